Source: an optimization exercise on an open RTL-to-GDS flow (aim: small area and a short achievable clock period). Production flows keep margins and buffers that such runs may drop. Where RTL was checked, it was by simulation tests only, not by an equivalence proof against the original. Order is by start time. A run may have started before the one above it ended, and the first run may already hold edits. Not every run is shown, and edits may drop behaviour that the tests do not exercise. Function not checked in runs 2 to 8 and 12: the RTL went through the layout flow alone.

[run.sh]
#!/bin/bash
# synth_recipe.tcl (not shown) runs the flow's synth.tcl, then flattens the netlist and writes it again
# the make line also repeats each setting of config.mk as NAME=value (left out here)
make -C /OpenROAD-flow-scripts/flow DESIGN_CONFIG=/design/flow/config.mk WORK_HOME=/design/flow/orfs CLKGATE_MAP_FILE= SYNTH_SCRIPT=/design/flow/synth_recipe.tcl finish
[constraint.sdc]
create_clock -name core_clock -period 8.5 [get_ports {clk}]
set_input_delay 1.7000 -clock core_clock [delete_from_list [all_inputs] [get_ports {clk}]]
set_output_delay 1.7000 -clock core_clock [all_outputs]
set_load 0.01 [all_outputs]
[design.v]
module nco_sin_rom (
    input      [9:0]  addr,
    output reg [15:0] data
);
    always @(*) begin
        case (addr)
        10'd0: data = 16'h0000;
        10'd1: data = 16'h00c9;
        10'd2: data = 16'h0192;
        10'd3: data = 16'h025b;
        10'd4: data = 16'h0324;
        10'd5: data = 16'h03ed;
        10'd6: data = 16'h04b6;
        10'd7: data = 16'h057f;
        10'd8: data = 16'h0648;
        10'd9: data = 16'h0711;
        10'd10: data = 16'h07d9;
        10'd11: data = 16'h08a2;
        10'd12: data = 16'h096a;
        10'd13: data = 16'h0a33;
        10'd14: data = 16'h0afb;
        10'd15: data = 16'h0bc4;
        10'd16: data = 16'h0c8c;
        10'd17: data = 16'h0d54;
        10'd18: data = 16'h0e1c;
        10'd19: data = 16'h0ee3;
        10'd20: data = 16'h0fab;
        10'd21: data = 16'h1072;
        10'd22: data = 16'h113a;
        10'd23: data = 16'h1201;
        10'd24: data = 16'h12c8;
        10'd25: data = 16'h138f;
        10'd26: data = 16'h1455;
        10'd27: data = 16'h151c;
        10'd28: data = 16'h15e2;
        10'd29: data = 16'h16a8;
        10'd30: data = 16'h176e;
        10'd31: data = 16'h1833;
        10'd32: data = 16'h18f9;
        10'd33: data = 16'h19be;
        10'd34: data = 16'h1a82;
        10'd35: data = 16'h1b47;
        10'd36: data = 16'h1c0b;
        10'd37: data = 16'h1ccf;
        10'd38: data = 16'h1d93;
        10'd39: data = 16'h1e57;
        10'd40: data = 16'h1f1a;
        10'd41: data = 16'h1fdd;
        10'd42: data = 16'h209f;
        10'd43: data = 16'h2161;
        10'd44: data = 16'h2223;
        10'd45: data = 16'h22e5;
        10'd46: data = 16'h23a6;
        10'd47: data = 16'h2467;
        10'd48: data = 16'h2528;
        10'd49: data = 16'h25e8;
        10'd50: data = 16'h26a8;
        10'd51: data = 16'h2767;
        10'd52: data = 16'h2826;
        10'd53: data = 16'h28e5;
        10'd54: data = 16'h29a3;
        10'd55: data = 16'h2a61;
        10'd56: data = 16'h2b1f;
        10'd57: data = 16'h2bdc;
        10'd58: data = 16'h2c99;
        10'd59: data = 16'h2d55;
        10'd60: data = 16'h2e11;
        10'd61: data = 16'h2ecc;
        10'd62: data = 16'h2f87;
        10'd63: data = 16'h3041;
        10'd64: data = 16'h30fb;
        10'd65: data = 16'h31b5;
        10'd66: data = 16'h326e;
        10'd67: data = 16'h3326;
        10'd68: data = 16'h33df;
        10'd69: data = 16'h3496;
        10'd70: data = 16'h354d;
        10'd71: data = 16'h3604;
        10'd72: data = 16'h36ba;
        10'd73: data = 16'h376f;
        10'd74: data = 16'h3824;
        10'd75: data = 16'h38d9;
        10'd76: data = 16'h398c;
        10'd77: data = 16'h3a40;
        10'd78: data = 16'h3af2;
        10'd79: data = 16'h3ba5;
        10'd80: data = 16'h3c56;
        10'd81: data = 16'h3d07;
        10'd82: data = 16'h3db8;
        10'd83: data = 16'h3e68;
        10'd84: data = 16'h3f17;
        10'd85: data = 16'h3fc5;
        10'd86: data = 16'h4073;
        10'd87: data = 16'h4121;
        10'd88: data = 16'h41ce;
        10'd89: data = 16'h427a;
        10'd90: data = 16'h4325;
        10'd91: data = 16'h43d0;
        10'd92: data = 16'h447a;
        10'd93: data = 16'h4524;
        10'd94: data = 16'h45cd;
        10'd95: data = 16'h4675;
        10'd96: data = 16'h471c;
        10'd97: data = 16'h47c3;
        10'd98: data = 16'h4869;
        10'd99: data = 16'h490f;
        10'd100: data = 16'h49b4;
        10'd101: data = 16'h4a58;
        10'd102: data = 16'h4afb;
        10'd103: data = 16'h4b9d;
        10'd104: data = 16'h4c3f;
        10'd105: data = 16'h4ce0;
        10'd106: data = 16'h4d81;
        10'd107: data = 16'h4e20;
        10'd108: data = 16'h4ebf;
        10'd109: data = 16'h4f5d;
        10'd110: data = 16'h4ffb;
        10'd111: data = 16'h5097;
        10'd112: data = 16'h5133;
        10'd113: data = 16'h51ce;
        10'd114: data = 16'h5268;
        10'd115: data = 16'h5302;
        10'd116: data = 16'h539b;
        10'd117: data = 16'h5432;
        10'd118: data = 16'h54c9;
        10'd119: data = 16'h5560;
        10'd120: data = 16'h55f5;
        10'd121: data = 16'h568a;
        10'd122: data = 16'h571d;
        10'd123: data = 16'h57b0;
        10'd124: data = 16'h5842;
        10'd125: data = 16'h58d3;
        10'd126: data = 16'h5964;
        10'd127: data = 16'h59f3;
        10'd128: data = 16'h5a82;
        10'd129: data = 16'h5b0f;
        10'd130: data = 16'h5b9c;
        10'd131: data = 16'h5c28;
        10'd132: data = 16'h5cb3;
        10'd133: data = 16'h5d3e;
        10'd134: data = 16'h5dc7;
        10'd135: data = 16'h5e4f;
        10'd136: data = 16'h5ed7;
        10'd137: data = 16'h5f5d;
        10'd138: data = 16'h5fe3;
        10'd139: data = 16'h6068;
        10'd140: data = 16'h60eb;
        10'd141: data = 16'h616e;
        10'd142: data = 16'h61f0;
        10'd143: data = 16'h6271;
        10'd144: data = 16'h62f1;
        10'd145: data = 16'h6370;
        10'd146: data = 16'h63ee;
        10'd147: data = 16'h646c;
        10'd148: data = 16'h64e8;
        10'd149: data = 16'h6563;
        10'd150: data = 16'h65dd;
        10'd151: data = 16'h6656;
        10'd152: data = 16'h66cf;
        10'd153: data = 16'h6746;
        10'd154: data = 16'h67bc;
        10'd155: data = 16'h6832;
        10'd156: data = 16'h68a6;
        10'd157: data = 16'h6919;
        10'd158: data = 16'h698b;
        10'd159: data = 16'h69fd;
        10'd160: data = 16'h6a6d;
        10'd161: data = 16'h6adc;
        10'd162: data = 16'h6b4a;
        10'd163: data = 16'h6bb7;
        10'd164: data = 16'h6c23;
        10'd165: data = 16'h6c8e;
        10'd166: data = 16'h6cf8;
        10'd167: data = 16'h6d61;
        10'd168: data = 16'h6dc9;
        10'd169: data = 16'h6e30;
        10'd170: data = 16'h6e96;
        10'd171: data = 16'h6efb;
        10'd172: data = 16'h6f5e;
        10'd173: data = 16'h6fc1;
        10'd174: data = 16'h7022;
        10'd175: data = 16'h7083;
        10'd176: data = 16'h70e2;
        10'd177: data = 16'h7140;
        10'd178: data = 16'h719d;
        10'd179: data = 16'h71f9;
        10'd180: data = 16'h7254;
        10'd181: data = 16'h72ae;
        10'd182: data = 16'h7307;
        10'd183: data = 16'h735e;
        10'd184: data = 16'h73b5;
        10'd185: data = 16'h740a;
        10'd186: data = 16'h745f;
        10'd187: data = 16'h74b2;
        10'd188: data = 16'h7504;
        10'd189: data = 16'h7555;
        10'd190: data = 16'h75a5;
        10'd191: data = 16'h75f3;
        10'd192: data = 16'h7641;
        10'd193: data = 16'h768d;
        10'd194: data = 16'h76d8;
        10'd195: data = 16'h7722;
        10'd196: data = 16'h776b;
        10'd197: data = 16'h77b3;
        10'd198: data = 16'h77fa;
        10'd199: data = 16'h783f;
        10'd200: data = 16'h7884;
        10'd201: data = 16'h78c7;
        10'd202: data = 16'h7909;
        10'd203: data = 16'h794a;
        10'd204: data = 16'h7989;
        10'd205: data = 16'h79c8;
        10'd206: data = 16'h7a05;
        10'd207: data = 16'h7a41;
        10'd208: data = 16'h7a7c;
        10'd209: data = 16'h7ab6;
        10'd210: data = 16'h7aee;
        10'd211: data = 16'h7b26;
        10'd212: data = 16'h7b5c;
        10'd213: data = 16'h7b91;
        10'd214: data = 16'h7bc5;
        10'd215: data = 16'h7bf8;
        10'd216: data = 16'h7c29;
        10'd217: data = 16'h7c59;
        10'd218: data = 16'h7c88;
        10'd219: data = 16'h7cb6;
        10'd220: data = 16'h7ce3;
        10'd221: data = 16'h7d0e;
        10'd222: data = 16'h7d39;
        10'd223: data = 16'h7d62;
        10'd224: data = 16'h7d89;
        10'd225: data = 16'h7db0;
        10'd226: data = 16'h7dd5;
        10'd227: data = 16'h7dfa;
        10'd228: data = 16'h7e1d;
        10'd229: data = 16'h7e3e;
        10'd230: data = 16'h7e5f;
        10'd231: data = 16'h7e7e;
        10'd232: data = 16'h7e9c;
        10'd233: data = 16'h7eb9;
        10'd234: data = 16'h7ed5;
        10'd235: data = 16'h7eef;
        10'd236: data = 16'h7f09;
        10'd237: data = 16'h7f21;
        10'd238: data = 16'h7f37;
        10'd239: data = 16'h7f4d;
        10'd240: data = 16'h7f61;
        10'd241: data = 16'h7f74;
        10'd242: data = 16'h7f86;
        10'd243: data = 16'h7f97;
        10'd244: data = 16'h7fa6;
        10'd245: data = 16'h7fb4;
        10'd246: data = 16'h7fc1;
        10'd247: data = 16'h7fcd;
        10'd248: data = 16'h7fd8;
        10'd249: data = 16'h7fe1;
        10'd250: data = 16'h7fe9;
        10'd251: data = 16'h7ff0;
        10'd252: data = 16'h7ff5;
        10'd253: data = 16'h7ff9;
        10'd254: data = 16'h7ffd;
        10'd255: data = 16'h7ffe;
        10'd256: data = 16'h7fff;
        10'd257: data = 16'h7ffe;
        10'd258: data = 16'h7ffd;
        10'd259: data = 16'h7ff9;
        10'd260: data = 16'h7ff5;
        10'd261: data = 16'h7ff0;
        10'd262: data = 16'h7fe9;
        10'd263: data = 16'h7fe1;
        10'd264: data = 16'h7fd8;
        10'd265: data = 16'h7fcd;
        10'd266: data = 16'h7fc1;
        10'd267: data = 16'h7fb4;
        10'd268: data = 16'h7fa6;
        10'd269: data = 16'h7f97;
        10'd270: data = 16'h7f86;
        10'd271: data = 16'h7f74;
        10'd272: data = 16'h7f61;
        10'd273: data = 16'h7f4d;
        10'd274: data = 16'h7f37;
        10'd275: data = 16'h7f21;
        10'd276: data = 16'h7f09;
        10'd277: data = 16'h7eef;
        10'd278: data = 16'h7ed5;
        10'd279: data = 16'h7eb9;
        10'd280: data = 16'h7e9c;
        10'd281: data = 16'h7e7e;
        10'd282: data = 16'h7e5f;
        10'd283: data = 16'h7e3e;
        10'd284: data = 16'h7e1d;
        10'd285: data = 16'h7dfa;
        10'd286: data = 16'h7dd5;
        10'd287: data = 16'h7db0;
        10'd288: data = 16'h7d89;
        10'd289: data = 16'h7d62;
        10'd290: data = 16'h7d39;
        10'd291: data = 16'h7d0e;
        10'd292: data = 16'h7ce3;
        10'd293: data = 16'h7cb6;
        10'd294: data = 16'h7c88;
        10'd295: data = 16'h7c59;
        10'd296: data = 16'h7c29;
        10'd297: data = 16'h7bf8;
        10'd298: data = 16'h7bc5;
        10'd299: data = 16'h7b91;
        10'd300: data = 16'h7b5c;
        10'd301: data = 16'h7b26;
        10'd302: data = 16'h7aee;
        10'd303: data = 16'h7ab6;
        10'd304: data = 16'h7a7c;
        10'd305: data = 16'h7a41;
        10'd306: data = 16'h7a05;
        10'd307: data = 16'h79c8;
        10'd308: data = 16'h7989;
        10'd309: data = 16'h794a;
        10'd310: data = 16'h7909;
        10'd311: data = 16'h78c7;
        10'd312: data = 16'h7884;
        10'd313: data = 16'h783f;
        10'd314: data = 16'h77fa;
        10'd315: data = 16'h77b3;
        10'd316: data = 16'h776b;
        10'd317: data = 16'h7722;
        10'd318: data = 16'h76d8;
        10'd319: data = 16'h768d;
        10'd320: data = 16'h7641;
        10'd321: data = 16'h75f3;
        10'd322: data = 16'h75a5;
        10'd323: data = 16'h7555;
        10'd324: data = 16'h7504;
        10'd325: data = 16'h74b2;
        10'd326: data = 16'h745f;
        10'd327: data = 16'h740a;
        10'd328: data = 16'h73b5;
        10'd329: data = 16'h735e;
        10'd330: data = 16'h7307;
        10'd331: data = 16'h72ae;
        10'd332: data = 16'h7254;
        10'd333: data = 16'h71f9;
        10'd334: data = 16'h719d;
        10'd335: data = 16'h7140;
        10'd336: data = 16'h70e2;
        10'd337: data = 16'h7083;
        10'd338: data = 16'h7022;
        10'd339: data = 16'h6fc1;
        10'd340: data = 16'h6f5e;
        10'd341: data = 16'h6efb;
        10'd342: data = 16'h6e96;
        10'd343: data = 16'h6e30;
        10'd344: data = 16'h6dc9;
        10'd345: data = 16'h6d61;
        10'd346: data = 16'h6cf8;
        10'd347: data = 16'h6c8e;
        10'd348: data = 16'h6c23;
        10'd349: data = 16'h6bb7;
        10'd350: data = 16'h6b4a;
        10'd351: data = 16'h6adc;
        10'd352: data = 16'h6a6d;
        10'd353: data = 16'h69fd;
        10'd354: data = 16'h698b;
        10'd355: data = 16'h6919;
        10'd356: data = 16'h68a6;
        10'd357: data = 16'h6832;
        10'd358: data = 16'h67bc;
        10'd359: data = 16'h6746;
        10'd360: data = 16'h66cf;
        10'd361: data = 16'h6656;
        10'd362: data = 16'h65dd;
        10'd363: data = 16'h6563;
        10'd364: data = 16'h64e8;
        10'd365: data = 16'h646c;
        10'd366: data = 16'h63ee;
        10'd367: data = 16'h6370;
        10'd368: data = 16'h62f1;
        10'd369: data = 16'h6271;
        10'd370: data = 16'h61f0;
        10'd371: data = 16'h616e;
        10'd372: data = 16'h60eb;
        10'd373: data = 16'h6068;
        10'd374: data = 16'h5fe3;
        10'd375: data = 16'h5f5d;
        10'd376: data = 16'h5ed7;
        10'd377: data = 16'h5e4f;
        10'd378: data = 16'h5dc7;
        10'd379: data = 16'h5d3e;
        10'd380: data = 16'h5cb3;
        10'd381: data = 16'h5c28;
        10'd382: data = 16'h5b9c;
        10'd383: data = 16'h5b0f;
        10'd384: data = 16'h5a82;
        10'd385: data = 16'h59f3;
        10'd386: data = 16'h5964;
        10'd387: data = 16'h58d3;
        10'd388: data = 16'h5842;
        10'd389: data = 16'h57b0;
        10'd390: data = 16'h571d;
        10'd391: data = 16'h568a;
        10'd392: data = 16'h55f5;
        10'd393: data = 16'h5560;
        10'd394: data = 16'h54c9;
        10'd395: data = 16'h5432;
        10'd396: data = 16'h539b;
        10'd397: data = 16'h5302;
        10'd398: data = 16'h5268;
        10'd399: data = 16'h51ce;
        10'd400: data = 16'h5133;
        10'd401: data = 16'h5097;
        10'd402: data = 16'h4ffb;
        10'd403: data = 16'h4f5d;
        10'd404: data = 16'h4ebf;
        10'd405: data = 16'h4e20;
        10'd406: data = 16'h4d81;
        10'd407: data = 16'h4ce0;
        10'd408: data = 16'h4c3f;
        10'd409: data = 16'h4b9d;
        10'd410: data = 16'h4afb;
        10'd411: data = 16'h4a58;
        10'd412: data = 16'h49b4;
        10'd413: data = 16'h490f;
        10'd414: data = 16'h4869;
        10'd415: data = 16'h47c3;
        10'd416: data = 16'h471c;
        10'd417: data = 16'h4675;
        10'd418: data = 16'h45cd;
        10'd419: data = 16'h4524;
        10'd420: data = 16'h447a;
        10'd421: data = 16'h43d0;
        10'd422: data = 16'h4325;
        10'd423: data = 16'h427a;
        10'd424: data = 16'h41ce;
        10'd425: data = 16'h4121;
        10'd426: data = 16'h4073;
        10'd427: data = 16'h3fc5;
        10'd428: data = 16'h3f17;
        10'd429: data = 16'h3e68;
        10'd430: data = 16'h3db8;
        10'd431: data = 16'h3d07;
        10'd432: data = 16'h3c56;
        10'd433: data = 16'h3ba5;
        10'd434: data = 16'h3af2;
        10'd435: data = 16'h3a40;
        10'd436: data = 16'h398c;
        10'd437: data = 16'h38d9;
        10'd438: data = 16'h3824;
        10'd439: data = 16'h376f;
        10'd440: data = 16'h36ba;
        10'd441: data = 16'h3604;
        10'd442: data = 16'h354d;
        10'd443: data = 16'h3496;
        10'd444: data = 16'h33df;
        10'd445: data = 16'h3326;
        10'd446: data = 16'h326e;
        10'd447: data = 16'h31b5;
        10'd448: data = 16'h30fb;
        10'd449: data = 16'h3041;
        10'd450: data = 16'h2f87;
        10'd451: data = 16'h2ecc;
        10'd452: data = 16'h2e11;
        10'd453: data = 16'h2d55;
        10'd454: data = 16'h2c99;
        10'd455: data = 16'h2bdc;
        10'd456: data = 16'h2b1f;
        10'd457: data = 16'h2a61;
        10'd458: data = 16'h29a3;
        10'd459: data = 16'h28e5;
        10'd460: data = 16'h2826;
        10'd461: data = 16'h2767;
        10'd462: data = 16'h26a8;
        10'd463: data = 16'h25e8;
        10'd464: data = 16'h2528;
        10'd465: data = 16'h2467;
        10'd466: data = 16'h23a6;
        10'd467: data = 16'h22e5;
        10'd468: data = 16'h2223;
        10'd469: data = 16'h2161;
        10'd470: data = 16'h209f;
        10'd471: data = 16'h1fdd;
        10'd472: data = 16'h1f1a;
        10'd473: data = 16'h1e57;
        10'd474: data = 16'h1d93;
        10'd475: data = 16'h1ccf;
        10'd476: data = 16'h1c0b;
        10'd477: data = 16'h1b47;
        10'd478: data = 16'h1a82;
        10'd479: data = 16'h19be;
        10'd480: data = 16'h18f9;
        10'd481: data = 16'h1833;
        10'd482: data = 16'h176e;
        10'd483: data = 16'h16a8;
        10'd484: data = 16'h15e2;
        10'd485: data = 16'h151c;
        10'd486: data = 16'h1455;
        10'd487: data = 16'h138f;
        10'd488: data = 16'h12c8;
        10'd489: data = 16'h1201;
        10'd490: data = 16'h113a;
        10'd491: data = 16'h1072;
        10'd492: data = 16'h0fab;
        10'd493: data = 16'h0ee3;
        10'd494: data = 16'h0e1c;
        10'd495: data = 16'h0d54;
        10'd496: data = 16'h0c8c;
        10'd497: data = 16'h0bc4;
        10'd498: data = 16'h0afb;
        10'd499: data = 16'h0a33;
        10'd500: data = 16'h096a;
        10'd501: data = 16'h08a2;
        10'd502: data = 16'h07d9;
        10'd503: data = 16'h0711;
        10'd504: data = 16'h0648;
        10'd505: data = 16'h057f;
        10'd506: data = 16'h04b6;
        10'd507: data = 16'h03ed;
        10'd508: data = 16'h0324;
        10'd509: data = 16'h025b;
        10'd510: data = 16'h0192;
        10'd511: data = 16'h00c9;
        10'd512: data = 16'h0000;
        10'd513: data = 16'hff37;
        10'd514: data = 16'hfe6e;
        10'd515: data = 16'hfda5;
        10'd516: data = 16'hfcdc;
        10'd517: data = 16'hfc13;
        10'd518: data = 16'hfb4a;
        10'd519: data = 16'hfa81;
        10'd520: data = 16'hf9b8;
        10'd521: data = 16'hf8ef;
        10'd522: data = 16'hf827;
        10'd523: data = 16'hf75e;
        10'd524: data = 16'hf696;
        10'd525: data = 16'hf5cd;
        10'd526: data = 16'hf505;
        10'd527: data = 16'hf43c;
        10'd528: data = 16'hf374;
        10'd529: data = 16'hf2ac;
        10'd530: data = 16'hf1e4;
        10'd531: data = 16'hf11d;
        10'd532: data = 16'hf055;
        10'd533: data = 16'hef8e;
        10'd534: data = 16'heec6;
        10'd535: data = 16'hedff;
        10'd536: data = 16'hed38;
        10'd537: data = 16'hec71;
        10'd538: data = 16'hebab;
        10'd539: data = 16'heae4;
        10'd540: data = 16'hea1e;
        10'd541: data = 16'he958;
        10'd542: data = 16'he892;
        10'd543: data = 16'he7cd;
        10'd544: data = 16'he707;
        10'd545: data = 16'he642;
        10'd546: data = 16'he57e;
        10'd547: data = 16'he4b9;
        10'd548: data = 16'he3f5;
        10'd549: data = 16'he331;
        10'd550: data = 16'he26d;
        10'd551: data = 16'he1a9;
        10'd552: data = 16'he0e6;
        10'd553: data = 16'he023;
        10'd554: data = 16'hdf61;
        10'd555: data = 16'hde9f;
        10'd556: data = 16'hdddd;
        10'd557: data = 16'hdd1b;
        10'd558: data = 16'hdc5a;
        10'd559: data = 16'hdb99;
        10'd560: data = 16'hdad8;
        10'd561: data = 16'hda18;
        10'd562: data = 16'hd958;
        10'd563: data = 16'hd899;
        10'd564: data = 16'hd7da;
        10'd565: data = 16'hd71b;
        10'd566: data = 16'hd65d;
        10'd567: data = 16'hd59f;
        10'd568: data = 16'hd4e1;
        10'd569: data = 16'hd424;
        10'd570: data = 16'hd367;
        10'd571: data = 16'hd2ab;
        10'd572: data = 16'hd1ef;
        10'd573: data = 16'hd134;
        10'd574: data = 16'hd079;
        10'd575: data = 16'hcfbf;
        10'd576: data = 16'hcf05;
        10'd577: data = 16'hce4b;
        10'd578: data = 16'hcd92;
        10'd579: data = 16'hccda;
        10'd580: data = 16'hcc21;
        10'd581: data = 16'hcb6a;
        10'd582: data = 16'hcab3;
        10'd583: data = 16'hc9fc;
        10'd584: data = 16'hc946;
        10'd585: data = 16'hc891;
        10'd586: data = 16'hc7dc;
        10'd587: data = 16'hc727;
        10'd588: data = 16'hc674;
        10'd589: data = 16'hc5c0;
        10'd590: data = 16'hc50e;
        10'd591: data = 16'hc45b;
        10'd592: data = 16'hc3aa;
        10'd593: data = 16'hc2f9;
        10'd594: data = 16'hc248;
        10'd595: data = 16'hc198;
        10'd596: data = 16'hc0e9;
        10'd597: data = 16'hc03b;
        10'd598: data = 16'hbf8d;
        10'd599: data = 16'hbedf;
        10'd600: data = 16'hbe32;
        10'd601: data = 16'hbd86;
        10'd602: data = 16'hbcdb;
        10'd603: data = 16'hbc30;
        10'd604: data = 16'hbb86;
        10'd605: data = 16'hbadc;
        10'd606: data = 16'hba33;
        10'd607: data = 16'hb98b;
        10'd608: data = 16'hb8e4;
        10'd609: data = 16'hb83d;
        10'd610: data = 16'hb797;
        10'd611: data = 16'hb6f1;
        10'd612: data = 16'hb64c;
        10'd613: data = 16'hb5a8;
        10'd614: data = 16'hb505;
        10'd615: data = 16'hb463;
        10'd616: data = 16'hb3c1;
        10'd617: data = 16'hb320;
        10'd618: data = 16'hb27f;
        10'd619: data = 16'hb1e0;
        10'd620: data = 16'hb141;
        10'd621: data = 16'hb0a3;
        10'd622: data = 16'hb005;
        10'd623: data = 16'haf69;
        10'd624: data = 16'haecd;
        10'd625: data = 16'hae32;
        10'd626: data = 16'had98;
        10'd627: data = 16'hacfe;
        10'd628: data = 16'hac65;
        10'd629: data = 16'habce;
        10'd630: data = 16'hab37;
        10'd631: data = 16'haaa0;
        10'd632: data = 16'haa0b;
        10'd633: data = 16'ha976;
        10'd634: data = 16'ha8e3;
        10'd635: data = 16'ha850;
        10'd636: data = 16'ha7be;
        10'd637: data = 16'ha72d;
        10'd638: data = 16'ha69c;
        10'd639: data = 16'ha60d;
        10'd640: data = 16'ha57e;
        10'd641: data = 16'ha4f1;
        10'd642: data = 16'ha464;
        10'd643: data = 16'ha3d8;
        10'd644: data = 16'ha34d;
        10'd645: data = 16'ha2c2;
        10'd646: data = 16'ha239;
        10'd647: data = 16'ha1b1;
        10'd648: data = 16'ha129;
        10'd649: data = 16'ha0a3;
        10'd650: data = 16'ha01d;
        10'd651: data = 16'h9f98;
        10'd652: data = 16'h9f15;
        10'd653: data = 16'h9e92;
        10'd654: data = 16'h9e10;
        10'd655: data = 16'h9d8f;
        10'd656: data = 16'h9d0f;
        10'd657: data = 16'h9c90;
        10'd658: data = 16'h9c12;
        10'd659: data = 16'h9b94;
        10'd660: data = 16'h9b18;
        10'd661: data = 16'h9a9d;
        10'd662: data = 16'h9a23;
        10'd663: data = 16'h99aa;
        10'd664: data = 16'h9931;
        10'd665: data = 16'h98ba;
        10'd666: data = 16'h9844;
        10'd667: data = 16'h97ce;
        10'd668: data = 16'h975a;
        10'd669: data = 16'h96e7;
        10'd670: data = 16'h9675;
        10'd671: data = 16'h9603;
        10'd672: data = 16'h9593;
        10'd673: data = 16'h9524;
        10'd674: data = 16'h94b6;
        10'd675: data = 16'h9449;
        10'd676: data = 16'h93dd;
        10'd677: data = 16'h9372;
        10'd678: data = 16'h9308;
        10'd679: data = 16'h929f;
        10'd680: data = 16'h9237;
        10'd681: data = 16'h91d0;
        10'd682: data = 16'h916a;
        10'd683: data = 16'h9105;
        10'd684: data = 16'h90a2;
        10'd685: data = 16'h903f;
        10'd686: data = 16'h8fde;
        10'd687: data = 16'h8f7d;
        10'd688: data = 16'h8f1e;
        10'd689: data = 16'h8ec0;
        10'd690: data = 16'h8e63;
        10'd691: data = 16'h8e07;
        10'd692: data = 16'h8dac;
        10'd693: data = 16'h8d52;
        10'd694: data = 16'h8cf9;
        10'd695: data = 16'h8ca2;
        10'd696: data = 16'h8c4b;
        10'd697: data = 16'h8bf6;
        10'd698: data = 16'h8ba1;
        10'd699: data = 16'h8b4e;
        10'd700: data = 16'h8afc;
        10'd701: data = 16'h8aab;
        10'd702: data = 16'h8a5b;
        10'd703: data = 16'h8a0d;
        10'd704: data = 16'h89bf;
        10'd705: data = 16'h8973;
        10'd706: data = 16'h8928;
        10'd707: data = 16'h88de;
        10'd708: data = 16'h8895;
        10'd709: data = 16'h884d;
        10'd710: data = 16'h8806;
        10'd711: data = 16'h87c1;
        10'd712: data = 16'h877c;
        10'd713: data = 16'h8739;
        10'd714: data = 16'h86f7;
        10'd715: data = 16'h86b6;
        10'd716: data = 16'h8677;
        10'd717: data = 16'h8638;
        10'd718: data = 16'h85fb;
        10'd719: data = 16'h85bf;
        10'd720: data = 16'h8584;
        10'd721: data = 16'h854a;
        10'd722: data = 16'h8512;
        10'd723: data = 16'h84da;
        10'd724: data = 16'h84a4;
        10'd725: data = 16'h846f;
        10'd726: data = 16'h843b;
        10'd727: data = 16'h8408;
        10'd728: data = 16'h83d7;
        10'd729: data = 16'h83a7;
        10'd730: data = 16'h8378;
        10'd731: data = 16'h834a;
        10'd732: data = 16'h831d;
        10'd733: data = 16'h82f2;
        10'd734: data = 16'h82c7;
        10'd735: data = 16'h829e;
        10'd736: data = 16'h8277;
        10'd737: data = 16'h8250;
        10'd738: data = 16'h822b;
        10'd739: data = 16'h8206;
        10'd740: data = 16'h81e3;
        10'd741: data = 16'h81c2;
        10'd742: data = 16'h81a1;
        10'd743: data = 16'h8182;
        10'd744: data = 16'h8164;
        10'd745: data = 16'h8147;
        10'd746: data = 16'h812b;
        10'd747: data = 16'h8111;
        10'd748: data = 16'h80f7;
        10'd749: data = 16'h80df;
        10'd750: data = 16'h80c9;
        10'd751: data = 16'h80b3;
        10'd752: data = 16'h809f;
        10'd753: data = 16'h808c;
        10'd754: data = 16'h807a;
        10'd755: data = 16'h8069;
        10'd756: data = 16'h805a;
        10'd757: data = 16'h804c;
        10'd758: data = 16'h803f;
        10'd759: data = 16'h8033;
        10'd760: data = 16'h8028;
        10'd761: data = 16'h801f;
        10'd762: data = 16'h8017;
        10'd763: data = 16'h8010;
        10'd764: data = 16'h800b;
        10'd765: data = 16'h8007;
        10'd766: data = 16'h8003;
        10'd767: data = 16'h8002;
        10'd768: data = 16'h8001;
        10'd769: data = 16'h8002;
        10'd770: data = 16'h8003;
        10'd771: data = 16'h8007;
        10'd772: data = 16'h800b;
        10'd773: data = 16'h8010;
        10'd774: data = 16'h8017;
        10'd775: data = 16'h801f;
        10'd776: data = 16'h8028;
        10'd777: data = 16'h8033;
        10'd778: data = 16'h803f;
        10'd779: data = 16'h804c;
        10'd780: data = 16'h805a;
        10'd781: data = 16'h8069;
        10'd782: data = 16'h807a;
        10'd783: data = 16'h808c;
        10'd784: data = 16'h809f;
        10'd785: data = 16'h80b3;
        10'd786: data = 16'h80c9;
        10'd787: data = 16'h80df;
        10'd788: data = 16'h80f7;
        10'd789: data = 16'h8111;
        10'd790: data = 16'h812b;
        10'd791: data = 16'h8147;
        10'd792: data = 16'h8164;
        10'd793: data = 16'h8182;
        10'd794: data = 16'h81a1;
        10'd795: data = 16'h81c2;
        10'd796: data = 16'h81e3;
        10'd797: data = 16'h8206;
        10'd798: data = 16'h822b;
        10'd799: data = 16'h8250;
        10'd800: data = 16'h8277;
        10'd801: data = 16'h829e;
        10'd802: data = 16'h82c7;
        10'd803: data = 16'h82f2;
        10'd804: data = 16'h831d;
        10'd805: data = 16'h834a;
        10'd806: data = 16'h8378;
        10'd807: data = 16'h83a7;
        10'd808: data = 16'h83d7;
        10'd809: data = 16'h8408;
        10'd810: data = 16'h843b;
        10'd811: data = 16'h846f;
        10'd812: data = 16'h84a4;
        10'd813: data = 16'h84da;
        10'd814: data = 16'h8512;
        10'd815: data = 16'h854a;
        10'd816: data = 16'h8584;
        10'd817: data = 16'h85bf;
        10'd818: data = 16'h85fb;
        10'd819: data = 16'h8638;
        10'd820: data = 16'h8677;
        10'd821: data = 16'h86b6;
        10'd822: data = 16'h86f7;
        10'd823: data = 16'h8739;
        10'd824: data = 16'h877c;
        10'd825: data = 16'h87c1;
        10'd826: data = 16'h8806;
        10'd827: data = 16'h884d;
        10'd828: data = 16'h8895;
        10'd829: data = 16'h88de;
        10'd830: data = 16'h8928;
        10'd831: data = 16'h8973;
        10'd832: data = 16'h89bf;
        10'd833: data = 16'h8a0d;
        10'd834: data = 16'h8a5b;
        10'd835: data = 16'h8aab;
        10'd836: data = 16'h8afc;
        10'd837: data = 16'h8b4e;
        10'd838: data = 16'h8ba1;
        10'd839: data = 16'h8bf6;
        10'd840: data = 16'h8c4b;
        10'd841: data = 16'h8ca2;
        10'd842: data = 16'h8cf9;
        10'd843: data = 16'h8d52;
        10'd844: data = 16'h8dac;
        10'd845: data = 16'h8e07;
        10'd846: data = 16'h8e63;
        10'd847: data = 16'h8ec0;
        10'd848: data = 16'h8f1e;
        10'd849: data = 16'h8f7d;
        10'd850: data = 16'h8fde;
        10'd851: data = 16'h903f;
        10'd852: data = 16'h90a2;
        10'd853: data = 16'h9105;
        10'd854: data = 16'h916a;
        10'd855: data = 16'h91d0;
        10'd856: data = 16'h9237;
        10'd857: data = 16'h929f;
        10'd858: data = 16'h9308;
        10'd859: data = 16'h9372;
        10'd860: data = 16'h93dd;
        10'd861: data = 16'h9449;
        10'd862: data = 16'h94b6;
        10'd863: data = 16'h9524;
        10'd864: data = 16'h9593;
        10'd865: data = 16'h9603;
        10'd866: data = 16'h9675;
        10'd867: data = 16'h96e7;
        10'd868: data = 16'h975a;
        10'd869: data = 16'h97ce;
        10'd870: data = 16'h9844;
        10'd871: data = 16'h98ba;
        10'd872: data = 16'h9931;
        10'd873: data = 16'h99aa;
        10'd874: data = 16'h9a23;
        10'd875: data = 16'h9a9d;
        10'd876: data = 16'h9b18;
        10'd877: data = 16'h9b94;
        10'd878: data = 16'h9c12;
        10'd879: data = 16'h9c90;
        10'd880: data = 16'h9d0f;
        10'd881: data = 16'h9d8f;
        10'd882: data = 16'h9e10;
        10'd883: data = 16'h9e92;
        10'd884: data = 16'h9f15;
        10'd885: data = 16'h9f98;
        10'd886: data = 16'ha01d;
        10'd887: data = 16'ha0a3;
        10'd888: data = 16'ha129;
        10'd889: data = 16'ha1b1;
        10'd890: data = 16'ha239;
        10'd891: data = 16'ha2c2;
        10'd892: data = 16'ha34d;
        10'd893: data = 16'ha3d8;
        10'd894: data = 16'ha464;
        10'd895: data = 16'ha4f1;
        10'd896: data = 16'ha57e;
        10'd897: data = 16'ha60d;
        10'd898: data = 16'ha69c;
        10'd899: data = 16'ha72d;
        10'd900: data = 16'ha7be;
        10'd901: data = 16'ha850;
        10'd902: data = 16'ha8e3;
        10'd903: data = 16'ha976;
        10'd904: data = 16'haa0b;
        10'd905: data = 16'haaa0;
        10'd906: data = 16'hab37;
        10'd907: data = 16'habce;
        10'd908: data = 16'hac65;
        10'd909: data = 16'hacfe;
        10'd910: data = 16'had98;
        10'd911: data = 16'hae32;
        10'd912: data = 16'haecd;
        10'd913: data = 16'haf69;
        10'd914: data = 16'hb005;
        10'd915: data = 16'hb0a3;
        10'd916: data = 16'hb141;
        10'd917: data = 16'hb1e0;
        10'd918: data = 16'hb27f;
        10'd919: data = 16'hb320;
        10'd920: data = 16'hb3c1;
        10'd921: data = 16'hb463;
        10'd922: data = 16'hb505;
        10'd923: data = 16'hb5a8;
        10'd924: data = 16'hb64c;
        10'd925: data = 16'hb6f1;
        10'd926: data = 16'hb797;
        10'd927: data = 16'hb83d;
        10'd928: data = 16'hb8e4;
        10'd929: data = 16'hb98b;
        10'd930: data = 16'hba33;
        10'd931: data = 16'hbadc;
        10'd932: data = 16'hbb86;
        10'd933: data = 16'hbc30;
        10'd934: data = 16'hbcdb;
        10'd935: data = 16'hbd86;
        10'd936: data = 16'hbe32;
        10'd937: data = 16'hbedf;
        10'd938: data = 16'hbf8d;
        10'd939: data = 16'hc03b;
        10'd940: data = 16'hc0e9;
        10'd941: data = 16'hc198;
        10'd942: data = 16'hc248;
        10'd943: data = 16'hc2f9;
        10'd944: data = 16'hc3aa;
        10'd945: data = 16'hc45b;
        10'd946: data = 16'hc50e;
        10'd947: data = 16'hc5c0;
        10'd948: data = 16'hc674;
        10'd949: data = 16'hc727;
        10'd950: data = 16'hc7dc;
        10'd951: data = 16'hc891;
        10'd952: data = 16'hc946;
        10'd953: data = 16'hc9fc;
        10'd954: data = 16'hcab3;
        10'd955: data = 16'hcb6a;
        10'd956: data = 16'hcc21;
        10'd957: data = 16'hccda;
        10'd958: data = 16'hcd92;
        10'd959: data = 16'hce4b;
        10'd960: data = 16'hcf05;
        10'd961: data = 16'hcfbf;
        10'd962: data = 16'hd079;
        10'd963: data = 16'hd134;
        10'd964: data = 16'hd1ef;
        10'd965: data = 16'hd2ab;
        10'd966: data = 16'hd367;
        10'd967: data = 16'hd424;
        10'd968: data = 16'hd4e1;
        10'd969: data = 16'hd59f;
        10'd970: data = 16'hd65d;
        10'd971: data = 16'hd71b;
        10'd972: data = 16'hd7da;
        10'd973: data = 16'hd899;
        10'd974: data = 16'hd958;
        10'd975: data = 16'hda18;
        10'd976: data = 16'hdad8;
        10'd977: data = 16'hdb99;
        10'd978: data = 16'hdc5a;
        10'd979: data = 16'hdd1b;
        10'd980: data = 16'hdddd;
        10'd981: data = 16'hde9f;
        10'd982: data = 16'hdf61;
        10'd983: data = 16'he023;
        10'd984: data = 16'he0e6;
        10'd985: data = 16'he1a9;
        10'd986: data = 16'he26d;
        10'd987: data = 16'he331;
        10'd988: data = 16'he3f5;
        10'd989: data = 16'he4b9;
        10'd990: data = 16'he57e;
        10'd991: data = 16'he642;
        10'd992: data = 16'he707;
        10'd993: data = 16'he7cd;
        10'd994: data = 16'he892;
        10'd995: data = 16'he958;
        10'd996: data = 16'hea1e;
        10'd997: data = 16'heae4;
        10'd998: data = 16'hebab;
        10'd999: data = 16'hec71;
        10'd1000: data = 16'hed38;
        10'd1001: data = 16'hedff;
        10'd1002: data = 16'heec6;
        10'd1003: data = 16'hef8e;
        10'd1004: data = 16'hf055;
        10'd1005: data = 16'hf11d;
        10'd1006: data = 16'hf1e4;
        10'd1007: data = 16'hf2ac;
        10'd1008: data = 16'hf374;
        10'd1009: data = 16'hf43c;
        10'd1010: data = 16'hf505;
        10'd1011: data = 16'hf5cd;
        10'd1012: data = 16'hf696;
        10'd1013: data = 16'hf75e;
        10'd1014: data = 16'hf827;
        10'd1015: data = 16'hf8ef;
        10'd1016: data = 16'hf9b8;
        10'd1017: data = 16'hfa81;
        10'd1018: data = 16'hfb4a;
        10'd1019: data = 16'hfc13;
        10'd1020: data = 16'hfcdc;
        10'd1021: data = 16'hfda5;
        10'd1022: data = 16'hfe6e;
        10'd1023: data = 16'hff37;
        default: data = 16'h0000;
        endcase
    end
endmodule
module nco (
    input         aclk,
    input         aresetn,
    input         s_axis_phase_tvalid,
    input  [31:0] s_axis_phase_tdata,
    output        m_axis_data_tvalid,
    output [31:0] m_axis_data_tdata
);
    reg [25:0] inc_r;
    reg [25:0] acc;
    reg [9:0]  addr_r;
    reg [15:0] sin_r [0:3];
    reg [15:0] cos_r [0:3];
    reg [6:0]  vld;
    wire [15:0] sin_w, cos_w;
    nco_sin_rom sin_rom (.addr(addr_r),           .data(sin_w));
    nco_sin_rom cos_rom (.addr(addr_r + 10'd256), .data(cos_w));
    integer k;
    always @(posedge aclk or negedge aresetn) begin
        if (!aresetn) begin
            inc_r  <= 26'd0;
            acc    <= 26'd0;
            addr_r <= 10'd0;
            for (k = 0; k < 4; k = k + 1) begin
                sin_r[k] <= 16'd0;
                cos_r[k] <= 16'd0;
            end
            vld    <= 7'd0;
        end else begin
            inc_r  <= s_axis_phase_tdata[25:0];
            acc    <= acc + inc_r;
            addr_r <= acc[25:16];
            sin_r[0] <= sin_w;
            cos_r[0] <= cos_w;
            for (k = 1; k < 4; k = k + 1) begin
                sin_r[k] <= sin_r[k-1];
                cos_r[k] <= cos_r[k-1];
            end
            vld    <= {vld[5:0], s_axis_phase_tvalid};
        end
    end
    assign m_axis_data_tdata  = {sin_r[3], cos_r[3]};
    assign m_axis_data_tvalid = vld[6];
endmodule
module cmpy_0 (
    input         aclk,
    input         aresetn,
    input         s_axis_a_tvalid,
    input  [31:0] s_axis_a_tdata,
    input         s_axis_b_tvalid,
    input  [31:0] s_axis_b_tdata,
    output [79:0] m_axis_dout_tdata
);
    reg signed [15:0] ar, ai, br, bi;
    reg signed [31:0] p_rr, p_ii, p_ri, p_ir;
    reg signed [32:0] re_s, im_s;
    reg signed [32:0] re_o, im_o;
    always @(posedge aclk or negedge aresetn) begin
        if (!aresetn) begin
            ar <= 16'd0; ai <= 16'd0; br <= 16'd0; bi <= 16'd0;
            p_rr <= 32'd0; p_ii <= 32'd0; p_ri <= 32'd0; p_ir <= 32'd0;
            re_s <= 33'd0; im_s <= 33'd0;
            re_o <= 33'd0; im_o <= 33'd0;
        end else begin
            ar <= s_axis_a_tdata[15:0];
            ai <= s_axis_a_tdata[31:16];
            br <= s_axis_b_tdata[15:0];
            bi <= s_axis_b_tdata[31:16];
            p_rr <= ar * br;
            p_ii <= ai * bi;
            p_ri <= ar * bi;
            p_ir <= ai * br;
            re_s <= {p_rr[31], p_rr} - {p_ii[31], p_ii};
            im_s <= {p_ri[31], p_ri} + {p_ir[31], p_ir};
            re_o <= re_s;
            im_o <= im_s;
        end
    end
    assign m_axis_dout_tdata = {7'd0, im_o, 7'd0, re_o};
endmodule
module c_addsub_0 (
    input  [15:0] A,
    input  [15:0] B,
    input         CLK,
    input         ARESETN,
    output [16:0] S
);
    reg signed [16:0] s_r;
    always @(posedge CLK or negedge ARESETN) begin
        if (!ARESETN)
            s_r <= 17'd0;
        else
            s_r <= $signed({A[15], A}) - $signed({B[15], B});
    end
    assign S = s_r;
endmodule
module add_pre_phase (
    input  [26:0] A,
    output [27:0] S
);
    assign S = {1'b0, A + 27'h4000000};
endmodule
module loop_filter
#(
	parameter AVE_DATA_NUM = 64,
	parameter AVE_DATA_BIT = 6
)
(
   input rst_n,
   input clk,
   input signed [16:0] pd,                 
   output signed [22:0] dout   
);
reg [16:0] data_reg [AVE_DATA_NUM-1:0];
reg [7:0]temp_i;
always @ (posedge clk or negedge rst_n)
if(!rst_n)
	for (temp_i=0; temp_i<AVE_DATA_NUM; temp_i=temp_i+1)
		data_reg[temp_i] <= 'd0;
else
begin
	data_reg[0] <= pd;
	for (temp_i=0; temp_i<AVE_DATA_NUM-1; temp_i=temp_i+1)
		data_reg[temp_i+1] <= data_reg[temp_i];
end
reg signed [22:0] sum;
always @ (posedge clk or negedge rst_n)
if (!rst_n)
	sum <= 'd0;
else
	sum <= sum + {{6{pd[16]}}, pd} - {{6{data_reg[AVE_DATA_NUM-1][16]}}, data_reg[AVE_DATA_NUM-1]};  
assign dout = sum;  
endmodule
module polar_costas(
    input ce_clk,
    input ce_rst,
    input signed [15:0] i, q,
    output signed [15:0] i_sync, q_sync
);
    wire nco_tvalid;
    wire [31:0] nco_complex_cos_sin;
    wire [31: 0] loopfilter_out;
    nco nco (
        .aclk(ce_clk),                         
        .aresetn(ce_rst),                      
        .s_axis_phase_tvalid(1'b1),            
        .s_axis_phase_tdata(loopfilter_out),   
        .m_axis_data_tvalid(nco_tvalid),
        .m_axis_data_tdata(nco_complex_cos_sin)         
    );
    wire [79:0] cmult_m_axis_dout_tdata;
    wire signed [15:0] i_after_nco_s;
    wire signed [15:0] q_after_nco_s;
    assign q_after_nco_s = cmult_m_axis_dout_tdata[72:57];
    assign i_after_nco_s = cmult_m_axis_dout_tdata[32:17];
    reg signed [15:0] before_LF_plus;
    reg signed [15:0] before_LF_minus;
    wire signed [16:0] pd;
    cmpy_0 cmult_nco (
        .aclk(ce_clk),                               
        .aresetn(ce_rst),                         
        .s_axis_a_tvalid(nco_tvalid),         
        .s_axis_a_tdata({q,i}),           
        .s_axis_b_tvalid(nco_tvalid),         
        .s_axis_b_tdata(nco_complex_cos_sin),           
        .m_axis_dout_tdata(cmult_m_axis_dout_tdata)     
    );
    always @ (posedge ce_clk or negedge ce_rst) begin
        if(!ce_rst) begin
            before_LF_plus <= 0;
            before_LF_minus <= 0;
        end
        else begin
            if (i_after_nco_s[15])   
                before_LF_plus <= -q_after_nco_s;
            else
                before_LF_plus <= q_after_nco_s;
            if (q_after_nco_s[15])
                before_LF_minus <= -i_after_nco_s;
            else
                before_LF_minus <= i_after_nco_s;
        end
    end
    c_addsub_0 pd_sub (
        .A(before_LF_plus),       
        .B(before_LF_minus),       
        .CLK(ce_clk),   
        .ARESETN(ce_rst),
        .S(pd)       
    );
    assign i_sync = i_after_nco_s;
    assign q_sync = q_after_nco_s;
    wire [22:0] loop_filter;
    wire [27:0] loop_pre_phase;
    assign loopfilter_out = {{6'b0}, loop_pre_phase[25:0]};
    loop_filter lp
    (
       .rst_n(ce_rst),
       .clk(ce_clk),
       .pd(pd),                 
       .dout(loop_filter)  
    );
    add_pre_phase add_pre_phase (
      .A(-{{5{loop_filter[22]}},loop_filter}),   
      .S(loop_pre_phase)   
    );
endmodule
module clktrans (
	rst,clk32,       
	clk_d1,clk_d2);
	input		rst;    
	input		clk32;  
	output clk_d1;   
    output clk_d2;	  
	 reg [1:0] c;
	 reg clkd1,clkd2;
	 always @(posedge clk32 or posedge rst)
	    if (rst)
		    begin
			    c = 0;
				 clkd1 <= 0;
				 clkd2 <= 0;
			end
		else
		   begin
			   c = c+1'b1;
				if (c==0)
				   begin 
					   clkd1 <= 1'b1;
						clkd2 <= 1'b0;
					end
				else if (c==2)
				   begin
					   clkd1 <= 1'b0;
						clkd2 <= 1'b1;
					end
				else 
				   begin
					   clkd1 <= 1'b0;
						clkd2 <= 1'b0;
					end
			end
   assign clk_d1 = clkd1;
   assign clk_d2 = clkd2;
endmodule
module differpd (
	rst,clk32,datain,clk_i,clk_q,
	pd_bef,pd_aft);
	input		rst;     
	input		clk32;   
	input[5:0] datain;  
	input    clk_i;   
	input    clk_q;   
	output pd_bef;    
   output pd_aft;	   
	 wire din;
	 assign din = datain[5];
	 reg din_d,din_edge;
	 reg pdbef,pdaft;
	 always @(posedge clk32 or posedge rst)
	    if (rst)
		    begin
			    din_d <= 0;
				 din_edge <= 0;
				 pdbef <= 0;
				 pdaft <= 0;
			 end
	    else 
		    begin
			    din_d <= din;
				 din_edge <= (din ^ din_d); 
				 pdbef <= (din_edge & clk_i);  
				 pdaft <= (din_edge & clk_q);  
			 end
	 assign pd_bef = pdbef;
	 assign pd_aft = pdaft;
endmodule
module monostable(
	rst,clk32,din,
	dout);
	input		rst;     
	input		clk32;   
	input    din;    
   output   dout;	   
	reg [1:0] c;
	reg start,dtem;
	always @(posedge clk32 or posedge rst)
	   if (rst)
		   begin
			   c = 0;
				start = 0;
				dtem <= 0;
			end 
		else
		   begin
			   if (din)
				   begin
					   start = 1'b1;
						dtem <= 1'b1;
					end
				if (start)
				   begin
					   dtem <= 1'b1;
						if (c<1) 
						   c = c+2'b01;
						else
						   start = 1'b0;
				   end
				else
				   begin
					   c = 0;
						dtem <= 1'b0;
					end
			end
	assign dout = dtem;
endmodule
module controldivfreq(
	rst,clk32,clk_d1,clk_d2,pd_before,pd_after,
	clk_i,clk_q);
	input		rst;     
	input		clk32;   
	input    clk_d1;  
	input    clk_d2;   
	input    pd_before;   
	input    pd_after;   
   output   clk_i;	  
   output   clk_q;
   wire gate_open,gate_close,clk_in;
	assign gate_open  = (~ pd_before) & clk_d1;
	assign gate_close = pd_after & clk_d2;
	assign clk_in = gate_open | gate_close;
	reg clki,clkq;
	reg [1:0] c;
	always @(posedge clk32 or posedge rst)
	   if (rst)
		   begin
			   c = 0;
				clki <= 0;
				clkq <= 0;
			end
		else 
		   begin
			   if (clk_in)
				   c = c + 2'b01;
			   clki <= ~c[1];
				clkq <= c[1];
			end
   assign clk_i = clki;
	assign clk_q = clkq;
endmodule
module syncout(
	rst,clk32,clk_i,clk_d2,datain,
	Bit_Sync,dataout);
	input		rst;     
	input		clk32;   
	input    clk_d2;   
	input    clk_i;  
	input   [5:0] datain;   
   output   Bit_Sync;	  
   output  [5:0] dataout;
	 reg clki,sync;
	 always @(posedge clk32 or posedge rst)
	    if (rst)
		    begin
			    sync <= 0;
				 clki <= 0;
			 end
		 else
		    begin
			    clki <= clk_i;
				 if ((clki==1'b0) & (clk_i==1'b1))
				    sync <= 1'b1;
				 else
				    sync <= 1'b0;
			end	 
	assign Bit_Sync = sync;	
	reg clk_d2_d;
	reg [5:0] dtem;
	always @(posedge clk32 or posedge rst)
	   if (rst)
		   begin
			   clk_d2_d <= 0;
				dtem <= 0;
			end
		else
		   begin
			   clk_d2_d <= clk_d2;
				if ((clk_d2==1'b0) & (clk_d2_d==1'b1))
				   dtem <= datain;
			end
	assign dataout = dtem;
endmodule
module BitSync (
    rst,clk,datain,
    dataout,Bit_Sync);
    input  rst;                    
    input  clk;                    
    input  signed [5:0] datain;    
    output signed [5:0] dataout;   
    output Bit_Sync;               
    wire clk_d1,clk_d2;
    clktrans u2(
        .rst   (rst),
        .clk32 (clk),
        .clk_d1(clk_d1),
        .clk_d2(clk_d2));
    wire clk_i,clk_q,pd_bef,pd_aft;
    differpd u3(
        .rst    (rst),
        .clk32  (clk),
        .datain (datain),
        .clk_i  (clk_i),
        .clk_q  (clk_q),
        .pd_bef (pd_bef),
        .pd_aft (pd_aft));
    wire pd_before,pd_after;
    monostable u4 (
        .rst   (rst),
        .clk32 (clk),
        .din   (pd_bef),
        .dout  (pd_before));
    monostable u5 (
        .rst   (rst),
        .clk32 (clk),
        .din   (pd_aft),
        .dout  (pd_after));
    controldivfreq u6 (
        .rst       (rst),
        .clk32     (clk),
        .clk_d1    (clk_d1),
        .clk_d2    (clk_d2),
        .pd_before (pd_before),
        .pd_after  (pd_after),
        .clk_i     (clk_i),
        .clk_q     (clk_q));
    syncout u7 (
        .rst      (rst),
        .clk32    (clk),
        .clk_i    (clk_i),
        .clk_d2   (clk_d2),
        .datain   (datain),
        .Bit_Sync (Bit_Sync),
        .dataout  (dataout));
endmodule
module qpsk_demod (
    input         clk,
    input         rst,
    input  [15:0] in_i,
    input  [15:0] in_q,
    output [15:0] i_sync,
    output [15:0] q_sync,
    output        bit_sync,
    output [31:0] sym_iq
);
  wire ce_clk = clk;
  wire ce_rst = rst;
  wire [15:0] i = in_i;
  wire [15:0] q = in_q;
  wire [15:0] i_out;
  wire [15:0] q_out;
  polar_costas polar_costas(
    .ce_clk(ce_clk),
    .ce_rst(~ce_rst),
    .i(i),
    .q(q),
    .i_sync(i_out),
    .q_sync(q_out)
  );
  wire [31:0] iq_out = {i_out, q_out};
  reg [15:0] i_out_div2;
  reg div_flag;
  always @(posedge ce_clk or posedge ce_rst) begin
      if (ce_rst) begin
          div_flag <= 0;
          i_out_div2 <= 16'b0;
      end
      else begin
          div_flag <= div_flag + 1'b1;
          if (div_flag == 1'b1) begin
              i_out_div2 <= i_out;
          end
          else begin
              i_out_div2 <= i_out_div2;
          end
      end
  end
  wire Bit_Sync;
  wire signed [5:0] datain;    
  assign datain = {6{i_out_div2[15]}};
  BitSync tb_bs(
    .rst(ce_rst),
    .clk(ce_clk),
    .datain(datain),
    .dataout(),
    .Bit_Sync(Bit_Sync)
  );
  reg [31:0] iq_out_bitsync;
  always @(posedge ce_clk or posedge ce_rst) begin
      if (ce_rst) begin
          iq_out_bitsync <= 32'b0;
      end
      else begin
          if (Bit_Sync) begin
              iq_out_bitsync <= iq_out;
          end
          else begin
              iq_out_bitsync <= iq_out_bitsync;
          end
      end
  end
  assign i_sync   = i_out;
  assign q_sync   = q_out;
  assign bit_sync = Bit_Sync;
  assign sym_iq   = iq_out_bitsync;
endmodule
[config.mk]
export PLATFORM = sky130hd
export DESIGN_NAME = qpsk_demod
export DESIGN_NICKNAME = qpsk_demod
export VERILOG_FILES = /design/flow/design.v
export SDC_FILE = /design/flow/constraint.sdc
export NUM_CORES = 4
export LEC_CHECK = 0
export CAP_MARGIN = 20
export CORE_MARGIN = 2
export CORE_UTILIZATION = 40
export SLEW_MARGIN = 20
export SYNTH_MEMORY_MAX_BITS = 65536
==> implementation parameters, run 1 <==
Parameter                              Value

STA
  Unrepaired setup endpoints after global routing ... false
  Setup-failing EPs final ... 0
  Actual slew at the worst max-slew pin ... 1.26 ns
  Slew Viols, Final ... 0
  Setup TNS Final ... 0 ns
  Minimum clock period ... 7.62 ns
  Period Utilization, post-route ... 0.896
  Hold Violations, Final ... 0
  Rel. slew slack ... 0.156
  Worst Skew ... 0.109 ns
  Highest Clock Rate ... around 130 MHz

Layout
  Final Non-Filler Cells ... 12,700
  Post-Layout Inst Area ... 112,000 µm²
  Largest register FFs ... 1,088
  Total number of nets in the final design ... 10,800
  Layout cell share with drive strength beyond 1 ... 0.0784
  Synthesis-to-layout area growth ... 11.5%
  Share of the core filled with cells ... 0.447

Synthesis
  Library cells used by synthesis ... 92
  Fraction of registers with async set or reset after synthesis ... 1.00
  Primary flip-flop cell chosen by synthesis mapping ... dfrtp_1
  Number of synthesized register bits ... 1,661
  Number of instances in the synthesized netlist ... 9,199
  Seq/Total Area, Yosys ... 0.413
  Number of warnings issued by yosys ... 16
  Fraction of post-synthesis cell area in the top cell type by area ... 0.413
  Post-synthesis instance area ... 101,000 µm²
  Top post-synthesis cells by count ... dfrtp_1 (1,661), inv_1 (1,337), fa_1 (1,072)
  Cell taking the most area after synthesis ... dfrtp_1
  Average instance area after synthesis ... 11.0 µm²
  Cells taking the most area after synthesis ... dfrtp_1 (41%), fa_1 (21%), ha_1 (6.1%)
  Post-synth EDFFs ... 0
  Most common cell in the synthesized netlist ... dfrtp_1

Setup path
  Startpoint types ... flip-flop
  Crit path arrival time ... about 8.3 ns
  Launching element of the worst setup path ... polar_costas.cmult_nco.bi[1]
  Worst flop-to-flop path startpoint ... polar_costas.cmult_nco.bi[1]
  Worst endpoint required time ... between 9 and 10 ns
  Biggest fanout along the worst timing path ... 18
  Start-to-end type of the worst setup path ... reg -> reg
  Kind of end point of the critical path ... flip-flop

Placed design
  HPWL after detailed placement ... approximately 250,000 µm
  Cell total after placement ... 12,400
  Number of input and output port buffers inserted ... 98
  RD Place Congestion ... between 1 and 1.5
  Placed cell areas ... 106,000 µm²

Clock network
  Clock transition at the register clock pins on the worst setup and hold paths after CTS ... around 0.070 ns
  TritonCTS buffer count ... 170
  Clock insertion delay at the later pin of the skew report ... 0.84 ns
  TritonCTS clock tree ... yes
  Hold-fix buffers at CTS ... 0
  Number of levels in the clock H-tree ... 4
  Number of cells upsized or downsized after cts ... 0
  TritonCTS sink count ... between 1,500 and 2,000
  Number of buffers on the longest clock path ... 3
  Master cell of the clock root buffer ... clkbuf_16
  Post-CTS setup buffer count ... 0

Drt
  Antenna viol nets, final ... 0
  Violation count after the first detailed-route iteration ... 6,912
  Wirelength per Cell ... 27.0 µm
  Iteration count of the initial detailed-routing pass ... 6
  Wirelength, routed ... between 300,000 and 400,000 µm
  Vias/cell ... approximately 5.5
  Number of design rule violations left after detail routing ... 0
  DR vias ... 70,000

Min path
  Min-Delay Startpoint ... polar_costas.nco.cos_r[1][15]
  Class of the worst hold path ... reg -> reg

Global route
  GRT Resource Usage Total ... 0.272
  Antenna violations before repair ... 30
  Global-route congestion overflow total ... 0
  Via count of the first global-routing pass ... 73,900
  First-pass GRT wire length ... 510,000 µm
  Maximum number of pins on one net before global-route repair ... 192

Floorplanning
  Cell Rows ... around 180
  Height of the die ... 506 µm
  Die area ... 256,000 µm²
  Initial core utilization ... 0.401
  Core box area ... 251,000 µm²
  # IOs ... 99
  Floorplan die width ... 506 µm

Run
  Max capacitance violation total ... 0

Status
  Run status ... timing/DRC/antenna clean
[metrics by stage]
stage	hold WS [ns]	setup WS, ns
6_report	0.281	0.884
5_1_grt	0.290	0.505
4_1_cts	0.284	0.915
3_5_place_dp	0.335	1.01
3_3_place_gp	0.331	1.15
2_1_floorplan	0.331	-16.22
[routing by layer]
layer,global-route usage,vias to the layer above,part of all wire,routed length [µm]
met3,0.0515,912,0.072,24600
li1,-,29700,-,-
met2,0.414,2932,0.45,153000
met1,0.362,36500,0.41,140000
met4,0.165,14,0.075,25700
met5,0,-,0.00026,88
[layout make-up]
cell class                      count  area, µm²
Sequential cell                  1661      41600
Tap cell                         3348       4190
Timing Repair Buffer              357       3150
Fill cell                       23300     139000
Inverter                         1340       5040
Clock buffer                      237       4880
Antenna cell                       18       45.0
Multi-Input combinational cell   5700      52300
Clock inverter                     77       1100
[critical path, cell delays in order (launching register included)]
cell	delay [ns]
dfrtp_1	1.01
nand2_1	0.23
inv_1	0.19
fa_1	0.55
fa_1	0.93
fa_1	0.54
fa_1	0.50
fa_1	0.50
inv_1	0.05
fa_1	0.48
inv_1	0.04
ha_1	0.35
a21o_1	0.22
nand3_1	0.09
o211ai_1	0.11
a2111oi_0	0.45
nor2_1	0.18
and4_1	0.26
a2111oi_2	0.45
a21oi_1	0.14
xnor2_1	0.15
[placed cells by master (no fill, tap or decap), drive strengths merged, types with 128 or more instances in the layout]
cell / count
nand2: 823
xnor2: 217
dfrtp: 1661
a21oi: 420
clkbuf: 237
buf: 259
inv: 1348
nor2: 346
o21ai: 372
and2: 522
fa: 1072
ha: 490
nor3: 128
[final timing paths]
path                                                    to  depth (start not counted)  slack [ns]
hold / removal               polar_costas.nco.cos_r[2][15]                          0        0.28
max in group asynchronous  polar_costas.lp.data_reg[30][9]                          4        5.17
setup reg to reg           polar_costas.cmult_nco.p_ri[31]                         20        0.88
min in group asynchronous                   tb_bs.u4.start                          2        1.34
hold reg to reg              polar_costas.nco.cos_r[2][15]                          0        0.28
setup / recovery           polar_costas.cmult_nco.p_ri[31]                         20        0.88
[kinds of logic after synthesis]
kind of cell | count (synthesis) | share of synthesized area
flops | 1661 | 0.413
xor+xnor | 273 | 0.0237
simple gates | 2170 | 0.103
compound gates | 1597 | 0.103
mux | 98 | 0.0136
buf+inv | 1838 | 0.0699
fa+ha+maj | 1562 | 0.274
Power of run 1 is left out: the tool's default activity adds up to more than one toggle a clock period on the data nets, which glitch-free logic cannot reach.
## Run 2: large edit since run 1, in outline
design.v: 1549 -> 3953 lines; modules unchanged: 6
  qpsk_demod: edited, 71 -> 3716 lines, shown in part
  removed: nco_sin_rom, nco, cmpy_0, c_addsub_0, add_pre_phase, loop_filter, polar_costas
==> module qpsk_demod, changes in run 2, first 61 of 3760 lines <==
@@ -9,62 +9,3707 @@
     output [31:0] sym_iq
 );
-  wire ce_clk = clk;
-  wire ce_rst = rst;
-  wire [15:0] i = in_i;
-  wire [15:0] q = in_q;
-  wire [15:0] i_out;
-  wire [15:0] q_out;
-  polar_costas polar_costas(
-    .ce_clk(ce_clk),
-    .ce_rst(~ce_rst),
-    .i(i),
-    .q(q),
-    .i_sync(i_out),
-    .q_sync(q_out)
-  );
-  wire [31:0] iq_out = {i_out, q_out};
-  reg [15:0] i_out_div2;
-  reg div_flag;
-  always @(posedge ce_clk or posedge ce_rst) begin
-      if (ce_rst) begin
-          div_flag <= 0;
-          i_out_div2 <= 16'b0;
-      end
-      else begin
-          div_flag <= div_flag + 1'b1;
-          if (div_flag == 1'b1) begin
-              i_out_div2 <= i_out;
-          end
-          else begin
-              i_out_div2 <= i_out_div2;
-          end
-      end
+  reg [6:0] cnt;
+  always @(posedge clk or posedge rst)
+    if (rst) cnt <= 7'd0;
+    else if (!cnt[6]) cnt <= cnt + 7'd1;
+  wire run7  = cnt[6] | (|cnt[5:3]) | (&cnt[2:0]);
+  wire run64 = cnt[6];
+  reg  [15:0] re_o, im_o;             
+  reg  [15:0] plus, minus;
+  reg  [16:0] pdr;
+  always @(posedge clk) begin
+    plus  <= re_o[15] ? (16'd0 - im_o) : im_o;
+    minus <= im_o[15] ? (16'd0 - re_o) : re_o;
+  end
+  always @(posedge clk or posedge rst)
+    if (rst) pdr <= 17'd0;
+    else     pdr <= {plus[15], plus} - {minus[15], minus};
+  reg  [17*64-1:0] dl;                
+  always @(posedge clk) dl <= {dl[17*63-1:0], pdr};
+  wire [16:0] old = run64 ? dl[17*64-1:17*63] : 17'd0;
+  reg  [22:0] sum;
+  always @(posedge clk or posedge rst)
+    if (rst) sum <= 23'd0;
+    else     sum <= sum + {{6{pdr[16]}}, pdr} - {{6{old[16]}}, old};
+  reg  [22:0] sum_d;
+  always @(posedge clk) sum_d <= sum;
+  reg  [25:0] acc;
+  always @(posedge clk or posedge rst)
==> run 2 against run 1 <==
Clock skew shrank 0.033 ns; global-route usage shrank 3.0 points; hold slack gained 0.024 ns; flip-flop and latch count grew 107; count of clock-buffer cells in the layout grew 2; critical endpoint is now re_r790_q.
==> implementation parameters, run 2 <==
Parameter                              Value

Setup path
  Biggest fanout along the worst timing path ... 23
  Kind of end point of the critical path ... flip-flop
  CP cell instances ... buf_4, clkinv_1, xnor2_1, inv_1, fa_1, inv_1, fa_1, fa_1, inv_1, fa_1
  Delay of the slowest critical-path stage ... around 0.7 ns
  Start-to-end type of the worst setup path ... reg -> reg
  Startpoint types ... flip-flop
  Worst endpoint required time ... 9.15 ns
  Most used cell, CP ... fa_1
  Number of buffers and inverters on the critical path ... 5
  Family with the most delay on the worst path ... adder cells
  Worst-path cell with the longest stage delay ... clkinv_1
  Crit path arrival time ... a little under 5 ns

Layout
  Largest register FFs ... 1,088
  Layout cell share with drive strength beyond 1 ... 0.0890
  Synthesis-to-layout area growth ... 13.1%
  Total number of nets in the final design ... 7,244
  Commonest cells after routing, fill and taps aside ... dfxtp_1 (1,565), inv_1 (637), a22oi_1 (491)
  FILL cells ... 16,600
  Most common library cell in the layout ignoring fill and taps ... dfxtp_1

Global route
  Via count of the first global-routing pass ... 50,500
  First-pass GRT wire length ... between 300,000 and 400,000 µm
  Antenna violations before repair ... 17
  Global-route congestion overflow total ... 0
  Maximum number of pins on one net before global-route repair ... 154
  GRT Resource Usage Total ... 0.242

Synthesis
  Number of warnings issued by yosys ... 254
  Post-synthesis instance area ... 73,300 µm²
  Average instance area after synthesis ... 11.2 µm²
  Fraction of post-synthesis cell area in the top cell type by area ... 0.439
  Post-synth EDFFs ... 0
  Cells taking the most area after synthesis ... dfxtp_1 (44%), fa_1 (13%), xnor2_1 (5.6%)
  Number of synthesized register bits ... 1,768
  Cell taking the most area after synthesis ... dfxtp_1
  Fraction of registers with async set or reset after synthesis ... 0.0905
  Primary flip-flop cell chosen by synthesis mapping ... dfxtp_1
  Most common cell in the synthesized netlist ... dfxtp_1
  Seq/Total Area, Yosys ... 0.494
  Top post-synthesis cells by count ... dfxtp_1 (1,608), inv_1 (639), a22oi_1 (491)
  Number of instances in the synthesized netlist ... 6,529
  Library cells used by synthesis ... slightly above 90

Status
  Run status ... timing/DRC/antenna clean

Clock network
  Hold-fix buffers at CTS ... 0
  Clock insertion delay at the later pin of the skew report ... 0.84 ns
  Clock transition at the register clock pins on the worst setup and hold paths after CTS ... 0.06 ns
  TritonCTS clock tree ... yes
  Post-CTS setup buffer count ... 0
  Number of levels in the clock H-tree ... 4
  Master cell of the clock root buffer ... clkbuf_16
  TritonCTS buffer count ... approximately 180
  Number of buffers on the longest clock path ... 3
  Number of cells upsized or downsized after cts ... 0
  TritonCTS sink count ... 1,768

Floorplanning
  Height of the die ... 432 µm
  Die area ... between 150,000 and 200,000 µm²
  Core box area ... 182,000 µm²
  # IOs ... approximately 100
  Cell Rows ... 157
  Initial core utilization ... 0.402
  Floorplan die width ... 432 µm

STA
  Rel. slew slack ... 0.155
  Highest Clock Rate ... about 240 MHz
  Worst Skew ... 0.0759 ns
  Period Utilization, post-route ... 0.501
  Setup-failing EPs final ... 0
  Hold Violations, Final ... 0
  Unrepaired setup endpoints after global routing ... false
  Slew Viols, Final ... 0
  Setup TNS Final ... 0 ns
  Actual slew at the worst max-slew pin ... roughly 1.2 ns
  Minimum clock period ... 4.26 ns
  Final worst slack ... between 4 and 5 ns

Drt
  Iteration count of the initial detailed-routing pass ... 6
  Wirelength per Cell ... 25.1 µm
  Number of design rule violations left after detail routing ... 0
  Wirelength, routed ... roughly 230,000 µm
  DR vias ... 49,100
  Violation count after the first detailed-route iteration ... 4,762
  Antenna viol nets, final ... 0
  Vias/cell ... 5.43

Placed design
  RD Place Congestion ... 0.965
  Number of input and output port buffers inserted ... around 100
  HPWL after detailed placement ... 149,000 µm
  Placement-stage worst setup slack ... 4.33 ns

Run
  Max capacitance violation total ... 0

Min path
  Class of the worst hold path ... reg -> reg
## run 2: cell count changes in the layout (fill, tap and decap cells not counted), moves of 129 or more
cell	previous run	this run
dfxtp_1	0	1565
dfrtp_1	1650	159
inv_1	1332	637
nand2_1	821	227
fa_1	1072	482
and2_1	521	34
a22oi_1	9	491
ha_1	486	225
xnor2_1	217	471
a21oi_1	418	253
xor2_1	56	217
o21ai_0	364	221
nor2_1	331	202
## run 2: worst paths after layout
check | startpoint | end | slack [ns] | cells after the start
min in group asynchronous | rst | iq_out_bitsync[9] | 1.28 | 2
hold / removal | dl[1036] | dl[1053] | 0.31 | 0
max in group asynchronous | rst | sum[21] | 5.93 | 3
setup reg to reg | sb_neg[0] | re_r790_q | 4.24 | 10
setup / recovery | sb_neg[0] | re_r790_q | 4.24 | 10
hold reg to reg | dl[1036] | dl[1053] | 0.31 | 0
## run 2: cell families (layout without fill, tap and decap cells)
| group | count (synthesis) | in the layout | share of synthesized area |
|---|---|---|---|
| and+or+nand+nor | 800 | 800 | 0.0524 |
| AOI/OAI and AO/OA | 1375 | 1375 | 0.128 |
| buffers and inverters | 1091 | 1214 | 0.0572 |
| muxes | 96 | 96 | 0.0163 |
| DFF | 1768 | 1768 | 0.494 |
| xor gates and xnor gates | 688 | 688 | 0.0822 |
| other | 0 | 10 | 0 |
| adders and majority gates | 711 | 711 | 0.171 |
## run 2: stage by stage
stage	area (µm²)	instances	utilization	hold WS (ns)
2_1_floorplan	73300	6529	-	0.310
3_3_place_gp	76700	8711	0.420	0.310
3_5_place_dp	76700	8711	0.420	0.312
4_1_cts	82900	9037	0.454	0.305
5_1_grt	82900	9043	0.454	0.311
6_report	82900	9047	0.454	0.305
## run 2: routing by layer
| metal | track usage | part of all wire | up-vias |
|---|---|---|---|
| li1 | - | - | 21700 |
| met1 | 0.324 | 0.42 | 24500 |
| met2 | 0.371 | 0.44 | 2354 |
| met3 | 0.0554 | 0.085 | 578 |
| met4 | 0.111 | 0.048 | 2 |
| met5 | 0 | 0.000057 | - |
## run 2: cell type report
type / count / area [µm²] / area share
Clock inverter: 87 / 1160 / 0.0141
Clock buffer: 239 / 5000 / 0.0604
Tap cell: 2385 / 2980 / 0.0360
Sequential cell: 1768 / 36300 / 0.437
Inverter: 646 / 2430 / 0.0293
Antenna cell: 10 / 25.0 / 0.000302
Timing Repair Buffer: 242 / 2090 / 0.0252
Multi-Input combinational cell: 3670 / 32900 / 0.397
Power of run 2 is left out for the same reason.
==> run 3, diff against run 2 <==
--- a/config.mk
+++ b/config.mk
@@ -9,4 +9,5 @@
 export CORE_MARGIN = 2
 export CORE_UTILIZATION = 40
+export SETUP_SLACK_MARGIN = 5
 export SLEW_MARGIN = 20
 export SYNTH_MEMORY_MAX_BITS = 65536
==> run 3 against run 2 <==
Still clean; register-to-register slack improved by 0.62 ns; die area is the same; flip-flop and latch count unchanged; maximum frequency grew 17%; wire length is 0.42% higher; highest routed layer unchanged; synthesized cell count did not move; hold slack worse by 0.038 ns; critical endpoint is now v[2]; cell area is 0.77% higher; core utilization is 0.35 points higher.
==> implementation parameters, run 3 <==
Parameter                              Value

Status
  Run status ... timing/DRC/antenna clean

Clock network
  Number of buffers on the longest clock path ... 3
  Master cell of the clock root buffer ... clkbuf_16
  Number of levels in the clock H-tree ... 4
  Hold-fix buffers at CTS ... 0
  Clock transition at the register clock pins on the worst setup and hold paths after CTS ... approximately 0.070 ns
  TritonCTS sink count ... roughly 1,800
  TritonCTS buffer count ... 174
  TritonCTS clock tree ... yes
  Clock insertion delay at the later pin of the skew report ... roughly 0.85 ns

STA
  Slew Viols, Final ... 0
  Rel. slew slack ... 0.197
  Highest Clock Rate ... 275 MHz
  Hold Violations, Final ... 0
  Final worst slack ... 4.86 ns
  Actual slew at the worst max-slew pin ... 1.20 ns
  Worst Skew ... 0.0872 ns
  Unrepaired setup endpoints after global routing ... false
  Setup TNS Final ... 0 ns
  Setup-failing EPs final ... 0
  Minimum clock period ... 3.64 ns
  Period Utilization, post-route ... 0.428

Synthesis
  Fraction of registers with async set or reset after synthesis ... 0.0905
  Number of warnings issued by yosys ... between 200 and 300
  Seq/Total Area, Yosys ... 0.494
  Library cells used by synthesis ... 92
  Post-synth EDFFs ... 0
  Fraction of post-synthesis cell area in the top cell type by area ... 0.439
  Number of synthesized register bits ... 1,768
  Number of instances in the synthesized netlist ... between 6,000 and 7,000
  Cell taking the most area after synthesis ... dfxtp_1
  Cells taking the most area after synthesis ... dfxtp_1 (44%), fa_1 (13%), xnor2_1 (5.6%)
  Most common cell in the synthesized netlist ... dfxtp_1
  Top post-synthesis cells by count ... dfxtp_1 (1,608), inv_1 (639), a22oi_1 (491)
  Average instance area after synthesis ... 11.2 µm²
  Post-synthesis instance area ... ~73,000 µm²
  Primary flip-flop cell chosen by synthesis mapping ... dfxtp_1

Floorplanning
  Die area ... 187,000 µm²
  Floorplan die width ... 432 µm
  Cell Rows ... approximately 160
  Initial core utilization ... 0.402
  Height of the die ... 432 µm
  # IOs ... 99
  Core box area ... 182,000 µm²

Min path
  Class of the worst hold path ... reg -> reg

Drt
  Wirelength per Cell ... between 20 and 30 µm
  Number of design rule violations left after detail routing ... 0
  Vias/cell ... 5.46
  DR vias ... 49,500
  Antenna viol nets, final ... 0
  Iteration count of the initial detailed-routing pass ... 7
  Wirelength, routed ... 228,000 µm
  Violation count after the first detailed-route iteration ... ~4,700

Global route
  GRT Resource Usage Total ... 0.240
  Antenna violations before repair ... 19
  Global-route congestion overflow total ... 0
  Global Route met3 Usage ... 0.0634
  Maximum number of pins on one net before global-route repair ... 153
  Via count of the first global-routing pass ... a little over 50,000
  Met1 Use GR ... 0.318
  Met2 usage in global routing ... 0.361
  First-pass GRT wire length ... around 330,000 µm
  GR peak layer ... met2

Setup path
  Crit path arrival time ... 4.32 ns
  CP cell instances ... inv_1, ha_1, buf_4, nor2b_1, buf_4, nor3_1, o21ai_0, o211ai_1, o22ai_1, a21oi_1
  Worst-path cell with the longest stage delay ... nor3_1
  Most used cell, CP ... buf_4
  Worst endpoint required time ... 9.18 ns
  Family with the most delay on the worst path ... compound AO/OA/AOI/OAI gates
  Kind of end point of the critical path ... flip-flop
  Number of buffers and inverters on the critical path ... 3
  Startpoint types ... flip-flop
  Biggest fanout along the worst timing path ... 14
  Delay of the slowest critical-path stage ... 0.77 ns
  Start-to-end type of the worst setup path ... reg -> reg

Layout
  Most common library cell in the layout ignoring fill and taps ... dfxtp_1
  Total number of nets in the final design ... 7,263
  Synthesis-to-layout area growth ... 13.9%
  Layout cell share with drive strength beyond 1 ... 0.0972
  Commonest cells after routing, fill and taps aside ... dfxtp_1 (1,556), inv_1 (636), a22oi_1 (491)
  Largest register FFs ... 1,088
  Final Non-Filler Cells ... 9,065

Placed design
  Placement-stage worst setup slack ... 4.38 ns
  Cell total after placement ... 8,700
  HPWL after detailed placement ... 147,000 µm
  RD Place Congestion ... 1.01
  Number of input and output port buffers inserted ... just under 100

Run
  Max capacitance violation total ... 0
## run 3: cell counts after synthesis
Identical to the previous run, type by type.
## run 3: path summary, 6_finish.rpt
check                         from                  to  slack, ns  depth (start not counted)
min in group asynchronous      rst  iq_out_bitsync[16]       1.28                          2
hold reg to reg            dl[532]             dl[549]       0.27                          0
setup / recovery             a4[1]                v[2]       4.86                         10
setup reg to reg             a4[1]                v[2]       4.86                         10
max in group asynchronous      rst             im_o[0]       5.76                          3
hold / removal             dl[532]             dl[549]       0.27                          0
## run 3: cell type report
class	count	area (µm²)
Antenna cell	12	30.0
Clock buffer	236	4900
Clock inverter	86	1230
Fill cell	16700	99000
Inverter	646	2450
Multi-Input combinational cell	3670	33000
Sequential cell	1768	36300
Tap cell	2385	2980
Timing Repair Buffer	262	2540
## run 3: cell families (layout without fill, tap and decap cells)
family | count (synthesis) | after routing | share of synthesized area
adders and majority gates | 711 | 711 | 0.171
and+or+nand+nor | 800 | 800 | 0.0524
muxes | 96 | 96 | 0.0163
other | 0 | 12 | 0
xor gates and xnor gates | 688 | 688 | 0.0822
AOI/OAI and AO/OA | 1375 | 1375 | 0.128
buffers and inverters | 1091 | 1230 | 0.0572
DFF | 1768 | 1768 | 0.494
## run 3: timing repair
action / 4_1_cts / 5_1_grt
pin swaps: 1 / 2
setup endpoints to repair: 133 / 48
gates cloned: 2 / 0
buffers inserted: 17 / 11
gates resized for setup: 105 / 52
## run 3: per-stage QoR
stage,util,hold slack [ns],area (µm²)
floorplan,-,0.310,73300
global placement,0.420,0.310,76600
detailed placement,0.420,0.312,76600
CTS,0.456,0.260,83100
global route,0.458,0.263,83500
finish,0.458,0.267,83500
## run 3: per-layer routing
metal / up-vias / share of wire
li1: 21700 / -
met1: 24700 / 0.42
met2: 2458 / 0.44
met3: 649 / 0.094
met4: 8 / 0.054
met5: - / 0.00033
Power of run 3 is left out for the same reason.
==> run 4: too many edits to list; what changed since run 3 <==
design.v: 3953 -> 3433 lines; modules unchanged: 6
  qpsk_demod: edited, 3716 -> 3188 lines, shown in part
  fa1: new, 4 lines
  ha1: new, 4 lines
==> module qpsk_demod, changes in run 4, first 49 of 2908 lines <==
@@ -38,11 +38,11 @@
     if (rst) acc <= 26'd0;
     else     acc <= acc - {{3{sum_d[22]}}, sum_d};
-  reg  [9:0] a1, a2, a3, a4, a5;
+  reg  [9:0] a1, a2, a3, a4;
   always @(posedge clk) begin
-    a1 <= acc[25:16]; a2 <= a1; a3 <= a2; a4 <= a3; a5 <= a4;
+    a1 <= acc[25:16]; a2 <= a1; a3 <= a2; a4 <= a3;
   end
   reg [14:0] u, v;
   always @(*) begin
-    case (a5[7:0])
+    case (a4[7:0])
       8'd0: begin u = 15'd0; v = 15'd32767; end
       8'd1: begin u = 15'd201; v = 15'd32766; end
@@ -304,20 +304,34 @@
     endcase
   end
-  wire [14:0] smag = a5[8] ? v : u;
-  wire [14:0] cmag = a5[8] ? u : v;
-  wire        ssgn = a5[9];
-  wire        csgn = a5[9] ^ a5[8];
+  reg [14:0] u_r, v_r;
+  reg [1:0]  qd;
+  always @(posedge clk) begin
+    u_r <= u;
+    v_r <= v;
+    qd  <= a4[9:8];
+  end
+  wire [14:0] smag = qd[0] ? v_r : u_r;
+  wire [14:0] cmag = qd[0] ? u_r : v_r;
+  wire        ssgn = qd[1];
+  wire        csgn = qd[1] ^ qd[0];
   wire [16:0] sx = {2'b00, smag, 1'b0};
   wire [16:0] cx = {2'b00, cmag, 1'b0};
-  reg  [7:0] cb_one, cb_two, cb_neg, sb_one, sb_two, sb_neg;
+  reg  [7:0] rc_one, rc_two, rc_neg, rs_one, rs_two, rs_neg;
+  reg  [7:0] is_one, is_two, is_neg, ic_one, ic_two, ic_neg;
   integer j;
   always @(posedge clk)
     for (j = 0; j < 8; j = j + 1) begin
-      cb_one[j] <= cx[2*j+1] ^ cx[2*j];
-      cb_two[j] <= (cx[2*j+2] & ~cx[2*j+1] & ~cx[2*j]) | (~cx[2*j+2] & cx[2*j+1] & cx[2*j]);
-      cb_neg[j] <= cx[2*j+2] ^ csgn;
-      sb_one[j] <= sx[2*j+1] ^ sx[2*j];
-      sb_two[j] <= (sx[2*j+2] & ~sx[2*j+1] & ~sx[2*j]) | (~sx[2*j+2] & sx[2*j+1] & sx[2*j]);
-      sb_neg[j] <= sx[2*j+2] ^ ssgn;
+      rc_one[j] <= cx[2*j+1] ^ cx[2*j];
+      rc_two[j] <= (cx[2*j+2] & ~cx[2*j+1] & ~cx[2*j]) | (~cx[2*j+2] & cx[2*j+1] & cx[2*j]);
==> module fa1 as of run 4 <==
module fa1 (input a, input b, input c, output s, output co);
  assign s  = a ^ b ^ c;
  assign co = (a & b) | (a & c) | (b & c);
endmodule
==> module ha1 as of run 4 <==
module ha1 (input a, input b, output s, output co);
  assign s  = a ^ b;
  assign co = a & b;
endmodule
--- a/config.mk
+++ b/config.mk
@@ -11,3 +11,4 @@
 export SETUP_SLACK_MARGIN = 5
 export SLEW_MARGIN = 20
+export SYNTH_HIERARCHICAL = 1
 export SYNTH_MEMORY_MAX_BITS = 65536
==> run 4 against run 3 <==
Non-clock buffer count decreased by 19; largest cell class unchanged; cell area decreased by 1.7%; setup slack gained 0.033 ns; still clean on timing, DRC and antenna; final cell count down 4.9%; first-iteration DRC count decreased by 3.1%; wire length shrank 3.6%; highest routed layer unchanged; count of clock-buffer cells in the layout rose by 22; core utilization decreased by 0.19 points.
==> implementation parameters, run 4 <==
Parameter                              Value

Layout
  FILL cells ... 16,400
  Commonest cells after routing, fill and taps aside ... dfxtp_1 (1,555), xnor2_1 (639), fa_1 (520)
  Most common library cell in the layout ignoring fill and taps ... dfxtp_1
  Storage element area ... 36,500 µm²
  Multi-input gate area ... 33,400 µm²
  Post-Layout Inst Area ... 82,100 µm²
  Layout cell share with drive strength beyond 1 ... 0.102
  Total number of nets in the final design ... 6,869
  Synthesis-to-layout area growth ... 13.5%
  Largest register FFs ... 1,088

Placed design
  RD Place Congestion ... between 1 and 1.5
  Placement-stage worst setup slack ... 4.52 ns
  HPWL after detailed placement ... 144,000 µm
  Number of input and output port buffers inserted ... roughly 100
  Placed cell areas ... between 70,000 and 80,000 µm²

STA
  Rel. slew slack ... 0.203
  Slew Viols, Final ... 0
  Unrepaired setup endpoints after global routing ... false
  Worst Skew ... 0.0961 ns
  Final worst slack ... 4.89 ns
  Highest Clock Rate ... between 200 and 300 MHz
  Hold Violations, Final ... 0
  Setup TNS Final ... 0 ns
  Minimum clock period ... 3.61 ns
  Period Utilization, post-route ... 0.424
  Actual slew at the worst max-slew pin ... 1.19 ns
  Setup-failing EPs final ... 0
  Final hold slack ... 0.298 ns

Drt
  Wirelength, routed ... 220,000 µm
  Vias/cell ... 5.53
  Wirelength per Cell ... 25.5 µm
  Number of design rule violations left after detail routing ... 0
  Iteration count of the initial detailed-routing pass ... 7
  Violation count after the first detailed-route iteration ... 4,565
  DR vias ... 47,700
  Antenna viol nets, final ... 0

Clock network
  TritonCTS buffer count ... 173
  Clock insertion delay at the later pin of the skew report ... 0.86 ns
  Master cell of the clock root buffer ... clkbuf_16
  Number of levels in the clock H-tree ... 4
  Clock transition at the register clock pins on the worst setup and hold paths after CTS ... approximately 0.06 ns
  TritonCTS sink count ... 1,776
  Hold-fix buffers at CTS ... 0
  Number of buffers on the longest clock path ... 3
  TritonCTS clock tree ... yes

Synthesis
  Number of instances in the synthesized netlist ... roughly 6,100
  Post-synthesis instance area ... 72,300 µm²
  Average instance area after synthesis ... 11.8 µm²
  Number of warnings issued by yosys ... between 200 and 300

Status
  Run status ... timing/DRC/antenna clean

Setup path
  Worst endpoint required time ... 9.30 ns
  CP cell instances ... buf_12, nand2_1, a21oi_1, o21ai_0, o21ai_0, mux4_2
  Start-to-end type of the worst setup path ... reg -> reg
  Crit path arrival time ... 4.40 ns
  Delay of the slowest critical-path stage ... 0.70 ns
  Most used cell, CP ... o21ai_0
  Startpoint types ... flip-flop
  Worst-path cell with the longest stage delay ... nand2_1
  Biggest fanout along the worst timing path ... between 100 and 150
  Kind of end point of the critical path ... flip-flop

Floorplanning
  Core box area ... approximately 180,000 µm²
  # IOs ... 99
  Cell Rows ... 156
  Height of the die ... roughly 430 µm
  Initial core utilization ... 0.401
  Die area ... 184,000 µm²
  Floorplan die width ... approximately 430 µm

Global route
  Maximum number of pins on one net before global-route repair ... roughly 150
  GRT Resource Usage Total ... 0.237
  Global-route congestion overflow total ... 0
  Antenna violations before repair ... 9
  First-pass GRT wire length ... 327,000 µm
  Via count of the first global-routing pass ... 50,200

Run
  Max capacitance violation total ... 0

Min path
  Class of the worst hold path ... reg -> reg
run 4: routing by layer:
layer | part of all wire | track usage | vias up
met2 | 0.46 | 0.376 | 2325
met3 | 0.083 | 0.0539 | 806
li1 | - | - | 20800
met4 | 0.069 | 0.151 | 4
met5 | 0.00012 | 0 | -
met1 | 0.39 | 0.291 | 23700
run 4: worst max-delay path: cells and delay by family, from the launching register on:
family | cells | cell delay, ns
buffers and inverters | 1 | 0.52
AND/OR/NAND/NOR | 1 | 0.70
multiplexers | 1 | 0.36
flip-flops | 1 | 0.58
AO/OA/AOI/OAI | 3 | 1.20
run 4: what timing repair did:
item                                    4_1_cts  5_1_grt
endpoints found under the setup margin      131       85
pin swaps                                     0        4
buffers inserted                             22        7
resized for setup                           117       49
run 4: cell type report:
class,instances,area share
Timing Repair Buffer,243,0.0271
Clock inverter,64,0.0123
Tap cell,2370,0.0361
Clock buffer,258,0.0618
Antenna cell,1,0.0000305
Multi-Input combinational cell,3680,0.407
Sequential cell,1776,0.445
Inverter,230,0.0107
run 4: worst paths after layout:
path,start,to,slack (ns),cells past startpoint
worst max register to register,a4[2],u_r[4],4.89,6
max in group asynchronous,rst,acc[4],5.72,4
min in group asynchronous,rst,tb_bs.u7.clki,1.31,2
worst min register to register,dl[391],dl[408],0.30,0
worst max-delay path,a4[2],u_r[4],4.89,6
worst min-delay path,dl[391],dl[408],0.30,0
run 4: through the flow:
stage | util | instances
2_1_floorplan | - | 6141
3_3_place_gp | 0.419 | 8269
3_5_place_dp | 0.419 | 8269
4_1_cts | 0.454 | 8613
5_1_grt | 0.456 | 8621
6_report | 0.456 | 8622
Power of run 4 is left out for the same reason.
==> run 5: too many edits to list; what changed since run 4 <==
design.v: 3433 -> 3629 lines; modules unchanged: 8
  qpsk_demod: edited, 3188 -> 3384 lines, shown in part
==> module qpsk_demod as of run 5, first 53 of 3384 lines <==
module qpsk_demod (
    input         clk,
    input         rst,
    input  [15:0] in_i,
    input  [15:0] in_q,
    output [15:0] i_sync,
    output [15:0] q_sync,
    output        bit_sync,
    output [31:0] sym_iq
);
  reg [6:0] cnt;
  always @(posedge clk or posedge rst)
    if (rst) cnt <= 7'd0;
    else if (!cnt[6]) cnt <= cnt + 7'd1;
  wire run7  = cnt[6] | (|cnt[5:3]) | (&cnt[2:0]);
  wire run64 = cnt[6];
  reg  [15:0] re_o, im_o;             
  reg  [15:0] plus, minus;
  reg  [16:0] pdr;
  always @(posedge clk) begin
    plus  <= re_o[15] ? (16'd0 - im_o) : im_o;
    minus <= im_o[15] ? (16'd0 - re_o) : re_o;
  end
  always @(posedge clk or posedge rst)
    if (rst) pdr <= 17'd0;
    else     pdr <= {plus[15], plus} - {minus[15], minus};
  reg  [17*64-1:0] dl;                
  always @(posedge clk) dl <= {dl[17*63-1:0], pdr};
  wire [16:0] old = run64 ? dl[17*64-1:17*63] : 17'd0;
  reg  [22:0] sum;
  always @(posedge clk or posedge rst)
    if (rst) sum <= 23'd0;
    else     sum <= sum + {{6{pdr[16]}}, pdr} - {{6{old[16]}}, old};
  reg  [22:0] sum_d;
  always @(posedge clk) sum_d <= sum;
  reg  [25:0] acc;
  always @(posedge clk or posedge rst)
    if (rst) acc <= 26'd0;
    else     acc <= acc - {{3{sum_d[22]}}, sum_d};
  reg  [9:0] a1, a2, a3, a4;
  always @(posedge clk) begin
    a1 <= acc[25:16]; a2 <= a1; a3 <= a2; a4 <= a3;
  end
  reg [14:0] u, v;
  always @(*) begin
    case (a4[7:0])
      8'd0: begin u = 15'd0; v = 15'd32767; end
      8'd1: begin u = 15'd201; v = 15'd32766; end
      8'd2: begin u = 15'd402; v = 15'd32765; end
      8'd3: begin u = 15'd603; v = 15'd32761; end
      8'd4: begin u = 15'd804; v = 15'd32757; end
      8'd5: begin u = 15'd1005; v = 15'd32752; end
      8'd6: begin u = 15'd1206; v = 15'd32745; end
==> run 5 against run 4 <==
Still clean; count of clock-buffer cells in the layout is 3 lower; synthesized area is 2.4% higher; critical path depth is 3 higher; core utilization is 0.35 points higher; die area is 2.4% higher.
==> implementation parameters, run 5 <==
Parameter                              Value

Setup path
  Start-to-end type of the worst setup path ... reg -> reg
  Delay of the slowest critical-path stage ... 0.78 ns
  Worst endpoint required time ... 9.17 ns
  Startpoint types ... flip-flop
  Family with the most delay on the worst path ... simple AND/OR/NAND/NOR gates
  Number of buffers and inverters on the critical path ... 2
  Worst-path cell with the longest stage delay ... nand2_1
  Kind of end point of the critical path ... flip-flop
  Biggest fanout along the worst timing path ... 26
  CP cell instances ... buf_4, clkinvlp_4, ha_4, nand2_1, nand2_1, a221oi_1, o221ai_1, nand2_1, o21ai_0
  Most used cell, CP ... nand2_1
  Crit path arrival time ... 4.22 ns

Global route
  Maximum number of pins on one net before global-route repair ... 73
  Global-route congestion overflow total ... 0
  Antenna violations before repair ... 5
  GRT Resource Usage Total ... 0.234
  First-pass GRT wire length ... 328,000 µm
  Via count of the first global-routing pass ... 49,600

Drt
  Antenna viol nets, final ... 0
  Wirelength per Cell ... between 20 and 30 µm
  Number of design rule violations left after detail routing ... 0
  DR vias ... between 40,000 and 50,000
  Iteration count of the initial detailed-routing pass ... 8
  Vias/cell ... between 5 and 6
  Violation count after the first detailed-route iteration ... roughly 4,800
  Wirelength, routed ... 222,000 µm

STA
  Worst Skew ... 0.0879 ns
  Slew Viols, Final ... 0
  Setup-failing EPs final ... 0
  Hold Violations, Final ... 0
  Minimum clock period ... about 3.6 ns
  Highest Clock Rate ... 281 MHz
  Unrepaired setup endpoints after global routing ... true
  Setup TNS Final ... 0 ns
  Period Utilization, post-route ... 0.418
  Rel. slew slack ... 0.234
  Actual slew at the worst max-slew pin ... 1.15 ns

Floorplanning
  Core box area ... between 150,000 and 200,000 µm²
  Initial core utilization ... 0.404
  Cell Rows ... between 150 and 200
  Height of the die ... 434 µm
  Die area ... 189,000 µm²
  # IOs ... 99
  Floorplan die width ... 434 µm

Clock network
  Number of buffers on the longest clock path ... 3
  Master cell of the clock root buffer ... clkbuf_16
  TritonCTS buffer count ... about 180
  Number of levels in the clock H-tree ... 4
  Clock insertion delay at the later pin of the skew report ... 0.85 ns
  TritonCTS sink count ... approximately 1,900
  TritonCTS clock tree ... yes
  Hold-fix buffers at CTS ... 0
  Clock transition at the register clock pins on the worst setup and hold paths after CTS ... approximately 0.070 ns

Synthesis
  Post-synthesis instance area ... approximately 74,000 µm²
  Number of instances in the synthesized netlist ... 6,227
  Average instance area after synthesis ... roughly 12 µm²
  Number of warnings issued by yosys ... 358

Layout
  FILL cells ... 16,700
  Most common library cell in the layout ignoring fill and taps ... dfxtp_1
  Largest register FFs ... 1,088
  Total number of nets in the final design ... 6,997
  Commonest cells after routing, fill and taps aside ... dfxtp_1 (1,651), xnor2_1 (648), fa_1 (520)
  Layout cell share with drive strength beyond 1 ... 0.103
  Synthesis-to-layout area growth ... 13.8%

Min path
  Class of the worst hold path ... reg -> reg

Placed design
  HPWL after detailed placement ... 145,000 µm
  RD Place Congestion ... 0.991
  Number of input and output port buffers inserted ... 98

Run
  Max capacitance violation total ... 0

Status
  Run status ... timing/DRC/antenna clean
## run 5: final cells by class
| type | instances | area [µm²] | area share |
|---|---|---|---|
| diodes | 4 | 10.0 | 0.000119 |
| clock buffers | 255 | 5350 | 0.0635 |
| clock inverters | 83 | 1030 | 0.0122 |
| inverters | 226 | 856 | 0.0102 |
| multi-input cells | 3693 | 33400 | 0.396 |
| flip-flops and latches | 1872 | 38400 | 0.456 |
| well taps | 2464 | 3080 | 0.0366 |
| repair buffers | 255 | 2160 | 0.0256 |
## run 5: path summary, 6_finish.rpt
check	start	end	slack, ns	cells past startpoint
setup / recovery	a4[1]	u_r[0]	4.94	9
hold / removal	dl[448]	dl[465]	0.30	0
setup reg to reg	a4[1]	u_r[0]	4.94	9
hold reg to reg	dl[448]	dl[465]	0.30	0
max in group asynchronous	rst	re_o[1]	5.94	3
min in group asynchronous	rst	tb_bs.u7.sync	1.27	2
## run 5: timing repair
action                                  CTS  global route
endpoints found under the setup margin   73            29
resized for setup                        93            24
pin swaps                                 0             1
hold endpoints to repair                  0             0
setup buffers                            25             1
## run 5: through the flow
stage	area [µm²]	worst slack [ns]	instances	hold WS [ns]	utilization
after floorplan	74100	5.06	6242	0.310	-
after global placement	77500	4.42	8482	0.310	0.422
after detailed placement	77500	4.41	8482	0.312	0.422
after CTS	84100	4.91	8845	0.311	0.458
after global routing	84200	4.85	8849	0.309	0.459
final	84300	4.94	8852	0.296	0.459
## run 5: layer usage
| layer | global-route usage | vias to the layer above | wire [µm] |
|---|---|---|---|
| li1 | - | 21200 | - |
| met5 | 0.00102 | - | 13 |
| met4 | 0.131 | 2 | 14100 |
| met1 | 0.296 | 24300 | 89400 |
| met3 | 0.0537 | 664 | 17600 |
| met2 | 0.370 | 2276 | 101000 |
Power of run 5 is left out for the same reason.
==> run 6: too many edits to list; what changed since run 5 <==
design.v: 3629 -> 3313 lines; modules unchanged: 8
  qpsk_demod: edited, 3384 -> 3068 lines, shown in part
==> module qpsk_demod, changes in run 6, first 50 of 3772 lines <==
@@ -16,13 +16,12 @@
   wire run64 = cnt[6];
   reg  [15:0] re_o, im_o;             
-  reg  [15:0] plus, minus;
+  wire [15:0] plus  = re_o[15] ? (16'd0 - im_o) : im_o;
+  wire [15:0] minus = im_o[15] ? (16'd0 - re_o) : re_o;
+  reg  [16:0] pdg;
+  always @(posedge clk) pdg <= {plus[15], plus} - {minus[15], minus};
   reg  [16:0] pdr;
-  always @(posedge clk) begin
-    plus  <= re_o[15] ? (16'd0 - im_o) : im_o;
-    minus <= im_o[15] ? (16'd0 - re_o) : re_o;
-  end
   always @(posedge clk or posedge rst)
     if (rst) pdr <= 17'd0;
-    else     pdr <= {plus[15], plus} - {minus[15], minus};
+    else     pdr <= pdg;
   reg  [17*64-1:0] dl;                
   always @(posedge clk) dl <= {dl[17*63-1:0], pdr};
@@ -38,279 +37,163 @@
     if (rst) acc <= 26'd0;
     else     acc <= acc - {{3{sum_d[22]}}, sum_d};
-  reg  [9:0] a1, a2, a3, a4;
+  reg  [9:0] a1, a2, a3;
+  always @(posedge clk) begin
+    a1 <= acc[25:16]; a2 <= a1; a3 <= a2;
+  end
+  wire       big = a3[7] & (|a3[6:0]);
+  reg  [7:0] mf;
+  reg  [1:0] qd4;
+  reg        sw4;
   always @(posedge clk) begin
-    a1 <= acc[25:16]; a2 <= a1; a3 <= a2; a4 <= a3;
+    mf  <= big ? (8'd0 - a3[7:0]) : a3[7:0];
+    qd4 <= a3[9:8];
+    sw4 <= big ^ a3[8];
   end
-  reg [14:0] u, v;
+  reg [14:0] ts, tc;
   always @(*) begin
-    case (a4[7:0])
-      8'd0: begin u = 15'd0; v = 15'd32767; end
-      8'd1: begin u = 15'd201; v = 15'd32766; end
-      8'd2: begin u = 15'd402; v = 15'd32765; end
-      8'd3: begin u = 15'd603; v = 15'd32761; end
-      8'd4: begin u = 15'd804; v = 15'd32757; end
-      8'd5: begin u = 15'd1005; v = 15'd32752; end
-      8'd6: begin u = 15'd1206; v = 15'd32745; end
-      8'd7: begin u = 15'd1407; v = 15'd32737; end
-      8'd8: begin u = 15'd1608; v = 15'd32728; end
==> run 6 against run 5 <==
Non-clock buffer count shrank 16; final cell count shrank 9.9%; critical path type unchanged; still clean on timing, DRC and antenna; die area shrank 7.6%; sequential share of layout area shrank 0.22 points.
==> implementation parameters, run 6 <==
Parameter                              Value

Clock network
  TritonCTS buffer count ... 166
  Number of levels in the clock H-tree ... 4
  TritonCTS clock tree ... yes
  Clock transition at the register clock pins on the worst setup and hold paths after CTS ... 0.06 ns
  Master cell of the clock root buffer ... clkbuf_16
  Number of buffers on the longest clock path ... 3
  TritonCTS sink count ... 1,729
  Clock insertion delay at the later pin of the skew report ... 0.81 ns

Setup path
  Biggest fanout along the worst timing path ... 6
  Most used cell, CP ... a21o_1
  Delay of the slowest critical-path stage ... 0.54 ns
  Startpoint types ... flip-flop
  Kind of end point of the critical path ... flip-flop
  Worst-path cell with the longest stage delay ... fa_1
  Crit path arrival time ... 4.29 ns
  CP cell instances ... fa_1, fa_1, ha_2, a21o_1, a21o_1, a21oi_1, o21ai_0, o21bai_4, buf_12, a311o_1, a21o_1, a21o_1, xnor2_1
  Worst endpoint required time ... 9.16 ns
  Start-to-end type of the worst setup path ... reg -> reg

Drt
  Antenna viol nets, final ... 0
  Vias/cell ... 5.32
  Iteration count of the initial detailed-routing pass ... 6
  Violation count after the first detailed-route iteration ... 3,601
  Wirelength, routed ... 177,000 µm
  Number of design rule violations left after detail routing ... 0
  Wirelength per Cell ... between 20 and 25 µm
  DR vias ... 42,400

Placed design
  HPWL after detailed placement ... 112,000 µm
  Placed cell areas ... 71,500 µm²
  Placement-stage worst setup slack ... 4.29 ns
  Number of input and output port buffers inserted ... between 90 and 100
  RD Place Congestion ... 0.914

STA
  Actual slew at the worst max-slew pin ... 1.17 ns
  Minimum clock period ... 3.63 ns
  Highest Clock Rate ... 275 MHz
  Worst Skew ... 0.0604 ns
  Slew Viols, Final ... 0
  Unrepaired setup endpoints after global routing ... true
  Final worst slack ... about 4.9 ns
  Rel. slew slack ... 0.222
  Period Utilization, post-route ... 0.427
  Hold Violations, Final ... 0
  Setup TNS Final ... 0 ns
  Setup-failing EPs final ... 0

Global route
  First-pass GRT wire length ... 271,000 µm
  Met1 Use GR ... 0.256
  Global-route congestion overflow total ... 0
  Maximum number of pins on one net before global-route repair ... 74
  Antenna violations before repair ... 4
  GR peak layer ... met2
  GRT Resource Usage Total ... 0.201
  Met2 usage in global routing ... 0.328
  Via count of the first global-routing pass ... 44,600
  Global Route met3 Usage ... 0.0395

Layout
  Share of the core filled with cells ... 0.462
  FILL cells ... 15,200
  Total number of nets in the final design ... 6,377
  Commonest cells after routing, fill and taps aside ... dfxtp_1 (1,518), xnor2_1 (642), fa_1 (515)
  Synthesis-to-layout area growth ... 14.6%
  Layout cell share with drive strength beyond 1 ... 0.112
  Most common library cell in the layout ignoring fill and taps ... dfxtp_1
  Largest register FFs ... ~1,100
  Post-Layout Inst Area ... 78,400 µm²

Synthesis
  Number of instances in the synthesized netlist ... 5,580
  Post-synthesis instance area ... 68,400 µm²
  Number of warnings issued by yosys ... 260
  Average instance area after synthesis ... 12.3 µm²

Floorplanning
  Die area ... 174,000 µm²
  Floorplan die width ... 418 µm
  Core box area ... 170,000 µm²
  # IOs ... 99
  Cell Rows ... 151
  Height of the die ... approximately 420 µm
  Initial core utilization ... 0.403

Status
  Run status ... timing/DRC/antenna clean

Min path
  Class of the worst hold path ... reg -> reg

Run
  Max capacitance violation total ... 0
run 6: final cells by class:
class,instances,area (µm²),area share
well taps,2218,2780,0.0354
multi-input cells,3285,31400,0.400
inverters,198,754,0.00962
repair inverters,1,5.00,0.0000638
clock buffers,221,4660,0.0595
diodes,1,2.50,0.0000319
clock inverters,80,1010,0.0129
repair buffers,239,2280,0.0291
flip-flops and latches,1729,35600,0.454
run 6: through the flow:
step	hold slack [ns]	cells
CTS	0.258	7952
floorplan	0.310	5595
global placement	0.310	7619
global route	0.265	7971
detailed placement	0.312	7619
finish	0.269	7972
run 6: final timing paths:
check,from,endpoint,slack [ns],cells past startpoint
hold / removal,dl[202],dl[219],0.27,0
setup / recovery,im_r1773_q,im_h[15],4.87,13
setup reg to reg,im_r1773_q,im_h[15],4.87,13
max in group asynchronous,rst,re_o[15],6.00,3
hold reg to reg,dl[202],dl[219],0.27,0
min in group asynchronous,rst,tb_bs.u7.sync,1.33,2
run 6: what timing repair did:
item                                    CTS  global route
resized for setup                       137            80
endpoints found under the setup margin  152            72
pin swaps                                21            31
hold buffers                              0             0
setup buffers                            30            16
gates cloned                              2             2
run 6: critical path, delay by kind of cell (launching register included):
family                   cells  cell delay (ns)
buffers and inverters        1             0.14
XOR/XNOR                     1             0.11
adder cells (fa/ha/maj)      3             1.36
flip-flops                   1             0.31
AO/OA/AOI/OAI                8             1.57
run 6: per-layer routing:
layer  part of all wire  wire length, µm
met1               0.42            73600
met2               0.47            83100
met3              0.068            12000
met4              0.048             8470
met5           0.000085               15
Power of run 6 is left out for the same reason.
==> run 7, diff against run 6 <==
==> flow/run.sh (new file) <==
#!/bin/bash
set -euo pipefail
bash standard.sh SETUP_SLACK_MARGIN=6 finish > flow_standard.log 2>&1
==> standard.sh (new file) <==
#!/bin/bash
# synth_recipe.tcl (not shown) runs the flow's synth.tcl, then flattens the netlist and writes it again
# the make line also repeats each setting of config.mk as NAME=value (left out here)
make -C /OpenROAD-flow-scripts/flow DESIGN_CONFIG=/design/flow/config.mk WORK_HOME=/design/flow/orfs CLKGATE_MAP_FILE= SYNTH_SCRIPT=/design/flow/synth_recipe.tcl "${@:-finish}"
removed: run.sh
==> run 7 against run 6 <==
Still clean; flip-flop and latch count unchanged; die area unchanged; maximum frequency shrank 0.26%; register-to-register slack is essentially flat; largest cell class unchanged.
==> implementation parameters, run 7 <==
Parameter                              Value

Floorplanning
  Height of the die ... 418 µm
  Core box area ... 170,000 µm²
  Initial core utilization ... 0.403
  Die area ... 174,000 µm²
  Cell Rows ... between 150 and 200
  Floorplan die width ... 418 µm
  # IOs ... 99

STA
  Minimum clock period ... 3.64 ns
  Period Utilization, post-route ... 0.428
  Slew Viols, Final ... 0
  Rel. slew slack ... 0.341
  Hold Violations, Final ... 0
  Final hold slack ... 0.298 ns
  Highest Clock Rate ... approximately 270 MHz
  Unrepaired setup endpoints after global routing ... true
  Setup-failing EPs final ... 0
  Setup TNS Final ... 0 ns
  Worst Skew ... around 0.046 ns
  Actual slew at the worst max-slew pin ... 0.978 ns

Clock network
  Number of buffers on the longest clock path ... 3
  Clock transition at the register clock pins on the worst setup and hold paths after CTS ... 0.06 ns
  Master cell of the clock root buffer ... clkbuf_16
  TritonCTS sink count ... ~1,700
  Hold-fix buffers at CTS ... 0
  TritonCTS buffer count ... around 170
  TritonCTS clock tree ... yes
  Number of levels in the clock H-tree ... 4
  Clock insertion delay at the later pin of the skew report ... 0.80 ns

Global route
  Global-route congestion overflow total ... 0
  Maximum number of pins on one net before global-route repair ... 74
  Global Route met3 Usage ... 0.0696
  First-pass GRT wire length ... slightly above 300,000 µm
  Met1 Use GR ... 0.280
  Antenna violations before repair ... 9
  Met2 usage in global routing ... 0.371
  GRT Resource Usage Total ... 0.236
  Via count of the first global-routing pass ... 47,700
  GR peak layer ... met2

Placed design
  HPWL after detailed placement ... 112,000 µm
  Number of input and output port buffers inserted ... 98
  RD Place Congestion ... just over 0.9
  Placed cell areas ... ~73,000 µm²

Min path
  Hold Crit Depth ... 0
  Class of the worst hold path ... reg -> reg
  Min-Delay Startpoint ... dl[24]

Setup path
  Worst flop-to-flop path startpoint ... im_r1733_q
  Start-to-end type of the worst setup path ... reg -> reg
  Startpoint types ... flip-flop
  Biggest fanout along the worst timing path ... 4
  Worst endpoint required time ... 9.17 ns
  Launching element of the worst setup path ... im_r1733_q
  Length in cells of the worst reg-to-reg path ... 12
  Crit path arrival time ... 4.31 ns
  Kind of end point of the critical path ... flip-flop

Layout
  Synthesis-to-layout area growth ... 29.6%
  Share of the core filled with cells ... 0.523
  Largest register FFs ... around 1,100
  Post-Layout Inst Area ... 88,700 µm²
  Layout cell share with drive strength beyond 1 ... 0.306
  Commonest cells after routing, fill and taps aside ... dfxtp_1 (1,479), xnor2_1 (563), a22oi_1 (324)
  FILL cells ... 14,000
  Most common library cell in the layout ignoring fill and taps ... dfxtp_1
  Total number of nets in the final design ... 6,808

Drt
  Violation count after the first detailed-route iteration ... ~4,000
  Antenna viol nets, final ... 0
  Number of design rule violations left after detail routing ... 0
  Wirelength, routed ... 210,000 µm
  Iteration count of the initial detailed-routing pass ... 5
  DR vias ... 45,600
  Wirelength per Cell ... 24.9 µm
  Vias/cell ... about 5.4

Synthesis
  Number of instances in the synthesized netlist ... 5,580
  Number of warnings issued by yosys ... 260
  Post-synthesis instance area ... about 68,000 µm²
  Average instance area after synthesis ... approximately 12 µm²

Run
  Max capacitance violation total ... 0

Status
  Run status ... timing/DRC/antenna clean
==> run 7: layout make-up <==
cell class | count | area [µm²] | area share
Sequential cell | 1729 | 35700 | 0.403
Inverter | 198 | 773 | 0.00872
Multi-Input combinational cell | 3285 | 35000 | 0.394
Timing Repair inverter | 2 | 12.5 | 0.000141
Clock inverter | 72 | 1080 | 0.0121
Tap cell | 2218 | 2780 | 0.0313
Timing Repair Buffer | 670 | 8490 | 0.0957
Antenna cell | 5 | 12.5 | 0.000141
Clock buffer | 229 | 4860 | 0.0548
==> run 7: final timing paths <==
kind	slack [ns]	end
worst max-delay path	4.86	im_h[15]
max in group asynchronous	6.24	pdr[10]
worst min register to register	0.30	dl[41]
worst max register to register	4.86	im_h[15]
min in group asynchronous	1.39	asynchronous set/reset pin
worst min-delay path	0.30	dl[41]
==> run 7: stage by stage <==
stage | instances | setup slack (ns)
after floorplan | 5595 | 5.06
after global placement | 7607 | 4.09
after detailed placement | 7607 | 4.05
after CTS | 8317 | 4.88
after global routing | 8404 | 4.78
final | 8408 | 4.86
==> run 7: critical path, stage by stage, from the launching register on <==
cell	delay, ns
dfxtp_2	0.32
fa_1	0.55
fa_1	0.45
ha_4	0.25
a211o_1	0.27
a211oi_2	0.20
o211ai_1	0.18
a21boi_2	0.31
o21bai_4	0.18
a311o_1	0.34
a21o_1	0.19
a21o_1	0.17
xnor2_1	0.11
==> run 7: timing repair <==
item	CTS	global route
setup buffers	363	80
gates cloned	46	6
setup endpoints to repair	416	409
gates resized for setup	1098	276
pin swaps	394	242
==> run 7: per-layer routing <==
layer  wire [µm]  part of all wire  vias to the layer above
met3       20000             0.095                      866
met2       95100              0.45                     2455
li1            -                 -                    19800
met1       78500              0.37                    22500
met4       16100             0.077                        4
met5          24           0.00011                        -
Power of run 7 is left out for the same reason.
==> run 8, diff against run 7 <==
==> run.sh (new file) <==
#!/bin/bash
# synth_recipe.tcl (not shown) runs the flow's synth.tcl, then flattens the netlist and writes it again
# the make line also repeats each setting of config.mk as NAME=value (left out here)
make -C /OpenROAD-flow-scripts/flow DESIGN_CONFIG=/design/flow/config.mk WORK_HOME=/design/flow/orfs CLKGATE_MAP_FILE= SYNTH_SCRIPT=/design/flow/synth_recipe.tcl finish
--- a/config.mk
+++ b/config.mk
@@ -6,4 +6,5 @@
 export NUM_CORES = 4
 export LEC_CHECK = 0
+export ABC_CLOCK_PERIOD_IN_PS = 3000
 export CAP_MARGIN = 20
 export CORE_MARGIN = 2
removed: flow/run.sh
removed: standard.sh
==> run 8 against run 7 <==
Non-clock buffer count fell by 431; wire length shrank 16%; cell area down 12%; die area unchanged; sequential share of layout area rose by 5.1 points; global-route usage is 3.5 points lower; largest cell class unchanged.
==> implementation parameters, run 8 <==
Parameter                              Value

Synthesis
  Average instance area after synthesis ... 12.3 µm²
  Post-synthesis instance area ... 68,400 µm²
  Number of warnings issued by yosys ... 260
  Number of instances in the synthesized netlist ... 5,580

Clock network
  TritonCTS buffer count ... about 170
  TritonCTS clock tree ... yes
  Number of levels in the clock H-tree ... 4
  Number of buffers on the longest clock path ... 3
  Clock transition at the register clock pins on the worst setup and hold paths after CTS ... 0.06 ns
  TritonCTS sink count ... ~1,700
  Master cell of the clock root buffer ... clkbuf_16
  Hold-fix buffers at CTS ... 0
  Clock insertion delay at the later pin of the skew report ... 0.81 ns

Setup path
  Worst-path cell with the longest stage delay ... fa_1
  Crit path arrival time ... 4.29 ns
  Worst endpoint required time ... 9.16 ns
  Kind of end point of the critical path ... flip-flop
  Number of buffers and inverters on the critical path ... 1
  CP cell instances ... fa_1, fa_1, ha_2, a21o_1, a21o_1, a21oi_1, o21ai_0, o21bai_4, buf_12, a311o_1, a21o_1, a21o_1, xnor2_1
  Delay of the slowest critical-path stage ... 0.54 ns
  Biggest fanout along the worst timing path ... 6
  Start-to-end type of the worst setup path ... reg -> reg
  Family with the most delay on the worst path ... compound AO/OA/AOI/OAI gates
  Most used cell, CP ... a21o_1
  Startpoint types ... flip-flop

Global route
  First-pass GRT wire length ... 271,000 µm
  Via count of the first global-routing pass ... 44,600
  GRT Resource Usage Total ... 0.201
  Antenna violations before repair ... 4
  Global-route congestion overflow total ... 0
  Maximum number of pins on one net before global-route repair ... 74

STA
  Worst Skew ... 0.0604 ns
  Highest Clock Rate ... 275 MHz
  Hold Violations, Final ... 0
  Minimum clock period ... 3.63 ns
  Slew Viols, Final ... 0
  Setup-failing EPs final ... 0
  Period Utilization, post-route ... 0.427
  Setup TNS Final ... 0 ns
  Actual slew at the worst max-slew pin ... about 1.2 ns
  Unrepaired setup endpoints after global routing ... true
  Rel. slew slack ... 0.222

Drt
  Wirelength per Cell ... 22.2 µm
  Antenna viol nets, final ... 0
  Iteration count of the initial detailed-routing pass ... 6
  Vias/cell ... 5.32
  Wirelength, routed ... 177,000 µm
  Violation count after the first detailed-route iteration ... 3,601
  Number of design rule violations left after detail routing ... 0
  DR vias ... 42,400

Layout
  Synthesis-to-layout area growth ... 14.6%
  Total number of nets in the final design ... 6,377
  Most common library cell in the layout ignoring fill and taps ... dfxtp_1
  FILL cells ... 15,200
  Layout cell share with drive strength beyond 1 ... 0.112
  Largest register FFs ... between 1,000 and 1,500
  Commonest cells after routing, fill and taps aside ... dfxtp_1 (1,518), xnor2_1 (642), fa_1 (515)
  Final Non-Filler Cells ... 7,972

Floorplanning
  Initial core utilization ... 0.403
  Die area ... 174,000 µm²
  Height of the die ... 418 µm
  Core box area ... approximately 170,000 µm²
  Floorplan die width ... 418 µm
  Cell Rows ... 151
  # IOs ... 99

Placed design
  Number of input and output port buffers inserted ... 98
  HPWL after detailed placement ... 112,000 µm
  Cell total after placement ... 7,619
  RD Place Congestion ... 0.914

Status
  Run status ... timing/DRC/antenna clean

Run
  Max capacitance violation total ... 0

Min path
  Class of the worst hold path ... reg -> reg
-- run 8: changes by cell type in the layout (fill, tap and decap cells not counted), moves of 88 or more --
cell | before | now
a22oi_1 | 324 | 484
a22oi_2 | 160 | 0
buf_4 | 294 | 104
buf_6 | 138 | 21
buf_12 | 94 | 6
fa_2 | 237 | 1
fa_1 | 279 | 515
-- run 8: final timing paths --
| kind | start | to | slack, ns | depth (start not counted) |
|---|---|---|---|---|
| setup / recovery | im_r1773_q | im_h[15] | 4.87 | 13 |
| hold / removal | dl[202] | dl[219] | 0.27 | 0 |
| setup reg to reg | im_r1773_q | im_h[15] | 4.87 | 13 |
| hold reg to reg | dl[202] | dl[219] | 0.27 | 0 |
| max in group asynchronous | rst | re_o[15] | 6.00 | 3 |
| min in group asynchronous | rst | tb_bs.u7.sync | 1.33 | 2 |
-- run 8: repair_timing --
action                                  4_1_cts  5_1_grt
cloned                                        2        2
endpoints found under the setup margin      152       72
gates resized for setup                     137       80
pin swaps                                    21       31
endpoints found under the hold margin         0        0
buffers inserted                             30       16
-- run 8: metal layers --
metal,wire [µm],part of all wire,GRT usage
met1,73600,0.42,0.256
met2,83100,0.47,0.328
met5,15,0.000085,0
met3,12000,0.068,0.0395
met4,8470,0.048,0.0974
-- run 8: through the flow --
stage	util	setup slack, ns	cell area (µm²)	hold WS (ns)
finish	0.462	4.87	78400	0.269
global route	0.462	4.76	78400	0.265
CTS	0.459	4.90	77900	0.258
detailed placement	0.422	4.29	71500	0.312
global placement	0.422	4.26	71500	0.310
floorplan	-	5.05	68500	0.310
-- run 8: layout make-up --
type	instances	area (µm²)	share of cell area
inverter	198	754	0.00962
antenna	1	2.50	0.0000319
timing repair inverter	1	5.00	0.0000638
tap	2218	2780	0.0354
clock buffer	221	4660	0.0595
sequential	1729	35600	0.454
clock inverter	80	1010	0.0129
timing repair buffer	239	2280	0.0291
multi-input combinational	3285	31400	0.400
-- run 8: worst register-to-register path, cell delays in order, from the launching register on --
cell and delay, ns:
dfxtp_1 0.31, fa_1 0.51, fa_1 0.54, ha_2 0.31, a21o_1 0.17, a21o_1 0.18, a21oi_1 0.19, o21ai_0 0.13
o21bai_4 0.20, buf_12 0.14, a311o_1 0.33, a21o_1 0.21, a21o_1 0.17, xnor2_1 0.12
Power of run 8 is left out for the same reason.
==> run 9, diff against run 8 <==
--- a/design.v
+++ b/design.v
@@ -253,19 +253,23 @@
   wire run64 = cnt[6];
   reg  [15:0] re_o, im_o;             
-  wire [15:0] plus  = re_o[15] ? (16'd0 - im_o) : im_o;
-  wire [15:0] minus = im_o[15] ? (16'd0 - re_o) : re_o;
+  wire        si = re_o[15], sq = im_o[15];
+  wire [15:0] pa = im_o ^ {16{si}};
+  wire [15:0] pb = ~(re_o ^ {16{sq}});
+  wire [16:0] pds = {pa[15], pa} + {pb[15], pb} + {15'd0, si} + {15'd0, ~sq};
+  wire        ovp = si & (im_o == 16'h8000);
+  wire        ovm = sq & (re_o == 16'h8000);
   reg  [16:0] pdg;
-  always @(posedge clk) pdg <= {plus[15], plus} - {minus[15], minus};
-  reg  [16:0] pdr;
-  always @(posedge clk or posedge rst)
-    if (rst) pdr <= 17'd0;
-    else     pdr <= pdg;
-  reg  [17*64-1:0] dl;                
-  always @(posedge clk) dl <= {dl[17*63-1:0], pdr};
+  always @(posedge clk) pdg <= {pds[16] ^ ovp ^ ovm, pds[15:0]};
+  reg  [17*64-1:0] dl;
+  always @(posedge clk) dl <= {dl[17*63-1:0], pdg};
   wire [16:0] old = run64 ? dl[17*64-1:17*63] : 17'd0;
+  reg  [17:0] x;
+  always @(posedge clk or posedge rst)
+    if (rst) x <= 18'd0;
+    else     x <= {pdg[16], pdg} - {old[16], old};
   reg  [22:0] sum;
   always @(posedge clk or posedge rst)
     if (rst) sum <= 23'd0;
-    else     sum <= sum + {{6{pdr[16]}}, pdr} - {{6{old[16]}}, old};
+    else     sum <= sum + {{5{x[17]}}, x};
   reg  [22:0] sum_d;
   always @(posedge clk) sum_d <= sum;
@@ -3260,13 +3264,16 @@
   wire [32:0] re_a = {re5_c970, re5_c968, re5_c966, re5_c964, re5_c962, re5_c960, re5_c958, re5_c956, re5_c954, re5_c952, re5_c950, re5_c948, re5_c946, re5_c944, re5_c942, re5_c940, re5_c938, re5_c936, re5_c934, re5_c932, re5_c930, re5_c928, re5_c926, re5_c924, re5_c922, re5_c920, re5_c918, re5_c916, re5_c914, re5_c912, re5_c910, re5_c908, re5_s907};
   wire [32:0] re_b = {re4_c906, re5_s969, re5_s967, re5_s965, re5_s963, re5_s961, re5_s959, re5_s957, re5_s955, re5_s953, re5_s951, re5_s949, re5_s947, re5_s945, re5_s943, re5_s941, re5_s939, re5_s937, re5_s935, re5_s933, re5_s931, re5_s929, re5_s927, re5_s925, re5_s923, re5_s921, re5_s919, re5_s917, re5_s915, re5_s913, re5_s911, re5_s909, re_r724};
-  wire [32:0] re_s = re_a + re_b;
+  wire [17:0] re_lo = {1'b0, re_a[16:0]} + {1'b0, re_b[16:0]};
   wire [32:0] im_a = {im5_c1940, im5_c1938, im5_c1936, im5_c1934, im5_c1932, im5_c1930, im5_c1928, im5_c1926, im5_c1924, im5_c1922, im5_c1920, im5_c1918, im5_c1916, im5_c1914, im5_c1912, im5_c1910, im5_c1908, im5_c1906, im5_c1904, im5_c1902, im5_c1900, im5_c1898, im5_c1896, im5_c1894, im5_c1892, im5_c1890, im5_c1888, im5_c1886, im5_c1884, im5_c1882, im5_c1880, im5_c1878, im5_s1877};
   wire [32:0] im_b = {im4_c1876, im5_s1939, im5_s1937, im5_s1935, im5_s1933, im5_s1931, im5_s1929, im5_s1927, im5_s1925, im5_s1923, im5_s1921, im5_s1919, im5_s1917, im5_s1915, im5_s1913, im5_s1911, im5_s1909, im5_s1907, im5_s1905, im5_s1903, im5_s1901, im5_s1899, im5_s1897, im5_s1895, im5_s1893, im5_s1891, im5_s1889, im5_s1887, im5_s1885, im5_s1883, im5_s1881, im5_s1879, im_r1694};
-  wire [32:0] im_s = im_a + im_b;
-  reg [15:0] re_h, im_h;
+  wire [17:0] im_lo = {1'b0, im_a[16:0]} + {1'b0, im_b[16:0]};
+  reg [15:0] re_ha, re_hb, im_ha, im_hb;
+  reg        re_c, im_c;
   always @(posedge clk) begin
-    re_h <= re_s[32:17];
-    im_h <= im_s[32:17];
+    re_ha <= re_a[32:17]; re_hb <= re_b[32:17]; re_c <= re_lo[17];
+    im_ha <= im_a[32:17]; im_hb <= im_b[32:17]; im_c <= im_lo[17];
   end
+  wire [15:0] re_h = re_ha + re_hb + {15'd0, re_c};
+  wire [15:0] im_h = im_ha + im_hb + {15'd0, im_c};
   always @(posedge clk or posedge rst)
     if (rst) begin
--- a/config.mk
+++ b/config.mk
@@ -6,8 +6,9 @@
 export NUM_CORES = 4
 export LEC_CHECK = 0
-export ABC_CLOCK_PERIOD_IN_PS = 3000
 export CAP_MARGIN = 20
 export CORE_MARGIN = 2
-export CORE_UTILIZATION = 40
+export CORE_UTILIZATION = 50
+export CTS_CLUSTER_DIAMETER = 100
+export CTS_CLUSTER_SIZE = 25
 export SETUP_SLACK_MARGIN = 5
 export SLEW_MARGIN = 20
==> run 9 against run 8 <==
Synthesized area increased by 1.1%; die area shrank 19%; cell area fell by 4.9%; flip-flop and latch count up 35; first-iteration DRC count is 0.72% higher; setup slack improved by 0.13 ns; global-route usage grew 3.6 points; hold slack better by 0.031 ns; critical path type unchanged; sequential share of layout area up 3.3 points; clock skew hardly changed; critical endpoint is now tc_r[7]; maximum frequency rose by 3.6%; via count decreased by 2.2%.
==> implementation parameters, run 9 <==
Parameter                              Value

Floorplanning
  Height of the die ... 376 µm
  Initial core utilization ... 0.504
  Core box area ... 137,000 µm²
  Die area ... between 100,000 and 150,000 µm²
  # IOs ... 99
  Floorplan die width ... between 300 and 400 µm
  Cell Rows ... approximately 140

Drt
  Number of design rule violations left after detail routing ... 0
  Antenna viol nets, final ... 0
  Vias/cell ... ~5.6
  Wirelength per Cell ... 22.8 µm
  Iteration count of the initial detailed-routing pass ... 6
  Violation count after the first detailed-route iteration ... 3,627
  Wirelength, routed ... 168,000 µm
  DR vias ... slightly above 40,000

Placed design
  HPWL after detailed placement ... 106,000 µm
  Number of input and output port buffers inserted ... 98
  RD Place Congestion ... 0.914

Clock network
  TritonCTS clock tree ... yes
  Clock insertion delay at the later pin of the skew report ... approximately 0.76 ns
  Clock transition at the register clock pins on the worst setup and hold paths after CTS ... 0.10 ns
  Number of levels in the clock H-tree ... 3
  Master cell of the clock root buffer ... clkbuf_16
  Number of buffers on the longest clock path ... 3
  TritonCTS sink count ... 1,764
  TritonCTS buffer count ... 84

STA
  Rel. slew slack ... 0.176
  Slew Viols, Final ... 0
  Unrepaired setup endpoints after global routing ... true
  Hold Violations, Final ... 0
  Minimum clock period ... 3.51 ns
  Setup-failing EPs final ... 0
  Setup TNS Final ... 0 ns
  Final hold slack ... approximately 0.30 ns
  Period Utilization, post-route ... 0.412
  Actual slew at the worst max-slew pin ... 1.24 ns
  Worst Skew ... 0.0606 ns
  Highest Clock Rate ... 285 MHz

Layout
  FILL cells ... about 12,000
  Layout cell share with drive strength beyond 1 ... 0.0683
  Storage element area ... 36,300 µm²
  Multi-input gate area ... just over 30,000 µm²
  Synthesis-to-layout area growth ... 7.91%
  Largest register FFs ... 1,088
  Total number of nets in the final design ... 6,281
  Most common library cell in the layout ignoring fill and taps ... dfxtp_1
  Share of the core filled with cells ... 0.543
  Commonest cells after routing, fill and taps aside ... dfxtp_1 (1,554), xnor2_1 (646), fa_1 (501)

Global route
  Global-route congestion overflow total ... 0
  Antenna violations before repair ... 6
  Met1 Use GR ... 0.331
  Global Route met3 Usage ... 0.0407
  Via count of the first global-routing pass ... 41,900
  GRT Resource Usage Total ... 0.238
  First-pass GRT wire length ... between 200,000 and 300,000 µm
  GR peak layer ... met2
  Met2 usage in global routing ... 0.368
  Maximum number of pins on one net before global-route repair ... 78

Synthesis
  Number of warnings issued by yosys ... 260
  Post-synthesis instance area ... 69,200 µm²
  Number of instances in the synthesized netlist ... about 5,600
  Average instance area after synthesis ... approximately 12 µm²

Setup path
  Kind of end point of the critical path ... flip-flop
  Worst endpoint required time ... 9.07 ns
  Start-to-end type of the worst setup path ... reg -> reg
  Biggest fanout along the worst timing path ... 32
  Startpoint types ... flip-flop
  Crit path arrival time ... 4.08 ns

Min path
  Class of the worst hold path ... reg -> reg

Status
  Run status ... timing/DRC/antenna clean

Run
  Max capacitance violation total ... 0
[run 9: critical path: stages, from the launching register on]
cell      delay [ns]
dfxtp_1         0.33
buf_4           0.36
inv_1           0.14
buf_4           0.23
ha_1            0.29
buf_4           0.37
or2_1           0.39
nand3_1         0.16
o21ai_0         0.21
nand2_1         0.06
o21ai_0         0.13
a31oi_1         0.13
a221oi_1        0.49
[run 9: routing by layer]
| layer | up-vias | wire length (µm) |
|---|---|---|
| li1 | 18700 | - |
| met1 | 20700 | 73500 |
| met2 | 1715 | 74900 |
| met3 | 378 | 12200 |
| met4 | 2 | 7200 |
| met5 | - | 13 |
[run 9: worst paths after layout]
check / from / endpoint / slack, ns / cells past startpoint
min in group asynchronous: rst / tb_bs.u7.clki / 1.33 / 2
max reg2reg: mf[1] / tc_r[7] / 4.99 / 12
max: mf[1] / tc_r[7] / 4.99 / 12
min reg2reg: dl[765] / dl[782] / 0.30 / 0
min: dl[765] / dl[782] / 0.30 / 0
max in group asynchronous: rst / im_o[1] / 5.36 / 4
[run 9: cell type report]
cell class                      count  area share
Clock buffer                      104      0.0295
Antenna cell                        5    0.000168
Clock inverter                     17     0.00401
Inverter                          127     0.00644
Multi-Input combinational cell   3321       0.417
Sequential cell                  1764       0.486
Tap cell                         1794      0.0301
Timing Repair Buffer              216      0.0270
[run 9: stage by stage]
step | instance area, µm² | cells | setup slack (ns)
after floorplan | 69200 | 5607 | 5.05
after global placement | 71600 | 7191 | 4.35
after detailed placement | 71600 | 7191 | 4.34
after CTS | 74500 | 7336 | 4.89
after global routing | 74600 | 7344 | 4.86
final | 74600 | 7348 | 4.99
[run 9: repair_timing]
action / 4_1_cts / 5_1_grt
setup endpoints to repair: 117 / 45
hold buffers: 0 / 0
buffers inserted: 23 / 7
pin swaps: 2 / 3
cloned: 1 / 0
resized for setup: 77 / 17
Power of run 9 is left out for the same reason.
==> run 10, diff against run 9 <==
==> flow/run.sh (new file) <==
#!/bin/bash
set -euo pipefail
bash standard.sh SETUP_SLACK_MARGIN=5.5 finish > flow_standard.log 2>&1
==> standard.sh (new file) <==
#!/bin/bash
# synth_recipe.tcl (not shown) runs the flow's synth.tcl, then flattens the netlist and writes it again
# the make line also repeats each setting of config.mk as NAME=value (left out here)
make -C /OpenROAD-flow-scripts/flow DESIGN_CONFIG=/design/flow/config.mk WORK_HOME=/design/flow/orfs CLKGATE_MAP_FILE= SYNTH_SCRIPT=/design/flow/synth_recipe.tcl "${@:-finish}"
removed: run.sh
==> run 10 against run 9 <==
Still clean on timing, DRC and antenna; clock skew is 0.021 ns lower; wire length is 16% higher; flip-flop and latch count stayed put; largest cell class unchanged; highest routed layer unchanged.
==> implementation parameters, run 10 <==
Parameter                              Value

Global route
  Maximum number of pins on one net before global-route repair ... 75
  Global-route congestion overflow total ... 0
  Antenna violations before repair ... 11
  First-pass GRT wire length ... around 290,000 µm
  GRT Resource Usage Total ... 0.271
  Via count of the first global-routing pass ... 44,000

Placed design
  Placed cell areas ... roughly 70,000 µm²
  RD Place Congestion ... slightly above 0.9
  HPWL after detailed placement ... 106,000 µm
  Number of input and output port buffers inserted ... roughly 100

Layout
  Commonest cells after routing, fill and taps aside ... dfxtp_1 (1,530), xnor2_1 (616), fa_1 (420)
  Layout cell share with drive strength beyond 1 ... 0.167
  Total number of nets in the final design ... 6,552
  Post-Layout Inst Area ... 79,800 µm²
  Largest register FFs ... between 1,000 and 1,500
  Synthesis-to-layout area growth ... 15.4%
  Most common library cell in the layout ignoring fill and taps ... dfxtp_1

STA
  Hold Violations, Final ... 0
  Setup TNS Final ... 0 ns
  Rel. slew slack ... 0.246
  Period Utilization, post-route ... 0.378
  Worst Skew ... 0.0396 ns
  Actual slew at the worst max-slew pin ... 1.12 ns
  Minimum clock period ... 3.22 ns
  Highest Clock Rate ... 311 MHz
  Unrepaired setup endpoints after global routing ... true
  Setup-failing EPs final ... 0
  Slew Viols, Final ... 0

Setup path
  Crit path arrival time ... 3.83 ns
  Launching element of the worst setup path ... rc_one[1]
  Worst endpoint required time ... 9.11 ns
  Start-to-end type of the worst setup path ... reg -> reg
  Startpoint types ... flip-flop
  Worst flop-to-flop path startpoint ... rc_one[1]
  Biggest fanout along the worst timing path ... 7
  Length in cells of the worst reg-to-reg path ... 8
  Kind of end point of the critical path ... flip-flop

Floorplanning
  # IOs ... 99
  Initial core utilization ... 0.504
  Floorplan die width ... 376 µm
  Die area ... 141,000 µm²
  Height of the die ... 376 µm
  Core box area ... ~140,000 µm²
  Cell Rows ... ~140

Drt
  Antenna viol nets, final ... 0
  DR vias ... 44,100
  Wirelength, routed ... 194,000 µm
  Iteration count of the initial detailed-routing pass ... 6
  Violation count after the first detailed-route iteration ... approximately 4,500
  Wirelength per Cell ... 25.5 µm
  Vias/cell ... ~5.8
  Number of design rule violations left after detail routing ... 0

Min path
  Min-Delay Startpoint ... dl[842]
  Class of the worst hold path ... reg -> reg
  Hold Crit Depth ... 0

Clock network
  TritonCTS sink count ... approximately 1,800
  Number of buffers on the longest clock path ... 3
  Master cell of the clock root buffer ... clkbuf_16
  TritonCTS clock tree ... yes
  Clock transition at the register clock pins on the worst setup and hold paths after CTS ... approximately 0.1 ns
  Hold-fix buffers at CTS ... 0
  Number of levels in the clock H-tree ... 3
  Clock insertion delay at the later pin of the skew report ... ~0.75 ns
  TritonCTS buffer count ... 83

Synthesis
  Number of warnings issued by yosys ... 260
  Average instance area after synthesis ... 12.4 µm²
  Post-synthesis instance area ... 69,200 µm²
  Number of instances in the synthesized netlist ... 5,592

Status
  Run status ... timing/DRC/antenna clean

Run
  Max capacitance violation total ... 0
run 10: layout make-up:
cell class / count / area [µm²]
diodes: 2 / 5.00
clock buffers: 104 / 2170
clock inverters: 16 / 300
fillers: 11100 / 57500
inverters: 127 / 488
multi-input cells: 3321 / 32100
flip-flops and latches: 1764 / 36400
well taps: 1794 / 2240
repair buffers: 488 / 6060
run 10: final timing paths:
| check | end | slack (ns) |
|---|---|---|
| setup / recovery | re_r782_q | 5.28 |
| hold / removal | dl[859] | 0.32 |
| setup reg to reg | re_r782_q | 5.28 |
| hold reg to reg | dl[859] | 0.32 |
| max in group asynchronous | acc[23] | 5.77 |
| min in group asynchronous | tb_bs.u7.sync | 1.32 |
run 10: critical path: stages (launching register included):
cell and delay [ns]:
dfxtp_4 0.50, buf_6 0.23, buf_4 0.14, a22oi_2 0.06, xnor2_2 0.21, fa_2 0.49
fa_1 0.49, fa_2 0.56, fa_1 0.41
run 10: through the flow:
stage               utilization  hold WS, ns  std cells  setup slack [ns]
floorplan                     -        0.310       5607              5.05
global placement          0.522        0.310       7194              4.62
detailed placement        0.522        0.312       7194              4.57
CTS                       0.572        0.308       7559              5.33
global route              0.581        0.319       7614              5.28
finish                    0.581        0.317       7616              5.28
run 10: layer usage:
layer	routed length, µm	GRT usage	vias up	share of wire
met5	42	0.00206	-	0.00022
met4	12900	0.155	6	0.066
met3	19700	0.0737	716	0.10
met2	81400	0.396	2316	0.42
met1	80300	0.363	21800	0.41
li1	-	-	19300	-
run 10: what timing repair did:
action,in CTS,in global routing
resized for setup,709,149
pin swaps,182,121
gates cloned,38,7
setup buffers,207,48
setup endpoints to repair,305,207
Power of run 10 is left out for the same reason.
==> run 11, diff against run 10 <==
==> flow/run.sh (replaced) <==
#!/bin/bash
set -euo pipefail
bash standard.sh SETUP_SLACK_MARGIN=5.3 finish > flow_standard.log 2>&1
==> run 11 against run 10 <==
Still clean on timing, DRC and antenna; maximum frequency grew 1.2%; synthesized cell count unchanged; cell area down 4.2%; sequential share of layout area increased by 1.9 points; largest cell class unchanged; highest routed layer unchanged.
==> implementation parameters, run 11 <==
Parameter                              Value

Drt
  Number of design rule violations left after detail routing ... 0
  Vias/cell ... between 5 and 6
  Violation count after the first detailed-route iteration ... 4,311
  Wirelength per Cell ... 23.6 µm
  Antenna viol nets, final ... 0
  DR vias ... 41,900
  Iteration count of the initial detailed-routing pass ... 6
  Wirelength, routed ... approximately 180,000 µm

Layout
  Layout cell share with drive strength beyond 1 ... 0.0888
  Synthesis-to-layout area growth ... 10.5%
  Total number of nets in the final design ... 6,361
  Largest register FFs ... 1,088
  Commonest cells after routing, fill and taps aside ... dfxtp_1 (1,542), xnor2_1 (644), fa_1 (500)
  Most common library cell in the layout ignoring fill and taps ... dfxtp_1
  FILL cells ... approximately 11,000

Clock network
  Clock insertion delay at the later pin of the skew report ... 0.74 ns
  Clock transition at the register clock pins on the worst setup and hold paths after CTS ... approximately 0.10 ns
  Hold-fix buffers at CTS ... 0
  Number of buffers on the longest clock path ... 3
  TritonCTS sink count ... 1,764
  Master cell of the clock root buffer ... clkbuf_16
  Number of levels in the clock H-tree ... 3
  TritonCTS buffer count ... 83
  TritonCTS clock tree ... yes

STA
  Minimum clock period ... between 3 and 4 ns
  Unrepaired setup endpoints after global routing ... true
  Setup-failing EPs final ... 0
  Period Utilization, post-route ... 0.374
  Actual slew at the worst max-slew pin ... 1.03 ns
  Hold Violations, Final ... 0
  Slew Viols, Final ... 0
  Rel. slew slack ... 0.310
  Worst Skew ... 0.0593 ns
  Highest Clock Rate ... around 310 MHz
  Setup TNS Final ... 0 ns

Setup path
  Biggest fanout along the worst timing path ... 16
  Crit path arrival time ... ~3.8 ns
  Worst endpoint required time ... 9.12 ns
  Worst-path cell with the longest stage delay ... fa_1
  Family with the most delay on the worst path ... adder cells
  Most used cell, CP ... fa_1
  Kind of end point of the critical path ... flip-flop
  Delay of the slowest critical-path stage ... about 0.59 ns
  Number of buffers and inverters on the critical path ... 2
  Start-to-end type of the worst setup path ... reg -> reg
  Startpoint types ... flip-flop
  CP cell instances ... buf_12, o21ai_1, xnor2_2, inv_1, fa_1, fa_1, fa_1, fa_1

Global route
  Via count of the first global-routing pass ... 42,000
  Global-route congestion overflow total ... 0
  GRT Resource Usage Total ... 0.244
  Maximum number of pins on one net before global-route repair ... between 80 and 90
  Antenna violations before repair ... 4
  First-pass GRT wire length ... 263,000 µm

Floorplanning
  Height of the die ... 376 µm
  Floorplan die width ... 376 µm
  Cell Rows ... 136
  Die area ... 141,000 µm²
  # IOs ... 99
  Initial core utilization ... 0.504
  Core box area ... approximately 140,000 µm²

Run
  Max capacitance violation total ... 0

Synthesis
  Number of instances in the synthesized netlist ... 5,592
  Number of warnings issued by yosys ... 260
  Average instance area after synthesis ... 12.4 µm²
  Post-synthesis instance area ... between 60,000 and 70,000 µm²

Placed design
  Number of input and output port buffers inserted ... 98
  RD Place Congestion ... 0.884
  HPWL after detailed placement ... 106,000 µm

Status
  Run status ... timing/DRC/antenna clean

Min path
  Class of the worst hold path ... reg -> reg
==> run 11: layout make-up <==
class,instances,area (µm²),share of cell area
Antenna cell,3,7.51,0.0000982
Clock buffer,106,2180,0.0286
Inverter,127,482,0.00630
Tap cell,1794,2240,0.0294
Clock inverter,18,308,0.00403
Multi-Input combinational cell,3321,31200,0.408
Sequential cell,1764,36300,0.475
Timing Repair Buffer,297,3700,0.0484
==> run 11: worst register-to-register path: stages, from the launching register on <==
cell	delay, ns
dfxtp_4	0.40
buf_12	0.16
o21ai_1	0.12
xnor2_2	0.27
inv_1	0.11
fa_1	0.51
fa_1	0.59
fa_1	0.45
fa_1	0.47
==> run 11: through the flow <==
step	area [µm²]	util	hold slack, ns	setup WS, ns	instances
2_1_floorplan	69200	-	0.310	5.05	5607
3_3_place_gp	71600	0.521	0.310	4.68	7193
4_1_cts	75400	0.549	0.317	5.26	7379
5_1_grt	76400	0.557	0.325	5.22	7429
3_5_place_dp	71600	0.521	0.312	4.62	7193
6_report	76400	0.557	0.306	5.32	7430
==> run 11: layer usage <==
layer  GRT usage  wire [µm]
met5           0         19
met4       0.106       8630
met3      0.0492      14500
met2       0.365      75900
met1       0.343      76300
==> run 11: final timing paths <==
check / cells after the start / start / slack (ns) / end
max: 8 / ar[15] / 5.32 / im_r1768_q
min: 0 / dl[294] / 0.31 / dl[311]
max reg2reg: 8 / ar[15] / 5.32 / im_r1768_q
min reg2reg: 0 / dl[294] / 0.31 / dl[311]
max in group asynchronous: 3 / rst / 5.80 / im_o[8]
min in group asynchronous: 2 / rst / 1.35 / tb_bs.u7.clki
==> run 11: timing repair <==
item                                    in CTS  in global routing
endpoints found under the setup margin     203                157
gates cloned                                 5                 13
gates resized for setup                    257                128
pin swaps                                    5                 16
setup buffers                               57                 35
Power of run 11 is left out for the same reason.
## Run 12: large edit since run 11, in outline
design.v: 3320 -> 2804 lines; modules unchanged: 8
  qpsk_demod: edited, 3075 -> 2559 lines, shown in part
==> module qpsk_demod, changes in run 12, first 44 of 4616 lines <==
@@ -16,19 +16,17 @@
   wire run64 = cnt[6];
   reg  [15:0] re_o, im_o;             
-  wire        si = re_o[15], sq = im_o[15];
-  wire [15:0] pa = im_o ^ {16{si}};
-  wire [15:0] pb = ~(re_o ^ {16{sq}});
-  wire [16:0] pds = {pa[15], pa} + {pb[15], pb} + {15'd0, si} + {15'd0, ~sq};
-  wire        ovp = si & (im_o == 16'h8000);
-  wire        ovm = sq & (re_o == 16'h8000);
-  reg  [16:0] pdg;
-  always @(posedge clk) pdg <= {pds[16] ^ ovp ^ ovm, pds[15:0]};
+  reg  [15:0] plus, minus;
+  always @(posedge clk) begin
+    plus  <= re_o[15] ? (16'd0 - im_o) : im_o;
+    minus <= im_o[15] ? (16'd0 - re_o) : re_o;
+  end
+  wire [16:0] pd = {plus[15], plus} - {minus[15], minus};
   reg  [17*64-1:0] dl;
-  always @(posedge clk) dl <= {dl[17*63-1:0], pdg};
+  always @(posedge clk) dl <= {dl[17*63-1:0], pd};
   wire [16:0] old = run64 ? dl[17*64-1:17*63] : 17'd0;
   reg  [17:0] x;
   always @(posedge clk or posedge rst)
     if (rst) x <= 18'd0;
-    else     x <= {pdg[16], pdg} - {old[16], old};
+    else     x <= {plus[15], plus[15], plus} - {minus[15], minus[15], minus} - {old[16], old};
   reg  [22:0] sum;
   always @(posedge clk or posedge rst)
@@ -202,28 +200,50 @@
   wire        ssgn = qd[1];
   wire        csgn = qd[1] ^ qd[0];
-  wire [16:0] sx = {2'b00, smag, 1'b0};
-  wire [16:0] cx = {2'b00, cmag, 1'b0};
-  reg  [7:0] rc_one, rc_two, rc_neg, rs_one, rs_two, rs_neg;
-  reg  [7:0] is_one, is_two, is_neg, ic_one, ic_two, ic_neg;
+  wire [18:0] sx = {3'b000, smag, 1'b0};
+  wire [18:0] cx = {3'b000, cmag, 1'b0};
+  function [4:0] r8enc(input [3:0] w);   
+    case (w)
+      4'b0000: r8enc = 5'b00000;
+      4'b0001: r8enc = 5'b00010;
+      4'b0010: r8enc = 5'b00010;
+      4'b0011: r8enc = 5'b00100;
+      4'b0100: r8enc = 5'b00100;
==> run 12 against run 11 <==
Synthesized cell count rose by 5.6%; synthesized area grew 2.5%; first-iteration DRC count increased by 17%; final cell count rose by 4.3%; flip-flop and latch count rose by 52; maximum frequency is 1.9% lower; setup slack got worse by 0.063 ns; core utilization down 1.2 points; critical endpoint is now re_r584_q.
==> implementation parameters, run 12 <==
Parameter                              Value

Status
  Run status ... timing/DRC/antenna clean

Min path
  Min-Delay Startpoint ... dl[918]
  Class of the worst hold path ... reg -> reg
  Hold Crit Depth ... 0

Drt
  Iteration count of the initial detailed-routing pass ... 10
  Antenna viol nets, final ... 0
  Detailed route wirelength on metal3 ... about 17,000 µm
  Detailed-routing wirelength on met1 ... 81,800 µm
  Top sig layer ... met5
  DR vias ... 46,000
  Violation count after the first detailed-route iteration ... about 5,000
  Vias/cell ... around 5.9
  Number of design rule violations left after detail routing ... 0
  Wirelength, routed ... 196,000 µm
  Wirelength per Cell ... 25.2 µm
  Sum of met2 wire segment lengths after detailed routing ... 83,000 µm

Setup path
  Launching element of the worst setup path ... ai3[13]
  Worst flop-to-flop path startpoint ... ai3[13]
  CP Capture Point ... re_r584_q
  Register-to-Register Setup Slack ... around 5.3 ns
  Length in cells of the worst reg-to-reg path ... 5
  Reg2Reg Capture Point ... re_r584_q
  Startpoint types ... flip-flop
  Biggest fanout along the worst timing path ... 10
  Crit path arrival time ... 3.82 ns
  Worst endpoint required time ... 9.08 ns
  Start-to-end type of the worst setup path ... reg -> reg
  Kind of end point of the critical path ... flip-flop

STA
  Setup TNS Final ... 0 ns
  Rel. slew slack ... 0.250
  Slew Viols, Final ... 0
  Worst Skew ... 0.0545 ns
  Unrepaired setup endpoints after global routing ... true
  Setup-failing EPs final ... 0
  Final hold slack ... 0.312 ns
  Actual slew at the worst max-slew pin ... 1.12 ns
  Hold Violations, Final ... 0
  Highest Clock Rate ... between 300 and 400 MHz
  Period Utilization, post-route ... 0.381
  Minimum clock period ... 3.24 ns

Run
  Max capacitance violation total ... 0

Global route
  Antenna violations before repair ... 5
  First-pass GRT wire length ... 292,000 µm
  Via count of the first global-routing pass ... 45,100
  Global-route congestion overflow total ... 0
  GRT Resource Usage Total ... 0.265
  Maximum number of pins on one net before global-route repair ... 141

Clock network
  Clock transition at the register clock pins on the worst setup and hold paths after CTS ... 0.10 ns
  Number of levels in the clock H-tree ... 3
  Clock insertion delay at the later pin of the skew report ... 0.74 ns
  Number of buffers on the longest clock path ... 3
  Master cell of the clock root buffer ... clkbuf_16
  TritonCTS clock tree ... yes
  TritonCTS sink count ... around 1,800
  TritonCTS buffer count ... 86

Placed design
  Placed cell areas ... 73,500 µm²
  RD Place Congestion ... between 0.9 and 1
  Number of input and output port buffers inserted ... 98
  HPWL after detailed placement ... 124,000 µm

Layout
  Storage element area ... 37,400 µm²
  Total number of nets in the final design ... roughly 6,500
  Synthesis-to-layout area growth ... 8.43%
  Largest register FFs ... 1,088
  Most common library cell in the layout ignoring fill and taps ... dfxtp_1
  Layout cell share with drive strength beyond 1 ... 0.0906
  Total inserted antenna cells ... 0
  Commonest cells after routing, fill and taps aside ... dfxtp_1 (1,587), xnor2_1 (550), fa_1 (383)
  Post-Layout Inst Area ... 76,800 µm²
  Multi-input gate area ... 31,600 µm²
  FILL cells ... between 10,000 and 15,000
  Share of the core filled with cells ... 0.545

Synthesis
  Post-synthesis instance area ... 70,900 µm²
  Average instance area after synthesis ... 12.0 µm²
  Number of instances in the synthesized netlist ... 5,903
  Number of warnings issued by yosys ... roughly 260

Floorplanning
  Floorplan die width ... 380 µm
  Height of the die ... about 380 µm
  Initial core utilization ... 0.502
  Cell Rows ... 138
  Core box area ... roughly 140,000 µm²
  Die area ... 145,000 µm²
  # IOs ... 99
-- run 12: changes by cell type in the layout (fill, tap and decap cells not counted), sizes merged, moves of 38 or more --
cell,previous run,this run
fa,501,386
nand2,174,271
inv,129,183
a22o,1,283
a222oi,0,40
dfxtp,1603,1655
a221oi,15,292
o21ai,152,190
xnor2,647,553
ha,232,275
a22oi,487,5
-- run 12: timing repair --
item | CTS | global route
endpoints found under the hold margin | 0 | 0
endpoints found under the setup margin | 134 | 80
hold buffers | 0 | 0
cloned | 1 | 0
setup buffers | 31 | 25
pin swaps | 4 | 12
gates resized for setup | 247 | 61
-- run 12: how the worst min path moves through the flow --
stage                    to  slack [ns]
floorplan             a2[0]        0.31
global placement    dl[754]        0.31
detailed placement  dl[278]        0.31
CTS                 dl[533]        0.32
global route        dl[935]        0.32
finish              dl[935]        0.31
-- run 12: layout make-up --
| type | count | share of cell area |
|---|---|---|
| Inverter | 177 | 0.00876 |
| Sequential cell | 1816 | 0.486 |
| Clock inverter | 17 | 0.00406 |
| Timing Repair Buffer | 251 | 0.0288 |
| Tap cell | 1890 | 0.0308 |
| Clock buffer | 108 | 0.0295 |
| Multi-Input combinational cell | 3493 | 0.412 |
-- run 12: worst max-delay path, cell delays in order (launching register included) --
cell,delay (ns)
dfxtp_1,1.06
a221oi_1,0.24
xnor2_1,0.28
fa_1,0.47
fa_2,0.61
fa_1,0.44
-- run 12: per-layer routing --
metal  up-vias  GRT usage
met5         -          0
met4         2      0.157
met2      2429      0.395
met1     22500      0.357
li1      20400          -
met3       635     0.0538
-- run 12: per-stage QoR --
step	setup WS [ns]	instances
2_1_floorplan	5.05	5922
3_3_place_gp	4.34	7570
3_5_place_dp	4.36	7570
4_1_cts	5.08	7727
5_1_grt	5.24	7752
6_report	5.26	7752
Power of run 12 is left out for the same reason.
--- run 13: outline of the changes from run 12 ---
design.v: 2804 -> 3181 lines; modules unchanged: 8
  qpsk_demod: edited, 2559 -> 2936 lines, shown in part
==> module qpsk_demod, changes in run 13, first 47 of 4386 lines <==
@@ -16,30 +16,33 @@
   wire run64 = cnt[6];
   reg  [15:0] re_o, im_o;             
-  reg  [15:0] plus, minus;
-  always @(posedge clk) begin
-    plus  <= re_o[15] ? (16'd0 - im_o) : im_o;
-    minus <= im_o[15] ? (16'd0 - re_o) : re_o;
-  end
-  wire [16:0] pd = {plus[15], plus} - {minus[15], minus};
+  wire        si = re_o[15], sq = im_o[15];
+  wire [15:0] pa = im_o ^ {16{si}};
+  wire [15:0] pb = ~(re_o ^ {16{sq}});
+  wire [16:0] pds = {pa[15], pa} + {pb[15], pb} + {15'd0, si} + {15'd0, ~sq};
+  wire        ovp = si & (im_o == 16'h8000);
+  wire        ovm = sq & (re_o == 16'h8000);
+  reg  [16:0] pdg;
+  always @(posedge clk) pdg <= {pds[16] ^ ovp ^ ovm, pds[15:0]};
   reg  [17*64-1:0] dl;
-  always @(posedge clk) dl <= {dl[17*63-1:0], pd};
+  always @(posedge clk) dl <= {dl[17*63-1:0], pdg};
   wire [16:0] old = run64 ? dl[17*64-1:17*63] : 17'd0;
   reg  [17:0] x;
   always @(posedge clk or posedge rst)
     if (rst) x <= 18'd0;
-    else     x <= {plus[15], plus[15], plus} - {minus[15], minus[15], minus} - {old[16], old};
+    else     x <= {pdg[16], pdg} - {old[16], old};
   reg  [22:0] sum;
   always @(posedge clk or posedge rst)
     if (rst) sum <= 23'd0;
     else     sum <= sum + {{5{x[17]}}, x};
-  reg  [22:0] sum_d;
-  always @(posedge clk) sum_d <= sum;
   reg  [25:0] acc;
   always @(posedge clk or posedge rst)
     if (rst) acc <= 26'd0;
-    else     acc <= acc - {{3{sum_d[22]}}, sum_d};
-  reg  [9:0] a1, a2, a3;
+    else     acc <= acc - {{3{sum[22]}}, sum};
+  reg  [9:0] a0, a1, a2, a3;
+  always @(posedge clk or posedge rst)
+    if (rst) a0 <= 10'd0;
+    else     a0 <= acc[25:16];
   always @(posedge clk) begin
-    a1 <= acc[25:16]; a2 <= a1; a3 <= a2;
+    a1 <= a0; a2 <= a1; a3 <= a2;
   end
   wire       big = a3[7] & (|a3[6:0]);
==> flow/run.sh (replaced) <==
#!/bin/bash
set -euo pipefail
bash standard.sh SETUP_SLACK_MARGIN=5.1 finish > flow_standard.log 2>&1
==> run 13 against run 12 <==
Maximum frequency is 4.3% lower; highest routed layer unchanged; critical endpoint is now im_r1664_q; final cell count is 6.3% lower; still clean on timing, DRC and antenna; non-clock buffer count is 24 lower; flip-flop and latch count is 77 lower; cell area is 4.2% lower; clock skew is 0.025 ns lower.
==> implementation parameters, run 13 <==
Parameter                              Value

Global route
  Antenna violations before repair ... 7
  Maximum number of pins on one net before global-route repair ... 140
  GRT Resource Usage Total ... 0.254
  Met2 usage in global routing ... 0.386
  Met1 Use GR ... 0.349
  GR peak layer ... met2
  First-pass GRT wire length ... between 200,000 and 300,000 µm
  Global-route congestion overflow total ... 0
  Via count of the first global-routing pass ... 42,000
  Global Route met3 Usage ... 0.0449

Setup path
  Worst-path cell with the longest stage delay ... fa_1
  Crit path arrival time ... 4.00 ns
  Number of buffers and inverters on the critical path ... 1
  Startpoint types ... flip-flop
  Biggest fanout along the worst timing path ... 35
  Delay of the slowest critical-path stage ... 0.57 ns
  Kind of end point of the critical path ... flip-flop
  Worst endpoint required time ... 9.11 ns
  CP cell instances ... buf_4, xor2_1, fa_1, fa_1, fa_1, fa_1
  Most used cell, CP ... fa_1
  Family with the most delay on the worst path ... adder cells
  Start-to-end type of the worst setup path ... reg -> reg

Clock network
  TritonCTS sink count ... 1,739
  Clock insertion delay at the later pin of the skew report ... between 0.7 and 0.8 ns
  Master cell of the clock root buffer ... clkbuf_16
  Number of levels in the clock H-tree ... 3
  TritonCTS buffer count ... 84
  Clock transition at the register clock pins on the worst setup and hold paths after CTS ... approximately 0.10 ns
  TritonCTS clock tree ... yes
  Number of buffers on the longest clock path ... 3

Synthesis
  Number of warnings issued by yosys ... 252
  Average instance area after synthesis ... 12.4 µm²
  Post-synthesis instance area ... 67,900 µm²
  Number of instances in the synthesized netlist ... 5,498

Floorplanning
  Initial core utilization ... 0.503
  Core box area ... 135,000 µm²
  Die area ... 139,000 µm²
  Height of the die ... 373 µm
  Cell Rows ... around 140
  # IOs ... 99
  Floorplan die width ... 373 µm

Drt
  Vias/cell ... 5.71
  Antenna viol nets, final ... 0
  Wirelength, routed ... 177,000 µm
  Number of design rule violations left after detail routing ... 0
  Iteration count of the initial detailed-routing pass ... 6
  DR vias ... between 40,000 and 50,000
  Violation count after the first detailed-route iteration ... 4,101
  Wirelength per Cell ... between 20 and 25 µm

Layout
  Storage element area ... about 36,000 µm²
  Largest register FFs ... 1,088
  Most common library cell in the layout ignoring fill and taps ... dfxtp_1
  Multi-input gate area ... 30,400 µm²
  Layout cell share with drive strength beyond 1 ... 0.0716
  FILL cells ... roughly 11,000
  Total number of nets in the final design ... a little over 6,000
  Synthesis-to-layout area growth ... 8.41%
  Commonest cells after routing, fill and taps aside ... dfxtp_1 (1,516), xnor2_1 (616), a22oi_1 (484)

STA
  Highest Clock Rate ... 295 MHz
  Worst Skew ... 0.0291 ns
  Actual slew at the worst max-slew pin ... 1.23 ns
  Unrepaired setup endpoints after global routing ... false
  Setup TNS Final ... 0 ns
  Period Utilization, post-route ... 0.398
  Rel. slew slack ... 0.182
  Minimum clock period ... 3.39 ns
  Setup-failing EPs final ... 0
  Hold Violations, Final ... 0
  Slew Viols, Final ... 0
  Final worst slack ... approximately 5.1 ns

Placed design
  Number of input and output port buffers inserted ... 98
  RD Place Congestion ... 0.901
  HPWL after detailed placement ... 110,000 µm
  Placement-stage worst setup slack ... 4.86 ns

Status
  Run status ... timing/DRC/antenna clean

Min path
  Class of the worst hold path ... reg -> reg

Run
  Max capacitance violation total ... 0
==> run 13: final timing paths <==
path	startpoint	slack [ns]	endpoint	cells past startpoint
max in group asynchronous	rst	5.75	a0[1]	3
worst min register to register	dl[1038]	0.31	dl[1055]	0
worst min-delay path	dl[1038]	0.31	dl[1055]	0
worst max register to register	rc_neg[0]	5.11	im_r1664_q	6
min in group asynchronous	rst	1.46	tb_bs.u7.sync	2
worst max-delay path	rc_neg[0]	5.11	im_r1664_q	6
==> run 13: what timing repair did <==
| item | 4_1_cts | 5_1_grt |
|---|---|---|
| setup buffers | 25 | 4 |
| resized for setup | 90 | 54 |
| cloned | 2 | 0 |
| setup endpoints to repair | 112 | 57 |
| hold buffers | 0 | 0 |
==> run 13: area by class of cell <==
| cell class | count | share of cell area |
|---|---|---|
| Antenna cell | 2 | 0.0000680 |
| Timing Repair Buffer | 227 | 0.0302 |
| Multi-Input combinational cell | 3280 | 0.413 |
| Sequential cell | 1739 | 0.487 |
| Clock buffer | 114 | 0.0305 |
| Clock inverter | 17 | 0.00454 |
| Inverter | 101 | 0.00520 |
| Tap cell | 1781 | 0.0303 |
==> run 13: metrics by stage <==
| step | cell area (µm²) | hold slack (ns) | cells | utilization |
|---|---|---|---|---|
| global placement | 70500 | 0.310 | 7097 | 0.521 |
| global route | 73600 | 0.321 | 7259 | 0.545 |
| floorplan | 68000 | 0.310 | 5513 | - |
| detailed placement | 70500 | 0.312 | 7097 | 0.521 |
| CTS | 73400 | 0.314 | 7255 | 0.543 |
| finish | 73600 | 0.310 | 7261 | 0.545 |
==> run 13: metal layers <==
layer  vias up  wire [µm]
met1     20600      76400
met4         4       9840
met5         -         23
met2      1868      77500
met3       550      13500
li1      18500          -
Power of run 13 is left out for the same reason.
==> run 14, diff against run 13 <==
==> flow/run.sh (replaced) <==
#!/bin/bash
set -euo pipefail
bash standard.sh SETUP_SLACK_MARGIN=5.3 finish > flow_standard.log 2>&1
==> run 14 against run 13 <==
Sequential share of layout area decreased by 1.2 points; synthesized area unchanged; critical path depth increased by 2; critical path type unchanged; highest routed layer unchanged.
==> implementation parameters, run 14 <==
Parameter                              Value

Layout
  Multi-input gate area ... 30,400 µm²
  Largest register FFs ... 1,088
  FILL cells ... 11,300
  Synthesis-to-layout area growth ... 11.4%
  Commonest cells after routing, fill and taps aside ... dfxtp_1 (1,499), xnor2_1 (617), a22oi_1 (480)
  Layout cell share with drive strength beyond 1 ... 0.0998
  Total number of nets in the final design ... between 6,000 and 7,000
  Storage element area ... 35,900 µm²
  Most common library cell in the layout ignoring fill and taps ... dfxtp_1

Floorplanning
  # IOs ... 99
  Floorplan die width ... 373 µm
  Height of the die ... 373 µm
  Core box area ... 135,000 µm²
  Die area ... 139,000 µm²
  Initial core utilization ... 0.503
  Cell Rows ... between 100 and 150

Status
  Run status ... timing/DRC/antenna clean

Clock network
  TritonCTS sink count ... 1,739
  Number of buffers on the longest clock path ... 3
  TritonCTS buffer count ... 83
  Clock insertion delay at the later pin of the skew report ... 0.74 ns
  Number of levels in the clock H-tree ... 3
  Hold-fix buffers at CTS ... 0
  Clock transition at the register clock pins on the worst setup and hold paths after CTS ... 0.09 ns
  Master cell of the clock root buffer ... clkbuf_16
  TritonCTS clock tree ... yes

STA
  Minimum clock period ... 3.19 ns
  Hold Violations, Final ... 0
  Actual slew at the worst max-slew pin ... about 1.2 ns
  Worst Skew ... 0.0370 ns
  Unrepaired setup endpoints after global routing ... true
  Setup-failing EPs final ... 0
  Final hold slack ... 0.315 ns
  Rel. slew slack ... 0.191
  Highest Clock Rate ... 313 MHz
  Slew Viols, Final ... 0
  Setup TNS Final ... 0 ns
  Period Utilization, post-route ... 0.376

Synthesis
  Number of warnings issued by yosys ... 252
  Post-synthesis instance area ... 67,900 µm²
  Average instance area after synthesis ... 12.4 µm²
  Number of instances in the synthesized netlist ... 5,498

Drt
  Top sig layer ... met5
  Iteration count of the initial detailed-routing pass ... 8
  Wirelength, routed ... 184,000 µm
  Sum of met2 wire segment lengths after detailed routing ... 79,600 µm
  Wirelength per Cell ... 25.0 µm
  DR vias ... between 40,000 and 50,000
  Detailed-routing wirelength on met1 ... 77,500 µm
  Detailed route wirelength on metal3 ... 17,300 µm
  Vias/cell ... approximately 5.8
  Violation count after the first detailed-route iteration ... 4,630
  Number of design rule violations left after detail routing ... 0
  Antenna viol nets, final ... 0

Global route
  Maximum number of pins on one net before global-route repair ... approximately 150
  Global-route congestion overflow total ... 0
  First-pass GRT wire length ... 265,000 µm
  Antenna violations before repair ... 3
  Via count of the first global-routing pass ... about 42,000
  GRT Resource Usage Total ... 0.253

Setup path
  Biggest fanout along the worst timing path ... 26
  Length in cells of the worst reg-to-reg path ... 8
  Worst endpoint required time ... 9.08 ns
  Start-to-end type of the worst setup path ... reg -> reg
  Register-to-Register Setup Slack ... 5.31 ns
  Reg2Reg Capture Point ... tc_r[3]
  CP Capture Point ... tc_r[3]
  Launching element of the worst setup path ... mf[1]
  Worst flop-to-flop path startpoint ... mf[1]
  Crit path arrival time ... 3.78 ns
  Startpoint types ... flip-flop
  Kind of end point of the critical path ... flip-flop

Placed design
  RD Place Congestion ... slightly below 0.9
  HPWL after detailed placement ... 106,000 µm
  Number of input and output port buffers inserted ... 98

Min path
  Class of the worst hold path ... reg -> reg

Run
  Max capacitance violation total ... 0
run 14: worst min path at each step:
stage	from	depth (start not counted)	slack [ns]	to
global placement	dl[272]	0	0.31	dl[289]
global route	dl[0]	0	0.31	dl[17]
CTS	dl[389]	0	0.31	dl[406]
floorplan	a1[0]	0	0.31	a2[0]
finish	dl[1039]	0	0.31	dl[1056]
detailed placement	dl[10]	0	0.31	dl[27]
run 14: repair_timing:
item,4_1_cts,5_1_grt
gates resized for setup,232,166
setup buffers,47,82
pin swaps,0,29
cloned,2,28
endpoints found under the hold margin,0,0
setup endpoints to repair,174,96
run 14: critical path: stages (launching register included):
cell        delay (ns)
dfxtp_1           0.32
buf_4             0.30
clkinvlp_4        0.23
buf_4             0.17
ha_1              0.39
nor2b_1           0.29
o311ai_0          0.68
a311oi_1          0.20
a211oi_1          0.45
run 14: through the flow:
| stage | util | instance area, µm² | worst slack [ns] | instances |
|---|---|---|---|---|
| final | 0.560 | 75700 | 5.31 | 7376 |
| after global routing | 0.560 | 75700 | 5.23 | 7373 |
| after CTS | 0.546 | 73800 | 5.16 | 7263 |
| after detailed placement | 0.521 | 70400 | 4.85 | 7089 |
| after global placement | 0.521 | 70400 | 4.87 | 7089 |
| after floorplan | - | 68000 | 4.91 | 5513 |
run 14: cell type report:
class	instances	share of cell area
sequential	1739	0.475
multi-input combinational	3280	0.402
timing repair buffer	347	0.0549
tap	1781	0.0294
clock buffer	107	0.0286
inverter	101	0.00521
clock inverter	18	0.00476
antenna	3	0.0000992
run 14: routing by layer:
metal  GRT usage  vias up
met5           0        -
met4       0.104        4
met3      0.0506      588
met2       0.389     2196
met1       0.351    20900
li1            -    18700
Power of run 14 is left out for the same reason.
## Run 15: large edit since run 14, in outline
design.v: 3181 -> 3175 lines; modules unchanged: 8
  qpsk_demod: edited, 2936 -> 2930 lines, shown in part
==> module qpsk_demod, changes in run 15, first 51 of 3313 lines <==
@@ -16,19 +16,17 @@
   wire run64 = cnt[6];
   reg  [15:0] re_o, im_o;             
-  wire        si = re_o[15], sq = im_o[15];
-  wire [15:0] pa = im_o ^ {16{si}};
-  wire [15:0] pb = ~(re_o ^ {16{sq}});
-  wire [16:0] pds = {pa[15], pa} + {pb[15], pb} + {15'd0, si} + {15'd0, ~sq};
-  wire        ovp = si & (im_o == 16'h8000);
-  wire        ovm = sq & (re_o == 16'h8000);
-  reg  [16:0] pdg;
-  always @(posedge clk) pdg <= {pds[16] ^ ovp ^ ovm, pds[15:0]};
+  reg  [15:0] plus, minus;
+  always @(posedge clk) begin
+    plus  <= re_o[15] ? (16'd0 - im_o) : im_o;
+    minus <= im_o[15] ? (16'd0 - re_o) : re_o;
+  end
+  wire [16:0] pd = {plus[15], plus} - {minus[15], minus};
   reg  [17*64-1:0] dl;
-  always @(posedge clk) dl <= {dl[17*63-1:0], pdg};
+  always @(posedge clk) dl <= {dl[17*63-1:0], pd};
   wire [16:0] old = run64 ? dl[17*64-1:17*63] : 17'd0;
   reg  [17:0] x;
   always @(posedge clk or posedge rst)
     if (rst) x <= 18'd0;
-    else     x <= {pdg[16], pdg} - {old[16], old};
+    else     x <= {plus[15], plus[15], plus} - {minus[15], minus[15], minus} - {old[16], old};
   reg  [22:0] sum;
   always @(posedge clk or posedge rst)
@@ -516,260 +514,261 @@
   wire re_pp287;
   wire re_ng288;
-  wire re0_s289, re0_c290;
-  wire re0_s291, re0_c292;
-  wire re0_s293, re0_c294;
-  wire re0_s295, re0_c296;
-  wire re0_s297, re0_c298;
-  wire re0_s299, re0_c300;
-  wire re0_s301, re0_c302;
-  wire re0_s303, re0_c304;
-  wire re0_s305, re0_c306;
-  wire re0_s307, re0_c308;
-  wire re0_s309, re0_c310;
-  wire re0_s311, re0_c312;
-  wire re0_s313, re0_c314;
-  wire re0_s315, re0_c316;
-  wire re0_s317, re0_c318;
-  wire re0_s319, re0_c320;
-  wire re0_s321, re0_c322;
-  wire re0_s323, re0_c324;
-  wire re0_s325, re0_c326;
-  wire re0_s327, re0_c328;
==> flow/run.sh (replaced) <==
#!/bin/bash
set -euo pipefail
bash standard.sh SETUP_SLACK_MARGIN=5.4 finish > flow_standard.log 2>&1
==> run 15 against run 14 <==
Cell area grew 1.7%; maximum frequency is 2.5% higher; non-clock buffer count up 13; die area rose by 1.3%; first-iteration DRC count shrank 5.0%; flip-flop and latch count grew 15; critical path depth fell by 1; setup slack better by 0.076 ns; synthesized cell count rose by 2.3%; register-to-register slack gained 0.08 ns; final cell count increased by 2.0%; wire length is 1.4% higher.
==> implementation parameters, run 15 <==
Parameter                              Value

Status
  Run status ... timing/DRC/antenna clean

Drt
  Number of design rule violations left after detail routing ... 0
  Vias/cell ... 5.80
  DR vias ... 43,700
  Antenna viol nets, final ... 0
  Iteration count of the initial detailed-routing pass ... 7
  Violation count after the first detailed-route iteration ... 4,400
  Wirelength per Cell ... about 25 µm
  Wirelength, routed ... 187,000 µm

STA
  Worst Skew ... between 0.04 and 0.05 ns
  Minimum clock period ... 3.12 ns
  Hold Violations, Final ... 0
  Slew Viols, Final ... 0
  Unrepaired setup endpoints after global routing ... true
  Rel. slew slack ... 0.267
  Setup-failing EPs final ... 0
  Period Utilization, post-route ... 0.367
  Highest Clock Rate ... 321 MHz
  Setup TNS Final ... 0 ns
  Actual slew at the worst max-slew pin ... 1.10 ns
  Final hold slack ... 0.312 ns

Setup path
  Worst-path cell with the longest stage delay ... dfxtp_4
  Critical path depth in cells ... 7
  Startpoint types ... flip-flop
  Length in cells of the worst reg-to-reg path ... 7
  Worst endpoint required time ... 9.09 ns
  Kind of end point of the critical path ... flip-flop
  CP cell instances ... buf_16, a22oi_1, xnor2_1, fa_1, fa_1, fa_1, fa_1
  Most used cell, CP ... fa_1
  Reg2Reg Capture Point ... re_r735_q
  Crit path arrival time ... 3.71 ns
  Number of buffers and inverters on the critical path ... 1
  CP Capture Point ... re_r735_q
  Register-to-Register Setup Slack ... ~5.4 ns
  Launching element of the worst setup path ... ar[7]
  Start-to-end type of the worst setup path ... reg -> reg
  Biggest fanout along the worst timing path ... 17
  Delay of the slowest critical-path stage ... 0.58 ns
  Worst flop-to-flop path startpoint ... ar[7]
  Family with the most delay on the worst path ... adder cells

Global route
  GRT Resource Usage Total ... 0.256
  Antenna violations before repair ... 3
  Global-route congestion overflow total ... 0
  Via count of the first global-routing pass ... 43,400
  First-pass GRT wire length ... 273,000 µm
  Maximum number of pins on one net before global-route repair ... 151

Layout
  Synthesis-to-layout area growth ... 11.9%
  Final Non-Filler Cells ... 7,524
  FILL cells ... roughly 11,000
  Most common library cell in the layout ignoring fill and taps ... dfxtp_1
  Commonest cells after routing, fill and taps aside ... dfxtp_1 (1,513), xnor2_1 (620), a22oi_1 (483)
  Share of the core filled with cells ... 0.562
  Layout cell share with drive strength beyond 1 ... 0.111
  Largest register FFs ... between 1,000 and 1,500
  Total number of nets in the final design ... 6,431

Clock network
  TritonCTS buffer count ... 84
  Master cell of the clock root buffer ... clkbuf_16
  Number of buffers on the longest clock path ... 3
  Number of levels in the clock H-tree ... 3
  TritonCTS sink count ... 1,754
  TritonCTS clock tree ... yes
  Clock transition at the register clock pins on the worst setup and hold paths after CTS ... 0.09 ns
  Clock insertion delay at the later pin of the skew report ... 0.75 ns
  Hold-fix buffers at CTS ... 0

Min path
  Class of the worst hold path ... reg -> reg

Floorplanning
  # IOs ... between 90 and 100
  Cell Rows ... ~140
  Initial core utilization ... 0.502
  Floorplan die width ... 375 µm
  Core box area ... 137,000 µm²
  Die area ... 141,000 µm²
  Height of the die ... 375 µm

Run
  Max capacitance violation total ... 0

Synthesis
  Number of instances in the synthesized netlist ... 5,622
  Number of warnings issued by yosys ... approximately 250
  Average instance area after synthesis ... between 10 and 15 µm²
  Post-synthesis instance area ... 68,800 µm²

Placed design
  RD Place Congestion ... 0.982
  Cell total after placement ... 7,216
  Number of input and output port buffers inserted ... 98
  HPWL after detailed placement ... ~110,000 µm
==> run 15: changes by cell type in the layout (fill, tap and decap cells not counted), moves of 28 or more <==
cell | before | now
a21o_1 | 61 | 33
a21oi_1 | 180 | 208
buf_2 | 7 | 46
dlygate4sd2_1 | 32 | 0
inv_1 | 93 | 131
nor2_1 | 176 | 207
==> run 15: per-layer routing <==
layer / up-vias / global-route usage / part of all wire / wire length, µm
li1: 19200 / - / - / -
met2: 2424 / 0.388 / 0.43 / 80300
met3: 657 / 0.0542 / 0.099 / 18600
met5: - / 0.00309 / 0.00025 / 46
met4: 2 / 0.135 / 0.061 / 11400
met1: 21400 / 0.344 / 0.41 / 76800
==> run 15: what timing repair did <==
item                                   in CTS  in global routing
buffers inserted                           79                 81
resized for setup                         410                129
endpoints found under the hold margin       0                  0
gates cloned                                2                 20
setup endpoints to repair                 180                 67
pin swaps                                   0                 20
==> run 15: layout make-up <==
type                       instances  area [µm²]  area share
inverter                         135         517     0.00671
clock buffer                     105        2220      0.0289
clock inverter                    19         368     0.00478
multi-input combinational       3355       30900       0.402
timing repair buffer             360        4470      0.0581
antenna                            2        5.00   0.0000650
sequential                      1754       36200       0.471
tap                             1794        2240      0.0292
==> run 15: through the flow <==
step / area [µm²] / setup WS [ns]
2_1_floorplan: 68900 / 4.91
3_3_place_gp: 71200 / 4.98
3_5_place_dp: 71200 / 4.92
4_1_cts: 75200 / 5.23
5_1_grt: 77000 / 5.31
6_report: 77000 / 5.38
==> run 15: worst min path at each step <==
stage,start,cells past startpoint,slack [ns],endpoint
after floorplan,a1[0],0,0.31,a2[0]
after global placement,dl[618],0,0.31,dl[635]
after detailed placement,dl[101],0,0.31,dl[118]
after CTS,dl[309],0,0.32,dl[326]
after global routing,dl[502],0,0.32,dl[519]
final,dl[545],0,0.31,dl[562]
==> run 15: worst reg2reg max path: stages, from the launching register on <==
cell     delay, ns
dfxtp_4       0.58
buf_16        0.23
a22oi_1       0.11
xnor2_1       0.16
fa_1          0.47
fa_1          0.47
fa_1          0.47
fa_1          0.50
Power of run 15 is left out for the same reason.
==> run 16, diff against run 15 <==
--- a/design.v
+++ b/design.v
@@ -253,17 +253,19 @@
   wire run64 = cnt[6];
   reg  [15:0] re_o, im_o;             
-  reg  [15:0] plus, minus;
-  always @(posedge clk) begin
-    plus  <= re_o[15] ? (16'd0 - im_o) : im_o;
-    minus <= im_o[15] ? (16'd0 - re_o) : re_o;
-  end
-  wire [16:0] pd = {plus[15], plus} - {minus[15], minus};
+  wire        si = re_o[15], sq = im_o[15];
+  wire [15:0] pa = im_o ^ {16{si}};
+  wire [15:0] pb = ~(re_o ^ {16{sq}});
+  wire [16:0] pds = {pa[15], pa} + {pb[15], pb} + {15'd0, si} + {15'd0, ~sq};
+  wire        ovp = si & (im_o == 16'h8000);
+  wire        ovm = sq & (re_o == 16'h8000);
+  reg  [16:0] pdg;
+  always @(posedge clk) pdg <= {pds[16] ^ ovp ^ ovm, pds[15:0]};
   reg  [17*64-1:0] dl;
-  always @(posedge clk) dl <= {dl[17*63-1:0], pd};
+  always @(posedge clk) dl <= {dl[17*63-1:0], pdg};
   wire [16:0] old = run64 ? dl[17*64-1:17*63] : 17'd0;
   reg  [17:0] x;
   always @(posedge clk or posedge rst)
     if (rst) x <= 18'd0;
-    else     x <= {plus[15], plus[15], plus} - {minus[15], minus[15], minus} - {old[16], old};
+    else     x <= {pdg[16], pdg} - {old[16], old};
   reg  [22:0] sum;
   always @(posedge clk or posedge rst)
==> flow/run.sh (replaced) <==
#!/bin/bash
set -euo pipefail
bash standard.sh SETUP_SLACK_MARGIN=5.3 finish > flow_standard.log 2>&1
==> run 16 against run 15 <==
Register-to-register slack lost 0.08 ns; clock skew grew 0.018 ns; critical path depth shrank 5; first-iteration DRC count grew 2.2%; via count shrank 4.0%; wire length shrank 4.2%; non-clock buffer count shrank 114; die area shrank 1.3%; setup slack lost 0.097 ns; largest cell class unchanged; count of clock-buffer cells in the layout shrank 2.
==> implementation parameters, run 16 <==
Parameter                              Value

Setup path
  Crit path arrival time ... 1.51 ns
  Kind of end point of the critical path ... output port
  Start-to-end type of the worst setup path ... reg -> out
  Startpoint types ... flip-flop
  Biggest fanout along the worst timing path ... 21
  Worst endpoint required time ... 6.80 ns

Clock network
  TritonCTS buffer count ... 82
  TritonCTS sink count ... 1,739
  Master cell of the clock root buffer ... clkbuf_16
  Hold-fix buffers at CTS ... 0
  Number of buffers on the longest clock path ... 3
  Clock transition at the register clock pins on the worst setup and hold paths after CTS ... about 0.10 ns
  Clock insertion delay at the later pin of the skew report ... 0.76 ns
  Number of levels in the clock H-tree ... 3
  TritonCTS clock tree ... yes

Run
  Max capacitance violation total ... 0

Global route
  First-pass GRT wire length ... 265,000 µm
  Maximum number of pins on one net before global-route repair ... 130
  Via count of the first global-routing pass ... 42,200
  GRT Resource Usage Total ... 0.252
  Antenna violations before repair ... 5
  Global-route congestion overflow total ... 0

STA
  Final hold slack ... slightly below 0.3 ns
  Unrepaired setup endpoints after global routing ... true
  Minimum clock period ... 3.21 ns
  Hold Violations, Final ... 0
  Rel. slew slack ... 0.294
  Slew Viols, Final ... 0
  Setup TNS Final ... 0 ns
  Setup-failing EPs final ... 0
  Actual slew at the worst max-slew pin ... 1.06 ns
  Worst Skew ... approximately 0.063 ns
  Highest Clock Rate ... 311 MHz
  Period Utilization, post-route ... 0.378

Synthesis
  Number of instances in the synthesized netlist ... 5,496
  Average instance area after synthesis ... 12.4 µm²
  Post-synthesis instance area ... 67,900 µm²
  Number of warnings issued by yosys ... 252

Drt
  Detailed-routing wirelength on met1 ... 76,300 µm
  Antenna viol nets, final ... 0
  Wirelength, routed ... 179,000 µm
  Detailed route wirelength on metal3 ... 16,100 µm
  Sum of met2 wire segment lengths after detailed routing ... slightly below 80,000 µm
  Wirelength per Cell ... 24.7 µm
  Violation count after the first detailed-route iteration ... 4,495
  Number of design rule violations left after detail routing ... 0
  DR vias ... 41,900
  Vias/cell ... 5.77
  Top sig layer ... met4
  Iteration count of the initial detailed-routing pass ... 8

Floorplanning
  Core box area ... 135,000 µm²
  # IOs ... about 100
  Height of the die ... 372 µm
  Floorplan die width ... 372 µm
  Cell Rows ... 135
  Initial core utilization ... 0.502
  Die area ... 139,000 µm²

Placed design
  Number of input and output port buffers inserted ... 98
  RD Place Congestion ... 0.923
  HPWL after detailed placement ... 107,000 µm

Layout
  Synthesis-to-layout area growth ... 9.35%
  Largest register FFs ... 1,088
  Layout cell share with drive strength beyond 1 ... 0.0826
  Most common library cell in the layout ignoring fill and taps ... dfxtp_1
  Total number of nets in the final design ... a little over 6,000
  Commonest cells after routing, fill and taps aside ... dfxtp_1 (1,507), xnor2_1 (617), a22oi_1 (484)

Min path
  Class of the worst hold path ... reg -> reg

Status
  Run status ... timing/DRC/antenna clean
run 16: worst paths after layout:
check	cells past startpoint	to	startpoint	slack, ns
min in group asynchronous	2	tb_bs.u7.sync	rst	1.35
setup reg to reg	7	im_r1649_q	ai[9]	5.30
setup / recovery	2	q_sync[15]	im_o[15]	5.29
hold reg to reg	0	dl[153]	dl[136]	0.30
hold / removal	0	dl[153]	dl[136]	0.30
max in group asynchronous	3	im_o[4]	rst	5.87
run 16: repair_timing:
| action | 4_1_cts | 5_1_grt |
|---|---|---|
| pin swaps | 0 | 10 |
| resized for setup | 210 | 71 |
| endpoints found under the setup margin | 145 | 56 |
| setup buffers | 36 | 33 |
run 16: routing by layer:
layer,vias to the layer above,GRT usage
li1,18500,-
met1,20800,0.349
met2,2061,0.384
met3,520,0.0474
met4,0,0.113
met5,-,0
run 16: critical path, cell delays in order, from the launching register on:
cell and delay [ns]:
dfrtp_1 0.36, buf_8 0.22, clkbuf_2 0.19
run 16: final cells by class:
type | instances | area [µm²]
fill | 11500 | 60900
timing repair buffer | 246 | 2790
multi-input combinational | 3278 | 30400
inverter | 101 | 390
sequential | 1739 | 35900
clock inverter | 15 | 324
clock buffer | 103 | 2180
tap | 1781 | 2230
antenna | 4 | 10.0
run 16: metrics by stage:
stage,setup slack (ns),cells,cell area (µm²),utilization
after floorplan,4.91,5511,68000,-
after global placement,4.65,7076,70300,0.520
after detailed placement,4.96,7076,70300,0.520
after CTS,5.07,7230,73300,0.543
after global routing,5.21,7263,74200,0.549
final,5.29,7267,74200,0.549
Power of run 16 is left out for the same reason.
==> run 17, diff against run 16 <==
--- a/design.v
+++ b/design.v
@@ -253,19 +253,17 @@
   wire run64 = cnt[6];
   reg  [15:0] re_o, im_o;             
-  wire        si = re_o[15], sq = im_o[15];
-  wire [15:0] pa = im_o ^ {16{si}};
-  wire [15:0] pb = ~(re_o ^ {16{sq}});
-  wire [16:0] pds = {pa[15], pa} + {pb[15], pb} + {15'd0, si} + {15'd0, ~sq};
-  wire        ovp = si & (im_o == 16'h8000);
-  wire        ovm = sq & (re_o == 16'h8000);
-  reg  [16:0] pdg;
-  always @(posedge clk) pdg <= {pds[16] ^ ovp ^ ovm, pds[15:0]};
+  reg  [15:0] plus, minus;
+  always @(posedge clk) begin
+    plus  <= re_o[15] ? (16'd0 - im_o) : im_o;
+    minus <= im_o[15] ? (16'd0 - re_o) : re_o;
+  end
+  wire [16:0] pd = {plus[15], plus} - {minus[15], minus};
   reg  [17*64-1:0] dl;
-  always @(posedge clk) dl <= {dl[17*63-1:0], pdg};
+  always @(posedge clk) dl <= {dl[17*63-1:0], pd};
   wire [16:0] old = run64 ? dl[17*64-1:17*63] : 17'd0;
   reg  [17:0] x;
   always @(posedge clk or posedge rst)
     if (rst) x <= 18'd0;
-    else     x <= {pdg[16], pdg} - {old[16], old};
+    else     x <= {plus[15], plus[15], plus} - {minus[15], minus[15], minus} - {old[16], old};
   reg  [22:0] sum;
   always @(posedge clk or posedge rst)
==> run 17 against run 16 <==
Die area grew 1.3%; register-to-register slack better by 0.02 ns; non-clock buffer count grew 13; global-route usage is 0.16 points higher; final cell count rose by 2.1%; largest cell class unchanged; maximum frequency increased by 0.95%; flip-flop and latch count rose by 15; first-iteration DRC count down 2.3%.
==> implementation parameters, run 17 <==
Parameter                              Value

Status
  Run status ... timing/DRC/antenna clean

STA
  Unrepaired setup endpoints after global routing ... true
  Setup-failing EPs final ... 0
  Actual slew at the worst max-slew pin ... 1.01 ns
  Highest Clock Rate ... 314 MHz
  Worst Skew ... approximately 0.041 ns
  Final worst slack ... 5.32 ns
  Setup TNS Final ... 0 ns
  Rel. slew slack ... 0.324
  Hold Violations, Final ... 0
  Period Utilization, post-route ... 0.374
  Slew Viols, Final ... 0
  Minimum clock period ... 3.18 ns

Global route
  First-pass GRT wire length ... between 200,000 and 300,000 µm
  Via count of the first global-routing pass ... 43,600
  Maximum number of pins on one net before global-route repair ... about 150
  Global-route congestion overflow total ... 0
  Antenna violations before repair ... 4
  GRT Resource Usage Total ... 0.253

Clock network
  TritonCTS clock tree ... yes
  TritonCTS buffer count ... 84
  TritonCTS sink count ... 1,754
  Master cell of the clock root buffer ... clkbuf_16
  Number of levels in the clock H-tree ... 3
  Clock transition at the register clock pins on the worst setup and hold paths after CTS ... 0.10 ns
  Number of buffers on the longest clock path ... 3
  Clock insertion delay at the later pin of the skew report ... about 0.76 ns

Synthesis
  Number of instances in the synthesized netlist ... 5,622
  Average instance area after synthesis ... 12.2 µm²
  Number of warnings issued by yosys ... 252
  Post-synthesis instance area ... 68,800 µm²

Drt
  Wirelength, routed ... 182,000 µm
  DR vias ... approximately 43,000
  Antenna viol nets, final ... 0
  Vias/cell ... 5.79
  Wirelength per Cell ... around 25 µm
  Number of design rule violations left after detail routing ... 0
  Violation count after the first detailed-route iteration ... 4,390
  Iteration count of the initial detailed-routing pass ... 7

Min path
  Class of the worst hold path ... reg -> reg
  Min-Delay Startpoint ... dl[947]
  Hold Crit Depth ... 0
  Worst Hold End ... dl[964]

Layout
  Commonest cells after routing, fill and taps aside ... dfxtp_1 (1,522), xnor2_1 (620), fa_1 (488)
  Layout cell share with drive strength beyond 1 ... 0.0850
  Largest register FFs ... ~1,100
  Total number of nets in the final design ... 6,330
  Share of the core filled with cells ... 0.550
  FILL cells ... approximately 12,000
  Synthesis-to-layout area growth ... 9.59%
  Storage element area ... approximately 36,000 µm²
  Total inserted antenna cells ... 0
  Post-Layout Inst Area ... 75,400 µm²
  Most common library cell in the layout ignoring fill and taps ... dfxtp_1
  Multi-input gate area ... 30,900 µm²

Setup path
  Biggest fanout along the worst timing path ... 32
  CP cell instances ... buf_8, a22oi_1, xnor2_1, fa_1, fa_1, fa_1, fa_1
  Worst-path cell with the longest stage delay ... fa_1
  Worst flop-to-flop path startpoint ... ai[7]
  Register-to-Register Setup Slack ... 5.32 ns
  Worst endpoint required time ... 9.13 ns
  Kind of end point of the critical path ... flip-flop
  Length in cells of the worst reg-to-reg path ... 7
  Delay of the slowest critical-path stage ... 0.55 ns
  Crit path arrival time ... 3.81 ns
  Family with the most delay on the worst path ... adder cells
  Most used cell, CP ... fa_1
  Startpoint types ... flip-flop
  Reg2Reg Capture Point ... re_r748_q
  Start-to-end type of the worst setup path ... reg -> reg
  Number of buffers and inverters on the critical path ... 1

Floorplanning
  Floorplan die width ... 375 µm
  Die area ... 141,000 µm²
  # IOs ... 99
  Height of the die ... around 370 µm
  Cell Rows ... ~140
  Core box area ... 137,000 µm²
  Initial core utilization ... 0.502

Placed design
  RD Place Congestion ... between 0.9 and 1
  Number of input and output port buffers inserted ... between 90 and 100
  HPWL after detailed placement ... about 110,000 µm
  Placement-stage worst setup slack ... 4.91 ns
  Placed cell areas ... between 70,000 and 80,000 µm²

Run
  Max capacitance violation total ... 0
run 17: worst max path at each step:
stage | depth (start not counted) | from | end | slack [ns]
4_1_cts | 1 | tb_bs.u7.sync | bit_sync | 5.22
3_3_place_gp | 10 | mf[1] | tc_r[8] | 4.89
2_1_floorplan | 1 | rst | a0[0] | 4.91
5_1_grt | 11 | mf[0] | ts_r[1] | 5.26
6_report | 7 | ai[7] | re_r748_q | 5.32
3_5_place_dp | 10 | mf[1] | tc_r[8] | 4.91
run 17: what timing repair did:
item / in CTS / in global routing
endpoints found under the hold margin: 0 / 0
gates resized for setup: 247 / 75
endpoints found under the setup margin: 165 / 45
buffers inserted: 49 / 32
gates cloned: 1 / 0
hold buffers: 0 / 0
run 17: routing by layer:
metal / share of wire / vias to the layer above / wire (µm) / global-route usage
met4: 0.052 / 0 / 9470 / 0.118
met5: 0 / - / 0 / 0
met1: 0.42 / 21300 / 75800 / 0.343
met3: 0.092 / 569 / 16700 / 0.0535
li1: - / 18900 / - / -
met2: 0.44 / 2163 / 80400 / 0.391
run 17: metrics by stage:
step / std cells / hold slack, ns
after floorplan: 5637 / 0.310
final: 7420 / 0.317
after global placement: 7215 / 0.310
after CTS: 7388 / 0.320
after detailed placement: 7215 / 0.312
after global routing: 7420 / 0.312
run 17: layout make-up:
class,count,area share
Clock buffer,107,0.0294
Clock inverter,16,0.00461
Inverter,135,0.00685
Multi-Input combinational cell,3355,0.410
Sequential cell,1754,0.480
Tap cell,1794,0.0298
Timing Repair Buffer,259,0.0394
Power of run 17 is left out for the same reason.

[separate check: timing with driven ports]
Ports are ideal in the flow. The routed layouts listed here were re-timed in OpenROAD. Step 1 (the two cells are an assumption about what drives the block):
set clk [get_ports {clk}]
set_driving_cell -lib_cell sky130_fd_sc_hd__clkbuf_16 $clk
set_driving_cell -lib_cell sky130_fd_sc_hd__buf_2 [delete_from_list [all_inputs] $clk]
Step 2 adds t to the input delays and takes it off the output delays; t is the mean of the earliest and latest rising clock arrival at the registers after step 1. Input paths then give back, and output paths get back, about the clock's delay inside the block. Slacks: ideal / step 1 / step 2; pairs: ideal / step 1.
| run | t (ns) | setup slack, ns | hold WS [ns] | slew at the worst register clock pin (ns) |
|---|---|---|---|---|
| run 1 | 0.860 | 0.884 / 0.884 / 0.884 | 0.281 / 0.281 / 0.281 | 0.07 / 0.07 |
| run 2 | 0.887 | 4.245 / 4.245 / 4.245 | 0.305 / 0.305 / 0.305 | 0.08 / 0.08 |
| run 3 | 0.891 | 4.862 / 4.862 / 4.862 | 0.267 / 0.267 / 0.267 | 0.07 / 0.07 |
| run 4 | 0.910 | 4.895 / 4.895 / 4.889 | 0.298 / 0.298 / 0.298 | 0.07 / 0.07 |
| run 5 | 0.894 | 4.944 / 4.944 / 4.944 | 0.296 / 0.296 / 0.296 | 0.08 / 0.08 |
| run 6 | 0.859 | 4.868 / 4.868 / 4.868 | 0.269 / 0.269 / 0.269 | 0.08 / 0.08 |
| run 7 | 0.863 | 4.859 / 4.859 / 4.859 | 0.298 / 0.298 / 0.298 | 0.07 / 0.07 |
| run 8 | 0.859 | 4.868 / 4.868 / 4.868 | 0.269 / 0.269 / 0.269 | 0.08 / 0.08 |
| run 9 | 0.804 | 4.994 / 4.956 / 4.604 | 0.300 / 0.300 / 0.300 | 0.11 / 0.11 |
| run 10 | 0.816 | 5.284 / 5.284 / 5.013 | 0.317 / 0.317 / 0.317 | 0.11 / 0.11 |
| run 11 | 0.788 | 5.323 / 5.263 / 5.073 | 0.306 / 0.306 / 0.306 | 0.11 / 0.11 |
| run 12 | 0.789 | 5.260 / 5.260 / 4.644 | 0.312 / 0.312 / 0.312 | 0.11 / 0.11 |
| run 13 | 0.814 | 5.114 / 5.064 / 4.984 | 0.310 / 0.310 / 0.310 | 0.10 / 0.10 |
| run 14 | 0.803 | 5.308 / 5.279 / 5.211 | 0.315 / 0.315 / 0.315 | 0.11 / 0.11 |
| run 15 | 0.804 | 5.384 / 5.312 / 5.212 | 0.312 / 0.312 / 0.312 | 0.11 / 0.11 |
| run 16 | 0.811 | 5.287 / 5.207 / 5.115 | 0.298 / 0.298 / 0.298 | 0.12 / 0.12 |
| run 17 | 0.818 | 5.317 / 5.273 / 5.144 | 0.317 / 0.317 / 0.317 | 0.11 / 0.11 |
After both steps setup and hold are still met in every run listed. The setup slack of run 12, which loses most, moves by 0.000 ns with the drivers and by -0.616 ns with both steps. Setup slack includes reset recovery checks.
